Context: an optimization exercise on an open-source flow, tuned for small area. The choices shown serve that exercise and are no tape-out recipe. Where RTL was checked, it was by simulation tests only, not by an equivalence proof against the original. Runs are listed by start time; runs that overlapped did not see each other's results, and the first one shown may already differ from the original design. Some runs may be left out. An edit can pass the tests and still lose a function that they never use. Only the layout flow was run in runs 2 and 7 to 11; the RTL was not checked for function there. Power and IR drop assume default switching activity.

--- constraint.sdc ---
create_clock -name core_clock -period 10.0 [get_ports {CLK100MHZ}]
set_input_delay 2.0000 -clock core_clock [delete_from_list [all_inputs] [get_ports {CLK100MHZ}]]
set_output_delay 2.0000 -clock core_clock [all_outputs]
set_load 0.01 [all_outputs]
--- config.mk ---
export PLATFORM = sky130hd
export DESIGN_NAME = top
export DESIGN_NICKNAME = top
export VERILOG_FILES = /design/flow/design.v
export SDC_FILE = /design/flow/constraint.sdc
export NUM_CORES = 4
export LEC_CHECK = 0
export CAP_MARGIN = 20
export CORE_MARGIN = 2
export CORE_UTILIZATION = 40
export SLEW_MARGIN = 20
--- design.v ---
`timescale 1ns / 1ps
module debouncer #(
    parameter LIMIT = 200,           
    parameter W     = 8
) (
    input clk,
    input rst,
    input btn_in,
    output reg btn_out
);
    reg [W-1:0] counter;
    always @(posedge clk) begin
        if (rst) begin
            counter <= 0;
            btn_out <= 0;
        end
        else if (btn_in != btn_out) begin
            if (counter == LIMIT) begin
                btn_out <= btn_in;
                counter <= 0;
            end
            else counter <= counter + 1;
        end
        else counter <= 0;
    end
endmodule
module clock_divider #(
    parameter HALF_1HZ  = 5000,      
    parameter HALF_1KHZ = 5          
) (
    input clk,
    input rst,
    output reg clk_1Hz,
    output reg clk_1kHz,
    output tick_1Hz,                 
    output tick_1kHz                 
);
    reg [12:0] counter_1Hz;
    reg [2:0]  counter_1kHz;
    assign tick_1Hz  = (counter_1Hz  == HALF_1HZ  - 1) && !clk_1Hz;
    assign tick_1kHz = (counter_1kHz == HALF_1KHZ - 1) && !clk_1kHz;
    always @(posedge clk) begin
        if (rst) begin
            counter_1Hz <= 0;
            clk_1Hz <= 0;
        end
        else if (counter_1Hz == HALF_1HZ - 1) begin
            clk_1Hz <= ~clk_1Hz;
            counter_1Hz <= 0;
        end
        else
            counter_1Hz <= counter_1Hz + 1;
    end
    always @(posedge clk) begin
        if (rst) begin
            counter_1kHz <= 0;
            clk_1kHz <= 0;
        end
        else if (counter_1kHz == HALF_1KHZ - 1) begin
            clk_1kHz <= ~clk_1kHz;
            counter_1kHz <= 0;
        end
        else
            counter_1kHz <= counter_1kHz + 1;
    end
endmodule
module fsm (
    input clk,
    input rst,
    input brake_btn,
    input emergency_btn,
    input reverse_sw,
    input left_sw,
    input right_sw,
    input four_way_sw,
    input blink,                    
    output reg [4:0] leds,
    output reg emergency_active
);
    localparam[2:0]
     EMERGENCY  = 3'd0,
     LEFT_TURN  = 3'd1,
     RIGHT_TURN = 3'd2,
     FOUR_WAY   = 3'd3,
     NORMAL     = 3'd4;
    reg [2:0] current_state, next_state;
    reg emergency_btn_q;
    wire emergency_press = emergency_btn & ~emergency_btn_q;
    reg [1:0] turn_leds;
    always @(posedge clk) begin
        if (rst) begin
            current_state <= NORMAL;
            emergency_btn_q <= 1'b0;
        end
        else begin
            current_state <= next_state;
            emergency_btn_q <= emergency_btn;
        end
    end
    always @(*) begin
        next_state = current_state;  
        if (emergency_press) begin
            next_state = (current_state == EMERGENCY) ? NORMAL : EMERGENCY;
        end
        else if (current_state != EMERGENCY) begin
            case (current_state)
                NORMAL: begin  
                    if (four_way_sw)       next_state = FOUR_WAY;
                    else if (left_sw)      next_state = LEFT_TURN;
                    else if (right_sw)     next_state = RIGHT_TURN;
                end
                LEFT_TURN:  if (!left_sw && !four_way_sw)   next_state = NORMAL;
                RIGHT_TURN: if (!right_sw && !four_way_sw)  next_state = NORMAL;
                FOUR_WAY:   if (!four_way_sw)               next_state = NORMAL;
                default:    next_state = current_state;
            endcase
        end
    end
    always @(*) begin
        leds = 5'b00000;  
        emergency_active = 0;
        turn_leds = 2'b00;
        case (current_state)
            LEFT_TURN:  turn_leds = {blink, 1'b0};  
            RIGHT_TURN: turn_leds = {1'b0, blink};  
            FOUR_WAY:   turn_leds = {blink, blink};  
            EMERGENCY:  turn_leds = {blink, blink};  
            default:    turn_leds = 2'b00;
        endcase
        if (current_state == EMERGENCY) begin
            emergency_active = 1;
            leds[1] = turn_leds[1];  
            leds[0] = turn_leds[0];  
            leds[3] = 1'b1;          
            leds[2] = 1'b1;          
            leds[4] = reverse_sw;    
        end else begin  
            emergency_active = 0;
            leds[1] = turn_leds[1];  
            leds[0] = turn_leds[0];  
            if (brake_btn) begin     
                leds[3] = 1'b1;
                leds[2] = 1'b1;
            end
            leds[4] = reverse_sw;    
        end
    end
endmodule
module emergency_timer (
    input clk,
    input rst,
    input tick,              
    input reset_as,          
    input enable,            
    output reg [3:0] minutes,
    output reg [5:0] seconds
);
    reg reset_sync;
    always @(posedge clk) begin
        if (rst) begin
            reset_sync <= 1'b1;
            minutes <= 0;
            seconds <= 0;
        end
        else if (tick) begin
            reset_sync <= reset_as;
            if (reset_sync || !enable) begin  
                minutes <= 0;
                seconds <= 0;
            end
            else begin  
                if (seconds == 59) begin
                    seconds <= 0;
                    minutes <= (minutes == 15) ? 0 : minutes + 1;  
                end
                else seconds <= seconds + 1;
            end
        end
    end
endmodule
module seven_seg_driver (
    input clk,
    input rst,
    input tick,              
    input enable,            
    input [3:0] minutes,
    input [5:0] seconds,
    output reg [7:0] AN,     
    output reg [6:0] segments  
);
    reg [1:0] digit_sel;     
    reg [3:0] digit_value;   
    reg [3:0] minutes_reg;
    reg [5:0] seconds_reg;
    wire [3:0] min_tens = minutes_reg / 10;
    wire [3:0] min_units = minutes_reg % 10;
    wire [3:0] sec_tens = seconds_reg / 10;
    wire [3:0] sec_units = seconds_reg % 10;
    always @(*) begin
        case (digit_sel)
            2'd0: digit_value = sec_units;
            2'd1: digit_value = sec_tens;
            2'd2: digit_value = min_units;
            default: digit_value = min_tens;
        endcase
    end
    always @(posedge clk) begin
        if (rst) begin
            digit_sel <= 2'd0;
            AN <= 8'b11111111;       
            segments <= 7'b1111111;  
            minutes_reg <= 0;
            seconds_reg <= 0;
        end
        else if (tick) begin
            if (!enable) begin  
                digit_sel <= 2'd0;
                AN <= 8'b11111111;       
                segments <= 7'b1111111;  
                minutes_reg <= 0;
                seconds_reg <= 0;
            end
            else begin
                minutes_reg <= minutes;  
                seconds_reg <= seconds;
                case (digit_sel)
                    2'd0: AN <= 8'b11111110;
                    2'd1: AN <= 8'b11111101;
                    2'd2: AN <= 8'b11111011;
                    default: AN <= 8'b11110111;
                endcase
                case (digit_value)
                    4'h0: segments <= 7'b1000000;  
                    4'h1: segments <= 7'b1111001;  
                    4'h2: segments <= 7'b0100100;  
                    4'h3: segments <= 7'b0110000;  
                    4'h4: segments <= 7'b0011001;  
                    4'h5: segments <= 7'b0010010;  
                    4'h6: segments <= 7'b0000010;  
                    4'h7: segments <= 7'b1111000;  
                    4'h8: segments <= 7'b0000000;  
                    4'h9: segments <= 7'b0010000;  
                    default: segments <= 7'b1111111;  
                endcase
                digit_sel <= digit_sel + 1;  
            end
        end
    end
endmodule
module top (
    input CLK100MHZ,
    input BTNC, BTNU, BTNL,  
    input [15:0] swt,
    input rst,
    output [15:0] led,
    output [7:0] AN,
    output [6:0] segments
);
    wire clk_1Hz, clk_1kHz;
    wire tick_1Hz, tick_1kHz;
    wire brake_debounced, btnu_debounced, btnl_debounced, reverse_debounced;
    wire [4:0] leds_fsm;     
    wire [3:0] minutes;
    wire [5:0] seconds;
    wire emergency_active;
    clock_divider clk_div(CLK100MHZ, rst, clk_1Hz, clk_1kHz, tick_1Hz, tick_1kHz);
    debouncer deb_brake(CLK100MHZ, rst, BTNC, brake_debounced);
    debouncer deb_reverse(CLK100MHZ, rst, swt[8], reverse_debounced);  
    debouncer deb_u(CLK100MHZ, rst, BTNU, btnu_debounced);
    debouncer deb_l(CLK100MHZ, rst, BTNL, btnl_debounced);
    wire emergency_btn = btnu_debounced & btnl_debounced;
    fsm fsm_inst(
        .clk(CLK100MHZ),  
        .rst(rst),
        .brake_btn(brake_debounced),
        .emergency_btn(emergency_btn),
        .reverse_sw(reverse_debounced),
        .left_sw(swt[15]),
        .right_sw(swt[0]),
        .four_way_sw(swt[7]),
        .blink(clk_1Hz),
        .leds(leds_fsm),             
        .emergency_active(emergency_active)
    );
    emergency_timer timer(CLK100MHZ, rst, tick_1Hz, ~emergency_active, emergency_active, minutes, seconds);
    seven_seg_driver display(CLK100MHZ, rst, tick_1kHz, emergency_active, minutes, seconds, AN, segments);
    assign led[0]  = leds_fsm[2];                
    assign led[15] = leds_fsm[3];                
    assign led[7]  = leds_fsm[2] | leds_fsm[3];  
    assign led[1]  = leds_fsm[0];                
    assign led[14] = leds_fsm[1];                
    assign led[6]  = leds_fsm[4];                
    assign led[5:2]  = 4'b0000;
    assign led[13:8] = 6'b000000;
endmodule
--- run.sh ---
#!/bin/bash
# synth_recipe.tcl (not shown) runs the flow's synth.tcl, then flattens the netlist and writes it again
# the make line also repeats each setting of config.mk as NAME=value (left out here)
make -C /OpenROAD-flow-scripts/flow DESIGN_CONFIG=/design/flow/config.mk WORK_HOME=/design/flow/orfs CLKGATE_MAP_FILE= SYNTH_SCRIPT=/design/flow/synth_recipe.tcl finish
==> insert_results.sql, run 1 <==
INSERT INTO impl_metrics (metric_group, metric, value, unit) VALUES
('clock_network', 'worst_skew_pair.late_latency', '0.33', 'ns'),
('critical_path', 'criticalPathCategory', 'reg -> reg', ''),
('timing', 'setup_viol', '0', ''),
('hold_path', 'hold_class', 'reg -> reg', ''),
('pwr', 'power.density', '138', 'nW/um^2'),
('layout', 'design.final.nets', '624', ''),
('placement', 'detailed_place_hpwl', '6490', 'um'),
('pwr', 'max_ir_drop_vdd', '0.107', 'mV'),
('critical_path', 'depth_of_the_worst_register_to_register_path', '14', ''),
('layout', 'final_core_util', '0.449', ''),
('yosys', 'synth_area_per_cell', '8.48', 'um^2'),
('clock_network', 'cts_resized', '0', ''),
('routing', 'drt-initial-drc-count', '137', ''),
('hold_path', 'worstHoldEndpoint', 'clk_div.counter_1Hz[0]$_SDFF_PP0_', ''),
('critical_path', 'critPathArrivalTime', '4.06', 'ns'),
('yosys', 'ys_ff_latch', '92', ''),
('yosys', 'netlist.top_cell.by_area', 'sky130_fd_sc_hd__dfxtp_1', ''),
('clock_network', 'numCtsBuffers', '9', ''),
('clock_network', 'clock_tree.buffer_depth', '2', ''),
('critical_path', 'cpPeakStageDelay', '0.44', 'ns'),
('critical_path', 'path_delay_family', 'compound AO/OA/AOI/OAI gates', ''),
('die', 'placementRows', '40', ''),
('clock_network', 'clockRootBuffer', 'sky130_fd_sc_hd__clkbuf_16', ''),
('yosys', 'synth_most_common_cell', 'sky130_fd_sc_hd__dfxtp_1', ''),
('clock_network', 'cts_hold_buffers', '0', ''),
('placement', 'port-buffer-count', '25', ''),
('critical_path', 'end_kind', 'flip-flop', ''),
('timing', 'rsz_0062_raised_after_global_routing', 'false', ''),
('layout', 'post_route_cells_drive_above_1_share', '0.0516', ''),
('yosys', 'async_set_reset_flop_share_out_of_synthesis', '0', ''),
('yosys', 'post_synth_most_frequent_cells', '92 x sky130_fd_sc_hd__dfxtp_1, 88 x sky130_fd_sc_hd__nor2_1, 37 x sky130_fd_sc_hd__nand2_1, 31 x sky130_fd_sc_hd__inv_1, 29 x sky130_fd_sc_hd__xor2_1', ''),
('clock_network', 'post_cts_buffers', '0', ''),
('critical_path', 'critPathSlowestCell', 'sky130_fd_sc_hd__dfxtp_1', ''),
('pwr', 'internal_power', '0.000573', 'W'),
('critical_path', 'timing.rr.start', 'display.digit_sel[0]$_SDFFE_PP0P_', ''),
('timing', 'worst_pin_slew', '0.767', 'ns'),
('die', 'floorplan.io_pins', '52', ''),
('yosys', 'biggest_area_contributors_in_the_synthesized_netlist', 'sky130_fd_sc_hd__dfxtp_1 38%, sky130_fd_sc_hd__ha_1 7.0%, sky130_fd_sc_hd__nor2_1 6.8%', ''),
('critical_path', 'timing.critical_path.fanout_max', '18', ''),
('timing', 'max_freq', '0.258', 'GHz'),
('clock_network', 'htree_levels', '3', ''),
('routing', 'num_vias', '3745', ''),
('layout', 'sequential_cell_area', '1840', 'um^2'),
('die', 'die_width', '114', 'um'),
('yosys', 'synth_warnings', '5', ''),
('routing', 'routed_wirelength', '8870', 'um'),
('hold_path', 'worst_hold_path.num_cells', '1', ''),
('clock_network', 'clk_transition_reported_paths', '0.06', 'ns'),
('critical_path', 'reg2reg_setup_slack', '6.12', 'ns'),
('critical_path', 'crit_required', '10.18', 'ns'),
('yosys', 'synth_cell_type_count', '66', ''),
('routing', 'detailed_router_iteration_count_before_antenna_repair', '4', ''),
('clock_network', 'cts.sinks', '92', ''),
('layout', 'antennaDiodeCount', '0', ''),
('die', 'start_util', '0.406', ''),
('layout', 'postLayoutCellArea', '5350', 'um^2'),
('timing', 'fin_hold_ws', '0.447', 'ns'),
('pwr', 'cellLeakagePower', '2.02', 'nW'),
('yosys', 'dominantRegCellSynth', 'sky130_fd_sc_hd__dfxtp_1', ''),
('placement', 'place_congestion', '0.776', ''),
('die', 'core_area', '11900', 'um^2'),
('yosys', 'portion_of_synthesized_cell_area_occupied_by_the_leading_cell_type', '0.381', ''),
('critical_path', 'timing.critical_path.from_type', 'flip-flop', ''),
('timing', 'timing.final.crit_period', '3.88', 'ns'),
('critical_path', 'worstPathBufferInverterCount', '2', ''),
('timing', 'skew', '0.00620', 'ns'),
('yosys', 'postSynthCellCount', '570', ''),
('global_routing', 'global_route.usage.total', '0.146', ''),
('run_status', 'outcome', 'complete, no violations', ''),
('yosys', 'synth_enable_flop_cells', '0', ''),
('layout', 'max_flop_register', 'clk_div.counter_1Hz', '');
how the worst max path moves through the flow:
stage / start / end / slack [ns] / depth (start not counted)
2_1_floorplan: display.digit_sel[0]$_SDFFE_PP0P_ / display.segments[5]$_SDFFE_PP1P_ / 6.48 / 13
3_3_place_gp: rst / clk_div.counter_1Hz[9]$_SDFF_PP0_ / 6.12 / 5
3_5_place_dp: rst / clk_div.counter_1Hz[11]$_SDFF_PP0_ / 6.03 / 5
4_1_cts: display.digit_sel[0]$_SDFFE_PP0P_ / display.segments[3]$_SDFFE_PP1P_ / 6.10 / 14
5_1_grt: display.digit_sel[0]$_SDFFE_PP0P_ / display.segments[0]$_SDFFE_PP1P_ / 5.64 / 14
6_report: display.digit_sel[0]$_SDFFE_PP0P_ / display.segments[3]$_SDFFE_PP1P_ / 6.12 / 14
metal layers:
metal / GRT usage / routed length (um) / vias to the layer above
met5: 0 / 0 / -
met4: 0.0455 / 104 / 0
met3: 0.0287 / 358 / 9
li1: - / - / 1935
met1: 0.180 / 4190 / 1734
met2: 0.257 / 4220 / 67
power by group through the flow:
stage                     clock network, W  logic [W]  registers, W
after floorplan                          0  0.0000368      0.000383
after global placement                   0  0.0000401      0.000387
after detailed placement                 0  0.0000413      0.000388
after CTS                         0.000326  0.0000415      0.000380
after global routing              0.000340  0.0000468      0.000381
final                             0.000315  0.0000408      0.000380
stage by stage:
stage / setup WS (ns) / cells
floorplan: 6.48 / 582
global placement: 6.12 / 712
detailed placement: 6.03 / 712
CTS: 6.10 / 728
global route: 5.64 / 728
finish: 6.12 / 728
logic make-up (layout without fill, tap and decap cells):
| group | Yosys count | count (layout) | share of synthesized area |
|---|---|---|---|
| muxes | 8 | 8 | 0.0181 |
| buffers and inverters | 75 | 74 | 0.0782 |
| and+or+nand+nor | 222 | 222 | 0.221 |
| adders and majority gates | 27 | 27 | 0.0699 |
| xor gates and xnor gates | 48 | 48 | 0.0870 |
| AOI/OAI and AO/OA | 96 | 96 | 0.143 |
| DFF | 92 | 92 | 0.381 |
| other | 2 | 14 | 0.00155 |
cell usage in the layout, fill, tap and decap left out, types with 18 or more instances in the layout:
| cell type | Yosys | routed |
|---|---|---|
| sky130_fd_sc_hd__nor2_1 | 88 | 88 |
| sky130_fd_sc_hd__nand2_1 | 37 | 37 |
| sky130_fd_sc_hd__xnor2_1 | 19 | 19 |
| sky130_fd_sc_hd__xor2_1 | 29 | 29 |
| sky130_fd_sc_hd__o21ai_0 | 20 | 20 |
| sky130_fd_sc_hd__nand3_1 | 27 | 27 |
| sky130_fd_sc_hd__a21oi_1 | 18 | 18 |
| sky130_fd_sc_hd__inv_1 | 31 | 31 |
| sky130_fd_sc_hd__clkdlybuf4s50_1 | 0 | 25 |
| sky130_fd_sc_hd__ha_1 | 27 | 27 |
| sky130_fd_sc_hd__dfxtp_1 | 92 | 92 |
area by class of cell:
type | count | share of cell area
clock buffer | 13 | 0.0487
clock inverter | 3 | 0.00398
inverter | 31 | 0.0218
multi-input combinational | 415 | 0.497
sequential | 92 | 0.344
tap | 147 | 0.0344
timing repair buffer | 27 | 0.0496
==> run 2, diff against run 1 <==
==> design.v (replaced) <==
`timescale 1ns / 1ps
module debouncer (
    input clk,
    input rst,
    input btn_in,
    output reg btn_out
);
    reg [7:0] counter;
    wire mismatch = btn_in ^ btn_out;
    wire term = (counter == 8'd200);
    always @(posedge clk) begin
        if (rst || !mismatch || term) counter <= 8'd0;
        else counter <= counter + 8'd1;
        if (rst) btn_out <= 1'b0;
        else if (mismatch && term) btn_out <= btn_in;
    end
endmodule
module top (
    input CLK100MHZ,
    input BTNC, BTNU, BTNL,
    input [15:0] swt,
    input rst,
    output [15:0] led,
    output [7:0] AN,
    output [6:0] segments
);
    wire clk = CLK100MHZ;
    reg [3:0] p;
    reg [8:0] h;
    reg blink;
    wire p9 = (p == 4'd9);
    wire p4 = (p == 4'd4);
    wire h499 = (h == 9'd499);
    wire sec_tick = p9 & h499 & ~blink;           
    wire upd = p4 & (h == 9'd1) & blink;          
    always @(posedge clk) begin
        if (rst || p9) p <= 4'd0;
        else p <= p + 4'd1;
        if (rst || (p9 && h499)) h <= 9'd0;
        else if (p9) h <= h + 9'd1;
        if (rst) blink <= 1'b0;
        else if (p9 && h499) blink <= ~blink;
    end
    wire brake_db, rev_db, u_db, l_db;
    debouncer deb_brake(clk, rst, BTNC, brake_db);
    debouncer deb_rev(clk, rst, swt[8], rev_db);
    debouncer deb_u(clk, rst, BTNU, u_db);
    debouncer deb_l(clk, rst, BTNL, l_db);
    reg L, R, X, ebq;
    wire eb = u_db & l_db;
    wire press = eb & ~ebq;
    always @(posedge clk) begin
        if (rst) begin
            {L, R, X} <= 3'b000;
            ebq <= 1'b0;
        end else begin
            ebq <= eb;
            if (press) {L, R, X} <= X ? 3'b000 : 3'b111;
            else if (!X) begin
                case ({L, R})
                    2'b00: if (swt[7]) {L, R} <= 2'b11;
                           else if (swt[15]) {L, R} <= 2'b10;
                           else if (swt[0]) {L, R} <= 2'b01;
                    2'b10: if (!swt[15] && !swt[7]) {L, R} <= 2'b00;
                    2'b01: if (!swt[0] && !swt[7]) {L, R} <= 2'b00;
                    default: if (!swt[7]) {L, R} <= 2'b00;
                endcase
            end
        end
    end
    reg rs, A;
    reg [3:0] su;
    reg [2:0] st;
    reg [3:0] m;
    always @(posedge clk) begin
        if (rst) rs <= 1'b1;
        else if (sec_tick) rs <= ~X;
        if (sec_tick) A <= rs | ~X;
        if (rst || (upd && A)) begin
            su <= 4'd0; st <= 3'd0; m <= 4'd0;
        end else if (upd) begin
            if (su == 4'd9) begin
                su <= 4'd0;
                if (st == 3'd5) begin
                    st <= 3'd0;
                    m <= m + 4'd1;
                end else st <= st + 3'd1;
            end else su <= su + 4'd1;
        end
    end
    reg on, onp;
    reg [1:0] k;
    always @(posedge clk) begin
        if (rst) begin
            on <= 1'b0; onp <= 1'b0; k <= 2'd3;
        end else if (p4) begin
            onp <= on;
            on <= X;
            k <= X ? k + 2'd1 : 2'd3;
        end
    end
    wire m_ge10 = m[3] & (m[2] | m[1]);
    wire [3:0] m_units = m_ge10 ? m - 4'd10 : m;
    reg [3:0] dv;
    always @(*) begin
        case (k)
            2'd0: dv = su;
            2'd1: dv = {1'b0, st};
            2'd2: dv = m_units;
            default: dv = {3'b000, m_ge10};
        endcase
        if (!onp) dv = 4'd0;
    end
    reg [6:0] seg;
    always @(*) begin
        case (dv)
            4'h0: seg = 7'b1000000;
            4'h1: seg = 7'b1111001;
            4'h2: seg = 7'b0100100;
            4'h3: seg = 7'b0110000;
            4'h4: seg = 7'b0011001;
            4'h5: seg = 7'b0010010;
            4'h6: seg = 7'b0000010;
            4'h7: seg = 7'b1111000;
            4'h8: seg = 7'b0000000;
            default: seg = 7'b0010000;
        endcase
    end
    assign segments = on ? seg : 7'b1111111;
    assign AN = {4'b1111, ~({4{on}} & (4'b0001 << k))};
    wire brake = X | brake_db;
    assign led = {brake, blink & L, 6'b0, brake, rev_db, 4'b0, blink & R, brake};
endmodule
==> run 2 against run 1 <==
Against the previous run:
- final cell count is 17% lower
- clock power is 34% lower
- combinational power is 36% higher
- synthesized cell count is 21% lower
- critical path type is now reg -> out
- still clean on timing, DRC and antenna
- highest routed layer unchanged
- die area is 18% lower
- worst setup slack worse by 1.2 ns
- synthesized area is 18% lower
- utilization is 0.49 points higher
- routed wire length is 23% lower
==> insert_results.sql, run 2 <==
INSERT INTO impl_metrics (metric_group, metric, value, unit) VALUES
('timing', 'max_freq', '0.196', 'GHz'),
('critical_path', 'criticalPathCategory', 'reg -> out', ''),
('clock_network', 'clock_tree.buffer_depth', '2', ''),
('hold_path', 'min-delay-start', 'deb_l.counter[0]$_SDFF_PP0_', ''),
('critical_path', 'end_kind', 'output pin', ''),
('pwr', 'power.density', '127', 'nW/um^2'),
('clock_network', 'tritoncts', 'yes', ''),
('timing', 'worst_pin_slew', '0.649', 'ns'),
('yosys', 'synth_enable_flop_cells', '1', ''),
('clock_network', 'clockRootBuffer', 'sky130_fd_sc_hd__clkbuf_8', ''),
('yosys', 'synth_warnings', '2', ''),
('die', 'floorplan.io_pins', '52', ''),
('routing', 'detailed_router_iteration_count_before_antenna_repair', '4', ''),
('yosys', 'ys_ff_latch', '71', ''),
('layout', 'max_flop_register', 'h', ''),
('yosys', 'biggest_area_contributors_in_the_synthesized_netlist', 'sky130_fd_sc_hd__dfxtp_1 35%, sky130_fd_sc_hd__ha_1 9.8%, sky130_fd_sc_hd__xor2_1 5.5%', ''),
('yosys', 'netlist.top_cell.by_area', 'sky130_fd_sc_hd__dfxtp_1', ''),
('yosys', 'post_synth_most_frequent_cells', '70 x sky130_fd_sc_hd__dfxtp_1, 58 x sky130_fd_sc_hd__nor2_1, 31 x sky130_fd_sc_hd__ha_1, 31 x sky130_fd_sc_hd__inv_1, 30 x sky130_fd_sc_hd__nand3_1', ''),
('die', 'start_util', '0.408', ''),
('critical_path', 'crit_required', '8.00', 'ns'),
('layout', 'final.fill_count', '962', ''),
('layout', 'area_used_by_multi_input_combinational_logic', '2240', 'um^2'),
('global_routing', 'initial_antenna_violation_count', '0', ''),
('routing', 'drt.antenna.violating_nets', '0', ''),
('clock_network', 'cts_resized', '0', ''),
('routing', 'wire_per_inst', '11.3', 'um'),
('critical_path', 'critPathArrivalTime', '3.10', 'ns'),
('critical_path', 'timing.critical_path.from_type', 'flip-flop', ''),
('timing', 'timing.final.crit_period', '5.10', 'ns'),
('clock_network', 'htree_levels', '3', ''),
('placement', 'port-buffer-count', '25', ''),
('placement', 'place_congestion', '0.775', ''),
('critical_path', 'timing.rr.start', 'p[0]$_SDFF_PP0_', ''),
('yosys', 'synth_cell_type_count', '58', ''),
('yosys', 'seq_area_frac_synth', '0.362', ''),
('timing', 'final_max_slew_viol_count', '0', ''),
('timing', 'slew_headroom', '0.568', ''),
('global_routing', 'grt_start_max_net_pins', '23', ''),
('clock_network', 'cts.sinks', '71', ''),
('layout', 'post_route_cells_drive_above_1_share', '0.0551', ''),
('layout', 'layout_common_cells', '70 x sky130_fd_sc_hd__dfxtp_1, 58 x sky130_fd_sc_hd__nor2_1, 31 x sky130_fd_sc_hd__inv_1, 31 x sky130_fd_sc_hd__ha_1, 30 x sky130_fd_sc_hd__nand3_1', ''),
('timing', 'finalHoldViolCount', '0', ''),
('global_routing', 'first_pass_grt_wire_length', '12000', 'um'),
('pwr', 'max_ir_drop_vdd', '0.0612', 'mV'),
('global_routing', 'grt_overflow_total', '0', ''),
('routing', 'routed_via_density', '4.83', ''),
('placement', 'placement.setup.worst_slack', '5.32', 'ns'),
('timing', 'tns', '0', 'ns'),
('yosys', 'synth_most_common_cell', 'sky130_fd_sc_hd__dfxtp_1', ''),
('yosys', 'synth_area_per_cell', '8.80', 'um^2'),
('clock_network', 'cts_hold_buffers', '0', ''),
('yosys', 'synthesis.area', '3950', 'um^2'),
('pwr', 'cellLeakagePower', '1.63', 'nW'),
('timing', 'fin_hold_ws', '0.492', 'ns'),
('routing', 'drt-initial-drc-count', '81', ''),
('yosys', 'postSynthCellCount', '449', ''),
('yosys', 'portion_of_synthesized_cell_area_occupied_by_the_leading_cell_type', '0.355', ''),
('timing', 'setup_viol', '0', ''),
('die', 'placementRows', '36', ''),
('clock_network', 'numCtsBuffers', '9', ''),
('placement', 'detailed_place_hpwl', '4890', 'um'),
('layout', 'sequential_cell_area', '1430', 'um^2'),
('global_routing', 'global_route.usage.total', '0.138', ''),
('run_status', 'outcome', 'complete, no violations', ''),
('yosys', 'dominantRegCellSynth', 'sky130_fd_sc_hd__dfxtp_1', ''),
('timing', 'fin_ws', '4.90', 'ns'),
('clock_network', 'clk_transition_reported_paths', '0.08', 'ns'),
('clock_network', 'worst_skew_pair.late_latency', '0.34', 'ns'),
('die', 'chipHeight', '103', 'um'),
('timing', 'skew', '0.00647', 'ns'),
('hold_path', 'hold_class', 'reg -> reg', ''),
('yosys', 'async_set_reset_flop_share_out_of_synthesis', '0', ''),
('die', 'die_width', '103', 'um'),
('timing', 'timing.final.crit_share', '0.510', ''),
('layout', 'final_common_cell', 'sky130_fd_sc_hd__dfxtp_1', ''),
('critical_path', 'timing.critical_path.fanout_max', '8', ''),
('timing', 'rsz_0062_raised_after_global_routing', 'false', ''),
('global_routing', 'grt_pass1_vias', '2693', ''),
('routing', 'routed_wirelength', '6830', 'um'),
('die', 'die-area', '10700', 'um^2'),
('routing', 'num_vias', '2924', ''),
('layout', 'area_delta_synth_final', '11.3', '%'),
('layout', 'design.final.nets', '519', ''),
('critical_path', 'setup.worst_path.start', 'm[1]$_SDFFE_PP0P_', ''),
('routing', 'drc', '0', ''),
('clock_network', 'post_cts_buffers', '0', ''),
('job', 'maxcap_viol_count', '0', ''),
('layout', 'largest_reg_flops', '9', ''),
('layout', 'antennaDiodeCount', '0', ''),
('die', 'core_area', '9680', 'um^2');
run 2: changes by cell type in the layout (fill, tap and decap cells not counted), moves of 4 or more:
cell / change
sky130_fd_sc_hd__o21ai_0: -10
sky130_fd_sc_hd__nand3b_1: +5
sky130_fd_sc_hd__a21oi_1: -10
sky130_fd_sc_hd__nor2_1: -30
sky130_fd_sc_hd__dfxtp_1: -22
sky130_fd_sc_hd__clkbuf_8: +7
sky130_fd_sc_hd__a22oi_1: -13
sky130_fd_sc_hd__nand2_1: -20
sky130_fd_sc_hd__and3_1: -5
sky130_fd_sc_hd__clkbuf_16: -9
sky130_fd_sc_hd__ha_1: +4
sky130_fd_sc_hd__xor2_1: -4
run 2: per-layer routing:
layer,track usage,routed length [um],vias up
li1,-,-,1547
met1,0.183,3590,1329
met2,0.218,2960,39
met3,0.0309,194,9
met4,0.0567,91,0
met5,0,0,-
run 2: per-stage QoR:
| stage | utilization | power (W) | instances | instance area, um^2 |
|---|---|---|---|---|
| after detailed placement | 0.435 | 0.000359 | 589 | 4220 |
| final | 0.454 | 0.000560 | 605 | 4400 |
| after CTS | 0.454 | 0.000569 | 605 | 4400 |
| after floorplan | - | 0.000349 | 461 | 4000 |
| after global placement | 0.435 | 0.000358 | 589 | 4220 |
| after global routing | 0.454 | 0.000591 | 605 | 4400 |
run 2: layout make-up:
cell class | instances | area share
Multi-Input combinational cell | 328 | 0.510
Sequential cell | 71 | 0.326
Timing Repair Buffer | 26 | 0.0586
Tap cell | 133 | 0.0379
Clock buffer | 9 | 0.0282
Inverter | 31 | 0.0265
Clock inverter | 7 | 0.0128
run 2: kinds of logic (layout without fill, tap and decap cells):
group | count (synthesis) | after routing | synth area share
mux | 8 | 8 | 0.0203
compound gates | 46 | 46 | 0.0789
fa+ha+maj | 31 | 31 | 0.0982
xor+xnor | 42 | 42 | 0.0931
flops | 71 | 71 | 0.362
buf+inv | 62 | 73 | 0.0811
other cells | 2 | 14 | 0.00190
simple gates | 187 | 187 | 0.264
run 2: power by group:
group | switching [W] | internal [W] | total [W]
clock network | 0.000116 | 0.0000923 | 0.000208
registers | 0.00000730 | 0.000289 | 0.000297
logic | 0.0000300 | 0.0000255 | 0.0000555
total | 0.000153 | 0.000407 | 0.000560
run 2: worst paths after layout:
check	endpoint	slack (ns)	cells after the start
max	segments[0]	4.90	9
min	deb_l.counter[0]$_SDFF_PP0_	0.49	1
max reg2reg	m[3]$_SDFFE_PP0P_	8.00	6
min reg2reg	deb_l.counter[0]$_SDFF_PP0_	0.49	1
run 2: worst max-delay path: stages, from the launching register on:
cell,delay (ns)
sky130_fd_sc_hd__dfxtp_1,0.37
sky130_fd_sc_hd__inv_1,0.08
sky130_fd_sc_hd__ha_1,0.18
sky130_fd_sc_hd__inv_1,0.05
sky130_fd_sc_hd__ha_1,0.22
sky130_fd_sc_hd__or2_2,0.28
sky130_fd_sc_hd__a31oi_1,0.50
sky130_fd_sc_hd__a21oi_1,0.25
sky130_fd_sc_hd__o221ai_1,0.25
sky130_fd_sc_hd__clkdlybuf4s50_1,0.57
==> run 3, diff against run 2 <==
--- a/design.v
+++ b/design.v
@@ -5,12 +5,13 @@
     input btn_in,
     output reg btn_out
 );
-    reg [7:0] counter;
+    reg [7:0] c;
     wire mismatch = btn_in ^ btn_out;
-    wire term = (counter == 8'd200);
+    wire term = (c == 8'h0b);
+    wire fb = ~(c[7] ^ c[5] ^ c[4] ^ c[3]);
+    wire en = mismatch & ~term & ~rst;
     always @(posedge clk) begin
-        if (rst || !mismatch || term) counter <= 8'd0;
-        else counter <= counter + 8'd1;
+        c <= en ? {c[6:0], fb} : 8'd0;
         if (rst) btn_out <= 1'b0;
         else if (mismatch && term) btn_out <= btn_in;
     end
@@ -25,21 +26,21 @@
     output [6:0] segments
 );
     wire clk = CLK100MHZ;
-    reg [3:0] p;
+    reg [4:0] p;
     reg [8:0] h;
     reg blink;
-    wire p9 = (p == 4'd9);
-    wire p4 = (p == 4'd4);
-    wire h499 = (h == 9'd499);
-    wire sec_tick = p9 & h499 & ~blink;           
-    wire upd = p4 & (h == 9'd1) & blink;          
+    wire p9 = p[4] & ~p[3];
+    wire p4 = ~p[4] & p[3];
+    wire [8:0] hc = {h[7:0] & hc[7:0], p9};      
+    wire h499 = &{h[8:4], h[1:0]};
+    wire wrap = p9 & h499;
+    wire sec_tick = wrap & ~blink;                        
+    wire upd = p4 & blink & (h == 9'd1);                  
     always @(posedge clk) begin
-        if (rst || p9) p <= 4'd0;
-        else p <= p + 4'd1;
-        if (rst || (p9 && h499)) h <= 9'd0;
-        else if (p9) h <= h + 9'd1;
+        p <= rst ? 5'd0 : {p[3:0], ~p[4]};
+        h <= (rst | wrap) ? 9'd0 : h ^ hc;
         if (rst) blink <= 1'b0;
-        else if (p9 && h499) blink <= ~blink;
+        else if (wrap) blink <= ~blink;
     end
     wire brake_db, rev_db, u_db, l_db;
     debouncer deb_brake(clk, rst, BTNC, brake_db);
@@ -69,9 +70,19 @@
         end
     end
     reg rs, A;
-    reg [3:0] su;
-    reg [2:0] st;
-    reg [3:0] m;
+    reg [3:0] su;    
+    reg [2:0] st;    
+    reg [3:0] m;     
+    wire su9 = su[3] & su[0];
+    wire st5 = st[2] & st[0];
+    wire [3:0] su_n = {(su[3] & ~su[0]) | (su[2] & su[1] & su[0]),
+                       su[2] ^ (su[1] & su[0]),
+                       ~su[3] & (su[1] ^ su[0]),
+                       ~su[0]};
+    wire [2:0] st_n = {(st[2] & ~st[0]) | (st[1] & st[0]),
+                       ~st[2] & (st[1] ^ st[0]),
+                       ~st[0]};
+    wire [3:0] m_n = {m[3] ^ (m[2] & m[1] & m[0]), m[2] ^ (m[1] & m[0]), m[1] ^ m[0], ~m[0]};
     always @(posedge clk) begin
         if (rst) rs <= 1'b1;
         else if (sec_tick) rs <= ~X;
@@ -79,13 +90,11 @@
         if (rst || (upd && A)) begin
             su <= 4'd0; st <= 3'd0; m <= 4'd0;
         end else if (upd) begin
-            if (su == 4'd9) begin
-                su <= 4'd0;
-                if (st == 3'd5) begin
-                    st <= 3'd0;
-                    m <= m + 4'd1;
-                end else st <= st + 3'd1;
-            end else su <= su + 4'd1;
+            su <= su_n;
+            if (su9) begin
+                st <= st_n;
+                if (st5) m <= m_n;
+            end
         end
     end
     reg on, onp;
@@ -96,11 +105,11 @@
         end else if (p4) begin
             onp <= on;
             on <= X;
-            k <= X ? k + 2'd1 : 2'd3;
+            k <= X ? {k[1] ^ k[0], ~k[0]} : 2'd3;
         end
     end
     wire m_ge10 = m[3] & (m[2] | m[1]);
-    wire [3:0] m_units = m_ge10 ? m - 4'd10 : m;
+    wire [3:0] m_units = m_ge10 ? {1'b0, m[2] & m[1], m[2] & ~m[1], m[0]} : m;
     reg [3:0] dv;
     always @(*) begin
         case (k)
@@ -127,7 +136,7 @@
         endcase
     end
     assign segments = on ? seg : 7'b1111111;
-    assign AN = {4'b1111, ~({4{on}} & (4'b0001 << k))};
+    assign AN = {4'b1111, ~({4{on}} & {k[1] & k[0], k[1] & ~k[0], ~k[1] & k[0], ~k[1] & ~k[0]})};
     wire brake = X | brake_db;
     assign led = {brake, blink & L, 6'b0, brake, rev_db, 4'b0, blink & R, brake};
 endmodule
==> run 3 against run 2 <==
Against the previous run:
- count of clock-buffer cells in the layout up 1
- utilization up 1.5 points
- via count down 22%
- power up 7.9%
- fmax down 1.5%
- non-clock buffer count unchanged
- final cell count down 20%
- die area down 15%
- combinational power down 8.8%
- synthesized area down 16%
- critical endpoint is now segments[3]
==> insert_results.sql, run 3 <==
INSERT INTO impl_metrics (metric_group, metric, value, unit) VALUES
('timing', 'skew', '0.00639', 'ns'),
('clock_network', 'clk_transition_reported_paths', '0.07', 'ns'),
('timing', 'worst_pin_slew', '0.708', 'ns'),
('yosys', 'synth_compound_gate_area_share', '0.0810', ''),
('yosys', 'postSynthCellCount', '352', ''),
('hold_path', 'hold_class', 'reg -> reg', ''),
('yosys', 'dominantRegCellSynth', 'sky130_fd_sc_hd__dfxtp_1', ''),
('clock_network', 'numCtsBuffers', '9', ''),
('placement', 'port-buffer-count', '25', ''),
('global_routing', 'grt_start_max_net_pins', '31', ''),
('routing', 'drt.antenna.violating_nets', '0', ''),
('yosys', 'synth-adder-area-share', '0.0863', ''),
('routing', 'drt-initial-drc-count', '64', ''),
('timing', 'finalHoldViolCount', '0', ''),
('timing', 'final_max_slew_viol_count', '0', ''),
('yosys', 'yosys-mux-area-fraction', '0.0240', ''),
('layout', 'antennaDiodeCount', '0', ''),
('layout', 'post_route_cells_drive_above_1_share', '0.0661', ''),
('critical_path', 'criticalPathCategory', 'reg -> out', ''),
('yosys', 'synthesis.area', '3340', 'um^2'),
('clock_network', 'post_cts_buffers', '0', ''),
('routing', 'routed_via_density', '4.72', ''),
('layout', 'area_delta_synth_final', '14.4', '%'),
('critical_path', 'timing.critical_path.fanout_max', '6', ''),
('clock_network', 'cts_hold_buffers', '0', ''),
('timing', 'rsz_0062_raised_after_global_routing', 'false', ''),
('global_routing', 'initial_antenna_violation_count', '0', ''),
('job', 'maxcap_viol_count', '0', ''),
('critical_path', 'critPathSlowestCell', 'sky130_fd_sc_hd__a221oi_1', ''),
('yosys', 'xor_xnor_share_of_the_synthesized_area', '0.0630', ''),
('clock_network', 'htree_levels', '3', ''),
('yosys', 'netlist.top_cell.by_area', 'sky130_fd_sc_hd__dfxtp_1', ''),
('layout', 'final_common_cell', 'sky130_fd_sc_hd__dfxtp_1', ''),
('layout', 'max_flop_register', 'h', ''),
('layout', 'final_core_util', '0.469', ''),
('critical_path', 'timing.critical_path.from_type', 'flip-flop', ''),
('timing', 'fin_ws', '4.82', 'ns'),
('yosys', 'synth_area_per_cell', '9.48', 'um^2'),
('pwr', 'max_ir_drop_vdd', '0.102', 'mV'),
('pwr', 'power.density', '158', 'nW/um^2'),
('routing', 'routed_wirelength', '5420', 'um'),
('yosys', 'synth_enable_flop_cells', '1', ''),
('timing', 'max_freq', '0.193', 'GHz'),
('die', 'start_util', '0.410', ''),
('yosys', 'post_synth_and_or_nand_nor_area_fraction', '0.240', ''),
('global_routing', 'grt_overflow_total', '0', ''),
('yosys', 'portion_of_synthesized_cell_area_occupied_by_the_leading_cell_type', '0.426', ''),
('timing', 'timing.final.crit_period', '5.18', 'ns'),
('yosys', 'post_synth_most_frequent_cells', '71 x sky130_fd_sc_hd__dfxtp_1, 38 x sky130_fd_sc_hd__and2_1, 32 x sky130_fd_sc_hd__nor2_1, 23 x sky130_fd_sc_hd__ha_1, 18 x sky130_fd_sc_hd__buf_4', ''),
('yosys', 'ys_ff_latch', '72', ''),
('placement', 'place_congestion', '0.708', ''),
('yosys', 'biggest_area_contributors_in_the_synthesized_netlist', 'sky130_fd_sc_hd__dfxtp_1 43%, sky130_fd_sc_hd__ha_1 8.6%, sky130_fd_sc_hd__and2_1 7.1%', ''),
('global_routing', 'global_route.usage.total', '0.128', ''),
('placement', 'placement.setup.worst_slack', '5.19', 'ns'),
('clock_network', 'cts_resized', '0', ''),
('die', 'placementRows', '33', ''),
('clock_network', 'worst_skew_pair.late_latency', '0.33', 'ns'),
('die', 'core_area', '8130', 'um^2'),
('critical_path', 'cpPeakStageDelay', '0.55', 'ns'),
('die', 'die-area', '9090', 'um^2'),
('timing', 'slew_headroom', '0.524', ''),
('placement', 'detailed_place_hpwl', '3940', 'um'),
('yosys', 'largest_family_of_logic_cells_by_synthesized_area', 'simple AND/OR/NAND/NOR gates', ''),
('die', 'die_width', '95.3', 'um'),
('clock_network', 'clockRootBuffer', 'sky130_fd_sc_hd__clkbuf_8', ''),
('routing', 'detailed_router_iteration_count_before_antenna_repair', '4', ''),
('routing', 'wire_per_inst', '11.2', 'um'),
('clock_network', 'clock_tree.buffer_depth', '2', ''),
('pwr', 'cellLeakagePower', '1.59', 'nW'),
('critical_path', 'crit_required', '8.00', 'ns'),
('layout', 'design.final.nets', '417', ''),
('die', 'floorplan.io_pins', '52', ''),
('timing', 'tns', '0', 'ns'),
('routing', 'num_vias', '2282', ''),
('yosys', 'synth_cell_type_count', '51', ''),
('layout', 'layout_common_cells', '71 x sky130_fd_sc_hd__dfxtp_1, 38 x sky130_fd_sc_hd__and2_1, 32 x sky130_fd_sc_hd__nor2_1', ''),
('critical_path', 'path_delay_family', 'compound AO/OA/AOI/OAI gates', ''),
('global_routing', 'grt_pass1_vias', '2107', ''),
('clock_network', 'cts.sinks', '72', ''),
('run_status', 'outcome', 'complete, no violations', ''),
('clock_network', 'tritoncts', 'yes', ''),
('layout', 'largest_reg_flops', '9', ''),
('critical_path', 'end_kind', 'output pin', ''),
('critical_path', 'critical_path.cell_chain', 'inv_1, ha_1, a22oi_1, a221oi_1, inv_1, ha_1, nor3_1, a21oi_1, o21ai_0, clkdlybuf4s50_1', ''),
('timing', 'timing.final.crit_share', '0.518', ''),
('yosys', 'synth_warnings', '2', ''),
('critical_path', 'worstPathBufferInverterCount', '3', ''),
('critical_path', 'critPathArrivalTime', '3.18', 'ns'),
('die', 'chipHeight', '95.3', 'um'),
('yosys', 'seq_area_frac_synth', '0.435', ''),
('global_routing', 'first_pass_grt_wire_length', '9160', 'um'),
('yosys', 'synth_most_common_cell', 'sky130_fd_sc_hd__dfxtp_1', ''),
('yosys', 'async_set_reset_flop_share_out_of_synthesis', '0', ''),
('routing', 'drc', '0', ''),
('timing', 'setup_viol', '0', '');
## run 3: worst paths after layout
path / startpoint / to / slack (ns) / cells past startpoint
max: k[0]$_SDFFE_PP1P_ / segments[3] / 4.82 / 10
min: p[1]$_SDFF_PP0_ / p[2]$_SDFF_PP0_ / 0.44 / 1
max reg2reg: p[3]$_SDFF_PP0_ / h[8]$_SDFF_PP0_ / 7.76 / 11
min reg2reg: p[1]$_SDFF_PP0_ / p[2]$_SDFF_PP0_ / 0.44 / 1
## run 3: worst register-to-register path, delay by kind of cell, from the launching register on
family                   cells  cell delay [ns]
adder cells (fa/ha/maj)      8             1.46
flip-flops                   1             0.39
XOR/XNOR                     1             0.13
AND/OR/NAND/NOR              2             0.12
## run 3: layout make-up
type / instances / area [um^2]
clock buffers: 10 / 138
clock inverters: 6 / 90.1
well taps: 105 / 131
inverters: 12 / 45.0
multi-input cells: 252 / 1700
fillers: 794 / 4320
repair buffers: 26 / 258
flip-flops and latches: 72 / 1450
## run 3: routing by layer
metal  vias to the layer above  share of wire  GRT usage
li1                       1207              -          -
met1                      1033           0.52      0.170
met2                        37           0.42      0.195
met3                         5          0.042     0.0387
met4                         0          0.013     0.0507
met5                         -              0          0
## run 3: stage by stage
| step | hold slack [ns] | total power (W) | instances | instance area (um^2) |
|---|---|---|---|---|
| after floorplan | 0.408 | 0.000346 | 364 | 3380 |
| after CTS | 0.448 | 0.000612 | 483 | 3820 |
| after global routing | 0.462 | 0.000635 | 483 | 3820 |
| after global placement | 0.421 | 0.000354 | 467 | 3590 |
| final | 0.441 | 0.000604 | 483 | 3820 |
| after detailed placement | 0.429 | 0.000355 | 467 | 3590 |
## run 3: cell families after synthesis
group                      after synthesis
other                                    2
DFF                                     72
adders and majority gates               23
and+or+nand+nor                        140
muxes                                    8
buffers and inverters                   40
xor gates and xnor gates                24
AOI/OAI and AO/OA                       43
## run 3: report_power, final
| group | switching (W) | leakage (nW) | internal, W |
|---|---|---|---|
| clock | 0.000108 | 0.113 | 0.000148 |
| sequential | 0.00000450 | 0.585 | 0.000293 |
| combinational | 0.0000285 | 0.891 | 0.0000221 |
==> run 4, diff against run 3 <==
==> flow/run.sh (new file) <==
#!/bin/bash
# Own layout flow: the standard flow (standard.sh) with three changes:
#  - synthesis maps logic with an area-oriented ABC script (flow/area.abc)
#    and without the adder-extraction step (ADDER_MAP_FILE empty);
#    register mapping is untouched, so registers match the standard synthesis;
#  - ports are buffered with the smallest buffer (buf_1).
# Each tool's full output goes to its own log in this folder.
set -uo pipefail
HERE=$(pwd)
export MY_ABC_SCRIPT=$HERE/flow/area.abc
# reference: the standard synthesis, to check the registers against
bash standard.sh synth > std_synth.log 2>&1
STD=$HERE/orfs/results/$FLOW_PLATFORM/top/base/1_2_yosys.v
cp $STD $HERE/std_1_2_yosys.v
rm -rf $HERE/orfs
bash standard.sh SYNTH_SCRIPT=$HERE/flow/my_synth.tcl ADDER_MAP_FILE= \
  "BUFFER_PORTS_ARGS=-buffer_cell sky130_fd_sc_hd__buf_1" synth > my_synth.log 2>&1
grep -oE 'sky130_fd_sc_hd__(df|edf|sdf)[a-z0-9_]+ +[^ ]+' $HERE/std_1_2_yosys.v | sort > regs_std.txt
grep -oE 'sky130_fd_sc_hd__(df|edf|sdf)[a-z0-9_]+ +[^ ]+' $HERE/orfs/results/$FLOW_PLATFORM/top/base/1_2_yosys.v | sort > regs_my.txt
if ! cmp -s regs_std.txt regs_my.txt; then
  echo "registers differ: falling back to the standard flow" | tee fallback.txt
  rm -rf $HERE/orfs
  bash standard.sh > standard.log 2>&1
  exit $?
fi
bash standard.sh SYNTH_SCRIPT=$HERE/flow/my_synth.tcl ADDER_MAP_FILE= \
  "BUFFER_PORTS_ARGS=-buffer_cell sky130_fd_sc_hd__buf_1" finish > my_flow.log 2>&1
==> flow/area.abc (new file) <==
strash
&get -n
&fraig -x
&put
scorr
dc2
dc2
strash
&get -n
&dch -f
&nf -R 1000
&put
strash
&get -n
&dch -f
&nf -R 1000
&put
==> flow/my_synth.tcl (new file) <==
# Standard synthesis (synth_recipe.tcl) with one change: ABC maps the
# combinational logic with the area-oriented script in MY_ABC_SCRIPT.
proc synth {args} { yosys synth -nofsm -noshare {*}$args }
if {[info exists ::env(MY_ABC_SCRIPT)] && $::env(MY_ABC_SCRIPT) ne ""} {
  proc abc {args} {
    set i [lsearch $args -script]
    if {$i >= 0} { lset args [expr {$i+1}] $::env(MY_ABC_SCRIPT) }
    set j [lsearch $args -D]
    if {$j >= 0} { set args [lreplace $args $j [expr {$j+1}]] }
    puts "MYABC: abc $args"
    yosys abc {*}$args
  }
}
source $::env(SCRIPTS_DIR)/synth.tcl
# left out here: clear keep_hierarchy, flatten, clean up, hide names made inside functions, write 1_2_yosys.v
==> standard.sh (new file) <==
#!/bin/bash
# synth_recipe.tcl (not shown) runs the flow's synth.tcl, then flattens the netlist and writes it again
# the make line also repeats each setting of config.mk as NAME=value (left out here)
make -C /OpenROAD-flow-scripts/flow DESIGN_CONFIG=/design/flow/config.mk WORK_HOME=/design/flow/orfs CLKGATE_MAP_FILE= SYNTH_SCRIPT=/design/flow/synth_recipe.tcl "${@:-finish}"
removed: run.sh
==> run 4 against run 3 <==
Against the previous run:
- register-to-register slack is essentially flat
- fmax unchanged
- design area did not move
- worst hold slack unchanged
==> insert_results.sql, run 4 <==
INSERT INTO impl_metrics (metric_group, metric, value, unit) VALUES
('run_status', 'outcome', 'complete, no violations', ''),
('yosys', 'dominantRegCellSynth', 'sky130_fd_sc_hd__dfxtp_1', ''),
('pwr', 'clockPowerShare', '0.423', ''),
('job', 'maxcap_viol_count', '0', ''),
('clock_network', 'numCtsBuffers', '9', ''),
('yosys', 'synth_area_per_cell', '9.48', 'um^2'),
('critical_path', 'critical_path.cell_chain', 'inv_1, ha_1, a22oi_1, a221oi_1, inv_1, ha_1, nor3_1, a21oi_1, o21ai_0, clkdlybuf4s50_1', ''),
('pwr', 'max_ir_drop_vdd', '0.102', 'mV'),
('critical_path', 'depth_of_the_worst_register_to_register_path', '11', ''),
('critical_path', 'worstReg2RegEnd', 'h[8]$_SDFF_PP0_', ''),
('timing', 'skew', '0.00639', 'ns'),
('routing', 'routed_via_density', '4.72', ''),
('pwr', 'switchingPower', '0.000141', 'W'),
('timing', 'setup_viol', '0', ''),
('routing', 'routed_wirelength', '5420', 'um'),
('clock_network', 'clockRootBuffer', 'sky130_fd_sc_hd__clkbuf_8', ''),
('yosys', 'portion_of_synthesized_cell_area_occupied_by_the_leading_cell_type', '0.426', ''),
('clock_network', 'tritoncts', 'yes', ''),
('timing', 'timing.final.crit_period', '5.18', 'ns'),
('routing', 'drc', '0', ''),
('placement', 'place_congestion', '0.708', ''),
('routing', 'num_vias', '2282', ''),
('clock_network', 'post_cts_buffers', '0', ''),
('critical_path', 'reg2reg_setup_slack', '7.76', 'ns'),
('timing', 'slew_headroom', '0.524', ''),
('global_routing', 'initial_antenna_violation_count', '0', ''),
('routing', 'drt-initial-drc-count', '64', ''),
('pwr', 'internal_power', '0.000464', 'W'),
('pwr', 'share_comb_of_total_power', '0.084', ''),
('layout', 'antennaDiodeCount', '0', ''),
('timing', 'worst_pin_slew', '0.708', 'ns'),
('die', 'core_area', '8130', 'um^2'),
('critical_path', 'critPathArrivalTime', '3.18', 'ns'),
('layout', 'postLayoutCellArea', '3820', 'um^2'),
('layout', 'post_route_cells_drive_above_1_share', '0.0661', ''),
('clock_network', 'cts_hold_buffers', '0', ''),
('layout', 'max_flop_register', 'h', ''),
('yosys', 'synth_warnings', '2', ''),
('yosys', 'async_set_reset_flop_share_out_of_synthesis', '0', ''),
('clock_network', 'cts.sinks', '72', ''),
('critical_path', 'critical_path_cell_count', '10', ''),
('critical_path', 'setup.worst_path.start', 'k[0]$_SDFFE_PP1P_', ''),
('hold_path', 'hold_class', 'reg -> reg', ''),
('global_routing', 'global_route.usage.total', '0.128', ''),
('layout', 'final_common_cell', 'sky130_fd_sc_hd__dfxtp_1', ''),
('clock_network', 'worst_skew_pair.late_latency', '0.33', 'ns'),
('die', 'die_width', '95.3', 'um'),
('yosys', 'synth_enable_flop_cells', '1', ''),
('critical_path', 'worstSetupEndpoint', 'segments[3]', ''),
('pwr', 'switching_share', '0.233', ''),
('critical_path', 'end_kind', 'output pin', ''),
('critical_path', 'timing.critical_path.from_type', 'flip-flop', ''),
('critical_path', 'crit_required', '8.00', 'ns'),
('critical_path', 'criticalPathCategory', 'reg -> out', ''),
('routing', 'wire_per_inst', '11.2', 'um'),
('routing', 'drt.antenna.violating_nets', '0', ''),
('clock_network', 'clock_tree.buffer_depth', '2', ''),
('placement', 'port-buffer-count', '25', ''),
('clock_network', 'htree_levels', '3', ''),
('critical_path', 'worstPathBufferInverterCount', '3', ''),
('critical_path', 'cpPeakStageDelay', '0.55', 'ns'),
('global_routing', 'grt_pass1_vias', '2107', ''),
('yosys', 'synth_most_common_cell', 'sky130_fd_sc_hd__dfxtp_1', ''),
('yosys', 'biggest_area_contributors_in_the_synthesized_netlist', 'sky130_fd_sc_hd__dfxtp_1 43%, sky130_fd_sc_hd__ha_1 8.6%, sky130_fd_sc_hd__and2_1 7.1%', ''),
('critical_path', 'timing.rr.start', 'p[3]$_SDFF_PP0_', ''),
('die', 'start_util', '0.410', ''),
('layout', 'final-instance-count-excl-fill', '483', ''),
('pwr', 'sequentialPowerShare', '0.493', ''),
('placement', 'detailed_place_hpwl', '3940', 'um'),
('global_routing', 'grt_start_max_net_pins', '31', ''),
('pwr', 'power.density', '158', 'nW/um^2'),
('pwr', 'cellLeakagePower', '1.59', 'nW'),
('critical_path', 'path_delay_family', 'compound AO/OA/AOI/OAI gates', ''),
('yosys', 'synth_cell_type_count', '51', ''),
('die', 'die-area', '9090', 'um^2'),
('yosys', 'synthesis.area', '3340', 'um^2'),
('critical_path', 'timing.critical_path.fanout_max', '6', ''),
('clock_network', 'clk_transition_reported_paths', '0.07', 'ns'),
('global_routing', 'first_pass_grt_wire_length', '9160', 'um'),
('timing', 'max_freq', '0.193', 'GHz'),
('timing', 'rsz_0062_raised_after_global_routing', 'false', ''),
('placement', 'placedCellCount', '467', ''),
('yosys', 'postSynthCellCount', '352', ''),
('placement', 'post_dp_cell_area', '3590', 'um^2'),
('die', 'chipHeight', '95.3', 'um'),
('layout', 'largest_reg_flops', '9', ''),
('layout', 'design.final.nets', '417', ''),
('layout', 'layout_common_cells', '71 x sky130_fd_sc_hd__dfxtp_1, 38 x sky130_fd_sc_hd__and2_1, 32 x sky130_fd_sc_hd__nor2_1', ''),
('yosys', 'netlist.top_cell.by_area', 'sky130_fd_sc_hd__dfxtp_1', ''),
('timing', 'tns', '0', 'ns'),
('yosys', 'ys_ff_latch', '72', ''),
('yosys', 'seq_area_frac_synth', '0.435', ''),
('critical_path', 'critPathSlowestCell', 'sky130_fd_sc_hd__a221oi_1', ''),
('layout', 'area_delta_synth_final', '14.4', '%'),
('yosys', 'post_synth_most_frequent_cells', '71 x sky130_fd_sc_hd__dfxtp_1, 38 x sky130_fd_sc_hd__and2_1, 32 x sky130_fd_sc_hd__nor2_1, 23 x sky130_fd_sc_hd__ha_1, 18 x sky130_fd_sc_hd__buf_4', ''),
('global_routing', 'grt_overflow_total', '0', ''),
('die', 'floorplan.io_pins', '52', ''),
('clock_network', 'cts_resized', '0', ''),
('die', 'placementRows', '33', ''),
('timing', 'timing.final.crit_share', '0.518', ''),
('timing', 'final_max_slew_viol_count', '0', ''),
('routing', 'detailed_router_iteration_count_before_antenna_repair', '4', ''),
('timing', 'finalHoldViolCount', '0', '');
## run 4: cell counts in the layout (fill, tap and decap cells not counted)
No cell type changed its count.
## run 4: layout make-up
cell class | count | area (um^2)
Clock buffer | 10 | 138
Sequential cell | 72 | 1450
Timing Repair Buffer | 26 | 258
Fill cell | 794 | 4320
Tap cell | 105 | 131
Multi-Input combinational cell | 252 | 1700
Inverter | 12 | 45.0
Clock inverter | 6 | 90.1
## run 4: layer usage
metal  wire length [um]  global-route usage
met5                  0                   0
met4                 70              0.0507
met3                225              0.0387
met2               2300               0.195
met1               2820               0.170
## run 4: worst min path at each step
stage / startpoint / to / cells after the start
2_1_floorplan: p[4]$_SDFF_PP0_ / p[0]$_SDFF_PP0_ / 1
3_3_place_gp: p[1]$_SDFF_PP0_ / p[2]$_SDFF_PP0_ / 1
3_5_place_dp: p[1]$_SDFF_PP0_ / p[2]$_SDFF_PP0_ / 1
4_1_cts: p[1]$_SDFF_PP0_ / p[2]$_SDFF_PP0_ / 1
5_1_grt: p[1]$_SDFF_PP0_ / p[2]$_SDFF_PP0_ / 1
6_report: p[1]$_SDFF_PP0_ / p[2]$_SDFF_PP0_ / 1
## run 4: per-stage QoR
stage | util | setup slack (ns) | total power, W | hold WS, ns
after global routing | 0.469 | 4.54 | 0.000635 | 0.462
after floorplan | - | 5.90 | 0.000346 | 0.408
after detailed placement | 0.441 | 5.19 | 0.000355 | 0.429
after CTS | 0.469 | 4.80 | 0.000612 | 0.448
final | 0.469 | 4.82 | 0.000604 | 0.441
after global placement | 0.441 | 5.24 | 0.000354 | 0.421
## run 4: cell families (layout without fill, tap and decap cells)
group,Yosys count,count (layout),synth area share
mux,8,8,0.0240
flops,72,72,0.435
buf+inv,40,54,0.0679
other cells,2,14,0.00225
compound gates,43,43,0.0810
xor+xnor,24,24,0.0630
simple gates,140,140,0.240
fa+ha+maj,23,23,0.0863
## run 4: worst reg2reg max path, stage by stage, from the launching register on
cell	delay, ns
sky130_fd_sc_hd__dfxtp_1	0.39
sky130_fd_sc_hd__nor2_1	0.07
sky130_fd_sc_hd__ha_1	0.18
sky130_fd_sc_hd__ha_1	0.18
sky130_fd_sc_hd__ha_1	0.17
sky130_fd_sc_hd__ha_1	0.19
sky130_fd_sc_hd__ha_1	0.19
sky130_fd_sc_hd__ha_1	0.19
sky130_fd_sc_hd__ha_1	0.18
sky130_fd_sc_hd__ha_1	0.18
sky130_fd_sc_hd__xnor2_1	0.13
sky130_fd_sc_hd__nor3_1	0.05
## run 4: power groups by stage
stage	registers, W	logic, W	clock network, W
final	0.000298	0.0000506	0.000256
after global routing	0.000299	0.0000578	0.000278
after CTS	0.000298	0.0000506	0.000264
after detailed placement	0.000305	0.0000505	0
after global placement	0.000305	0.0000493	0
after floorplan	0.000303	0.0000429	0
==> run 5, diff against run 4 <==
==> flow/run.sh (replaced) <==
#!/bin/bash
# Own layout flow: the standard flow (standard.sh) with these changes:
#  - synthesis maps the logic with an area-oriented ABC script (flow/area.abc)
#    and without the adder-extraction step (ADDER_MAP_FILE empty); register
#    mapping is untouched, and flow/regnames.py gives every register the
#    instance name the standard synthesis gave it (paired by Q net, same
#    cell type), so the registers match the standard synthesis;
#  - ports are buffered with the smallest buffer (buf_1).
# If the registers do not pair up, it falls back to the standard flow.
# Each tool's full output goes to its own log in this folder.
set -uo pipefail
HERE=$(pwd)
RES=$HERE/orfs/results/$FLOW_PLATFORM/top/base
export MY_ABC_SCRIPT=$HERE/flow/area.abc
EXTRA=(SYNTH_SCRIPT=$HERE/flow/my_synth.tcl ADDER_MAP_FILE= "BUFFER_PORTS_ARGS=-buffer_cell sky130_fd_sc_hd__buf_1")

fallback() {
  echo "falling back to the standard flow: $1" | tee -a fallback.txt
  rm -rf $HERE/orfs
  bash standard.sh > standard.log 2>&1
  exit $?
}

# 1. the standard synthesis, for reference
bash standard.sh synth > std_synth.log 2>&1 || fallback "standard synthesis failed"
cp $RES/1_2_yosys.v $HERE/std_1_2_yosys.v
rm -rf $HERE/orfs
# 2. our synthesis
bash standard.sh "${EXTRA[@]}" $RES/1_2_yosys.v > my_synth.log 2>&1 || fallback "own synthesis failed"
cp $RES/1_2_yosys.v $HERE/my_1_2_yosys.v
python3 $HERE/flow/regnames.py $HERE/std_1_2_yosys.v $HERE/my_1_2_yosys.v $RES/1_2_yosys.v > regnames.log 2>&1 \
  || fallback "registers do not pair up ($(tail -1 regnames.log))"
# 3. the rest of the flow
bash standard.sh "${EXTRA[@]}" finish > my_flow.log 2>&1
==> flow/regnames.py (new file) <==
#!/usr/bin/env python3
"""Give the registers of netlist MINE the instance names that the standard
synthesis (netlist STD) gave them, pairing each register by the net on its Q
pin. Exits non-zero (and changes nothing) if the registers do not pair up one
to one with the same cell types.
usage: regnames.py STD MINE OUT"""
import re, sys

CELL = re.compile(r'^(\s*)(sky130_fd_sc_hd__\w+)\s+(\\\S+\s|[A-Za-z_][\w$]*)\s*\((.*?)\);', re.M | re.S)
FLOP = re.compile(r'sky130_fd_sc_hd__(df|edf|sdf|dl)')

def flops(text):
    res = {}
    for m in CELL.finditer(text):
        typ, name, body = m.group(2), m.group(3).strip(), m.group(4)
        if not FLOP.match(typ):
            continue
        q = re.search(r'\.Q\(\s*(\\\S+\s|[^\s()]+)\s*\)', body)
        if not q:
            sys.exit('no Q on %s' % name)
        key = q.group(1).strip()
        if key in res:
            sys.exit('Q net %s twice' % key)
        res[key] = (typ, name)
    return res

std_t = open(sys.argv[1]).read()
my_t = open(sys.argv[2]).read()
fs, fm = flops(std_t), flops(my_t)
if set(fs) != set(fm):
    sys.exit('register Q nets differ: %s' % sorted(set(fs) ^ set(fm))[:10])
for k in fs:
    if fs[k][0] != fm[k][0]:
        sys.exit('cell type differs on %s: %s vs %s' % (k, fs[k][0], fm[k][0]))
want = {fm[k][1]: fs[k][1] for k in fs}          # my flop name -> std name
taken = set(want.values())
n = [0]
def fresh():
    while True:
        n[0] += 1
        c = '_rn%d_' % n[0]
        if c not in taken:
            return c
def sub(m):
    name = m.group(3).strip()
    if name in want:
        new = want[name]
    elif name in taken:
        new = fresh()
    else:
        return m.group(0)
    tok = new + ' ' if new.startswith('\\') else new
    return '%s%s %s (%s);' % (m.group(1), m.group(2), tok, m.group(4))
out = CELL.sub(sub, my_t)
# check
fo = flops(out)
assert {k: v for k, v in fo.items()} == fs, 'rename failed'
open(sys.argv[3], 'w').write(out)
print('renamed %d registers' % sum(1 for k in fs if fs[k][1] != fm[k][1]))
==> run 5 against run 4 <==
Against the previous run:
- utilization fell by 1.1 points
- largest cell class is now registers
- fmax is 19% higher
- highest routed layer unchanged
- critical endpoint is now segments[1]
- synthesized area fell by 12%
- combinational power is 52% lower
==> insert_results.sql, run 5 <==
INSERT INTO impl_metrics (metric_group, metric, value, unit) VALUES
('layout', 'final-instance-count-excl-fill', '469', ''),
('die', 'die_width', '89.9', 'um'),
('layout', 'final_core_util', '0.458', ''),
('yosys', 'synth_cell_type_count', '39', ''),
('layout', 'area_used_by_multi_input_combinational_logic', '1390', 'um^2'),
('die', 'core_area', '7210', 'um^2'),
('timing', 'max_freq', '0.231', 'GHz'),
('yosys', 'synth_most_common_cell', 'sky130_fd_sc_hd__dfxtp_1', ''),
('yosys', 'netlist.top_cell.by_area', 'sky130_fd_sc_hd__dfxtp_1', ''),
('routing', 'routed_via_density', '4.67', ''),
('yosys', 'dominantRegCellSynth', 'sky130_fd_sc_hd__dfxtp_1', ''),
('critical_path', 'setup.worst_path.start', 'k[1]$_SDFFE_PP1P_', ''),
('layout', 'antennaDiodeCount', '0', ''),
('timing', 'fin_hold_ws', '0.440', 'ns'),
('yosys', 'seq_area_frac_synth', '0.492', ''),
('die', 'die-area', '8080', 'um^2'),
('clock_network', 'clockRootBuffer', 'sky130_fd_sc_hd__clkbuf_8', ''),
('die', 'floorplan.io_pins', '52', ''),
('timing', 'timing.final.crit_share', '0.433', ''),
('run_status', 'outcome', 'complete, no violations', ''),
('routing', 'drc', '0', ''),
('clock_network', 'tritoncts', 'yes', ''),
('layout', 'area_delta_synth_final', '11.9', '%'),
('global_routing', 'grt_start_max_net_pins', '32', ''),
('routing', 'num_vias', '2192', ''),
('yosys', 'postSynthCellCount', '334', ''),
('critical_path', 'critical_path.cell_chain', 'nor2b_1, and3b_1, a221oi_1, o21ai_0, nand2_1, and2_0, nor2_1, a21bo_1, buf_1', ''),
('job', 'maxcap_viol_count', '0', ''),
('hold_path', 'hold_class', 'reg -> reg', ''),
('global_routing', 'first_pass_grt_wire_length', '8920', 'um'),
('clock_network', 'clock_tree.buffer_depth', '2', ''),
('layout', 'sequential_cell_area', '1450', 'um^2'),
('critical_path', 'crit_required', '8.00', 'ns'),
('hold_path', 'min-delay-start', 'p[1]$_SDFF_PP0_', ''),
('timing', 'finalHoldViolCount', '0', ''),
('yosys', 'synth_enable_flop_cells', '1', ''),
('critical_path', 'timing.rr.start', 'p[4]$_SDFF_PP0_', ''),
('routing', 'routed_wirelength', '4950', 'um'),
('die', 'start_util', '0.409', ''),
('timing', 'worst_pin_slew', '0.569', 'ns'),
('critical_path', 'end_kind', 'output pin', ''),
('routing', 'wire_per_inst', '10.6', 'um'),
('clock_network', 'clk_transition_reported_paths', '0.07', 'ns'),
('critical_path', 'critPathSlowestCell', 'sky130_fd_sc_hd__dfxtp_1', ''),
('timing', 'tns', '0', 'ns'),
('timing', 'skew', '0.00937', 'ns'),
('clock_network', 'numCtsBuffers', '9', ''),
('critical_path', 'timing.critical_path.fanout_max', '8', ''),
('layout', 'layout_common_cells', '71 x sky130_fd_sc_hd__dfxtp_1, 35 x sky130_fd_sc_hd__and2_0, 34 x sky130_fd_sc_hd__nor2_1', ''),
('layout', 'post_route_cells_drive_above_1_share', '0.0459', ''),
('clock_network', 'worst_skew_pair.late_latency', '0.34', 'ns'),
('pwr', 'power.density', '169', 'nW/um^2'),
('yosys', 'synthesis.area', '2950', 'um^2'),
('clock_network', 'post_cts_buffers', '0', ''),
('clock_network', 'htree_levels', '3', ''),
('layout', 'design.final.nets', '386', ''),
('clock_network', 'cts_hold_buffers', '0', ''),
('layout', 'final_common_cell', 'sky130_fd_sc_hd__dfxtp_1', ''),
('yosys', 'async_set_reset_flop_share_out_of_synthesis', '0', ''),
('pwr', 'max_ir_drop_vdd', '0.105', 'mV'),
('global_routing', 'global_route.usage.total', '0.133', ''),
('timing', 'slew_headroom', '0.618', ''),
('global_routing', 'grt_overflow_total', '0', ''),
('clock_network', 'cts.sinks', '72', ''),
('timing', 'final_max_slew_viol_count', '0', ''),
('placement', 'place_congestion', '0.721', ''),
('layout', 'final.fill_count', '730', ''),
('global_routing', 'initial_antenna_violation_count', '0', ''),
('pwr', 'cellLeakagePower', '1.21', 'nW'),
('die', 'chipHeight', '89.9', 'um'),
('layout', 'largest_reg_flops', '9', ''),
('yosys', 'portion_of_synthesized_cell_area_occupied_by_the_leading_cell_type', '0.482', ''),
('yosys', 'biggest_area_contributors_in_the_synthesized_netlist', 'sky130_fd_sc_hd__dfxtp_1 48%, sky130_fd_sc_hd__and2_0 7.4%, sky130_fd_sc_hd__buf_4 4.6%', ''),
('critical_path', 'critPathArrivalTime', '2.33', 'ns'),
('routing', 'detailed_router_iteration_count_before_antenna_repair', '4', ''),
('placement', 'detailed_place_hpwl', '3550', 'um'),
('timing', 'rsz_0062_raised_after_global_routing', 'false', ''),
('timing', 'setup_viol', '0', ''),
('yosys', 'synth_area_per_cell', '8.84', 'um^2'),
('timing', 'timing.final.crit_period', '4.33', 'ns'),
('die', 'placementRows', '31', ''),
('yosys', 'ys_ff_latch', '72', ''),
('clock_network', 'cts_resized', '0', ''),
('layout', 'max_flop_register', 'h', ''),
('placement', 'port-buffer-count', '25', ''),
('global_routing', 'grt_pass1_vias', '2033', ''),
('critical_path', 'criticalPathCategory', 'reg -> out', ''),
('critical_path', 'cpPeakStageDelay', '0.45', 'ns'),
('yosys', 'synth_warnings', '2', ''),
('placement', 'placedCellCount', '453', ''),
('yosys', 'post_synth_most_frequent_cells', '71 x sky130_fd_sc_hd__dfxtp_1, 35 x sky130_fd_sc_hd__and2_0, 34 x sky130_fd_sc_hd__nor2_1, 32 x sky130_fd_sc_hd__nand2_1, 23 x sky130_fd_sc_hd__nor3_1', ''),
('critical_path', 'worstPathBufferInverterCount', '1', ''),
('critical_path', 'timing.critical_path.from_type', 'flip-flop', ''),
('critical_path', 'path_delay_family', 'simple AND/OR/NAND/NOR gates', ''),
('routing', 'drt.antenna.violating_nets', '0', ''),
('routing', 'drt-initial-drc-count', '70', '');
[run 5: metrics by stage]
stage / area, um^2 / setup slack (ns) / total power, W
CTS: 3300 / 5.64 / 0.000565
finish: 3300 / 5.67 / 0.000558
global placement: 3090 / 6.07 / 0.000326
floorplan: 3000 / 6.33 / 0.000323
global route: 3300 / 5.38 / 0.000583
detailed placement: 3090 / 6.02 / 0.000326
[run 5: power breakdown]
part | total (W) | switching [W] | internal, W
clock | 0.000239 | 0.000103 | 0.000136
combinational | 0.0000241 | 0.0000147 | 0.00000938
sequential | 0.000295 | 0.00000353 | 0.000292
[run 5: routing by layer]
| layer | vias up | part of all wire | track usage |
|---|---|---|---|
| li1 | 1175 | - | - |
| met5 | - | 0 | 0 |
| met4 | 0 | 0.010 | 0.0500 |
| met1 | 965 | 0.50 | 0.169 |
| met2 | 47 | 0.44 | 0.211 |
| met3 | 5 | 0.050 | 0.0461 |
[run 5: path summary, 6_finish.rpt]
check | end | slack (ns) | cells past startpoint
setup / recovery | segments[1] | 5.67 | 9
hold / removal | p[2]$_SDFF_PP0_ | 0.44 | 1
hold reg to reg | p[2]$_SDFF_PP0_ | 0.44 | 1
setup reg to reg | m[3]$_SDFFE_PP0P_ | 7.68 | 9
[run 5: worst register-to-register path, stage by stage, from the launching register on]
cell and delay (ns):
sky130_fd_sc_hd__dfxtp_1 0.35, sky130_fd_sc_hd__nand2b_1 0.23, sky130_fd_sc_hd__nor3_1 0.16, sky130_fd_sc_hd__nand3_1 0.14, sky130_fd_sc_hd__nor2_1 0.30, sky130_fd_sc_hd__and3_1 0.32, sky130_fd_sc_hd__and3_1 0.22, sky130_fd_sc_hd__and2_0 0.25
sky130_fd_sc_hd__and3_1 0.19, sky130_fd_sc_hd__nor3_1 0.05
[run 5: cells by family after synthesis]
| logic type | synth area share |
|---|---|
| xor gates and xnor gates | 0.0504 |
| other | 0.00254 |
| buffers and inverters | 0.0521 |
| DFF | 0.492 |
| muxes | 0.0136 |
| and+or+nand+nor | 0.290 |
| AOI/OAI and AO/OA | 0.100 |
[run 5: area by class of cell]
| cell class | instances | area share |
|---|---|---|
| timing repair buffer | 26 | 0.0307 |
| clock inverter | 4 | 0.0155 |
| sequential | 72 | 0.439 |
| multi-input combinational | 251 | 0.421 |
| inverter | 5 | 0.00568 |
| tap | 99 | 0.0375 |
| clock buffer | 12 | 0.0500 |
==> run 6, diff against run 5 <==
--- a/design.v
+++ b/design.v
@@ -5,13 +5,15 @@
     input btn_in,
     output reg btn_out
 );
-    reg [7:0] c;
+    localparam [7:0] POL = 8'hfd;
+    reg [7:0] s;
+    wire [7:0] q = s ^ POL;
     wire mismatch = btn_in ^ btn_out;
-    wire term = (c == 8'h0b);
-    wire fb = ~(c[7] ^ c[5] ^ c[4] ^ c[3]);
+    wire term = ~|{q[7:4], q[2], q[0]};
     wire en = mismatch & ~term & ~rst;
+    wire [7:0] q_n = en ? {q[6:0], q[7] ^ q[2]} : 8'h04;
     always @(posedge clk) begin
-        c <= en ? {c[6:0], fb} : 8'd0;
+        s <= q_n ^ POL;
         if (rst) btn_out <= 1'b0;
         else if (mismatch && term) btn_out <= btn_in;
     end
@@ -31,14 +33,15 @@
     reg blink;
     wire p9 = p[4] & ~p[3];
     wire p4 = ~p[4] & p[3];
-    wire [8:0] hc = {h[7:0] & hc[7:0], p9};      
-    wire h499 = &{h[8:4], h[1:0]};
+    wire h499 = ~|{h[7:5], h[3:0]};
+    wire h1 = ~|{h[7:4], h[2:0]};
     wire wrap = p9 & h499;
     wire sec_tick = wrap & ~blink;                        
-    wire upd = p4 & blink & (h == 9'd1);                  
+    wire upd = p4 & blink & h1;                           
     always @(posedge clk) begin
         p <= rst ? 5'd0 : {p[3:0], ~p[4]};
-        h <= (rst | wrap) ? 9'd0 : h ^ hc;
+        if (rst | wrap) h <= 9'h004;
+        else if (p9) h <= {h[7:0], h[8] ^ h[3]};
         if (rst) blink <= 1'b0;
         else if (wrap) blink <= ~blink;
     end
--- a/flow/run.sh
+++ b/flow/run.sh
@@ -5,14 +5,15 @@
 #    mapping is untouched, and flow/regnames.py gives every register the
 #    instance name the standard synthesis gave it (paired by Q net, same
 #    cell type), so the registers match the standard synthesis;
-#  - ports are buffered with the smallest buffer (buf_1).
+#  - ports are buffered with the smallest buffer (buf_1);
+#  - clock tree synthesis uses clkbuf_4, larger sink clusters and no dummy loads.
 # If the registers do not pair up, it falls back to the standard flow.
 # Each tool's full output goes to its own log in this folder.
 set -uo pipefail
 HERE=$(pwd)
 RES=$HERE/orfs/results/$FLOW_PLATFORM/top/base
 export MY_ABC_SCRIPT=$HERE/flow/area.abc
-EXTRA=(SYNTH_SCRIPT=$HERE/flow/my_synth.tcl ADDER_MAP_FILE= "BUFFER_PORTS_ARGS=-buffer_cell sky130_fd_sc_hd__buf_1")
+EXTRA=(SYNTH_SCRIPT=$HERE/flow/my_synth.tcl ADDER_MAP_FILE= "BUFFER_PORTS_ARGS=-buffer_cell sky130_fd_sc_hd__buf_1" "CTS_ARGS=-sink_clustering_enable -repair_clock_nets -dont_use_dummy_load -buf_list sky130_fd_sc_hd__clkbuf_4 -sink_clustering_size 25 -sink_clustering_max_diameter 100")
 
 fallback() {
   echo "falling back to the standard flow: $1" | tee -a fallback.txt
==> run 6 against run 5 <==
Against the previous run:
- largest power group unchanged
- worst hold slack worse by 0.069 ns
- via count increased by 0.96%
- largest cell class unchanged
- critical path type unchanged
- worst setup slack improved by 0.0018 ns
- still clean
- power decreased by 16%
- global-route usage increased by 0.25 points
==> insert_results.sql, run 6 <==
INSERT INTO impl_metrics (metric_group, metric, value, unit) VALUES
('yosys', 'biggest_area_contributors_in_the_synthesized_netlist', 'sky130_fd_sc_hd__dfxtp_1 50%, sky130_fd_sc_hd__nand2_1 5.6%, sky130_fd_sc_hd__nor2_1 5.2%', ''),
('global_routing', 'grt_overflow_total', '0', ''),
('routing', 'wire_per_inst', '10.9', 'um'),
('global_routing', 'grt_start_max_net_pins', '40', ''),
('clock_network', 'cts_resized', '0', ''),
('yosys', 'post_synth_most_frequent_cells', '71 x sky130_fd_sc_hd__dfxtp_1, 42 x sky130_fd_sc_hd__nand2_1, 39 x sky130_fd_sc_hd__nor2_1, 25 x sky130_fd_sc_hd__a21oi_1, 25 x sky130_fd_sc_hd__o21ai_0', ''),
('timing', 'setup_viol', '0', ''),
('yosys', 'synth_enable_flop_cells', '1', ''),
('die', 'start_util', '0.415', ''),
('pwr', 'cellLeakagePower', '1.09', 'nW'),
('layout', 'design.final.nets', '381', ''),
('yosys', 'synth_warnings', '2', ''),
('run_status', 'outcome', 'complete, no violations', ''),
('placement', 'place_congestion', '0.826', ''),
('timing', 'worst_pin_slew', '0.592', 'ns'),
('critical_path', 'end_kind', 'output pin', ''),
('clock_network', 'post_cts_buffers', '0', ''),
('layout', 'post_route_cells_drive_above_1_share', '0.0279', ''),
('layout', 'max_flop_register', 'h', ''),
('die', 'placementRows', '30', ''),
('clock_network', 'tritoncts', 'yes', ''),
('critical_path', 'timing.critical_path.fanout_max', '7', ''),
('global_routing', 'global_route.usage.total', '0.136', ''),
('routing', 'drt-initial-drc-count', '58', ''),
('routing', 'routed_wirelength', '4960', 'um'),
('layout', 'area_delta_synth_final', '7.02', '%'),
('yosys', 'async_set_reset_flop_share_out_of_synthesis', '0', ''),
('layout', 'layout_common_cells', '71 x sky130_fd_sc_hd__dfxtp_1, 42 x sky130_fd_sc_hd__nand2_1, 39 x sky130_fd_sc_hd__nor2_1', ''),
('timing', 'skew', '0.0320', 'ns'),
('timing', 'timing.final.crit_period', '4.33', 'ns'),
('clock_network', 'clockRootBuffer', 'sky130_fd_sc_hd__clkbuf_4', ''),
('global_routing', 'initial_antenna_violation_count', '0', ''),
('yosys', 'synth_area_per_cell', '8.62', 'um^2'),
('clock_network', 'clk_transition_reported_paths', '0.11', 'ns'),
('hold_path', 'hold_class', 'reg -> reg', ''),
('critical_path', 'timing.critical_path.from_type', 'flip-flop', ''),
('placement', 'port-buffer-count', '25', ''),
('clock_network', 'numCtsBuffers', '9', ''),
('clock_network', 'cts_hold_buffers', '0', ''),
('clock_network', 'cts.sinks', '72', ''),
('layout', 'antennaDiodeCount', '0', ''),
('timing', 'final_max_slew_viol_count', '0', ''),
('critical_path', 'crit_required', '8.00', 'ns'),
('routing', 'detailed_router_iteration_count_before_antenna_repair', '4', ''),
('yosys', 'portion_of_synthesized_cell_area_occupied_by_the_leading_cell_type', '0.501', ''),
('clock_network', 'worst_skew_pair.late_latency', '0.38', 'ns'),
('timing', 'timing.final.crit_share', '0.433', ''),
('timing', 'max_freq', '0.231', 'GHz'),
('layout', 'final_common_cell', 'sky130_fd_sc_hd__dfxtp_1', ''),
('die', 'die-area', '7780', 'um^2'),
('layout', 'postLayoutCellArea', '3030', 'um^2'),
('critical_path', 'reg2reg_setup_slack', '7.39', 'ns'),
('placement', 'post_dp_cell_area', '2970', 'um^2'),
('die', 'chipHeight', '88.2', 'um'),
('routing', 'routed_via_density', '4.87', ''),
('critical_path', 'criticalPathCategory', 'reg -> out', ''),
('yosys', 'dominantRegCellSynth', 'sky130_fd_sc_hd__dfxtp_1', ''),
('layout', 'final.fill_count', '704', ''),
('yosys', 'seq_area_frac_synth', '0.512', ''),
('timing', 'tns', '0', 'ns'),
('yosys', 'netlist.top_cell.by_area', 'sky130_fd_sc_hd__dfxtp_1', ''),
('yosys', 'synth_cell_type_count', '34', ''),
('routing', 'drc', '0', ''),
('global_routing', 'grt_pass1_vias', '1954', ''),
('clock_network', 'htree_levels', '3', ''),
('timing', 'slew_headroom', '0.604', ''),
('yosys', 'synth_most_common_cell', 'sky130_fd_sc_hd__dfxtp_1', ''),
('routing', 'num_vias', '2213', ''),
('die', 'die_width', '88.2', 'um'),
('die', 'floorplan.io_pins', '52', ''),
('pwr', 'max_ir_drop_vdd', '0.102', 'mV'),
('timing', 'finalHoldViolCount', '0', ''),
('die', 'core_area', '6830', 'um^2'),
('critical_path', 'critPathArrivalTime', '2.33', 'ns'),
('yosys', 'ys_ff_latch', '72', ''),
('job', 'maxcap_viol_count', '0', ''),
('pwr', 'power.density', '154', 'nW/um^2'),
('layout', 'largest_reg_flops', '9', ''),
('clock_network', 'clock_tree.buffer_depth', '2', ''),
('yosys', 'synthesis.area', '2840', 'um^2'),
('timing', 'rsz_0062_raised_after_global_routing', 'false', ''),
('placement', 'detailed_place_hpwl', '3540', 'um'),
('yosys', 'postSynthCellCount', '329', ''),
('routing', 'drt.antenna.violating_nets', '0', ''),
('global_routing', 'first_pass_grt_wire_length', '8270', 'um');
==> run 6: cell types whose count changed after synthesis, moves of 7 or more <==
cell and change:
sky130_fd_sc_hd__a21oi_1 +7, sky130_fd_sc_hd__and2_0 -28, sky130_fd_sc_hd__nand2_1 +10, sky130_fd_sc_hd__nor3_1 -15, sky130_fd_sc_hd__o21ai_0 +11, sky130_fd_sc_hd__or2_0 +8, sky130_fd_sc_hd__or3_1 +12, sky130_fd_sc_hd__xnor2_1 -7
==> run 6: critical path: stages, from the launching register on <==
cell and delay [ns]:
sky130_fd_sc_hd__dfxtp_1 0.43, sky130_fd_sc_hd__nor2b_1 0.37, sky130_fd_sc_hd__nand2_1 0.09, sky130_fd_sc_hd__o21ai_0 0.42
sky130_fd_sc_hd__nand2_1 0.15, sky130_fd_sc_hd__o21ai_0 0.23, sky130_fd_sc_hd__o21ai_0 0.12, sky130_fd_sc_hd__buf_1 0.15
==> run 6: power by group <==
part	switching (W)	internal (W)	total (W)
Sequential	0.00000736	0.000298	0.000305
Combinational	0.0000241	0.0000149	0.0000390
Clock	0.0000802	0.0000420	0.000122
Total	0.000112	0.000355	0.000467
==> run 6: cell type report <==
class / instances / area, um^2 / area share
clock buffers: 9 / 67.6 / 0.0223
inverters: 3 / 11.3 / 0.00371
multi-input cells: 248 / 1280 / 0.423
flip-flops and latches: 72 / 1450 / 0.478
well taps: 96 / 120 / 0.0396
repair buffers: 26 / 101 / 0.0334
==> run 6: final timing paths <==
check	from	endpoint	cells after the start
setup reg to reg	h[5]$_SDFFE_PP0P_	m[3]$_SDFFE_PP0P_	9
setup / recovery	k[1]$_SDFFE_PP1P_	segments[6]	7
hold / removal	deb_rev.s[1]$_SDFF_PN0_	deb_rev.s[2]$_DFF_P_	1
hold reg to reg	deb_rev.s[1]$_SDFF_PN0_	deb_rev.s[2]$_DFF_P_	1
==> run 6: logic make-up (layout without fill, tap and decap cells) <==
logic type | count (synthesis) | after routing | synth area share
and+or+nand+nor | 160 | 160 | 0.275
DFF | 72 | 72 | 0.512
AOI/OAI and AO/OA | 67 | 67 | 0.136
buffers and inverters | 21 | 38 | 0.0516
xor gates and xnor gates | 6 | 6 | 0.0185
other | 2 | 14 | 0.00265
muxes | 1 | 1 | 0.00353
==> run 6: metrics by stage <==
stage                     total power [W]  std cells  worst slack (ns)  utilization  hold WS (ns)
final                            0.000467        454              5.67        0.444         0.372
after global routing             0.000494        454              5.46        0.444         0.382
after CTS                        0.000477        454              5.64        0.444         0.364
after detailed placement         0.000351        445              6.09        0.434         0.380
after global placement           0.000350        445              6.11        0.434         0.372
after floorplan                  0.000345        341              6.37            -         0.368
==> run 6: layer usage <==
metal  track usage  share of wire
met4        0.0441         0.0063
met2         0.224           0.47
met1         0.160           0.48
met5             0              0
met3        0.0575          0.041
==> run 7, diff against run 6 <==
--- a/design.v
+++ b/design.v
@@ -28,18 +28,18 @@
     output [6:0] segments
 );
     wire clk = CLK100MHZ;
-    reg [4:0] p;
+    reg [3:0] p;
     reg [8:0] h;
     reg blink;
-    wire p9 = p[4] & ~p[3];
-    wire p4 = ~p[4] & p[3];
+    wire p9 = p[3] & ~p[2] & ~p[0];
+    wire p4 = ~p[2] & p[1] & p[0];
     wire h499 = ~|{h[7:5], h[3:0]};
     wire h1 = ~|{h[7:4], h[2:0]};
     wire wrap = p9 & h499;
     wire sec_tick = wrap & ~blink;                        
     wire upd = p4 & blink & h1;                           
     always @(posedge clk) begin
-        p <= rst ? 5'd0 : {p[3:0], ~p[4]};
+        p <= rst ? 4'd0 : {p[2:0], p[0] ? p[2] ^ p[3] : ~p[3]};
         if (rst | wrap) h <= 9'h004;
         else if (p9) h <= {h[7:0], h[8] ^ h[3]};
         if (rst) blink <= 1'b0;
@@ -100,14 +100,14 @@
             end
         end
     end
-    reg on, onp;
+    reg v;
     reg [1:0] k;
+    wire off = ~v & k[1] & k[0];
     always @(posedge clk) begin
         if (rst) begin
-            on <= 1'b0; onp <= 1'b0; k <= 2'd3;
+            v <= 1'b0; k <= 2'd3;
         end else if (p4) begin
-            onp <= on;
-            on <= X;
+            v <= X & ~off;
             k <= X ? {k[1] ^ k[0], ~k[0]} : 2'd3;
         end
     end
@@ -121,7 +121,7 @@
             2'd2: dv = m_units;
             default: dv = {3'b000, m_ge10};
         endcase
-        if (!onp) dv = 4'd0;
+        if (!v) dv = 4'd0;
     end
     reg [6:0] seg;
     always @(*) begin
@@ -138,8 +138,8 @@
             default: seg = 7'b0010000;
         endcase
     end
-    assign segments = on ? seg : 7'b1111111;
-    assign AN = {4'b1111, ~({4{on}} & {k[1] & k[0], k[1] & ~k[0], ~k[1] & k[0], ~k[1] & ~k[0]})};
+    assign segments = off ? 7'b1111111 : seg;
+    assign AN = {4'b1111, ~{v & k[1] & k[0], k[1] & ~k[0], ~k[1] & k[0], ~k[1] & ~k[0]}};
     wire brake = X | brake_db;
     assign led = {brake, blink & L, 6'b0, brake, rev_db, 4'b0, blink & R, brake};
 endmodule
--- a/flow/run.sh
+++ b/flow/run.sh
@@ -6,14 +6,15 @@
 #    instance name the standard synthesis gave it (paired by Q net, same
 #    cell type), so the registers match the standard synthesis;
 #  - ports are buffered with the smallest buffer (buf_1);
-#  - clock tree synthesis uses clkbuf_4, larger sink clusters and no dummy loads.
+#  - clock tree synthesis uses clkbuf_4 (clkbuf_8 at the root) and no dummy loads;
+#  - one tie cell per constant value drives all the constant outputs.
 # If the registers do not pair up, it falls back to the standard flow.
 # Each tool's full output goes to its own log in this folder.
 set -uo pipefail
 HERE=$(pwd)
 RES=$HERE/orfs/results/$FLOW_PLATFORM/top/base
 export MY_ABC_SCRIPT=$HERE/flow/area.abc
-EXTRA=(SYNTH_SCRIPT=$HERE/flow/my_synth.tcl ADDER_MAP_FILE= "BUFFER_PORTS_ARGS=-buffer_cell sky130_fd_sc_hd__buf_1" "CTS_ARGS=-sink_clustering_enable -repair_clock_nets -dont_use_dummy_load -buf_list sky130_fd_sc_hd__clkbuf_4 -sink_clustering_size 25 -sink_clustering_max_diameter 100")
+EXTRA=(SYNTH_SCRIPT=$HERE/flow/my_synth.tcl ADDER_MAP_FILE= SKIP_REPAIR_TIE_FANOUT=1 "BUFFER_PORTS_ARGS=-buffer_cell sky130_fd_sc_hd__buf_1" "CTS_ARGS=-sink_clustering_enable -repair_clock_nets -dont_use_dummy_load -buf_list sky130_fd_sc_hd__clkbuf_4 -root_buf sky130_fd_sc_hd__clkbuf_8 -sink_clustering_size 12 -sink_clustering_max_diameter 60")
 
 fallback() {
   echo "falling back to the standard flow: $1" | tee -a fallback.txt
==> run 7 against run 6 <==
Against the previous run:
- first-iteration DRC count increased by 47%
- flip-flop and latch count decreased by 2
- critical path depth increased by 2
- critical path type unchanged
- largest power group unchanged
==> insert_results.sql, run 7 <==
INSERT INTO impl_metrics (metric_group, metric, value, unit) VALUES
('routing', 'routed_wirelength', '4930', 'um'),
('routing', 'wire_per_inst', '11.1', 'um'),
('yosys', 'synth_enable_flop_cells', '1', ''),
('yosys', 'synth_area_per_cell', '8.47', 'um^2'),
('global_routing', 'grt_util_met2', '0.213', ''),
('pwr', 'clockPowerShare', '0.324', ''),
('clock_network', 'worst_skew_pair.late_latency', '0.33', 'ns'),
('yosys', 'synth_cell_type_count', '32', ''),
('global_routing', 'grt_start_max_net_pins', '38', ''),
('clock_network', 'clockRootBuffer', 'sky130_fd_sc_hd__clkbuf_8', ''),
('die', 'start_util', '0.414', ''),
('placement', 'port-buffer-count', '25', ''),
('pwr', 'switchingPower', '0.000120', 'W'),
('placement', 'place_congestion', '0.815', ''),
('timing', 'timing.final.crit_period', '4.25', 'ns'),
('clock_network', 'numCtsBuffers', '9', ''),
('global_routing', 'grt_met1_use', '0.179', ''),
('pwr', 'sequentialPowerShare', '0.589', ''),
('die', 'placementRows', '30', ''),
('timing', 'final_max_slew_viol_count', '0', ''),
('global_routing', 'first_pass_grt_wire_length', '8510', 'um'),
('layout', 'design.final.nets', '372', ''),
('clock_network', 'cts.sinks', '70', ''),
('critical_path', 'end_kind', 'output pin', ''),
('layout', 'final_common_cell', 'sky130_fd_sc_hd__dfxtp_1', ''),
('die', 'die_width', '87.8', 'um'),
('critical_path', 'timing.critical_path.from_type', 'flip-flop', ''),
('yosys', 'biggest_area_contributors_in_the_synthesized_netlist', 'sky130_fd_sc_hd__dfxtp_1 49%, sky130_fd_sc_hd__nand2_1 5.7%, sky130_fd_sc_hd__nor2_1 5.3%', ''),
('clock_network', 'post_cts_buffers', '0', ''),
('yosys', 'seq_area_frac_synth', '0.502', ''),
('global_routing', 'global_route.usage.total', '0.141', ''),
('die', 'core_area', '6790', 'um^2'),
('die', 'chipHeight', '87.8', 'um'),
('pwr', 'power.density', '168', 'nW/um^2'),
('placement', 'placement.setup.worst_slack', '6.10', 'ns'),
('pwr', 'share_comb_of_total_power', '0.087', ''),
('layout', 'antennaDiodeCount', '0', ''),
('timing', 'fin_hold_ws', '0.383', 'ns'),
('clock_network', 'cts_resized', '0', ''),
('critical_path', 'timing.critical_path.fanout_max', '9', ''),
('pwr', 'internal_power', '0.000388', 'W'),
('yosys', 'portion_of_synthesized_cell_area_occupied_by_the_leading_cell_type', '0.491', ''),
('routing', 'detailed_router_iteration_count_before_antenna_repair', '4', ''),
('routing', 'num_vias', '2148', ''),
('layout', 'max_flop_register', 'h', ''),
('global_routing', 'grt_pass1_vias', '1958', ''),
('layout', 'largest_reg_flops', '9', ''),
('yosys', 'synthesis.area', '2810', 'um^2'),
('routing', 'drt.antenna.violating_nets', '0', ''),
('yosys', 'dominantRegCellSynth', 'sky130_fd_sc_hd__dfxtp_1', ''),
('placement', 'detailed_place_hpwl', '3530', 'um'),
('global_routing', 'grt_most_used_layer', 'met2', ''),
('timing', 'fin_ws', '5.75', 'ns'),
('layout', 'post_route_cells_drive_above_1_share', '0.0287', ''),
('pwr', 'switching_share', '0.236', ''),
('global_routing', 'met3_global_route_usage', '0.0424', ''),
('pwr', 'cellLeakagePower', '1.06', 'nW'),
('routing', 'drc', '0', ''),
('global_routing', 'initial_antenna_violation_count', '0', ''),
('layout', 'postLayoutCellArea', '3020', 'um^2'),
('layout', 'final.fill_count', '681', ''),
('routing', 'routed_via_density', '4.83', ''),
('hold_path', 'hold_class', 'reg -> reg', ''),
('timing', 'setup_viol', '0', ''),
('die', 'die-area', '7710', 'um^2'),
('yosys', 'ys_ff_latch', '70', ''),
('placement', 'post_dp_cell_area', '2900', 'um^2'),
('clock_network', 'clk_transition_reported_paths', '0.06', 'ns'),
('timing', 'timing.final.crit_share', '0.425', ''),
('clock_network', 'htree_levels', '3', ''),
('timing', 'rsz_0062_raised_after_global_routing', 'false', ''),
('layout', 'layout_common_cells', '69 x sky130_fd_sc_hd__dfxtp_1, 43 x sky130_fd_sc_hd__nand2_1, 40 x sky130_fd_sc_hd__nor2_1', ''),
('yosys', 'post_synth_most_frequent_cells', '69 x sky130_fd_sc_hd__dfxtp_1, 43 x sky130_fd_sc_hd__nand2_1, 40 x sky130_fd_sc_hd__nor2_1, 28 x sky130_fd_sc_hd__a21oi_1, 21 x sky130_fd_sc_hd__o21ai_0', ''),
('die', 'floorplan.io_pins', '52', ''),
('clock_network', 'tritoncts', 'yes', ''),
('clock_network', 'cts_hold_buffers', '0', ''),
('pwr', 'max_ir_drop_vdd', '0.103', 'mV'),
('run_status', 'outcome', 'complete, no violations', ''),
('clock_network', 'clock_tree.buffer_depth', '2', ''),
('critical_path', 'critPathArrivalTime', '2.25', 'ns'),
('critical_path', 'crit_required', '8.00', 'ns'),
('timing', 'finalHoldViolCount', '0', ''),
('yosys', 'synth_warnings', '2', ''),
('yosys', 'synth_most_common_cell', 'sky130_fd_sc_hd__dfxtp_1', ''),
('yosys', 'async_set_reset_flop_share_out_of_synthesis', '0', ''),
('routing', 'drt-initial-drc-count', '85', ''),
('critical_path', 'criticalPathCategory', 'reg -> out', ''),
('layout', 'area_delta_synth_final', '7.48', '%'),
('job', 'maxcap_viol_count', '0', ''),
('timing', 'tns', '0', 'ns'),
('timing', 'skew', '0.0201', 'ns'),
('pwr', 'total_power', '0.000507', 'W'),
('timing', 'max_freq', '0.236', 'GHz'),
('yosys', 'postSynthCellCount', '332', ''),
('yosys', 'netlist.top_cell.by_area', 'sky130_fd_sc_hd__dfxtp_1', ''),
('global_routing', 'grt_overflow_total', '0', '');
[run 7: cell types whose count changed in the layout (fill, tap and decap cells not counted), sizes merged, moves of 3 or more]
cell | previous run | this run
conb | 14 | 2
o21ai | 25 | 21
a21oi | 25 | 28
clkinv | 3 | 6
nor2b | 11 | 8
[run 7: logic make-up (layout without fill, tap and decap cells)]
family / Yosys count / count (layout) / synth area share
other: 2 / 2 / 0.00267
AOI/OAI and AO/OA: 66 / 66 / 0.134
and+or+nand+nor: 162 / 162 / 0.279
buffers and inverters: 24 / 41 / 0.0561
xor gates and xnor gates: 7 / 7 / 0.0218
muxes: 1 / 1 / 0.00356
DFF: 70 / 70 / 0.502
[run 7: critical path: stages (launching register included)]
cell and delay [ns]:
sky130_fd_sc_hd__dfxtp_1 0.38, sky130_fd_sc_hd__nor2_1 0.28, sky130_fd_sc_hd__a221oi_1 0.13, sky130_fd_sc_hd__a31oi_1 0.32, sky130_fd_sc_hd__nand2_1 0.15, sky130_fd_sc_hd__nand2_1 0.11, sky130_fd_sc_hd__nand2_1 0.07, sky130_fd_sc_hd__a21o_1 0.19
sky130_fd_sc_hd__a21oi_1 0.14, sky130_fd_sc_hd__buf_1 0.16
[run 7: metal layers]
layer  wire length [um]  vias to the layer above
li1                   -                     1142
met1               2470                      960
met2               2090                       35
met3                263                       11
met4                100                        0
met5                  0                        -
[run 7: layout make-up]
type	instances	area (um^2)	area share
flip-flops and latches	70	1410	0.467
well taps	96	120	0.0398
clock buffers	9	124	0.0410
inverters	6	22.5	0.00745
multi-input cells	238	1240	0.411
repair buffers	26	101	0.0335
[run 7: path summary, 6_finish.rpt]
check,cells past startpoint,endpoint,slack (ns),startpoint
max,9,segments[1],5.75,k[0]$_SDFFE_PP1P_
max reg2reg,9,m[3]$_SDFFE_PP0P_,7.35,h[5]$_SDFFE_PP0P_
min,1,deb_brake.s[2]$_DFF_P_,0.38,deb_brake.s[1]$_SDFF_PN0_
min reg2reg,1,deb_brake.s[2]$_DFF_P_,0.38,deb_brake.s[1]$_SDFF_PN0_
[run 7: through the flow]
stage | cells | utilization
finish | 445 | 0.445
global route | 445 | 0.445
CTS | 445 | 0.445
detailed placement | 436 | 0.427
global placement | 436 | 0.427
floorplan | 332 | -
[run 7: power groups by stage]
stage	sequential [W]	combinational (W)	clock, W
3_3_place_gp	0.000305	0.0000433	0
4_1_cts	0.000299	0.0000443	0.000173
2_1_floorplan	0.000303	0.0000387	0
3_5_place_dp	0.000305	0.0000440	0
6_report	0.000299	0.0000440	0.000165
5_1_grt	0.000301	0.0000512	0.000183
==> run 8, diff against run 7 <==
--- a/flow/run.sh
+++ b/flow/run.sh
@@ -14,7 +14,7 @@
 HERE=$(pwd)
 RES=$HERE/orfs/results/$FLOW_PLATFORM/top/base
 export MY_ABC_SCRIPT=$HERE/flow/area.abc
-EXTRA=(SYNTH_SCRIPT=$HERE/flow/my_synth.tcl ADDER_MAP_FILE= SKIP_REPAIR_TIE_FANOUT=1 "BUFFER_PORTS_ARGS=-buffer_cell sky130_fd_sc_hd__buf_1" "CTS_ARGS=-sink_clustering_enable -repair_clock_nets -dont_use_dummy_load -buf_list sky130_fd_sc_hd__clkbuf_4 -root_buf sky130_fd_sc_hd__clkbuf_8 -sink_clustering_size 12 -sink_clustering_max_diameter 60")
+EXTRA=(SYNTH_SCRIPT=$HERE/flow/my_synth.tcl ADDER_MAP_FILE= SKIP_REPAIR_TIE_FANOUT=1 "BUFFER_PORTS_ARGS=-buffer_cell sky130_fd_sc_hd__buf_1" "CTS_ARGS=-sink_clustering_enable -repair_clock_nets -dont_use_dummy_load -buf_list sky130_fd_sc_hd__clkbuf_2 sky130_fd_sc_hd__clkbuf_4 -sink_clustering_size 10 -sink_clustering_max_diameter 50")
 
 fallback() {
   echo "falling back to the standard flow: $1" | tee -a fallback.txt
==> flow/area.abc (replaced) <==
strash
&get -n
&fraig -x
&put
scorr
dc2
strash
&get -n
&deepsyn -T 20
&put
strash
&get -n
&dch -f
&nf -R 1000
&put
mfs3 -a
==> run 8 against run 7 <==
Against the previous run:
- the flow now stops in 4_1_cts
- synthesized area is 4.4% lower
- synthesized cell count is 11% lower
==> insert_results.sql, run 8 <==
INSERT INTO impl_metrics (metric_group, metric, value, unit) VALUES
('run_status', 'outcome', 'aborted with a tool error', ''),
('run_status', 'last-stage-reached', '4_1_cts', ''),
('run_status', 'stop_error', '[ERROR STA-0564] clock_tree_synthesis positional arguments not supported.', ''),
('yosys', 'xor_xnor_share_of_the_synthesized_area', '0.0261', ''),
('yosys', 'synth-adder-area-share', '0', ''),
('yosys', 'synth_most_common_cell', 'sky130_fd_sc_hd__dfxtp_1', ''),
('yosys', 'synth_area_per_cell', '9.05', 'um^2'),
('yosys', 'seq_area_frac_synth', '0.525', ''),
('placement', 'place_congestion', '0.803', ''),
('yosys', 'synth_enable_flop_cells', '1', ''),
('yosys', 'dominantRegCellSynth', 'sky130_fd_sc_hd__dfxtp_1', ''),
('die', 'placementRows', '29', ''),
('yosys', 'ys_ff_latch', '70', ''),
('placement', 'port-buffer-count', '25', ''),
('yosys', 'synth_compound_gate_area_share', '0.128', ''),
('die', 'chipHeight', '86.0', 'um'),
('yosys', 'post_synth_and_or_nand_nor_area_fraction', '0.248', ''),
('yosys', 'yosys-mux-area-fraction', '0.00372', ''),
('yosys', 'postSynthCellCount', '297', ''),
('yosys', 'biggest_area_contributors_in_the_synthesized_netlist', 'sky130_fd_sc_hd__dfxtp_1 51%, sky130_fd_sc_hd__buf_4 5.0%, sky130_fd_sc_hd__or3_1 4.9%', ''),
('die', 'die_width', '86.0', 'um'),
('yosys', 'largest_family_of_logic_cells_by_synthesized_area', 'simple AND/OR/NAND/NOR gates', ''),
('yosys', 'post_synth_most_frequent_cells', '69 x sky130_fd_sc_hd__dfxtp_1, 28 x sky130_fd_sc_hd__nor2_1, 22 x sky130_fd_sc_hd__nand2_1, 21 x sky130_fd_sc_hd__or3_1, 19 x sky130_fd_sc_hd__o21ai_0', ''),
('yosys', 'synthesis.area', '2690', 'um^2'),
('placement', 'detailed_place_hpwl', '3420', 'um'),
('placement', 'placedCellCount', '382', ''),
('yosys', 'async_set_reset_flop_share_out_of_synthesis', '0', ''),
('yosys', 'synth_warnings', '2', ''),
('yosys', 'netlist.top_cell.by_area', 'sky130_fd_sc_hd__dfxtp_1', ''),
('yosys', 'portion_of_synthesized_cell_area_occupied_by_the_leading_cell_type', '0.514', ''),
('yosys', 'synth_cell_type_count', '32', ''),
('placement', 'placement.setup.worst_slack', '5.56', 'ns'),
('die', 'start_util', '0.419', ''),
('die', 'floorplan.io_pins', '52', '');
run 8: changes by cell type after synthesis, moves of 4 or more:
cell                       change
sky130_fd_sc_hd__nand2b_1      -4
sky130_fd_sc_hd__nor2b_1       +5
sky130_fd_sc_hd__a31oi_1       +4
sky130_fd_sc_hd__clkinv_1      +5
sky130_fd_sc_hd__a22o_1        +7
sky130_fd_sc_hd__nor3_1        +4
sky130_fd_sc_hd__a21oi_1      -12
sky130_fd_sc_hd__or3_1         +9
sky130_fd_sc_hd__nor2_1       -12
sky130_fd_sc_hd__nand3_1       -5
sky130_fd_sc_hd__or2_0         -8
sky130_fd_sc_hd__nand2_1      -21
run 8: how the worst max path moves through the flow:
stage / from / end / depth (start not counted)
2_1_floorplan: k[1]$_SDFFE_PP1P_ / segments[1] / 12
3_5_place_dp: k[1]$_SDFFE_PP1P_ / segments[1] / 14
3_3_place_gp: k[1]$_SDFFE_PP1P_ / segments[1] / 14
run 8: stage by stage:
stage,total power (W),utilization,area (um^2)
detailed placement,0.000359,0.428,2750
global placement,0.000359,0.428,2750
floorplan,0.000350,-,2690
run 8: kinds of logic after synthesis:
| logic type | count (synthesis) |
|---|---|
| AND/OR/NAND/NOR | 130 |
| other | 2 |
| XOR/XNOR | 8 |
| flip-flops | 70 |
| buffers and inverters | 29 |
| AO/OA/AOI/OAI | 57 |
| multiplexers | 1 |
run 8: power groups by stage:
stage                     clock, W  combinational (W)  sequential, W
after global placement           0          0.0000510       0.000308
after floorplan                  0          0.0000444       0.000306
after detailed placement         0          0.0000515       0.000308
==> run 9, diff against run 8 <==
--- a/flow/run.sh
+++ b/flow/run.sh
@@ -14,7 +14,7 @@
 HERE=$(pwd)
 RES=$HERE/orfs/results/$FLOW_PLATFORM/top/base
 export MY_ABC_SCRIPT=$HERE/flow/area.abc
-EXTRA=(SYNTH_SCRIPT=$HERE/flow/my_synth.tcl ADDER_MAP_FILE= SKIP_REPAIR_TIE_FANOUT=1 "BUFFER_PORTS_ARGS=-buffer_cell sky130_fd_sc_hd__buf_1" "CTS_ARGS=-sink_clustering_enable -repair_clock_nets -dont_use_dummy_load -buf_list sky130_fd_sc_hd__clkbuf_2 sky130_fd_sc_hd__clkbuf_4 -sink_clustering_size 10 -sink_clustering_max_diameter 50")
+EXTRA=(SYNTH_SCRIPT=$HERE/flow/my_synth.tcl ADDER_MAP_FILE= SKIP_REPAIR_TIE_FANOUT=1 "BUFFER_PORTS_ARGS=-buffer_cell sky130_fd_sc_hd__buf_1" "CTS_ARGS=-sink_clustering_enable -repair_clock_nets -dont_use_dummy_load -buf_list sky130_fd_sc_hd__clkbuf_4 -sink_clustering_size 24 -sink_clustering_max_diameter 80")
 
 fallback() {
   echo "falling back to the standard flow: $1" | tee -a fallback.txt
==> run 9 against run 8 <==
Against the previous run:
- now clean on timing, DRC and antenna
- synthesized cell count stayed put
- synthesized area unchanged
==> insert_results.sql, run 9 <==
INSERT INTO impl_metrics (metric_group, metric, value, unit) VALUES
('run_status', 'outcome', 'complete, no violations', ''),
('critical_path', 'depth_of_the_worst_register_to_register_path', '9', ''),
('pwr', 'power.density', '169', 'nW/um^2'),
('layout', 'area_delta_synth_final', '4.84', '%'),
('placement', 'detailed_place_hpwl', '3420', 'um'),
('pwr', 'cellLeakagePower', '1.00', 'nW'),
('critical_path', 'timing.rr.start', 'h[2]$_SDFFE_PP1P_', ''),
('timing', 'setup_viol', '0', ''),
('clock_network', 'numCtsBuffers', '9', ''),
('yosys', 'post_synth_most_frequent_cells', '69 x sky130_fd_sc_hd__dfxtp_1, 28 x sky130_fd_sc_hd__nor2_1, 22 x sky130_fd_sc_hd__nand2_1, 21 x sky130_fd_sc_hd__or3_1, 19 x sky130_fd_sc_hd__o21ai_0', ''),
('yosys', 'dominantRegCellSynth', 'sky130_fd_sc_hd__dfxtp_1', ''),
('clock_network', 'post_cts_buffers', '0', ''),
('clock_network', 'clockRootBuffer', 'sky130_fd_sc_hd__clkbuf_4', ''),
('global_routing', 'global_route.usage.total', '0.148', ''),
('critical_path', 'end_kind', 'output pin', ''),
('routing', 'detailed_router_iteration_count_before_antenna_repair', '4', ''),
('routing', 'routed_via_density', '5.23', ''),
('timing', 'max_freq', '0.206', 'GHz'),
('clock_network', 'htree_levels', '3', ''),
('placement', 'place_congestion', '0.803', ''),
('clock_network', 'cts_hold_buffers', '0', ''),
('yosys', 'synth_enable_flop_cells', '1', ''),
('routing', 'dr_wl_met2', '2140', 'um'),
('global_routing', 'first_pass_grt_wire_length', '8540', 'um'),
('layout', 'sequential_cell_area', '1410', 'um^2'),
('timing', 'slew_headroom', '0.516', ''),
('yosys', 'synth_area_per_cell', '9.05', 'um^2'),
('die', 'placementRows', '29', ''),
('yosys', 'netlist.top_cell.by_area', 'sky130_fd_sc_hd__dfxtp_1', ''),
('timing', 'tns', '0', 'ns'),
('die', 'die_width', '86.0', 'um'),
('timing', 'timing.final.crit_share', '0.486', ''),
('routing', 'met3RoutedLength', '235', 'um'),
('layout', 'final_core_util', '0.439', ''),
('clock_network', 'worst_skew_pair.late_latency', '0.41', 'ns'),
('yosys', 'portion_of_synthesized_cell_area_occupied_by_the_leading_cell_type', '0.514', ''),
('placement', 'port-buffer-count', '25', ''),
('clock_network', 'cts_resized', '0', ''),
('routing', 'routed_wirelength', '4830', 'um'),
('layout', 'final.fill_count', '637', ''),
('layout', 'max_flop_register', 'h', ''),
('timing', 'rsz_0062_raised_after_global_routing', 'false', ''),
('clock_network', 'tritoncts', 'yes', ''),
('die', 'start_util', '0.419', ''),
('hold_path', 'worst_hold_path.num_cells', '1', ''),
('layout', 'area_used_by_multi_input_combinational_logic', '1100', 'um^2'),
('critical_path', 'timing.critical_path.from_type', 'flip-flop', ''),
('yosys', 'synthesis.area', '2690', 'um^2'),
('yosys', 'synth_warnings', '2', ''),
('routing', 'wl_met1', '2380', 'um'),
('yosys', 'async_set_reset_flop_share_out_of_synthesis', '0', ''),
('routing', 'maxUsedRoutingLayer', 'met4', ''),
('clock_network', 'clock_tree.buffer_depth', '2', ''),
('routing', 'drt-initial-drc-count', '83', ''),
('timing', 'skew', '0.0495', 'ns'),
('yosys', 'synth_cell_type_count', '32', ''),
('global_routing', 'grt_overflow_total', '0', ''),
('timing', 'final_max_slew_viol_count', '0', ''),
('die', 'chipHeight', '86.0', 'um'),
('die', 'core_area', '6420', 'um^2'),
('layout', 'layout_common_cells', '69 x sky130_fd_sc_hd__dfxtp_1, 28 x sky130_fd_sc_hd__nor2_1, 25 x sky130_fd_sc_hd__buf_1', ''),
('die', 'die-area', '7390', 'um^2'),
('layout', 'final_common_cell', 'sky130_fd_sc_hd__dfxtp_1', ''),
('routing', 'drt.antenna.violating_nets', '0', ''),
('critical_path', 'critPathArrivalTime', '2.86', 'ns'),
('yosys', 'biggest_area_contributors_in_the_synthesized_netlist', 'sky130_fd_sc_hd__dfxtp_1 51%, sky130_fd_sc_hd__buf_4 5.0%, sky130_fd_sc_hd__or3_1 4.9%', ''),
('hold_path', 'worstHoldEndpoint', 'deb_brake.s[2]$_DFF_P_', ''),
('hold_path', 'hold_class', 'reg -> reg', ''),
('yosys', 'ys_ff_latch', '70', ''),
('yosys', 'synth_most_common_cell', 'sky130_fd_sc_hd__dfxtp_1', ''),
('global_routing', 'grt_pass1_vias', '1921', ''),
('yosys', 'postSynthCellCount', '297', ''),
('pwr', 'max_ir_drop_vdd', '0.0815', 'mV'),
('critical_path', 'reg2reg_setup_slack', '6.93', 'ns'),
('hold_path', 'min-delay-start', 'deb_brake.s[1]$_SDFF_PN0_', ''),
('yosys', 'seq_area_frac_synth', '0.525', ''),
('clock_network', 'clk_transition_reported_paths', '0.08', 'ns'),
('global_routing', 'grt_start_max_net_pins', '35', ''),
('clock_network', 'cts.sinks', '70', ''),
('routing', 'num_vias', '2045', ''),
('routing', 'drc', '0', ''),
('routing', 'wire_per_inst', '12.3', 'um'),
('layout', 'antennaDiodeCount', '0', ''),
('critical_path', 'criticalPathCategory', 'reg -> out', ''),
('layout', 'largest_reg_flops', '9', ''),
('layout', 'post_route_cells_drive_above_1_share', '0.0318', ''),
('timing', 'worst_pin_slew', '0.719', 'ns'),
('critical_path', 'worstReg2RegEnd', 'm[3]$_SDFFE_PP0P_', ''),
('job', 'maxcap_viol_count', '0', ''),
('layout', 'design.final.nets', '337', ''),
('timing', 'timing.final.crit_period', '4.86', 'ns'),
('global_routing', 'initial_antenna_violation_count', '0', ''),
('timing', 'finalHoldViolCount', '0', ''),
('critical_path', 'timing.critical_path.fanout_max', '7', ''),
('critical_path', 'crit_required', '8.00', 'ns'),
('die', 'floorplan.io_pins', '52', '');
[run 9: layout make-up]
| cell class | count | share of cell area |
|---|---|---|
| timing repair buffer | 26 | 0.0360 |
| inverter | 11 | 0.0146 |
| tap | 77 | 0.0342 |
| sequential | 70 | 0.501 |
| multi-input combinational | 198 | 0.391 |
| clock buffer | 9 | 0.0240 |
[run 9: routing by layer]
layer  GRT usage  vias to the layer above
met3      0.0597                        9
met4      0.0577                        0
met2       0.228                       35
met5           0                        -
met1       0.184                      947
li1            -                     1054
[run 9: worst max-delay path by stage]
stage / startpoint / cells after the start / slack [ns] / end
5_1_grt: k[1]$_SDFFE_PP1P_ / 14 / 4.67 / segments[1]
6_report: k[1]$_SDFFE_PP1P_ / 14 / 5.14 / segments[1]
4_1_cts: k[1]$_SDFFE_PP1P_ / 14 / 5.10 / segments[1]
3_3_place_gp: k[1]$_SDFFE_PP1P_ / 14 / 5.56 / segments[1]
2_1_floorplan: k[1]$_SDFFE_PP1P_ / 12 / 5.61 / segments[1]
3_5_place_dp: k[1]$_SDFFE_PP1P_ / 14 / 5.56 / segments[1]
[run 9: critical path: stages (launching register included)]
cell and delay, ns:
sky130_fd_sc_hd__dfxtp_1 0.43, sky130_fd_sc_hd__nor2b_1 0.29, sky130_fd_sc_hd__clkinv_1 0.18, sky130_fd_sc_hd__o22ai_1 0.18, sky130_fd_sc_hd__a31oi_1 0.05, sky130_fd_sc_hd__o21ai_0 0.18, sky130_fd_sc_hd__a31oi_1 0.18, sky130_fd_sc_hd__a21oi_1 0.22
sky130_fd_sc_hd__a21oi_1 0.09, sky130_fd_sc_hd__a31oi_1 0.14, sky130_fd_sc_hd__a21oi_1 0.08, sky130_fd_sc_hd__nand2_1 0.12, sky130_fd_sc_hd__nand2b_1 0.07, sky130_fd_sc_hd__o22ai_1 0.10, sky130_fd_sc_hd__buf_1 0.16
[run 9: cells by family (layout without fill, tap and decap cells)]
kind of cell | Yosys count | in the layout | synth area share
AND/OR/NAND/NOR | 130 | 130 | 0.248
buffers and inverters | 29 | 46 | 0.0656
multiplexers | 1 | 1 | 0.00372
flip-flops | 70 | 70 | 0.525
AO/OA/AOI/OAI | 57 | 57 | 0.128
XOR/XNOR | 8 | 8 | 0.0261
other | 2 | 2 | 0.00279
[run 9: where the power goes]
part | internal, W | switching (W) | total [W]
sequential | 0.000293 | 0.00000861 | 0.000302
combinational | 0.0000188 | 0.0000323 | 0.0000511
clock | 0.0000418 | 0.0000820 | 0.000124
total | 0.000354 | 0.000123 | 0.000476
[run 9: per-stage QoR]
step                      total power [W]  setup WS, ns  cell area (um^2)  instances  hold slack (ns)
after floorplan                  0.000350          5.61              2690        297            0.376
after global placement           0.000359          5.56              2750        382            0.381
after detailed placement         0.000359          5.56              2750        382            0.386
after CTS                        0.000485          5.10              2820        391            0.403
after global routing             0.000505          4.67              2820        391            0.419
final                            0.000476          5.14              2820        391            0.398
==> run 10, diff against run 9 <==
--- a/flow/run.sh
+++ b/flow/run.sh
@@ -14,7 +14,7 @@
 HERE=$(pwd)
 RES=$HERE/orfs/results/$FLOW_PLATFORM/top/base
 export MY_ABC_SCRIPT=$HERE/flow/area.abc
-EXTRA=(SYNTH_SCRIPT=$HERE/flow/my_synth.tcl ADDER_MAP_FILE= SKIP_REPAIR_TIE_FANOUT=1 "BUFFER_PORTS_ARGS=-buffer_cell sky130_fd_sc_hd__buf_1" "CTS_ARGS=-sink_clustering_enable -repair_clock_nets -dont_use_dummy_load -buf_list sky130_fd_sc_hd__clkbuf_4 -sink_clustering_size 24 -sink_clustering_max_diameter 80")
+EXTRA=(SYNTH_SCRIPT=$HERE/flow/my_synth.tcl ADDER_MAP_FILE= SKIP_REPAIR_TIE_FANOUT=1 "BUFFER_PORTS_ARGS=-buffer_cell sky130_fd_sc_hd__buf_1" "CTS_ARGS=-sink_clustering_enable -repair_clock_nets -dont_use_dummy_load -buf_list sky130_fd_sc_hd__clkbuf_4 -root_buf sky130_fd_sc_hd__clkbuf_8 -tree_buf sky130_fd_sc_hd__clkbuf_4 -sink_clustering_size 24 -sink_clustering_max_diameter 80")
 
 fallback() {
   echo "falling back to the standard flow: $1" | tee -a fallback.txt
==> run 10 against run 9 <==
Against the previous run:
- utilization grew 0.88 points
- worst hold slack worse by 0.0039 ns
- fmax grew 1.2%
- largest cell class unchanged
- largest power group unchanged
==> insert_results.sql, run 10 <==
INSERT INTO impl_metrics (metric_group, metric, value, unit) VALUES
('clock_network', 'cts_resized', '0', ''),
('clock_network', 'clockRootBuffer', 'sky130_fd_sc_hd__clkbuf_8', ''),
('timing', 'final_max_slew_viol_count', '0', ''),
('global_routing', 'initial_antenna_violation_count', '0', ''),
('timing', 'timing.final.crit_period', '4.81', 'ns'),
('placement', 'placedCellCount', '382', ''),
('timing', 'setup_viol', '0', ''),
('critical_path', 'reg2reg_setup_slack', '6.89', 'ns'),
('run_status', 'outcome', 'complete, no violations', ''),
('timing', 'worst_pin_slew', '0.721', 'ns'),
('timing', 'rsz_0062_raised_after_global_routing', 'false', ''),
('routing', 'wire_per_inst', '12.5', 'um'),
('routing', 'drt-initial-drc-count', '57', ''),
('yosys', 'synth_most_common_cell', 'sky130_fd_sc_hd__dfxtp_1', ''),
('critical_path', 'criticalPathCategory', 'reg -> out', ''),
('layout', 'final-instance-count-excl-fill', '391', ''),
('layout', 'layout_common_cells', '69 x sky130_fd_sc_hd__dfxtp_1, 28 x sky130_fd_sc_hd__nor2_1, 25 x sky130_fd_sc_hd__buf_1', ''),
('timing', 'finalHoldViolCount', '0', ''),
('critical_path', 'timing.critical_path.from_type', 'flip-flop', ''),
('clock_network', 'clock_tree.buffer_depth', '2', ''),
('yosys', 'biggest_area_contributors_in_the_synthesized_netlist', 'sky130_fd_sc_hd__dfxtp_1 51%, sky130_fd_sc_hd__buf_4 5.0%, sky130_fd_sc_hd__or3_1 4.9%', ''),
('clock_network', 'worst_skew_pair.late_latency', '0.34', 'ns'),
('critical_path', 'timing.critical_path.fanout_max', '7', ''),
('clock_network', 'cts_hold_buffers', '0', ''),
('hold_path', 'min-delay-start', 'deb_l.s[1]$_SDFF_PN0_', ''),
('yosys', 'synth_area_per_cell', '9.05', 'um^2'),
('yosys', 'dominantRegCellSynth', 'sky130_fd_sc_hd__dfxtp_1', ''),
('clock_network', 'htree_levels', '3', ''),
('routing', 'drc', '0', ''),
('critical_path', 'crit_required', '8.00', 'ns'),
('die', 'placementRows', '29', ''),
('timing', 'skew', '0.0261', 'ns'),
('die', 'die-area', '7390', 'um^2'),
('yosys', 'synth_cell_type_count', '32', ''),
('layout', 'largest_reg_flops', '9', ''),
('die', 'core_area', '6420', 'um^2'),
('routing', 'drt.antenna.violating_nets', '0', ''),
('timing', 'timing.final.crit_share', '0.481', ''),
('yosys', 'synth_enable_flop_cells', '1', ''),
('timing', 'slew_headroom', '0.515', ''),
('clock_network', 'numCtsBuffers', '9', ''),
('clock_network', 'post_cts_buffers', '0', ''),
('global_routing', 'global_route.usage.total', '0.148', ''),
('yosys', 'portion_of_synthesized_cell_area_occupied_by_the_leading_cell_type', '0.514', ''),
('yosys', 'synthesis.area', '2690', 'um^2'),
('job', 'maxcap_viol_count', '0', ''),
('global_routing', 'grt_pass1_vias', '1944', ''),
('pwr', 'cellLeakagePower', '1.03', 'nW'),
('routing', 'num_vias', '2031', ''),
('die', 'start_util', '0.419', ''),
('critical_path', 'critPathArrivalTime', '2.81', 'ns'),
('critical_path', 'worstSetupEndpoint', 'segments[1]', ''),
('timing', 'max_freq', '0.208', 'GHz'),
('critical_path', 'timing.rr.start', 'h[2]$_SDFFE_PP1P_', ''),
('layout', 'max_flop_register', 'h', ''),
('routing', 'routed_wirelength', '4870', 'um'),
('yosys', 'postSynthCellCount', '297', ''),
('routing', 'routed_via_density', '5.19', ''),
('critical_path', 'worstReg2RegEnd', 'm[3]$_SDFFE_PP0P_', ''),
('clock_network', 'tritoncts', 'yes', ''),
('critical_path', 'end_kind', 'output pin', ''),
('die', 'die_width', '86.0', 'um'),
('die', 'chipHeight', '86.0', 'um'),
('global_routing', 'grt_overflow_total', '0', ''),
('die', 'floorplan.io_pins', '52', ''),
('critical_path', 'depth_of_the_worst_register_to_register_path', '9', ''),
('hold_path', 'worst_hold_path.num_cells', '1', ''),
('yosys', 'synth_warnings', '2', ''),
('global_routing', 'grt_start_max_net_pins', '35', ''),
('hold_path', 'hold_class', 'reg -> reg', ''),
('yosys', 'ys_ff_latch', '70', ''),
('yosys', 'post_synth_most_frequent_cells', '69 x sky130_fd_sc_hd__dfxtp_1, 28 x sky130_fd_sc_hd__nor2_1, 22 x sky130_fd_sc_hd__nand2_1, 21 x sky130_fd_sc_hd__or3_1, 19 x sky130_fd_sc_hd__o21ai_0', ''),
('timing', 'tns', '0', 'ns'),
('yosys', 'seq_area_frac_synth', '0.525', ''),
('pwr', 'power.density', '181', 'nW/um^2'),
('layout', 'antennaDiodeCount', '0', ''),
('placement', 'detailed_place_hpwl', '3420', 'um'),
('routing', 'detailed_router_iteration_count_before_antenna_repair', '4', ''),
('layout', 'area_delta_synth_final', '6.93', '%'),
('clock_network', 'clk_transition_reported_paths', '0.07', 'ns'),
('placement', 'port-buffer-count', '25', ''),
('clock_network', 'cts.sinks', '70', ''),
('layout', 'post_route_cells_drive_above_1_share', '0.0318', ''),
('layout', 'final_common_cell', 'sky130_fd_sc_hd__dfxtp_1', ''),
('critical_path', 'setup.worst_path.start', 'k[1]$_SDFFE_PP1P_', ''),
('yosys', 'netlist.top_cell.by_area', 'sky130_fd_sc_hd__dfxtp_1', ''),
('placement', 'place_congestion', '0.803', ''),
('yosys', 'async_set_reset_flop_share_out_of_synthesis', '0', ''),
('global_routing', 'first_pass_grt_wire_length', '8600', 'um'),
('layout', 'design.final.nets', '337', ''),
('pwr', 'max_ir_drop_vdd', '0.0986', 'mV');
## run 10: worst min-delay path by stage
stage	slack (ns)	end
floorplan	0.38	deb_brake.s[2]$_DFF_P_
global placement	0.38	deb_u.s[2]$_DFF_P_
detailed placement	0.39	deb_brake.s[2]$_DFF_P_
CTS	0.40	deb_l.s[2]$_DFF_P_
global route	0.41	deb_l.s[2]$_DFF_P_
finish	0.39	deb_l.s[2]$_DFF_P_
## run 10: per-stage QoR
| step | power, W | hold slack [ns] | utilization | cell area, um^2 | setup WS, ns |
|---|---|---|---|---|---|
| after floorplan | 0.000350 | 0.376 | - | 2690 | 5.61 |
| after global placement | 0.000359 | 0.381 | 0.428 | 2750 | 5.56 |
| after detailed placement | 0.000359 | 0.386 | 0.428 | 2750 | 5.56 |
| after CTS | 0.000529 | 0.399 | 0.448 | 2880 | 5.18 |
| after global routing | 0.000548 | 0.412 | 0.448 | 2880 | 4.76 |
| final | 0.000519 | 0.394 | 0.448 | 2880 | 5.19 |
## run 10: cells by family after synthesis
| group | Yosys count | share of synthesized area |
|---|---|---|
| DFF | 70 | 0.525 |
| buffers and inverters | 29 | 0.0656 |
| AOI/OAI and AO/OA | 57 | 0.128 |
| and+or+nand+nor | 130 | 0.248 |
| other | 2 | 0.00279 |
| muxes | 1 | 0.00372 |
| xor gates and xnor gates | 8 | 0.0261 |
## run 10: layer usage
layer,track usage,routed length (um)
met3,0.0568,225
met4,0.0491,32
met1,0.187,2390
met2,0.231,2230
met5,0,0
## run 10: area by class of cell
| class | instances | area (um^2) |
|---|---|---|
| Sequential cell | 70 | 1410 |
| Fill cell | 634 | 3550 |
| Inverter | 11 | 41.3 |
| Tap cell | 77 | 96.3 |
| Multi-Input combinational cell | 198 | 1100 |
| Timing Repair Buffer | 26 | 101 |
| Clock buffer | 9 | 124 |
## run 10: critical path, stage by stage (launching register included)
cell	delay, ns
sky130_fd_sc_hd__dfxtp_1	0.42
sky130_fd_sc_hd__nor2b_1	0.30
sky130_fd_sc_hd__clkinv_1	0.18
sky130_fd_sc_hd__o22ai_1	0.18
sky130_fd_sc_hd__a31oi_1	0.05
sky130_fd_sc_hd__o21ai_0	0.18
sky130_fd_sc_hd__a31oi_1	0.18
sky130_fd_sc_hd__a21oi_1	0.22
sky130_fd_sc_hd__a21oi_1	0.09
sky130_fd_sc_hd__a31oi_1	0.14
sky130_fd_sc_hd__a21oi_1	0.08
sky130_fd_sc_hd__nand2_1	0.12
sky130_fd_sc_hd__nand2b_1	0.07
sky130_fd_sc_hd__o22ai_1	0.10
sky130_fd_sc_hd__buf_1	0.16
## run 10: where the power goes
group,switching [W],internal [W],total [W]
combinational,0.0000324,0.0000188,0.0000512
clock,0.0000864,0.0000800,0.000166
sequential,0.00000865,0.000293,0.000302
total,0.000127,0.000392,0.000519
==> run 11, diff against run 10 <==
--- a/flow/run.sh
+++ b/flow/run.sh
@@ -13,6 +13,9 @@
 set -uo pipefail
 HERE=$(pwd)
 RES=$HERE/orfs/results/$FLOW_PLATFORM/top/base
+# keep every file the tools write inside this folder
+mkdir -p $HERE/tmp $HERE/home
+export TMPDIR=$HERE/tmp HOME=$HERE/home XDG_CACHE_HOME=$HERE/home/.cache
 export MY_ABC_SCRIPT=$HERE/flow/area.abc
 EXTRA=(SYNTH_SCRIPT=$HERE/flow/my_synth.tcl ADDER_MAP_FILE= SKIP_REPAIR_TIE_FANOUT=1 "BUFFER_PORTS_ARGS=-buffer_cell sky130_fd_sc_hd__buf_1" "CTS_ARGS=-sink_clustering_enable -repair_clock_nets -dont_use_dummy_load -buf_list sky130_fd_sc_hd__clkbuf_4 -root_buf sky130_fd_sc_hd__clkbuf_8 -tree_buf sky130_fd_sc_hd__clkbuf_4 -sink_clustering_size 24 -sink_clustering_max_diameter 80")
 
@@ -34,3 +37,7 @@
   || fallback "registers do not pair up ($(tail -1 regnames.log))"
 # 3. the rest of the flow
 bash standard.sh "${EXTRA[@]}" finish > my_flow.log 2>&1
+rc=$?
+wait
+rm -rf $HERE/tmp
+exit $rc
==> run 11 against run 10 <==
Against the previous run:
- design area is the same
- combinational power is essentially flat
- sequential share of layout area is the same
- routed wire length is the same
- first-iteration DRC count is the same
- power is the same
- sequential power is essentially flat
- non-clock buffer count is the same
- clock power is essentially flat
- worst hold slack is the same
- synthesized cell count is the same
- count of clock-buffer cells in the layout is the same
- largest cell class unchanged
- largest power group unchanged
==> insert_results.sql, run 11 <==
INSERT INTO impl_metrics (metric_group, metric, value, unit) VALUES
('routing', 'maxUsedRoutingLayer', 'met4', ''),
('global_routing', 'first_pass_grt_wire_length', '8600', 'um'),
('routing', 'detailed_router_iteration_count_before_antenna_repair', '4', ''),
('yosys', 'seq_area_frac_synth', '0.525', ''),
('die', 'die-area', '7390', 'um^2'),
('routing', 'dr_wl_met2', '2230', 'um'),
('critical_path', 'critical_path.cell_chain', 'nor2b_1, clkinv_1, o22ai_1, a31oi_1, o21ai_0, a31oi_1, a21oi_1, a21oi_1, a31oi_1, a21oi_1, nand2_1, nand2b_1, o22ai_1, buf_1', ''),
('yosys', 'synth_cell_type_count', '32', ''),
('timing', 'tns', '0', 'ns'),
('global_routing', 'initial_antenna_violation_count', '0', ''),
('die', 'core_area', '6420', 'um^2'),
('global_routing', 'grt_overflow_total', '0', ''),
('yosys', 'dominantRegCellSynth', 'sky130_fd_sc_hd__dfxtp_1', ''),
('timing', 'slew_headroom', '0.515', ''),
('layout', 'antennaDiodeCount', '0', ''),
('clock_network', 'clock_tree.buffer_depth', '2', ''),
('yosys', 'post_synth_most_frequent_cells', '69 x sky130_fd_sc_hd__dfxtp_1, 28 x sky130_fd_sc_hd__nor2_1, 22 x sky130_fd_sc_hd__nand2_1, 21 x sky130_fd_sc_hd__or3_1, 19 x sky130_fd_sc_hd__o21ai_0', ''),
('layout', 'largest_reg_flops', '9', ''),
('critical_path', 'worstPathBufferInverterCount', '2', ''),
('layout', 'layout_common_cells', '69 x sky130_fd_sc_hd__dfxtp_1, 28 x sky130_fd_sc_hd__nor2_1, 25 x sky130_fd_sc_hd__buf_1', ''),
('yosys', 'synth_warnings', '2', ''),
('critical_path', 'crit_required', '8.00', 'ns'),
('clock_network', 'clk_transition_reported_paths', '0.07', 'ns'),
('clock_network', 'tritoncts', 'yes', ''),
('layout', 'design.final.nets', '337', ''),
('timing', 'timing.final.crit_period', '4.81', 'ns'),
('critical_path', 'criticalPathCategory', 'reg -> out', ''),
('placement', 'placement.setup.worst_slack', '5.56', 'ns'),
('yosys', 'synth_most_common_cell', 'sky130_fd_sc_hd__dfxtp_1', ''),
('layout', 'max_flop_register', 'h', ''),
('timing', 'max_freq', '0.208', 'GHz'),
('clock_network', 'numCtsBuffers', '9', ''),
('clock_network', 'cts_resized', '0', ''),
('timing', 'worst_pin_slew', '0.721', 'ns'),
('clock_network', 'post_cts_buffers', '0', ''),
('die', 'placementRows', '29', ''),
('timing', 'rsz_0062_raised_after_global_routing', 'false', ''),
('clock_network', 'cts.sinks', '70', ''),
('placement', 'port-buffer-count', '25', ''),
('yosys', 'biggest_area_contributors_in_the_synthesized_netlist', 'sky130_fd_sc_hd__dfxtp_1 51%, sky130_fd_sc_hd__buf_4 5.0%, sky130_fd_sc_hd__or3_1 4.9%', ''),
('placement', 'place_congestion', '0.803', ''),
('critical_path', 'path_delay_family', 'compound AO/OA/AOI/OAI gates', ''),
('yosys', 'synth_area_per_cell', '9.05', 'um^2'),
('routing', 'wire_per_inst', '12.5', 'um'),
('clock_network', 'htree_levels', '3', ''),
('critical_path', 'timing.critical_path.fanout_max', '7', ''),
('layout', 'final_common_cell', 'sky130_fd_sc_hd__dfxtp_1', ''),
('timing', 'setup_viol', '0', ''),
('routing', 'num_vias', '2031', ''),
('timing', 'skew', '0.0261', 'ns'),
('critical_path', 'critPathArrivalTime', '2.81', 'ns'),
('global_routing', 'global_route.usage.total', '0.148', ''),
('pwr', 'max_ir_drop_vdd', '0.0986', 'mV'),
('yosys', 'postSynthCellCount', '297', ''),
('critical_path', 'critPathSlowestCell', 'sky130_fd_sc_hd__dfxtp_1', ''),
('timing', 'final_max_slew_viol_count', '0', ''),
('clock_network', 'worst_skew_pair.late_latency', '0.34', 'ns'),
('global_routing', 'grt_pass1_vias', '1944', ''),
('routing', 'drt-initial-drc-count', '57', ''),
('timing', 'fin_ws', '5.19', 'ns'),
('clock_network', 'clockRootBuffer', 'sky130_fd_sc_hd__clkbuf_8', ''),
('critical_path', 'cpPeakStageDelay', '0.42', 'ns'),
('die', 'start_util', '0.419', ''),
('hold_path', 'hold_class', 'reg -> reg', ''),
('run_status', 'outcome', 'complete, no violations', ''),
('pwr', 'power.density', '181', 'nW/um^2'),
('timing', 'timing.final.crit_share', '0.481', ''),
('yosys', 'synthesis.area', '2690', 'um^2'),
('yosys', 'portion_of_synthesized_cell_area_occupied_by_the_leading_cell_type', '0.514', ''),
('layout', 'area_used_by_multi_input_combinational_logic', '1100', 'um^2'),
('layout', 'sequential_cell_area', '1410', 'um^2'),
('critical_path', 'timing.critical_path.from_type', 'flip-flop', ''),
('yosys', 'netlist.top_cell.by_area', 'sky130_fd_sc_hd__dfxtp_1', ''),
('routing', 'drt.antenna.violating_nets', '0', ''),
('die', 'floorplan.io_pins', '52', ''),
('timing', 'finalHoldViolCount', '0', ''),
('yosys', 'synth_enable_flop_cells', '1', ''),
('routing', 'routed_via_density', '5.19', ''),
('routing', 'routed_wirelength', '4870', 'um'),
('job', 'maxcap_viol_count', '0', ''),
('pwr', 'cellLeakagePower', '1.03', 'nW'),
('clock_network', 'cts_hold_buffers', '0', ''),
('routing', 'met3RoutedLength', '225', 'um'),
('die', 'chipHeight', '86.0', 'um'),
('layout', 'final.fill_count', '634', ''),
('die', 'die_width', '86.0', 'um'),
('routing', 'wl_met1', '2390', 'um'),
('layout', 'post_route_cells_drive_above_1_share', '0.0318', ''),
('placement', 'detailed_place_hpwl', '3420', 'um'),
('layout', 'area_delta_synth_final', '6.93', '%'),
('yosys', 'ys_ff_latch', '70', ''),
('critical_path', 'end_kind', 'output pin', ''),
('routing', 'drc', '0', ''),
('yosys', 'async_set_reset_flop_share_out_of_synthesis', '0', ''),
('global_routing', 'grt_start_max_net_pins', '35', '');
run 11: final cells by class:
| class | count | area share |
|---|---|---|
| Multi-Input combinational cell | 198 | 0.383 |
| Timing Repair Buffer | 26 | 0.0352 |
| Clock buffer | 9 | 0.0431 |
| Sequential cell | 70 | 0.491 |
| Inverter | 11 | 0.0144 |
| Tap cell | 77 | 0.0335 |
run 11: per-stage QoR:
step | total power [W] | hold WS, ns | cells | utilization | cell area, um^2
after floorplan | 0.000350 | 0.376 | 297 | - | 2690
after global routing | 0.000548 | 0.412 | 391 | 0.448 | 2880
after global placement | 0.000359 | 0.381 | 382 | 0.428 | 2750
final | 0.000519 | 0.394 | 391 | 0.448 | 2880
after detailed placement | 0.000359 | 0.386 | 382 | 0.428 | 2750
after CTS | 0.000529 | 0.399 | 391 | 0.448 | 2880
run 11: layer usage:
| layer | global-route usage | vias to the layer above |
|---|---|---|
| li1 | - | 1050 |
| met1 | 0.187 | 940 |
| met2 | 0.231 | 36 |
| met3 | 0.0568 | 5 |
| met4 | 0.0491 | 0 |
| met5 | 0 | - |
run 11: worst paths after layout:
check,from,to,slack (ns),cells after the start
worst min register to register,deb_l.s[1]$_SDFF_PN0_,deb_l.s[2]$_DFF_P_,0.39,1
worst max-delay path,k[1]$_SDFFE_PP1P_,segments[1],5.19,14
worst max register to register,h[2]$_SDFFE_PP1P_,m[3]$_SDFFE_PP0P_,6.89,9
worst min-delay path,deb_l.s[1]$_SDFF_PN0_,deb_l.s[2]$_DFF_P_,0.39,1
run 11: kinds of logic after synthesis:
logic type	synth area share
flip-flops	0.525
AND/OR/NAND/NOR	0.248
multiplexers	0.00372
buffers and inverters	0.0656
XOR/XNOR	0.0261
other	0.00279
AO/OA/AOI/OAI	0.128
run 11: where the power goes:
part / leakage (nW) / switching [W] / internal [W]
Combinational: 0.388 / 0.0000324 / 0.0000188
Sequential: 0.574 / 0.00000865 / 0.000293
Clock: 0.0647 / 0.0000864 / 0.0000800
==> run 12, diff against run 11 <==
--- a/design.v
+++ b/design.v
@@ -14,8 +14,7 @@
     wire [7:0] q_n = en ? {q[6:0], q[7] ^ q[2]} : 8'h04;
     always @(posedge clk) begin
         s <= q_n ^ POL;
-        if (rst) btn_out <= 1'b0;
-        else if (mismatch && term) btn_out <= btn_in;
+        btn_out <= ~rst & (term ? btn_in : btn_out);
     end
 endmodule
 module top (
--- a/flow/run.sh
+++ b/flow/run.sh
@@ -17,7 +17,7 @@
 mkdir -p $HERE/tmp $HERE/home
 export TMPDIR=$HERE/tmp HOME=$HERE/home XDG_CACHE_HOME=$HERE/home/.cache
 export MY_ABC_SCRIPT=$HERE/flow/area.abc
-EXTRA=(SYNTH_SCRIPT=$HERE/flow/my_synth.tcl ADDER_MAP_FILE= SKIP_REPAIR_TIE_FANOUT=1 "BUFFER_PORTS_ARGS=-buffer_cell sky130_fd_sc_hd__buf_1" "CTS_ARGS=-sink_clustering_enable -repair_clock_nets -dont_use_dummy_load -buf_list sky130_fd_sc_hd__clkbuf_4 -root_buf sky130_fd_sc_hd__clkbuf_8 -tree_buf sky130_fd_sc_hd__clkbuf_4 -sink_clustering_size 24 -sink_clustering_max_diameter 80")
+EXTRA=(SYNTH_SCRIPT=$HERE/flow/my_synth.tcl ADDER_MAP_FILE= SKIP_REPAIR_TIE_FANOUT=1 "BUFFER_PORTS_ARGS=-buffer_cell sky130_fd_sc_hd__buf_1" "CTS_ARGS=-sink_clustering_enable -repair_clock_nets -dont_use_dummy_load -buf_list sky130_fd_sc_hd__clkbuf_4 -sink_clustering_size 24 -sink_clustering_max_diameter 80")
 
 fallback() {
   echo "falling back to the standard flow: $1" | tee -a fallback.txt
==> run 12 against run 11 <==
Against the previous run:
- still clean
- non-clock buffer count fell by 1
- via count fell by 5.3%
- worst hold slack improved by 0.00060 ns
- combinational power fell by 27%
==> insert_results.sql, run 12 <==
INSERT INTO impl_metrics (metric_group, metric, value, unit) VALUES
('run_status', 'outcome', 'complete, no violations', ''),
('yosys', 'synth_enable_flop_cells', '1', ''),
('critical_path', 'end_kind', 'output pin', ''),
('die', 'floorplan.io_pins', '52', ''),
('placement', 'port-buffer-count', '25', ''),
('global_routing', 'first_pass_grt_wire_length', '7560', 'um'),
('clock_network', 'worst_skew_pair.late_latency', '0.39', 'ns'),
('timing', 'worst_pin_slew', '0.956', 'ns'),
('layout', 'final.fill_count', '626', ''),
('yosys', 'netlist.top_cell.by_area', 'sky130_fd_sc_hd__dfxtp_1', ''),
('routing', 'routed_via_density', '5.09', ''),
('yosys', 'synth_most_common_cell', 'sky130_fd_sc_hd__dfxtp_1', ''),
('critical_path', 'timing.critical_path.fanout_max', '7', ''),
('clock_network', 'htree_levels', '3', ''),
('critical_path', 'criticalPathCategory', 'reg -> out', ''),
('global_routing', 'grt_pass1_vias', '1690', ''),
('layout', 'final_common_cell', 'sky130_fd_sc_hd__dfxtp_1', ''),
('yosys', 'synth_area_per_cell', '9.36', 'um^2'),
('yosys', 'synth_warnings', '2', ''),
('routing', 'drc', '0', ''),
('yosys', 'dominantRegCellSynth', 'sky130_fd_sc_hd__dfxtp_1', ''),
('critical_path', 'reg2reg_setup_slack', '7.06', 'ns'),
('clock_network', 'clk_transition_reported_paths', '0.08', 'ns'),
('layout', 'largest_reg_flops', '9', ''),
('routing', 'num_vias', '1924', ''),
('layout', 'layout_common_cells', '69 x sky130_fd_sc_hd__dfxtp_1, 31 x sky130_fd_sc_hd__nor2_1, 28 x sky130_fd_sc_hd__nand2_1', ''),
('yosys', 'synth_cell_type_count', '37', ''),
('timing', 'final_max_slew_viol_count', '0', ''),
('timing', 'max_freq', '0.208', 'GHz'),
('clock_network', 'cts_hold_buffers', '0', ''),
('critical_path', 'timing.critical_path.from_type', 'flip-flop', ''),
('yosys', 'synthesis.area', '2670', 'um^2'),
('routing', 'detailed_router_iteration_count_before_antenna_repair', '4', ''),
('timing', 'setup_viol', '0', ''),
('timing', 'skew', '0.0300', 'ns'),
('yosys', 'biggest_area_contributors_in_the_synthesized_netlist', 'sky130_fd_sc_hd__dfxtp_1 52%, sky130_fd_sc_hd__buf_4 5.1%, sky130_fd_sc_hd__nor2_1 4.4%', ''),
('timing', 'tns', '0', 'ns'),
('critical_path', 'crit_required', '8.00', 'ns'),
('routing', 'drt-initial-drc-count', '63', ''),
('timing', 'finalHoldViolCount', '0', ''),
('global_routing', 'grt_start_max_net_pins', '55', ''),
('pwr', 'max_ir_drop_vdd', '0.123', 'mV'),
('critical_path', 'timing.rr.start', 'h[5]$_SDFFE_PP0P_', ''),
('routing', 'drt.antenna.violating_nets', '0', ''),
('critical_path', 'cpPeakStageDelay', '0.45', 'ns'),
('clock_network', 'cts_resized', '0', ''),
('die', 'start_util', '0.418', ''),
('clock_network', 'post_cts_buffers', '0', ''),
('timing', 'rsz_0062_raised_after_global_routing', 'false', ''),
('global_routing', 'initial_antenna_violation_count', '0', ''),
('critical_path', 'critPathSlowestCell', 'sky130_fd_sc_hd__dfxtp_1', ''),
('die', 'chipHeight', '85.7', 'um'),
('routing', 'routed_wirelength', '4320', 'um'),
('timing', 'timing.final.crit_period', '4.80', 'ns'),
('critical_path', 'critical_path.cell_chain', 'nor2b_1, clkinv_1, o21ai_0, a31oi_1, o21ai_0, nor2b_1, nor2b_1, nor2_1, nor2_1, and2_0, buf_1', ''),
('die', 'core_area', '6390', 'um^2'),
('critical_path', 'critPathArrivalTime', '2.80', 'ns'),
('placement', 'place_congestion', '0.851', ''),
('global_routing', 'global_route.usage.total', '0.130', ''),
('yosys', 'async_set_reset_flop_share_out_of_synthesis', '0', ''),
('clock_network', 'clockRootBuffer', 'sky130_fd_sc_hd__clkbuf_4', ''),
('clock_network', 'tritoncts', 'yes', ''),
('die', 'die-area', '7340', 'um^2'),
('layout', 'area_delta_synth_final', '4.64', '%'),
('yosys', 'post_synth_most_frequent_cells', '69 x sky130_fd_sc_hd__dfxtp_1, 31 x sky130_fd_sc_hd__nor2_1, 28 x sky130_fd_sc_hd__nand2_1, 18 x sky130_fd_sc_hd__buf_4, 16 x sky130_fd_sc_hd__or3_1', ''),
('routing', 'wire_per_inst', '11.4', 'um'),
('clock_network', 'cts.sinks', '70', ''),
('hold_path', 'min-delay-start', 'deb_l.s[1]$_SDFF_PN0_', ''),
('die', 'die_width', '85.7', 'um'),
('yosys', 'seq_area_frac_synth', '0.529', ''),
('critical_path', 'worstReg2RegEnd', 'm[3]$_SDFFE_PP0P_', ''),
('critical_path', 'critPathMostFrequentCell', 'sky130_fd_sc_hd__nor2b_1', ''),
('timing', 'timing.final.crit_share', '0.480', ''),
('hold_path', 'worst_hold_path.num_cells', '1', ''),
('layout', 'final_core_util', '0.437', ''),
('layout', 'design.final.nets', '324', ''),
('pwr', 'cellLeakagePower', '1.01', 'nW'),
('clock_network', 'clock_tree.buffer_depth', '2', ''),
('placement', 'detailed_place_hpwl', '2970', 'um'),
('die', 'placementRows', '29', ''),
('critical_path', 'depth_of_the_worst_register_to_register_path', '9', ''),
('hold_path', 'hold_class', 'reg -> reg', ''),
('layout', 'post_route_cells_drive_above_1_share', '0.0332', ''),
('pwr', 'power.density', '162', 'nW/um^2'),
('job', 'maxcap_viol_count', '0', ''),
('global_routing', 'grt_overflow_total', '0', ''),
('yosys', 'ys_ff_latch', '70', ''),
('timing', 'slew_headroom', '0.363', ''),
('yosys', 'portion_of_synthesized_cell_area_occupied_by_the_leading_cell_type', '0.518', ''),
('clock_network', 'numCtsBuffers', '9', ''),
('layout', 'antennaDiodeCount', '0', ''),
('layout', 'max_flop_register', 'h', ''),
('hold_path', 'worstHoldEndpoint', 'deb_l.s[2]$_DFF_P_', ''),
('yosys', 'postSynthCellCount', '285', '');
[run 12: layout make-up]
cell class | instances | area (um^2) | area share
Inverter | 6 | 22.5 | 0.00806
Multi-Input combinational cell | 191 | 1100 | 0.394
Tap cell | 77 | 96.3 | 0.0345
Clock buffer | 9 | 67.6 | 0.0242
Sequential cell | 70 | 1410 | 0.505
Timing Repair Buffer | 25 | 95.1 | 0.0341
[run 12: critical path, delay by kind of cell, from the launching register on]
kind | cells | cell delay (ns)
and+or+nand+nor | 6 | 0.92
AOI/OAI and AO/OA | 3 | 0.78
DFF | 1 | 0.45
buffers and inverters | 2 | 0.26
[run 12: cell families (layout without fill, tap and decap cells)]
kind of cell,count (synthesis),count (layout),synth area share
AOI/OAI and AO/OA,41,41,0.103
xor gates and xnor gates,12,12,0.0394
buffers and inverters,24,40,0.0591
DFF,70,70,0.529
muxes,5,5,0.0188
other,2,2,0.00281
and+or+nand+nor,131,131,0.248
[run 12: how the worst max path moves through the flow]
stage,start,slack [ns],endpoint
final,k[1]$_SDFFE_PP1P_,5.20,segments[2]
after global routing,k[1]$_SDFFE_PP1P_,4.72,segments[2]
after CTS,k[1]$_SDFFE_PP1P_,5.18,segments[2]
after detailed placement,k[1]$_SDFFE_PP1P_,5.60,segments[2]
after global placement,k[1]$_SDFFE_PP1P_,5.65,segments[2]
after floorplan,k[1]$_SDFFE_PP1P_,5.37,segments[2]
[run 12: per-stage QoR]
step / cells / cell area [um^2] / hold WS [ns] / worst slack, ns / total power, W
2_1_floorplan: 285 / 2670 / 0.374 / 5.37 / 0.000332
3_3_place_gp: 369 / 2730 / 0.377 / 5.65 / 0.000339
3_5_place_dp: 369 / 2730 / 0.385 / 5.60 / 0.000340
4_1_cts: 378 / 2790 / 0.399 / 5.18 / 0.000462
5_1_grt: 378 / 2790 / 0.409 / 4.72 / 0.000479
6_report: 378 / 2790 / 0.395 / 5.20 / 0.000453
[run 12: per-layer routing]
metal,GRT usage,wire length [um]
met3,0.0587,240
met5,0,0
met2,0.183,1770
met4,0.0577,68
met1,0.171,2240
[run 12: where the power goes]
group	internal, W	leakage, nW	total (W)	switching (W)
Clock	0.0000418	0.0414	0.000120	0.0000785
Combinational	0.0000136	0.398	0.0000375	0.0000240
Sequential	0.000289	0.574	0.000295	0.00000614
==> run 13, diff against run 12 <==
--- a/design.v
+++ b/design.v
@@ -5,13 +5,13 @@
     input btn_in,
     output reg btn_out
 );
-    localparam [7:0] POL = 8'hfd;
+    localparam [7:0] POL = 8'haa;
     reg [7:0] s;
     wire [7:0] q = s ^ POL;
     wire mismatch = btn_in ^ btn_out;
-    wire term = ~|{q[7:4], q[2], q[0]};
+    wire term = (q & 8'hf7) == 8'hd4;
     wire en = mismatch & ~term & ~rst;
-    wire [7:0] q_n = en ? {q[6:0], q[7] ^ q[2]} : 8'h04;
+    wire [7:0] q_n = en ? {q[6:0], q[7] ^ q[2]} : 8'h55;
     always @(posedge clk) begin
         s <= q_n ^ POL;
         btn_out <= ~rst & (term ? btn_in : btn_out);
--- a/flow/run.sh
+++ b/flow/run.sh
@@ -1,12 +1,13 @@
 #!/bin/bash
 # Own layout flow: the standard flow (standard.sh) with these changes:
-#  - synthesis maps the logic with an area-oriented ABC script (flow/area.abc)
-#    and without the adder-extraction step (ADDER_MAP_FILE empty); register
+#  - synthesis maps the logic with an area-oriented ABC script (flow/area.abc),
+#    module by module (SYNTH_HIERARCHICAL 1, flattened after mapping), and
+#    without the adder-extraction step (ADDER_MAP_FILE empty); register
 #    mapping is untouched, and flow/regnames.py gives every register the
 #    instance name the standard synthesis gave it (paired by Q net, same
 #    cell type), so the registers match the standard synthesis;
 #  - ports are buffered with the smallest buffer (buf_1);
-#  - clock tree synthesis uses clkbuf_4 (clkbuf_8 at the root) and no dummy loads;
+#  - clock tree synthesis uses clkbuf_4 buffers and no dummy loads;
 #  - one tie cell per constant value drives all the constant outputs.
 # If the registers do not pair up, it falls back to the standard flow.
 # Each tool's full output goes to its own log in this folder.
@@ -31,7 +32,7 @@
 cp $RES/1_2_yosys.v $HERE/std_1_2_yosys.v
 rm -rf $HERE/orfs
 # 2. our synthesis
-bash standard.sh "${EXTRA[@]}" $RES/1_2_yosys.v > my_synth.log 2>&1 || fallback "own synthesis failed"
+bash standard.sh "${EXTRA[@]}" SYNTH_HIERARCHICAL=1 SYNTH_MINIMUM_KEEP_SIZE=0 $RES/1_2_yosys.v > my_synth.log 2>&1 || fallback "own synthesis failed"
 cp $RES/1_2_yosys.v $HERE/my_1_2_yosys.v
 python3 $HERE/flow/regnames.py $HERE/std_1_2_yosys.v $HERE/my_1_2_yosys.v $RES/1_2_yosys.v > regnames.log 2>&1 \
   || fallback "registers do not pair up ($(tail -1 regnames.log))"
==> run 13 against run 12 <==
Against the previous run:
- final cell count grew 0.79%
- count of clock-buffer cells in the layout is the same
- largest power group unchanged
- power shrank 1.9%
- highest routed layer unchanged
- first-iteration DRC count grew 51%
==> insert_results.sql, run 13 <==
INSERT INTO impl_metrics (metric_group, metric, value, unit) VALUES
('layout', 'layout_common_cells', '69 x sky130_fd_sc_hd__dfxtp_1, 53 x sky130_fd_sc_hd__nand2_1, 25 x sky130_fd_sc_hd__buf_1', ''),
('timing', 'tns', '0', 'ns'),
('critical_path', 'crit_required', '8.00', 'ns'),
('global_routing', 'grt_overflow_total', '0', ''),
('routing', 'drc', '0', ''),
('pwr', 'power.density', '161', 'nW/um^2'),
('global_routing', 'grt_start_max_net_pins', '27', ''),
('yosys', 'synthesis.area', '2640', 'um^2'),
('timing', 'final_max_slew_viol_count', '0', ''),
('timing', 'fin_hold_ws', '0.373', 'ns'),
('routing', 'drt-initial-drc-count', '95', ''),
('yosys', 'ys_ff_latch', '70', ''),
('yosys', 'post_synth_most_frequent_cells', '69 x sky130_fd_sc_hd__dfxtp_1, 53 x sky130_fd_sc_hd__nand2_1, 21 x sky130_fd_sc_hd__nor2_1, 18 x sky130_fd_sc_hd__buf_4, 16 x sky130_fd_sc_hd__nor3_1', ''),
('routing', 'routed_wirelength', '4200', 'um'),
('die', 'start_util', '0.416', ''),
('clock_network', 'post_cts_buffers', '0', ''),
('routing', 'wire_per_inst', '11.0', 'um'),
('pwr', 'cellLeakagePower', '1.05', 'nW'),
('layout', 'antennaDiodeCount', '0', ''),
('yosys', 'netlist.top_cell.by_area', 'sky130_fd_sc_hd__dfxtp_1', ''),
('die', 'core_area', '6350', 'um^2'),
('timing', 'timing.final.crit_share', '0.463', ''),
('clock_network', 'cts_resized', '0', ''),
('yosys', 'synth_area_per_cell', '9.20', 'um^2'),
('die', 'die_width', '85.2', 'um'),
('critical_path', 'end_kind', 'output pin', ''),
('global_routing', 'met3_global_route_usage', '0.0613', ''),
('layout', 'postLayoutCellArea', '2770', 'um^2'),
('layout', 'final_core_util', '0.436', ''),
('layout', 'final.fill_count', '656', ''),
('routing', 'num_vias', '1918', ''),
('global_routing', 'grt_most_used_layer', 'met2', ''),
('yosys', 'biggest_area_contributors_in_the_synthesized_netlist', 'sky130_fd_sc_hd__dfxtp_1 52%, sky130_fd_sc_hd__nand2_1 7.5%, sky130_fd_sc_hd__buf_4 5.1%', ''),
('clock_network', 'numCtsBuffers', '9', ''),
('critical_path', 'timing.critical_path.from_type', 'flip-flop', ''),
('yosys', 'synth_enable_flop_cells', '1', ''),
('critical_path', 'timing.critical_path.fanout_max', '4', ''),
('layout', 'final_common_cell', 'sky130_fd_sc_hd__dfxtp_1', ''),
('timing', 'finalHoldViolCount', '0', ''),
('yosys', 'dominantRegCellSynth', 'sky130_fd_sc_hd__dfxtp_1', ''),
('die', 'placementRows', '29', ''),
('timing', 'slew_headroom', '0.495', ''),
('placement', 'place_congestion', '0.837', ''),
('clock_network', 'worst_skew_pair.late_latency', '0.40', 'ns'),
('timing', 'max_freq', '0.216', 'GHz'),
('routing', 'drt.antenna.violating_nets', '0', ''),
('timing', 'timing.final.crit_period', '4.63', 'ns'),
('placement', 'port-buffer-count', '25', ''),
('job', 'maxcap_viol_count', '0', ''),
('layout', 'largest_reg_flops', '9', ''),
('clock_network', 'htree_levels', '3', ''),
('clock_network', 'cts.sinks', '70', ''),
('timing', 'fin_ws', '5.37', 'ns'),
('global_routing', 'grt_pass1_vias', '1725', ''),
('hold_path', 'hold_class', 'reg -> reg', ''),
('yosys', 'async_set_reset_flop_share_out_of_synthesis', '0', ''),
('die', 'die-area', '7270', 'um^2'),
('pwr', 'max_ir_drop_vdd', '0.105', 'mV'),
('timing', 'setup_viol', '0', ''),
('global_routing', 'global_route.usage.total', '0.128', ''),
('clock_network', 'clock_tree.buffer_depth', '2', ''),
('routing', 'routed_via_density', '5.03', ''),
('yosys', 'synth_most_common_cell', 'sky130_fd_sc_hd__dfxtp_1', ''),
('timing', 'rsz_0062_raised_after_global_routing', 'false', ''),
('yosys', 'synth_warnings', '8', ''),
('layout', 'post_route_cells_drive_above_1_share', '0.0329', ''),
('clock_network', 'clk_transition_reported_paths', '0.08', 'ns'),
('layout', 'area_delta_synth_final', '4.93', '%'),
('clock_network', 'tritoncts', 'yes', ''),
('placement', 'post_dp_cell_area', '2700', 'um^2'),
('clock_network', 'clockRootBuffer', 'sky130_fd_sc_hd__clkbuf_4', ''),
('global_routing', 'grt_met1_use', '0.155', ''),
('yosys', 'postSynthCellCount', '287', ''),
('placement', 'detailed_place_hpwl', '3000', 'um'),
('yosys', 'seq_area_frac_synth', '0.535', ''),
('yosys', 'synth_cell_type_count', '37', ''),
('yosys', 'portion_of_synthesized_cell_area_occupied_by_the_leading_cell_type', '0.523', ''),
('layout', 'design.final.nets', '327', ''),
('global_routing', 'initial_antenna_violation_count', '0', ''),
('die', 'floorplan.io_pins', '52', ''),
('timing', 'worst_pin_slew', '0.752', 'ns'),
('run_status', 'outcome', 'complete, no violations', ''),
('global_routing', 'first_pass_grt_wire_length', '7360', 'um'),
('critical_path', 'criticalPathCategory', 'reg -> out', ''),
('placement', 'placement.setup.worst_slack', '5.77', 'ns'),
('clock_network', 'cts_hold_buffers', '0', ''),
('routing', 'detailed_router_iteration_count_before_antenna_repair', '5', ''),
('global_routing', 'grt_util_met2', '0.198', ''),
('critical_path', 'critPathArrivalTime', '2.63', 'ns'),
('timing', 'skew', '0.0274', 'ns'),
('layout', 'max_flop_register', 'h', ''),
('die', 'chipHeight', '85.2', 'um');
==> run 13: logic make-up after synthesis <==
group / synth area share
buffers and inverters: 0.0640
flip-flops: 0.535
other: 0.00284
multiplexers: 0.0190
XOR/XNOR: 0.0498
AND/OR/NAND/NOR: 0.214
AO/OA/AOI/OAI: 0.116
==> run 13: routing by layer <==
layer  vias to the layer above  share of wire
li1                        997              -
met1                       879           0.48
met2                        36           0.44
met3                         6          0.065
met4                         0          0.016
met5                         -              0
==> run 13: path summary, 6_finish.rpt <==
path	from	end	slack, ns	cells after the start
min	deb_u.s[3]$_DFF_P_	deb_u.s[4]$_SDFF_PN1_	0.37	1
min reg2reg	deb_u.s[3]$_DFF_P_	deb_u.s[4]$_SDFF_PN1_	0.37	1
max reg2reg	h[2]$_SDFFE_PP1P_	m[3]$_SDFFE_PP0P_	7.10	9
max	k[0]$_SDFFE_PP1P_	segments[1]	5.37	10
==> run 13: layout make-up <==
type | instances | area (um^2) | area share
Tap cell | 77 | 96.3 | 0.0348
Clock buffer | 9 | 67.6 | 0.0244
Multi-Input combinational cell | 190 | 1060 | 0.383
Sequential cell | 70 | 1410 | 0.509
Timing Repair Buffer | 26 | 101 | 0.0366
Inverter | 9 | 33.8 | 0.0122
==> run 13: Yosys stat by module, one instance, submodules excluded <==
module / times used / cells inside / flip-flops and latches
debouncer: 4 / 25 / 9
top: 1 / 187 / 34
==> run 13: metrics by stage <==
step                      total power (W)  instances
after floorplan                  0.000324        287
after global placement           0.000329        372
after detailed placement         0.000330        372
after CTS                        0.000452        381
after global routing             0.000469        381
final                            0.000445        381
==> run 13: worst max-delay path: stages (launching register included) <==
cell                       delay (ns)
sky130_fd_sc_hd__dfxtp_1         0.38
sky130_fd_sc_hd__clkinv_1        0.13
sky130_fd_sc_hd__nor2_1          0.27
sky130_fd_sc_hd__a222oi_1        0.20
sky130_fd_sc_hd__a21o_1          0.22
sky130_fd_sc_hd__o21ai_0         0.17
sky130_fd_sc_hd__o22ai_1         0.12
sky130_fd_sc_hd__a21oi_1         0.30
sky130_fd_sc_hd__a21oi_1         0.07
sky130_fd_sc_hd__a211oi_1        0.22
sky130_fd_sc_hd__buf_1           0.17
==> run 13: report_power, final <==
part	switching, W	internal, W	total, W	leakage (nW)
Combinational	0.0000176	0.0000101	0.0000277	0.427
Clock	0.0000800	0.0000418	0.000122	0.0414
Sequential	0.00000575	0.000289	0.000295	0.577
Total	0.000103	0.000341	0.000445	1.05
==> run 14, diff against run 13 <==
--- a/design.v
+++ b/design.v
@@ -52,24 +52,13 @@
     reg L, R, X, ebq;
     wire eb = u_db & l_db;
     wire press = eb & ~ebq;
+    wire Ln = (swt[7] & ~(R & ~L)) | (swt[15] & ~R);
+    wire Rn = (swt[7] & ~(L & ~R)) | (swt[0] & ~L & (R | ~swt[15]));
     always @(posedge clk) begin
-        if (rst) begin
-            {L, R, X} <= 3'b000;
-            ebq <= 1'b0;
-        end else begin
-            ebq <= eb;
-            if (press) {L, R, X} <= X ? 3'b000 : 3'b111;
-            else if (!X) begin
-                case ({L, R})
-                    2'b00: if (swt[7]) {L, R} <= 2'b11;
-                           else if (swt[15]) {L, R} <= 2'b10;
-                           else if (swt[0]) {L, R} <= 2'b01;
-                    2'b10: if (!swt[15] && !swt[7]) {L, R} <= 2'b00;
-                    2'b01: if (!swt[0] && !swt[7]) {L, R} <= 2'b00;
-                    default: if (!swt[7]) {L, R} <= 2'b00;
-                endcase
-            end
-        end
+        ebq <= ~rst & eb;
+        X <= ~rst & (X ^ press);
+        L <= ~rst & (press ? ~X : (X | Ln));
+        R <= ~rst & (press ? ~X : (X | Rn));
     end
     reg rs, A;
     reg [3:0] su;    
==> run 14 against run 13 <==
Against the previous run:
- fmax up 1.6%
- synthesized area down 0.33%
- utilization down 0.26 points
- non-clock buffer count down 1
- routed wire length up 0.14%
- die area down 0.32%
- final cell count down 1.0%
- critical endpoint unchanged
- design area down 0.59%
- still clean
- worst setup slack better by 0.074 ns
- critical path type unchanged
- register-to-register slack worse by 0.05 ns
==> insert_results.sql, run 14 <==
INSERT INTO impl_metrics (metric_group, metric, value, unit) VALUES
('critical_path', 'end_kind', 'output pin', ''),
('timing', 'timing.final.crit_share', '0.455', ''),
('pwr', 'power.density', '160', 'nW/um^2'),
('clock_network', 'cts_resized', '0', ''),
('yosys', 'dominantRegCellSynth', 'sky130_fd_sc_hd__dfxtp_1', ''),
('yosys', 'synth_warnings', '8', ''),
('global_routing', 'first_pass_grt_wire_length', '7480', 'um'),
('hold_path', 'hold_class', 'reg -> reg', ''),
('global_routing', 'grt_start_max_net_pins', '24', ''),
('timing', 'slew_headroom', '0.347', ''),
('die', 'start_util', '0.414', ''),
('routing', 'detailed_router_iteration_count_before_antenna_repair', '4', ''),
('critical_path', 'timing.rr.start', 'h[7]$_SDFFE_PP0P_', ''),
('yosys', 'postSynthCellCount', '284', ''),
('yosys', 'async_set_reset_flop_share_out_of_synthesis', '0', ''),
('yosys', 'portion_of_synthesized_cell_area_occupied_by_the_leading_cell_type', '0.525', ''),
('placement', 'port-buffer-count', '25', ''),
('job', 'maxcap_viol_count', '0', ''),
('layout', 'largest_reg_flops', '9', ''),
('global_routing', 'grt_pass1_vias', '1717', ''),
('timing', 'worst_pin_slew', '0.979', 'ns'),
('layout', 'post_route_cells_drive_above_1_share', '0.0300', ''),
('pwr', 'cellLeakagePower', '1.02', 'nW'),
('critical_path', 'depth_of_the_worst_register_to_register_path', '9', ''),
('hold_path', 'worstHoldEndpoint', 'deb_rev.s[7]$_DFF_P_', ''),
('critical_path', 'reg2reg_setup_slack', '7.05', 'ns'),
('routing', 'drc', '0', ''),
('clock_network', 'htree_levels', '3', ''),
('placement', 'placement.setup.worst_slack', '5.88', 'ns'),
('routing', 'routed_via_density', '5.00', ''),
('run_status', 'outcome', 'complete, no violations', ''),
('die', 'chipHeight', '85.1', 'um'),
('hold_path', 'min-delay-start', 'deb_rev.s[6]$_SDFF_PN1_', ''),
('yosys', 'post_synth_most_frequent_cells', '69 x sky130_fd_sc_hd__dfxtp_1, 49 x sky130_fd_sc_hd__nand2_1, 22 x sky130_fd_sc_hd__nor2_1, 18 x sky130_fd_sc_hd__buf_4, 16 x sky130_fd_sc_hd__a21oi_1', ''),
('clock_network', 'tritoncts', 'yes', ''),
('layout', 'sequential_cell_area', '1410', 'um^2'),
('layout', 'antennaDiodeCount', '0', ''),
('clock_network', 'clock_tree.buffer_depth', '2', ''),
('die', 'floorplan.io_pins', '52', ''),
('placement', 'detailed_place_hpwl', '2980', 'um'),
('timing', 'timing.final.crit_period', '4.55', 'ns'),
('critical_path', 'critPathSlowestCell', 'sky130_fd_sc_hd__dfxtp_1', ''),
('clock_network', 'numCtsBuffers', '9', ''),
('critical_path', 'criticalPathCategory', 'reg -> out', ''),
('yosys', 'netlist.top_cell.by_area', 'sky130_fd_sc_hd__dfxtp_1', ''),
('routing', 'drt.antenna.violating_nets', '0', ''),
('yosys', 'synth_enable_flop_cells', '1', ''),
('timing', 'skew', '0.0323', 'ns'),
('clock_network', 'cts_hold_buffers', '0', ''),
('yosys', 'synth_most_common_cell', 'sky130_fd_sc_hd__dfxtp_1', ''),
('global_routing', 'grt_overflow_total', '0', ''),
('layout', 'postLayoutCellArea', '2750', 'um^2'),
('timing', 'final_max_slew_viol_count', '0', ''),
('yosys', 'synthesis.area', '2630', 'um^2'),
('routing', 'wire_per_inst', '11.2', 'um'),
('pwr', 'max_ir_drop_vdd', '0.0923', 'mV'),
('clock_network', 'post_cts_buffers', '0', ''),
('timing', 'rsz_0062_raised_after_global_routing', 'false', ''),
('yosys', 'seq_area_frac_synth', '0.536', ''),
('global_routing', 'global_route.usage.total', '0.129', ''),
('critical_path', 'crit_required', '8.00', 'ns'),
('global_routing', 'initial_antenna_violation_count', '0', ''),
('hold_path', 'worst_hold_path.num_cells', '1', ''),
('die', 'core_area', '6350', 'um^2'),
('layout', 'final.fill_count', '604', ''),
('layout', 'design.final.nets', '323', ''),
('yosys', 'ys_ff_latch', '70', ''),
('critical_path', 'worstReg2RegEnd', 'm[3]$_SDFFE_PP0P_', ''),
('layout', 'max_flop_register', 'h', ''),
('timing', 'finalHoldViolCount', '0', ''),
('placement', 'place_congestion', '0.788', ''),
('critical_path', 'critPathArrivalTime', '2.55', 'ns'),
('critical_path', 'timing.critical_path.from_type', 'flip-flop', ''),
('die', 'placementRows', '29', ''),
('layout', 'final_core_util', '0.434', ''),
('clock_network', 'cts.sinks', '70', ''),
('timing', 'fin_ws', '5.45', 'ns'),
('clock_network', 'worst_skew_pair.late_latency', '0.39', 'ns'),
('timing', 'max_freq', '0.220', 'GHz'),
('pwr', 'total_power', '0.000439', 'W'),
('yosys', 'biggest_area_contributors_in_the_synthesized_netlist', 'sky130_fd_sc_hd__dfxtp_1 52%, sky130_fd_sc_hd__nand2_1 7.0%, sky130_fd_sc_hd__buf_4 5.1%', ''),
('layout', 'final_common_cell', 'sky130_fd_sc_hd__dfxtp_1', ''),
('yosys', 'synth_area_per_cell', '9.27', 'um^2'),
('placement', 'post_dp_cell_area', '2690', 'um^2'),
('clock_network', 'clockRootBuffer', 'sky130_fd_sc_hd__clkbuf_4', ''),
('yosys', 'synth_cell_type_count', '36', ''),
('routing', 'routed_wirelength', '4210', 'um'),
('routing', 'num_vias', '1886', ''),
('critical_path', 'timing.critical_path.fanout_max', '9', ''),
('die', 'die_width', '85.1', 'um'),
('routing', 'drt-initial-drc-count', '65', ''),
('timing', 'tns', '0', 'ns'),
('critical_path', 'critical_path.cell_chain', 'nor2b_1, clkinv_1, o22ai_1, a31oi_1, o21a_1, a21oi_1, nor3b_1, nand2b_1, buf_1', ''),
('layout', 'area_used_by_multi_input_combinational_logic', '1060', 'um^2'),
('layout', 'area_delta_synth_final', '4.66', '%'),
('timing', 'setup_viol', '0', ''),
('layout', 'layout_common_cells', '69 x sky130_fd_sc_hd__dfxtp_1, 49 x sky130_fd_sc_hd__nand2_1, 25 x sky130_fd_sc_hd__buf_1', ''),
('critical_path', 'cpPeakStageDelay', '0.47', 'ns'),
('die', 'die-area', '7240', 'um^2'),
('clock_network', 'clk_transition_reported_paths', '0.11', 'ns');
## run 14: changes by cell type in the layout (fill, tap and decap cells not counted), sizes merged, moves of 2 or more
cell and change:
a31oi +2, nand2 -4, nor3b +3, clkinv -2, a21oi +2, nor2b +4, o21ai -2
## run 14: final cells by class
type	instances	share of cell area
Sequential cell	70	0.512
Timing Repair Buffer	25	0.0341
Inverter	7	0.00954
Clock buffer	9	0.0245
Tap cell	77	0.0350
Multi-Input combinational cell	189	0.384
## run 14: worst max-delay path by stage
stage / start / endpoint / slack (ns)
floorplan: k[0]$_SDFFE_PP1P_ / segments[0] / 6.12
global placement: k[0]$_SDFFE_PP1P_ / segments[1] / 5.88
detailed placement: k[0]$_SDFFE_PP1P_ / segments[1] / 5.88
CTS: k[0]$_SDFFE_PP1P_ / segments[1] / 5.45
global route: k[0]$_SDFFE_PP1P_ / segments[1] / 5.07
finish: k[0]$_SDFFE_PP1P_ / segments[1] / 5.45
## run 14: stage by stage
stage,cells,hold WS [ns]
2_1_floorplan,284,0.343
3_3_place_gp,368,0.351
3_5_place_dp,368,0.351
4_1_cts,377,0.378
5_1_grt,377,0.392
6_report,377,0.370
## run 14: cell families (layout without fill, tap and decap cells)
group           Yosys count  after routing  synth area share
xor+xnor                 13             13            0.0433
compound gates           45             45             0.112
buf+inv                  25             41            0.0613
flops                    70             70             0.536
other cells               2              2           0.00285
simple gates            124            124             0.225
mux                       5              5            0.0190
## run 14: worst max-delay path, delay by kind of cell, from the launching register on
kind,cells,cell delay [ns]
flops,1,0.47
buf+inv,2,0.29
simple gates,3,0.78
compound gates,4,0.64
## run 14: report_power, final
group	switching, W	internal [W]
clock network	0.0000793	0.0000419
registers	0.00000546	0.000289
logic	0.0000151	0.00000874
total	0.0000998	0.000340
## run 14: layer usage
layer | GRT usage | part of all wire | vias up
met4 | 0.0346 | 0.0090 | 0
met1 | 0.160 | 0.49 | 863
met5 | 0 | 0 | -
met2 | 0.200 | 0.44 | 35
met3 | 0.0623 | 0.060 | 5
li1 | - | - | 983
## run 14: Yosys stat by module (local to each module, per instance)
module / flops+latches / cell area [um^2]
top: 34 / 1580
debouncer: 9 / 264
==> run 15, diff against run 14 <==
==> flow/area.abc (replaced) <==
strash
&get -n
&fraig -x
&put
scorr
dc2
strash
&get -n
&deepsyn -J 2000 -T 200
&put
strash
&get -n
&dch -f
&nf -R 1000
&put
mfs3 -a
==> run 15 against run 14 <==
Against the previous run:
- synthesized area is 0.52% lower
- design area is 0.23% lower
- sequential share of layout area is 0.12 points higher
- critical path type unchanged
- final cell count stayed put
- still clean on timing, DRC and antenna
- routed wire length is 0.59% lower
==> insert_results.sql, run 15 <==
INSERT INTO impl_metrics (metric_group, metric, value, unit) VALUES
('layout', 'antennaDiodeCount', '0', ''),
('die', 'core_area', '6350', 'um^2'),
('global_routing', 'grt_overflow_total', '0', ''),
('yosys', 'synth_enable_flop_cells', '1', ''),
('yosys', 'synthesis.area', '2620', 'um^2'),
('pwr', 'share_comb_of_total_power', '0.060', ''),
('hold_path', 'min-delay-start', 'deb_rev.s[6]$_SDFF_PN1_', ''),
('yosys', 'synth_warnings', '8', ''),
('routing', 'drc', '0', ''),
('yosys', 'dominantRegCellSynth', 'sky130_fd_sc_hd__dfxtp_1', ''),
('global_routing', 'initial_antenna_violation_count', '0', ''),
('timing', 'timing.final.crit_period', '4.69', 'ns'),
('global_routing', 'first_pass_grt_wire_length', '7290', 'um'),
('pwr', 'switching_share', '0.233', ''),
('clock_network', 'numCtsBuffers', '9', ''),
('pwr', 'clockPowerShare', '0.275', ''),
('timing', 'finalHoldViolCount', '0', ''),
('placement', 'detailed_place_hpwl', '3000', 'um'),
('job', 'maxcap_viol_count', '0', ''),
('pwr', 'sequentialPowerShare', '0.664', ''),
('pwr', 'switchingPower', '0.000103', 'W'),
('die', 'placementRows', '29', ''),
('routing', 'routed_wirelength', '4190', 'um'),
('routing', 'routed_via_density', '4.89', ''),
('clock_network', 'clk_transition_reported_paths', '0.10', 'ns'),
('placement', 'place_congestion', '0.791', ''),
('critical_path', 'criticalPathCategory', 'reg -> out', ''),
('yosys', 'seq_area_frac_synth', '0.539', ''),
('global_routing', 'grt_pass1_vias', '1709', ''),
('clock_network', 'htree_levels', '3', ''),
('die', 'start_util', '0.412', ''),
('yosys', 'synth_most_common_cell', 'sky130_fd_sc_hd__dfxtp_1', ''),
('pwr', 'cellLeakagePower', '1.02', 'nW'),
('die', 'chipHeight', '84.9', 'um'),
('critical_path', 'timing.critical_path.from_type', 'flip-flop', ''),
('clock_network', 'cts_hold_buffers', '0', ''),
('layout', 'final_common_cell', 'sky130_fd_sc_hd__dfxtp_1', ''),
('die', 'die-area', '7210', 'um^2'),
('timing', 'fin_hold_ws', '0.369', 'ns'),
('yosys', 'synth_cell_type_count', '35', ''),
('yosys', 'postSynthCellCount', '283', ''),
('routing', 'wire_per_inst', '11.1', 'um'),
('timing', 'slew_headroom', '0.488', ''),
('hold_path', 'hold_class', 'reg -> reg', ''),
('layout', 'design.final.nets', '323', ''),
('critical_path', 'worstReg2RegEnd', 'm[3]$_SDFFE_PP0P_', ''),
('yosys', 'biggest_area_contributors_in_the_synthesized_netlist', 'sky130_fd_sc_hd__dfxtp_1 53%, sky130_fd_sc_hd__nand2_1 6.6%, sky130_fd_sc_hd__buf_4 5.2%', ''),
('hold_path', 'worstHoldEndpoint', 'deb_rev.s[7]$_DFF_P_', ''),
('timing', 'tns', '0', 'ns'),
('clock_network', 'clock_tree.buffer_depth', '2', ''),
('run_status', 'outcome', 'complete, no violations', ''),
('clock_network', 'tritoncts', 'yes', ''),
('global_routing', 'global_route.usage.total', '0.128', ''),
('critical_path', 'timing.critical_path.fanout_max', '6', ''),
('clock_network', 'worst_skew_pair.late_latency', '0.41', 'ns'),
('global_routing', 'grt_start_max_net_pins', '24', ''),
('die', 'floorplan.io_pins', '52', ''),
('layout', 'post_route_cells_drive_above_1_share', '0.0333', ''),
('routing', 'detailed_router_iteration_count_before_antenna_repair', '4', ''),
('timing', 'rsz_0062_raised_after_global_routing', 'false', ''),
('layout', 'largest_reg_flops', '9', ''),
('critical_path', 'end_kind', 'output pin', ''),
('pwr', 'max_ir_drop_vdd', '0.0934', 'mV'),
('layout', 'area_delta_synth_final', '4.97', '%'),
('critical_path', 'reg2reg_setup_slack', '7.09', 'ns'),
('routing', 'num_vias', '1845', ''),
('yosys', 'async_set_reset_flop_share_out_of_synthesis', '0', ''),
('die', 'die_width', '84.9', 'um'),
('critical_path', 'critPathArrivalTime', '2.69', 'ns'),
('timing', 'timing.final.crit_share', '0.469', ''),
('pwr', 'internal_power', '0.000341', 'W'),
('yosys', 'portion_of_synthesized_cell_area_occupied_by_the_leading_cell_type', '0.528', ''),
('critical_path', 'timing.rr.start', 'h[7]$_SDFFE_PP0P_', ''),
('routing', 'drt-initial-drc-count', '52', ''),
('placement', 'port-buffer-count', '25', ''),
('routing', 'drt.antenna.violating_nets', '0', ''),
('clock_network', 'post_cts_buffers', '0', ''),
('yosys', 'synth_area_per_cell', '9.25', 'um^2'),
('critical_path', 'crit_required', '8.00', 'ns'),
('clock_network', 'cts_resized', '0', ''),
('timing', 'final_max_slew_viol_count', '0', ''),
('layout', 'max_flop_register', 'h', ''),
('clock_network', 'clockRootBuffer', 'sky130_fd_sc_hd__clkbuf_4', ''),
('timing', 'setup_viol', '0', ''),
('timing', 'worst_pin_slew', '0.762', 'ns'),
('pwr', 'power.density', '162', 'nW/um^2'),
('layout', 'layout_common_cells', '69 x sky130_fd_sc_hd__dfxtp_1, 46 x sky130_fd_sc_hd__nand2_1, 25 x sky130_fd_sc_hd__buf_1', ''),
('yosys', 'post_synth_most_frequent_cells', '69 x sky130_fd_sc_hd__dfxtp_1, 46 x sky130_fd_sc_hd__nand2_1, 24 x sky130_fd_sc_hd__nor2_1, 18 x sky130_fd_sc_hd__buf_4', ''),
('timing', 'skew', '0.0370', 'ns'),
('yosys', 'ys_ff_latch', '70', ''),
('timing', 'max_freq', '0.213', 'GHz'),
('pwr', 'total_power', '0.000444', 'W'),
('yosys', 'netlist.top_cell.by_area', 'sky130_fd_sc_hd__dfxtp_1', ''),
('critical_path', 'depth_of_the_worst_register_to_register_path', '9', ''),
('clock_network', 'cts.sinks', '70', ''),
('hold_path', 'worst_hold_path.num_cells', '1', '');
[run 15: power by group through the flow]
| stage | clock network, W | logic (W) | registers, W |
|---|---|---|---|
| global route | 0.000141 | 0.0000313 | 0.000297 |
| CTS | 0.000128 | 0.0000274 | 0.000295 |
| global placement | 0 | 0.0000268 | 0.000302 |
| floorplan | 0 | 0.0000237 | 0.000300 |
| detailed placement | 0 | 0.0000273 | 0.000302 |
| finish | 0.000122 | 0.0000268 | 0.000295 |
[run 15: worst max path at each step]
stage                           start     endpoint  slack, ns  depth (start not counted)
CTS                 k[1]$_SDFFE_PP1P_  segments[2]       5.31                         11
global route        k[1]$_SDFFE_PP1P_  segments[2]       4.95                         11
floorplan           k[1]$_SDFFE_PP1P_  segments[2]       5.83                         10
finish              k[1]$_SDFFE_PP1P_  segments[2]       5.31                         11
global placement    k[1]$_SDFFE_PP1P_  segments[2]       5.78                         11
detailed placement  k[1]$_SDFFE_PP1P_  segments[2]       5.75                         11
[run 15: cell type report]
| class | instances | area (um^2) |
|---|---|---|
| Clock buffer | 9 | 67.6 |
| Timing Repair Buffer | 26 | 101 |
| Tap cell | 77 | 96.3 |
| Inverter | 8 | 30.0 |
| Sequential cell | 70 | 1410 |
| Multi-Input combinational cell | 187 | 1040 |
| Fill cell | 618 | 3600 |
[run 15: cell families (layout without fill, tap and decap cells)]
| family | Yosys count | in the layout | share of synthesized area |
|---|---|---|---|
| other | 2 | 2 | 0.00287 |
| buffers and inverters | 26 | 43 | 0.0631 |
| XOR/XNOR | 14 | 14 | 0.0468 |
| flip-flops | 70 | 70 | 0.539 |
| AO/OA/AOI/OAI | 45 | 45 | 0.109 |
| AND/OR/NAND/NOR | 121 | 121 | 0.219 |
| multiplexers | 5 | 5 | 0.0191 |
[run 15: stage by stage]
stage | worst slack, ns | instance area [um^2] | utilization | cells
global placement | 5.78 | 2680 | 0.422 | 368
detailed placement | 5.75 | 2680 | 0.422 | 368
global route | 4.95 | 2750 | 0.433 | 377
CTS | 5.31 | 2750 | 0.433 | 377
finish | 5.31 | 2750 | 0.433 | 377
floorplan | 5.83 | 2620 | - | 283
[run 15: critical path, stage by stage, from the launching register on]
cell and delay (ns):
sky130_fd_sc_hd__dfxtp_1 0.42, sky130_fd_sc_hd__nor2b_1 0.27, sky130_fd_sc_hd__clkinv_1 0.14, sky130_fd_sc_hd__a21oi_1 0.19, sky130_fd_sc_hd__a221o_1 0.21, sky130_fd_sc_hd__nor2_1 0.09, sky130_fd_sc_hd__a21oi_1 0.17, sky130_fd_sc_hd__o21ai_0 0.13
sky130_fd_sc_hd__nand2b_1 0.22, sky130_fd_sc_hd__a21oi_1 0.19, sky130_fd_sc_hd__and2_0 0.14, sky130_fd_sc_hd__buf_1 0.15
[run 15: per-layer routing]
metal / vias to the layer above / wire, um / GRT usage
li1: 984 / - / -
met4: 0 / 56 / 0.0606
met3: 4 / 240 / 0.0574
met1: 829 / 2100 / 0.157
met2: 28 / 1790 / 0.193
met5: - / 0 / 0
[run 15: per-module statistics from Yosys (local to each module, per instance)]
module	copies in the design	cells inside
top	1	183
debouncer	4	25

[port drivers added, routing unchanged]
No port has a modelled driver above. Below, the same layouts with a new extraction and two added sets of constraints. Step 1, drivers: a clkbuf_16 drives CLK100MHZ and a buf_2 each remaining input, both assumed. Step 2 moves the port delays by t, midway between the first and last clock arrival at a register: inputs arrive t later, outputs are due t later. That takes back most of the time a late clock gives input paths. a / b / c = ideal / step 1 / step 2; a / b = the first two.
run | t (ns) | setup slack, ns | worst hold slack (ns) | cell pins on the clock port's net
run 1 | 0.366 | 6.125 / 6.089 / 6.083 | 0.447 / 0.447 / 0.447 | 1
run 2 | 0.371 | 4.899 / 4.869 / 5.241 | 0.492 / 0.492 / 0.492 | 1
run 3 | 0.360 | 4.823 / 4.791 / 5.151 | 0.441 / 0.441 / 0.441 | 1
run 4 | 0.360 | 4.823 / 4.791 / 5.151 | 0.441 / 0.441 / 0.441 | 1
run 5 | 0.360 | 5.665 / 5.637 / 5.997 | 0.440 / 0.440 / 0.440 | 1
run 6 | 0.393 | 5.667 / 5.640 / 6.033 | 0.372 / 0.372 / 0.372 | 1
run 7 | 0.352 | 5.754 / 5.725 / 6.077 | 0.383 / 0.383 / 0.383 | 1
run 9 | 0.413 | 5.136 / 5.110 / 5.523 | 0.398 / 0.398 / 0.398 | 1
run 10 | 0.353 | 5.193 / 5.168 / 5.521 | 0.394 / 0.394 / 0.394 | 1
run 11 | 0.353 | 5.193 / 5.168 / 5.521 | 0.394 / 0.394 / 0.394 | 1
run 12 | 0.406 | 5.201 / 5.175 / 5.581 | 0.395 / 0.395 / 0.395 | 1
run 13 | 0.409 | 5.371 / 5.346 / 5.755 | 0.373 / 0.373 / 0.373 | 1
run 14 | 0.403 | 5.446 / 5.420 / 5.823 | 0.370 / 0.370 / 0.370 | 1
run 15 | 0.413 | 5.307 / 5.281 / 5.694 | 0.369 / 0.369 / 0.369 | 1
After both steps every run listed still meets setup and hold. For run 1, which loses most, drivers alone change the setup slack by -0.036 ns; drivers and shift together by -0.042 ns.
